Source: an optimization exercise on an open RTL-to-GDS flow (aim: small area). Production flows keep margins and buffers that such runs may drop.
Where RTL was checked, it was by simulation tests only, not by an equivalence proof against the original.
The runs stand in the order in which they began. Some may have run side by side, so a run need not build on the results above it, and the first need not be the original design.
Some runs may be left out. An edit can pass the tests and still lose a function that they never use.
The RTL of runs 3 to 11 and 21 was laid out without a check of its function.
In runs 16 to 23 the design's own scripts or RTL, not TritonCTS, make the clock network.
No driver is modelled on the clock port, so clock power and skew are understated where the tree is cut down; a real chip needs a root buffer or a tree.
Power and IR drop assume default switching activity.

[flow/config.mk]
export PLATFORM = sky130hd
export DESIGN_NAME = top_parking_system_4slot
export DESIGN_NICKNAME = top_parking_system_4slot
export VERILOG_FILES = /design/flow/design.v
export SDC_FILE = /design/flow/constraint.sdc
export NUM_CORES = 4
export LEC_CHECK = 0
export CAP_MARGIN = 20
export CORE_MARGIN = 2
export CORE_UTILIZATION = 40
export PLACE_DENSITY = 0.6
export SLEW_MARGIN = 20
[flow/constraint.sdc]
create_clock -name core_clock -period 4.0 [get_ports {clk}]
set_input_delay 0.8000 -clock core_clock [delete_from_list [all_inputs] [get_ports {clk}]]
set_output_delay 0.8000 -clock core_clock [all_outputs]
set_load 0.01 [all_outputs]
[flow/design.v]
module fsm_parking(
input  wire       clk,
input  wire       rst,
input  wire       entry_pulse,
input  wire       exit_pulse_in,
input  wire       payment_received,     
input  wire       slot_available,
input  wire [3:0] occupancy,
output reg        alloc_req,
output reg        free_req,
output reg        entry_gate,
output reg        exit_gate,
output reg        full_led,
output reg        fee_ready          
);
localparam S_IDLE          = 3'd0;
localparam S_ALLOC         = 3'd1;
localparam S_GATEOPEN      = 3'd2;
localparam S_EXIT_REQUEST  = 3'd3;
localparam S_WAIT_PAYMENT  = 3'd4;
localparam S_EXITOPEN      = 3'd5;
reg [2:0] state, next;
always @(posedge clk or posedge rst)
    if (rst) state <= S_IDLE;
    else     state <= next;
always @(*) begin
    alloc_req=0; free_req=0; entry_gate=0; exit_gate=0;
    fee_ready=0;
    full_led = ~slot_available;
    next = state;
    case(state)
        S_IDLE:
            if(entry_pulse && slot_available)
                next = S_ALLOC;
            else if(exit_pulse_in && occupancy!=0)
                next = S_EXIT_REQUEST;
        S_ALLOC: begin
            alloc_req = 1;
            next = S_GATEOPEN;
        end
        S_GATEOPEN: begin
            entry_gate = 1;
            next = S_IDLE;
        end
        S_EXIT_REQUEST: begin
            fee_ready = 1;
            next = S_WAIT_PAYMENT;
        end
        S_WAIT_PAYMENT: begin
            fee_ready = 1;
            if(payment_received) begin
                free_req = 1;
                next = S_EXITOPEN;
            end
        end
        S_EXITOPEN: begin
            exit_gate = 1;
            next = S_IDLE;
        end
    endcase
end
endmodule
module slot_manager_4slot(
input  wire       clk,
input  wire       rst,
input  wire       alloc_req,
input  wire       free_req,
input  wire [1:0] exit_car_select,
output reg        slot_available,
output reg [1:0]  allocated_slot,
output reg [3:0]  occupancy,
output reg [2:0]  free_count,
output reg [1:0]  exit_slot
);
integer i;
reg found;
always @(posedge clk or posedge rst) begin
    if (rst) begin
        occupancy      <= 0;
        free_count     <= 4;
        slot_available <= 1;
        allocated_slot <= 0;
        exit_slot      <= 0;
    end else begin
        found = 0;
        if (free_req) begin
            if (occupancy[exit_car_select]) begin
                occupancy[exit_car_select] <= 0;
                exit_slot <= exit_car_select;
                free_count <= free_count + 1;
            end else begin
                for (i=0;i<4;i=i+1)
                    if (occupancy[i] && !found) begin
                        occupancy[i] <= 0;
                        exit_slot <= i;
                        free_count <= free_count + 1;
                        found = 1;
                    end
            end
        end
        found = 0;
        if (alloc_req && free_count > 0) begin
            for (i=0;i<4;i=i+1)
                if (!occupancy[i] && !found) begin
                    occupancy[i] <= 1;
                    allocated_slot <= i;
                    free_count <= free_count - 1;
                    found = 1;
                end
        end
        slot_available <= (free_count > 0);
    end
end
endmodule
module time_billing_4slot(
input  wire        clk,
input  wire        rst,
input  wire [3:0]  occupancy,
input  wire        exit_pulse,
input  wire [1:0]  exit_slot,
output reg [15:0]  elapsed0,
output reg [15:0]  elapsed1,
output reg [15:0]  elapsed2,
output reg [15:0]  elapsed3,
output reg [31:0]  fee
);
parameter RATE = 10;
reg run0, run1, run2, run3;
always @(posedge clk or posedge rst) begin
    if (rst) begin
        run0<=0; run1<=0; run2<=0; run3<=0;
        elapsed0<=0; elapsed1<=0; elapsed2<=0; elapsed3<=0;
        fee <= 0;
    end else begin
        if (exit_pulse) begin
            case(exit_slot)
                0: fee <= elapsed0 * RATE;
                1: fee <= elapsed1 * RATE;
                2: fee <= elapsed2 * RATE;
                3: fee <= elapsed3 * RATE;
            endcase
        end
        if (occupancy[0]) begin if(!run0) elapsed0<=0; run0<=1; end else run0<=0;
        if (occupancy[1]) begin if(!run1) elapsed1<=0; run1<=1; end else run1<=0;
        if (occupancy[2]) begin if(!run2) elapsed2<=0; run2<=1; end else run2<=0;
        if (occupancy[3]) begin if(!run3) elapsed3<=0; run3<=1; end else run3<=0;
        if (run0) elapsed0 <= elapsed0 + 1;
        if (run1) elapsed1 <= elapsed1 + 1;
        if (run2) elapsed2 <= elapsed2 + 1;
        if (run3) elapsed3 <= elapsed3 + 1;
    end
end
endmodule
module top_parking_system_4slot(
    input  wire        clk,
    input  wire        rst,
    input  wire        entry_pulse,
    input  wire        exit_pulse_for_system,
    input  wire        payment_received,     
    input  wire [1:0]  exit_car_select,
    output wire        entry_gate,
    output wire        exit_gate,
    output wire        full_led,
    output wire        fee_ready,            
    output wire [3:0]  occupancy,
    output wire [2:0]  free_count,
    output wire [15:0] e0,
    output wire [15:0] e1,
    output wire [15:0] e2,
    output wire [15:0] e3,
    output wire [31:0] fee
);
wire alloc_req, free_req;
wire slot_available;
wire [1:0] allocated_slot;
wire [1:0] exit_slot;
reg exit_event_for_billing;
always @(posedge clk or posedge rst) begin
    if (rst)
        exit_event_for_billing <= 0;
    else
        exit_event_for_billing <= payment_received; 
end
fsm_parking FSM(
    .clk(clk),
    .rst(rst),
    .entry_pulse(entry_pulse),
    .exit_pulse_in(exit_pulse_for_system),
    .payment_received(payment_received), 
    .slot_available(slot_available),
    .occupancy(occupancy),
    .alloc_req(alloc_req),
    .free_req(free_req),
    .entry_gate(entry_gate),
    .exit_gate(exit_gate),
    .full_led(full_led),
    .fee_ready(fee_ready)             
);
slot_manager_4slot SM(
    .clk(clk),
    .rst(rst),
    .alloc_req(alloc_req),
    .free_req(free_req),
    .slot_available(slot_available),
    .allocated_slot(allocated_slot),
    .occupancy(occupancy),
    .free_count(free_count),
    .exit_slot(exit_slot),
    .exit_car_select(exit_car_select)
);
time_billing_4slot TM(
    .clk(clk),
    .rst(rst),
    .occupancy(occupancy),
    .exit_pulse(exit_event_for_billing),
    .exit_slot(exit_slot),
    .elapsed0(e0),
    .elapsed1(e1),
    .elapsed2(e2),
    .elapsed3(e3),
    .fee(fee)
);
endmodule
[flow/run.sh]
#!/bin/bash
# synth_recipe.tcl (not shown) runs the flow's synth.tcl, then flattens the netlist and writes it again
# the make line also repeats each setting of config.mk as NAME=value (left out here)
make -C /OpenROAD-flow-scripts/flow DESIGN_CONFIG=/design/flow/config.mk WORK_HOME=/design/flow/orfs CLKGATE_MAP_FILE= SYNTH_SCRIPT=/design/flow/synth_recipe.tcl finish
==> results of run 1 <==
[flip-flops by register name, summed over array words and instances, names as in the netlist, 3 cells and up]
| register | cells |
|---|---|
| SM.free_count | 3 |
| TM.elapsed2 | 16 |
| TM.elapsed3 | 16 |
| TM.fee | 19 |
| TM.elapsed0 | 16 |
| FSM.state | 3 |
| SM.occupancy | 4 |
| TM.elapsed1 | 16 |
[worst max-delay path, stage by stage (launching register included)]
cell      delay (ps)
dfrtp_1          460
ha_1             370
ha_1             340
a211oi_2         200
nor2_1           100
o41a_1           340
o41a_1           370
xor2_1           150
mux4_2           460
mux2_2           270
[worst paths after layout]
check | from | to | slack (ps) | cells past startpoint
worst max-delay path | TM.elapsed0[2] | TM.fee[13] | 830 | 9
worst min-delay path | SM.free_count[2] | SM.free_count[2] | 510 | 1
worst max register to register | TM.elapsed0[2] | TM.fee[13] | 830 | 9
worst min register to register | SM.free_count[2] | SM.free_count[2] | 510 | 1
max in group asynchronous | rst | TM.elapsed1[15] | 2450 | 3
min in group asynchronous | rst | TM.elapsed1[2] | 840 | 2
[final cells by class]
type	instances	area [um^2]	share of cell area [%]
Sequential cell	101	2530	25.30
Clock buffer	9	225.2	2.252
Clock inverter	7	75.07	0.7507
Timing Repair Buffer	104	1044	10.43
Tap cell	275	344.1	3.441
Inverter	28	107.6	1.076
Multi-Input combinational cell	782	5675	56.75
[power breakdown]
part	switching (mW)	internal (mW)	total, mW
combinational	1.08	1.11	2.19
clock	0.474	0.447	0.920
sequential	0.470	1.26	1.73
total	2.03	2.82	4.84
[cell families (layout without fill, tap and decap cells)]
logic type,after synthesis,in the layout,synth area share (%)
simple gates,320,320,18.03
compound gates,242,242,18.79
fa+ha+maj,123,123,18.54
flops,101,101,29.89
buf+inv,68,148,3.592
xor+xnor,45,45,4.656
mux,39,39,6.460
other cells,1,13,0.04430
[cells in the final DEF, fill, tap and decap left out, drive strengths merged, types with 11 or more instances in the layout]
| cell type | count |
|---|---|
| o21ai | 72 |
| o21a | 15 |
| nand2b | 16 |
| nand3 | 59 |
| a21o | 13 |
| and3 | 11 |
| inv | 32 |
| mux2i | 13 |
| a211oi | 14 |
| a31oi | 13 |
| ha | 119 |
| a21oi | 39 |
| nor2b | 14 |
| nand2 | 85 |
| clkdlybuf4s50 | 100 |
| dfrtp | 99 |
| o211ai | 11 |
| o31ai | 13 |
| mux2 | 15 |
| xor2 | 17 |
| xnor2 | 28 |
| nor3 | 27 |
| conb | 13 |
| nand4 | 14 |
| nor2 | 69 |
| mux4 | 11 |
[routing by layer]
| layer | global-route usage [%] | wire length, um | up-vias |
|---|---|---|---|
| li1 | - | - | 3660 |
| met1 | 27.82 | 10480 | 3439 |
| met2 | 32.25 | 9792 | 118 |
| met3 | 3.323 | 730 | 18 |
| met4 | 5.238 | 323 | 0 |
| met5 | 0 | 0 | - |
[per-stage QoR]
step / hold slack (ps) / power (mW)
CTS: 508.6 / 4.904
floorplan: 485.3 / 3.015
global route: 533.2 / 5.231
detailed placement: 491.0 / 3.954
global placement: 486.5 / 3.944
finish: 508.4 / 4.844
==> results.json, run 1 <==
{
  "synth_top_cell_area_share_pct": 29.27,
  "placement.io_buffers": 100,
  "yosys_warnings": 4,
  "numClockSinks": 101,
  "cts.repair.resized": 0,
  "die_area_mm2": 0.02234,
  "vias": 7235,
  "synth-seq-cells": 101,
  "peakVddDrop_uv": 314.3,
  "cts_buffers": 9,
  "synthTopCellsByCount": "ha_1 (119), dfrtp_1 (99), nand2_1 (85), o21ai_0 (72), nor2_1 (69)",
  "setup_tns_ps": 0,
  "fin_skew_ps": 10.82,
  "worstPathMaxFanout": 8,
  "cellPowerDensity_mw_per_mm2": 484.3,
  "pre_cts_ws_ps": 852.6,
  "period_share_pct": 79.34,
  "cts_setup_buffers": 0,
  "overflow": 0,
  "grt_setup_unrepaired": "no",
  "worstSkewPairLatency_ps": 370,
  "setup_viol": 0,
  "p_leak_nw": 4.585,
  "hold_buffers": 0,
  "syn_to_final_growth_pct": 18.15,
  "ys_seq_area_share_pct": 29.89,
  "maxSlewViolCount": 0,
  "critical_path_class": "flip-flop to flip-flop",
  "drtIter0Drc": 300,
  "ioPinCount": 114,
  "syn_inst": 939,
  "placeableCoreArea_mm2": 0.02089,
  "finalWorstSetupSlack_ps": 826.2,
  "htree_levels": 3,
  "drc": 0,
  "start_kind": "flip-flop",
  "maxCapViolCount": 0,
  "status": "complete, no violations",
  "cts_tree": "built",
  "grt.total_usage_pct": 19.97,
  "dp_cells": 1290,
  "nets": 1156,
  "synth_top_flop_cell": "dfrtp_1",
  "viasPerCell": 5.540,
  "yosys.area.top_type": "dfrtp_1",
  "num_rows": 53,
  "detail_route.first_pass.iterations": 4,
  "fin_cells": 1306,
  "synth.most_common_cell": "ha_1",
  "start_util_pct": 40.52,
  "hp-class": "flip-flop to flip-flop",
  "tightestPinTransition_ps": 863.2,
  "place_congestion": 0.8887,
  "cts_root_buf": "clkbuf_16",
  "synth_area_leaders": "dfrtp_1 (29%), ha_1 (18%), o21ai_0 (4.3%), nand2_1 (3.8%), nand3_1 (3.5%)",
  "ys_types": 66,
  "routed_wl_mm": 21.33,
  "antenna_cells": 0,
  "grt_pass1_wl_mm": 35.67,
  "detail_route.wl_per_cell_um": 16.33,
  "cp.required_ps": 4250,
  "die_w_um": 149.5,
  "clk_pin_slew_worst_paths_ps": 80,
  "fill_cells": 2041,
  "grt_pass1_vias": 6985,
  "worstPathArrival_ps": 3420,
  "endpoint_kind": "flip-flop",
  "antenna_found_initial": 0,
  "hold_viol": 0,
  "drive_gt1_share_pct": 5.626,
  "ys_async_sr_fraction_pct": 100.0,
  "cts_buffer_depth": 2,
  "relSlewSlack_pct": 42.45,
  "placedInstanceArea_mm2": 0.009701,
  "syn_avg_cell_area_um2": 9.014,
  "fmax_mhz": 315.1,
  "min_period_ps": 3174,
  "die_h_um": 149.5,
  "ant_nets": 0,
  "dpl.hpwl_mm": 16.40,
  "final_util_pct": 47.88,
  "syn_area_mm2": 0.008464,
  "stdcell_area_mm2": 0.01000,
  "grt_max_degree": 45,
  "synth_edf_count": 0
}
==> run 2: changes to the inputs <==
==> flow/design.v (replaced) <==
module top_parking_system_4slot(
    input  wire        clk,
    input  wire        rst,
    input  wire        entry_pulse,
    input  wire        exit_pulse_for_system,
    input  wire        payment_received,
    input  wire [1:0]  exit_car_select,
    output wire        entry_gate,
    output wire        exit_gate,
    output wire        full_led,
    output wire        fee_ready,
    output wire [3:0]  occupancy,
    output wire [2:0]  free_count,
    output wire [15:0] e0,
    output wire [15:0] e1,
    output wire [15:0] e2,
    output wire [15:0] e3,
    output wire [31:0] fee
);
reg        st_f, st_x, st_y;
reg [3:0]  occ;
reg        slot_available;
reg [1:0]  exit_slot;
reg        bill;
reg [3:0]  run;
reg [15:0] t0, t1, t2, t3;
reg [15:0] fee_t;             
wire idle     = ~st_f & ~st_x & ~st_y;
wire alloc    = ~st_f & ~st_x &  st_y;
wire free     =  st_f & st_y & payment_received;
wire go_alloc = entry_pulse & slot_available;
wire go_exit  = ~go_alloc & exit_pulse_for_system & (|occ);
assign entry_gate = st_x & ~st_y;
assign exit_gate  = st_x &  st_y;
assign fee_ready  = st_f;
assign full_led   = ~slot_available;
assign occupancy  = occ;
assign free_count = 3'd4 - ({2'd0, occ[0]} + {2'd0, occ[1]} + {2'd0, occ[2]} + {2'd0, occ[3]});
wire [3:0] lo_empty = {occ[0] & occ[1] & occ[2] & ~occ[3],
                       occ[0] & occ[1] & ~occ[2],
                       occ[0] & ~occ[1],
                       ~occ[0]};
wire sel_occ = occ[exit_car_select];
wire [1:0] free_idx = sel_occ  ? exit_car_select :
                      occ[0]   ? 2'd0 :
                      occ[1]   ? 2'd1 :
                      occ[2]   ? 2'd2 : 2'd3;
wire [3:0] free_oh = 4'b0001 << free_idx;
always @(posedge clk or posedge rst) begin
    if (rst) begin
        st_f <= 1'b0; st_x <= 1'b0; st_y <= 1'b0;
        occ <= 4'b0;
        slot_available <= 1'b1;
        exit_slot <= 2'd0;
        bill <= 1'b0;
        run <= 4'b0;
    end else begin
        st_f <= (idle & go_exit) | (st_f & ~(st_y & payment_received));
        st_x <= alloc | free;
        st_y <= (idle & go_alloc) | st_f;
        occ <= (occ & ~(free ? free_oh : 4'b0)) | (alloc ? lo_empty : 4'b0);
        if (free) exit_slot <= free_idx;
        slot_available <= ~(&occ);
        bill <= payment_received;
        run <= occ;
    end
end
always @(posedge clk or posedge rst) begin
    if (rst) begin
        t0 <= 16'd0; t1 <= 16'd0; t2 <= 16'd0; t3 <= 16'd0;
    end else begin
        if (occ[0] & ~run[0]) t0 <= 16'd0; else if (run[0]) t0 <= t0 + 16'd1;
        if (occ[1] & ~run[1]) t1 <= 16'd0; else if (run[1]) t1 <= t1 + 16'd1;
        if (occ[2] & ~run[2]) t2 <= 16'd0; else if (run[2]) t2 <= t2 + 16'd1;
        if (occ[3] & ~run[3]) t3 <= 16'd0; else if (run[3]) t3 <= t3 + 16'd1;
    end
end
reg [15:0] t_sel;
always @(*) begin
    case (exit_slot)
        2'd0: t_sel = t0;
        2'd1: t_sel = t1;
        2'd2: t_sel = t2;
        default: t_sel = t3;
    endcase
end
always @(posedge clk or posedge rst) begin
    if (rst) fee_t <= 16'd0;
    else if (bill) fee_t <= t_sel;
end
assign e0 = t0;
assign e1 = t1;
assign e2 = t2;
assign e3 = t3;
assign fee = {12'd0, fee_t, 3'd0} + {14'd0, fee_t, 1'b0};
endmodule
==> run 2 against run 1 <==
  * Clock skew decreased by 1.1 ps
  * Largest power group is now sequential cells
  * Still clean on timing, DRC and antenna
  * Total power shrank 17%
  * Combinational power fell by 32%
==> results.json, run 2 <==
{
  "fin_cells": 825,
  "die_w_um": 122.6,
  "routed_wl_mm": 14.02,
  "setup_tns_ps": 0,
  "maxCapViolCount": 0,
  "drtIter0Drc": 219,
  "cp_slowest_cell": "clkdlybuf4s50_1",
  "whs_endpoint": "t2[15]",
  "relSlewSlack_pct": 36.91,
  "syn_area_mm2": 0.005622,
  "cts_setup_buffers": 0,
  "fmax_mhz": 269.6,
  "nets": 670,
  "syn_avg_cell_area_um2": 10.24,
  "yosys.area.top_type": "dfrtp_1",
  "cts_root_buf": "clkbuf_16",
  "peakVddDrop_uv": 332.4,
  "reg2reg_setup_slack_ps": 2000,
  "ys_types": 57,
  "p_total_mw": 4.028,
  "ioPinCount": 114,
  "hp-start": "t2[15]",
  "cts_buffers": 9,
  "period_share_pct": 92.73,
  "critical_path_class": "flip-flop to output pin",
  "synth-seq-cells": 95,
  "overflow": 0,
  "tightestPinTransition_ps": 946.4,
  "placement.io_buffers": 100,
  "maxSlewViolCount": 0,
  "grt_pass1_vias": 4461,
  "p_leak_nw": 2.917,
  "num_rows": 43,
  "placeableCoreArea_mm2": 0.01383,
  "stdcell_area_mm2": 0.007034,
  "r2r_cells": 2,
  "cp.required_ps": 3200,
  "viasPerCell": 5.565,
  "antenna_found_initial": 0,
  "ys_seq_area_share_pct": 42.31,
  "grt_pass1_wl_mm": 23.14,
  "synth_top_flop_cell": "dfrtp_1",
  "synth_top_cell_area_share_pct": 41.84,
  "syn_inst": 549,
  "grt.total_usage_pct": 19.59,
  "cts_buffer_depth": 2,
  "grt_max_degree": 50,
  "placedInstanceArea_mm2": 0.006715,
  "ant_nets": 0,
  "fin_skew_ps": 9.753,
  "setup_viol": 0,
  "grt_setup_unrepaired": "no",
  "dp_cells": 809,
  "numClockSinks": 95,
  "finalWorstSetupSlack_ps": 290.7,
  "final_util_pct": 50.87,
  "drive_gt1_share_pct": 11.16,
  "fill_cells": 1222,
  "dpl.hpwl_mm": 10.60,
  "ys_async_sr_fraction_pct": 100.0,
  "worstSkewPairLatency_ps": 340,
  "r2r_end": "fee_t[12]",
  "detail_route.wl_per_cell_um": 17.00,
  "vias": 4591,
  "path_cells": "ha_1, fa_1, a211oi_2, nor3_2, nor2_1, o31ai_2, xor2_1, clkdlybuf4s50_1",
  "final_cell_mix": "clkdlybuf4s50_1 (99), dfrtp_1 (94), nand2_1 (59)",
  "die_h_um": 122.6,
  "hold_buffers": 0,
  "worstPathMaxFanout": 3,
  "cts_tree": "built",
  "endpoint_kind": "output pin",
  "synth.most_common_cell": "dfrtp_1",
  "hold_viol": 0,
  "htree_levels": 3,
  "synth_area_leaders": "dfrtp_1 (42%), mux4_2 (6.4%), ha_1 (4.7%), nand2_1 (3.9%), nand3_1 (3.9%)",
  "syn_to_final_growth_pct": 25.13,
  "critPathTopFamily": "adder cells",
  "worstPathArrival_ps": 2910,
  "reg2reg_from": "exit_slot[1]",
  "slowest_delay_ps": 550,
  "die_area_mm2": 0.01502,
  "hold_depth": 1,
  "mostFrequentLayoutCell": "clkdlybuf4s50_1",
  "hold_slack_ps": 528.5,
  "start_util_pct": 40.66,
  "start_kind": "flip-flop",
  "min_period_ps": 3709,
  "synth_edf_count": 0,
  "cp_num_buf_inv": 1,
  "yosys_warnings": 1,
  "cellPowerDensity_mw_per_mm2": 572.7,
  "synthTopCellsByCount": "dfrtp_1 (94), nand2_1 (59), nand3_1 (44), o21ai_0 (31)",
  "pre_cts_ws_ps": 491.9,
  "detail_route.first_pass.iterations": 4,
  "drc": 0,
  "antenna_cells": 0,
  "hp-class": "flip-flop to flip-flop",
  "place_congestion": 0.8804,
  "status": "complete, no violations",
  "clk_pin_slew_worst_paths_ps": 60
}
[run 2: cell types whose count changed in the layout (fill, tap and decap cells not counted), moves of 12 or more]
cell / delta
ha_1: -98
nor2_1: -47
o21ai_0: -41
nand2_1: -26
a21oi_1: -24
nor3_1: -21
xnor2_1: -19
nand3_1: -15
o21a_1: -15
xor2_1: -14
a211oi_1: -12
[run 2: worst max-delay path by stage]
stage                  start  endpoint  slack, ps  depth (start not counted)
CTS                 fee_t[0]   fee[13]        120                          8
global placement    fee_t[0]   fee[13]        570                          8
global route        fee_t[0]   fee[15]        100                          8
detailed placement  fee_t[0]   fee[13]        490                          8
floorplan                rst      bill        720                          1
finish              fee_t[0]   fee[17]        290                          8
[run 2: cell families (layout without fill, tap and decap cells)]
group / count (synthesis) / after routing / share of synthesized area (%)
AND/OR/NAND/NOR: 188 / 188 / 17.18
AO/OA/AOI/OAI: 117 / 117 / 14.02
flip-flops: 95 / 95 / 42.31
buffers and inverters: 57 / 141 / 5.208
multiplexers: 56 / 56 / 13.96
adder cells (fa/ha/maj): 23 / 23 / 5.386
XOR/XNOR: 12 / 12 / 1.870
other: 1 / 13 / 0.06671
[run 2: power by group]
group          internal [mW]  total, mW  switching, mW
clock                  0.563      0.912          0.349
combinational          0.859       1.50          0.640
sequential              1.16       1.62          0.455
[run 2: timing repair]
item                                   in CTS  in global routing
endpoints found under the hold margin       0                  0
setup endpoints to repair                   0                  1
resized for setup                           0                  1
[run 2: cell type report]
cell class	count	area, um^2	share of cell area, %
Multi-Input combinational cell	409	2995	42.58
Sequential cell	95	2379	33.81
Timing Repair Buffer	102	1031	14.66
Inverter	23	87.58	1.245
Clock buffer	12	246.5	3.504
Clock inverter	4	70.07	0.9961
Tap cell	180	225.2	3.202
[run 2: metal layers]
metal | up-vias | GRT usage, % | share of wire, %
li1 | 2188 | - | -
met1 | 2254 | 26.75 | 45
met2 | 134 | 32.15 | 49
met3 | 15 | 2.835 | 4.7
met4 | 0 | 6.394 | 1.5
met5 | - | 0 | 0
==> run 3: changes to the inputs <==
--- a/flow/design.v
+++ b/flow/design.v
@@ -65,28 +65,35 @@
         run <= occ;
     end
 end
-always @(posedge clk or posedge rst) begin
-    if (rst) begin
-        t0 <= 16'd0; t1 <= 16'd0; t2 <= 16'd0; t3 <= 16'd0;
-    end else begin
-        if (occ[0] & ~run[0]) t0 <= 16'd0; else if (run[0]) t0 <= t0 + 16'd1;
-        if (occ[1] & ~run[1]) t1 <= 16'd0; else if (run[1]) t1 <= t1 + 16'd1;
-        if (occ[2] & ~run[2]) t2 <= 16'd0; else if (run[2]) t2 <= t2 + 16'd1;
-        if (occ[3] & ~run[3]) t3 <= 16'd0; else if (run[3]) t3 <= t3 + 16'd1;
+wire [3:0] clr = occ & ~run;
+wire [16:0] c0, c1, c2, c3;
+assign c0[0] = run[0];
+assign c1[0] = run[1];
+assign c2[0] = run[2];
+assign c3[0] = run[3];
+genvar k;
+generate for (k = 0; k < 16; k = k + 1) begin : tb
+    assign c0[k+1] = c0[k] & t0[k];
+    assign c1[k+1] = c1[k] & t1[k];
+    assign c2[k+1] = c2[k] & t2[k];
+    assign c3[k+1] = c3[k] & t3[k];
+    always @(posedge clk or posedge rst) begin
+        if (rst) begin
+            t0[k] <= 1'b0; t1[k] <= 1'b0; t2[k] <= 1'b0; t3[k] <= 1'b0;
+        end else begin
+            t0[k] <= ~clr[0] & (t0[k] ^ c0[k]);
+            t1[k] <= ~clr[1] & (t1[k] ^ c1[k]);
+            t2[k] <= ~clr[2] & (t2[k] ^ c2[k]);
+            t3[k] <= ~clr[3] & (t3[k] ^ c3[k]);
+        end
     end
-end
-reg [15:0] t_sel;
-always @(*) begin
-    case (exit_slot)
-        2'd0: t_sel = t0;
-        2'd1: t_sel = t1;
-        2'd2: t_sel = t2;
-        default: t_sel = t3;
-    endcase
-end
+end endgenerate
+wire [3:0] ld = {4{bill}} & (4'b0001 << exit_slot);
 always @(posedge clk or posedge rst) begin
     if (rst) fee_t <= 16'd0;
-    else if (bill) fee_t <= t_sel;
+    else fee_t <= ({16{ld[0]}} & t0) | ({16{ld[1]}} & t1) |
+                  ({16{ld[2]}} & t2) | ({16{ld[3]}} & t3) |
+                  ({16{~bill}} & fee_t);
 end
 assign e0 = t0;
 assign e1 = t1;
==> run 3 against run 2 <==
  * Synthesized cell count fell by 15%
  * Sequential power fell by 7%
  * Highest routed layer unchanged
  * Total power rose by 6.3%
  * Flip-flop and latch count did not move
  * Fmax fell by 1.1%
  * Clock power fell by 13%
  * Final cell count fell by 10%
  * Non-clock buffer count rose by 1
  * Clock skew fell by 3.4 ps
  * Critical path type unchanged
==> results.json, run 3 <==
{
  "status": "complete, no violations",
  "cts_tree": "built",
  "dp_cells": 726,
  "start_kind": "flip-flop",
  "fmax_mhz": 266.6,
  "routed_wl_mm": 11.43,
  "grt_pass1_vias": 3661,
  "regArea_mm2": 0.002379,
  "antenna_cells": 0,
  "synth_edf_count": 0,
  "yosys.area.top_type": "dfrtp_1",
  "pre_cts_ws_ps": 399.7,
  "cp_slowest_cell": "clkdlybuf4s50_1",
  "ys_async_sr_fraction_pct": 100.0,
  "ioPinCount": 114,
  "hold_buffers": 0,
  "cts_setup_buffers": 0,
  "period_share_pct": 93.79,
  "multi_input_area_mm2": 0.002766,
  "syn_to_final_growth_pct": 26.28,
  "drive_gt1_share_pct": 5.654,
  "placement.io_buffers": 100,
  "placeableCoreArea_mm2": 0.01314,
  "pwr-share-clk_pct": 18.5,
  "maxCapViolCount": 0,
  "detail_route.first_pass.iterations": 4,
  "synth_area_leaders": "dfrtp_1 (44%), ha_1 (18%), and2_1 (7.6%), mux2i_1 (2.4%), a221o_1 (2.3%)",
  "dpl.hpwl_mm": 8.672,
  "grt_max_degree": 60,
  "ant_nets": 0,
  "overflow": 0,
  "comb_power_share_pct": 46.4,
  "worstSkewPairLatency_ps": 340,
  "seqPwrFrac_pct": 35.1,
  "placedInstanceArea_mm2": 0.006455,
  "die_h_um": 119.4,
  "drtIter0Drc": 257,
  "min_period_ps": 3751,
  "num_rows": 42,
  "synth.most_common_cell": "dfrtp_1",
  "critPathTopFamily": "compound AO/OA/AOI/OAI gates",
  "mostFrequentLayoutCell": "clkdlybuf4s50_1",
  "finalWorstSetupSlack_ps": 248.6,
  "slowest_delay_ps": 600,
  "setup_tns_ps": 0,
  "cts.repair.resized": 0,
  "ys_types": 55,
  "critical_path_class": "flip-flop to output pin",
  "cts_buffers": 9,
  "synth_top_cell_area_share_pct": 44.15,
  "switching_share_pct": 36.10,
  "intPower_mw": 2.737,
  "worstPathArrival_ps": 2950,
  "grt.total_usage_pct": 17.04,
  "grt_setup_unrepaired": "no",
  "cellPowerDensity_mw_per_mm2": 636.7,
  "syn_inst": 465,
  "maxSlewViolCount": 0,
  "grt_pass1_wl_mm": 19.06,
  "cts_buffer_depth": 2,
  "synthTopCellsByCount": "dfrtp_1 (94), ha_1 (77), and2_1 (65), a21oi_1 (23), buf_4 (15)",
  "ys_seq_area_share_pct": 44.65,
  "nets": 647,
  "final_cell_mix": "clkdlybuf4s50_1 (100), dfrtp_1 (94), ha_1 (77)",
  "die_area_mm2": 0.01426,
  "peakVddDrop_uv": 334.7,
  "relSlewSlack_pct": 38.28,
  "start_util_pct": 40.55,
  "fin_skew_ps": 6.320,
  "drc": 0,
  "fin_cells": 742,
  "cp.required_ps": 3200,
  "p_leak_nw": 3.362,
  "vias": 3704,
  "syn_area_mm2": 0.005328,
  "fill_cells": 1211,
  "tightestPinTransition_ps": 925.8,
  "synth-seq-cells": 95,
  "cts_root_buf": "clkbuf_16",
  "die_w_um": 119.4,
  "htree_levels": 3,
  "viasPerCell": 4.992,
  "antenna_found_initial": 0,
  "hp-class": "flip-flop to flip-flop",
  "worstPathMaxFanout": 3,
  "syn_avg_cell_area_um2": 11.46,
  "numClockSinks": 95,
  "clk_pin_slew_worst_paths_ps": 60,
  "stdcell_area_mm2": 0.006728,
  "synth_top_flop_cell": "dfrtp_1",
  "cp_num_buf_inv": 2,
  "hold_viol": 0,
  "endpoint_kind": "output pin",
  "p_switching_mw": 1.546,
  "path_cells": "ha_1, inv_1, fa_1, nor2b_1, o31a_1, o21bai_1, nand2_2, a211o_1, o311ai_1, clkdlybuf4s50_1",
  "detail_route.wl_per_cell_um": 15.41,
  "yosys_warnings": 1,
  "place_congestion": 0.8150,
  "setup_viol": 0
}
[run 3: layout make-up]
class	instances	share of cell area [%]
tap	176	3.273
timing repair buffer	103	15.40
multi-input combinational	338	41.12
clock buffer	15	3.980
inverter	14	0.7997
sequential	95	35.35
clock inverter	1	0.07439
[run 3: power by group through the flow]
stage / Clock, mW / Combinational [mW] / Sequential [mW]
after global routing: 0.862 / 2.20 / 1.55
final: 0.792 / 1.99 / 1.50
after detailed placement: 0 / 2.00 / 1.52
after floorplan: 0 / 1.19 / 1.46
after CTS: 0.810 / 2.02 / 1.51
after global placement: 0 / 1.98 / 1.52
[run 3: path summary, 6_finish.rpt]
check	startpoint	end	slack, ps	cells past startpoint
min	t0[0]	fee_t[0]	540	1
max	fee_t[0]	fee[17]	250	10
min reg2reg	t0[0]	fee_t[0]	540	1
max reg2reg	t3[0]	t3[15]	400	17
min in group asynchronous	rst	fee_t[14]	850	2
max in group asynchronous	rst	t2[0]	2440	3
[run 3: per-layer routing]
metal / GRT usage, % / up-vias / part of all wire [%]
li1: - / 1843 / -
met1: 24.24 / 1764 / 49
met2: 24.89 / 85 / 43
met3: 4.885 / 12 / 5.7
met4: 5.882 / 0 / 1.6
met5: 0 / - / 0
[run 3: kinds of logic after synthesis]
group | count (synthesis) | share of synthesized area [%]
and+or+nand+nor | 124 | 13.34
AOI/OAI and AO/OA | 89 | 11.98
other | 1 | 0.07039
xor gates and xnor gates | 14 | 2.302
muxes | 19 | 4.556
DFF | 95 | 44.65
adders and majority gates | 79 | 18.84
buffers and inverters | 44 | 4.274
[run 3: per-stage QoR]
stage | utilization, % | power, mW | hold slack, ps
detailed placement | 49.13 | 3.525 | 529.7
floorplan | - | 2.646 | 452.4
CTS | 51.21 | 4.335 | 543.7
global placement | 49.13 | 3.502 | 525.8
finish | 51.21 | 4.283 | 541.5
global route | 51.21 | 4.616 | 577.0
==> run 4: changes to the inputs <==
--- a/flow/config.mk
+++ b/flow/config.mk
@@ -7,6 +7,7 @@
 export LEC_CHECK = 0
 export CAP_MARGIN = 20
 export CORE_MARGIN = 2
-export CORE_UTILIZATION = 40
-export PLACE_DENSITY = 0.6
+export CORE_UTILIZATION = 65
+export CTS_BUF_LIST = sky130_fd_sc_hd__clkbuf_8
+export PLACE_DENSITY = 0.75
 export SLEW_MARGIN = 20
==> run 4 against run 3 <==
  * Still clean on timing, DRC and antenna
  * Fmax decreased by 1.6%
  * Non-clock buffer count increased by 1
  * Sequential power about the same
  * Core utilization grew 30 points
  * Wire length fell by 4.8%
  * Register-to-register slack worse by 60 ps
  * Worst hold slack better by 3.5 ps
  * Critical path depth unchanged
  * Final cell count fell by 9.4%
  * Flip-flop and latch count unchanged
  * Die area decreased by 37%
  * Largest cell class unchanged
==> results.json, run 4 <==
{
  "grt_pass1_wl_mm": 17.87,
  "grt_setup_unrepaired": "no",
  "die_area_mm2": 0.008937,
  "yosys.area.top_type": "dfrtp_1",
  "peakVddDrop_uv": 442.8,
  "drive_gt1_share_pct": 6.526,
  "cts_setup_buffers": 0,
  "period_share_pct": 95.29,
  "worstSkewPairLatency_ps": 360,
  "grt.total_usage_pct": 25.83,
  "htree_levels": 3,
  "syn_to_final_growth_pct": 23.04,
  "setup_viol": 0,
  "worstPathMaxFanout": 3,
  "placement.io_buffers": 100,
  "endpoint_kind": "output pin",
  "ys_async_sr_fraction_pct": 100.0,
  "final_util_pct": 81.00,
  "antenna_cells": 0,
  "clk_pin_slew_worst_paths_ps": 100,
  "start_kind": "flip-flop",
  "setup_tns_ps": 0,
  "die_w_um": 94.54,
  "min_period_ps": 3812,
  "ant_nets": 0,
  "critPathTopFamily": "compound AO/OA/AOI/OAI gates",
  "cp_slowest_cell": "clkdlybuf4s50_1",
  "busiest_layer": "met2",
  "synth_edf_count": 0,
  "start_util_pct": 65.83,
  "detail_route.wl_per_cell_um": 16.20,
  "path_cells": "ha_1, inv_1, fa_1, nor2b_1, o31a_1, o21bai_1, nand2_2, a211o_1, o311ai_1, clkdlybuf4s50_1",
  "dpl.hpwl_mm": 8.383,
  "fin_skew_ps": 12.53,
  "num_rows": 33,
  "viasPerCell": 5.603,
  "die_h_um": 94.54,
  "synth_top_flop_cell": "dfrtp_1",
  "grt_pass1_vias": 3655,
  "tightestPinTransition_ps": 919.7,
  "cp_num_buf_inv": 2,
  "pre_cts_ws_ps": 399.7,
  "hold_viol": 0,
  "mostFrequentLayoutCell": "clkdlybuf4s50_1",
  "grt_max_degree": 37,
  "met3_usage_pct": 5.427,
  "ys_types": 55,
  "slowest_delay_ps": 580,
  "drc": 0,
  "fmax_mhz": 262.3,
  "maxSlewViolCount": 0,
  "hold_slack_ps": 545.1,
  "relSlewSlack_pct": 38.69,
  "worstPathArrival_ps": 3010,
  "syn_area_mm2": 0.005328,
  "status": "complete, no violations",
  "syn_inst": 465,
  "nets": 648,
  "finalWorstSetupSlack_ps": 188.2,
  "use_met2_pct": 41.90,
  "routed_wl_mm": 10.89,
  "antenna_found_initial": 0,
  "synthTopCellsByCount": "dfrtp_1 (94), ha_1 (77), and2_1 (65), a21oi_1 (23), buf_4 (15)",
  "dp_cells": 656,
  "cts_tree": "built",
  "vias": 3765,
  "use_met1_pct": 36.53,
  "synth.most_common_cell": "dfrtp_1",
  "cts_buffer_depth": 2,
  "hold_buffers": 0,
  "yosys_warnings": 1,
  "overflow": 0,
  "placeableCoreArea_mm2": 0.008093,
  "ys_seq_area_share_pct": 44.65,
  "place_congestion": 0.8161,
  "fin_cells": 672,
  "numClockSinks": 95,
  "syn_avg_cell_area_um2": 11.46,
  "drtIter0Drc": 220,
  "cellPowerDensity_mw_per_mm2": 629.8,
  "detail_route.first_pass.iterations": 4,
  "cts_root_buf": "clkbuf_8",
  "hp-class": "flip-flop to flip-flop",
  "final_cell_mix": "clkdlybuf4s50_1 (100), dfrtp_1 (94), ha_1 (77)",
  "synth-seq-cells": 95,
  "maxCapViolCount": 0,
  "synth_area_leaders": "dfrtp_1 (44%), ha_1 (18%), and2_1 (7.6%), mux2i_1 (2.4%), a221o_1 (2.3%)",
  "cts.repair.resized": 0,
  "ioPinCount": 114,
  "cts_buffers": 9,
  "critical_path_class": "flip-flop to output pin",
  "p_leak_nw": 3.328,
  "synth_top_cell_area_share_pct": 44.15,
  "cp.required_ps": 3200
}
-- run 4: final cells by class --
class                      count  area (um^2)
clock buffer                   9        123.9
clock inverter                 7        70.07
fill                         511         1538
inverter                      14        53.80
multi-input combinational    338         2766
sequential                    95         2379
tap                          105        131.4
timing repair buffer         104         1031
-- run 4: where the power goes --
| part | total [mW] | switching, mW | internal (mW) |
|---|---|---|---|
| combinational | 1.97 | 0.882 | 1.09 |
| sequential | 1.53 | 0.335 | 1.20 |
| clock | 0.624 | 0.334 | 0.290 |
| total | 4.13 | 1.55 | 2.58 |
-- run 4: final timing paths --
kind | start | end | slack, ps | cells past startpoint
max in group asynchronous | rst | slot_available | 2390 | 3
max | fee_t[0] | fee[17] | 190 | 10
min | t0[12] | fee_t[12] | 550 | 1
min reg2reg | t0[12] | fee_t[12] | 550 | 1
min in group asynchronous | rst | t0[15] | 780 | 2
max reg2reg | t3[0] | t3[15] | 340 | 17
-- run 4: logic make-up after synthesis --
kind of cell	share of synthesized area [%]
compound gates	11.98
buf+inv	4.274
simple gates	13.34
fa+ha+maj	18.84
flops	44.65
xor+xnor	2.302
other cells	0.07039
mux	4.556
-- run 4: layer usage --
layer,part of all wire (%),vias up
met4,0.62,0
met2,48,85
met3,5.0,8
li1,-,1845
met5,0,-
met1,46,1827
-- run 4: metrics by stage --
stage                     cell area (um^2)  power (mW)
after detailed placement              6361       3.530
after floorplan                       5373       2.646
after global routing                  6555       4.461
final                                 6555       4.128
after global placement                6361       3.444
after CTS                             6555       4.164
==> run 5: changes to the inputs <==
==> flow/flow/run.sh (new file) <==
#!/bin/bash
# Standard layout, with the port buffers made of the smallest buffer cell.
set -euo pipefail
export BUFFER_PORTS_ARGS="-buffer_cell sky130_fd_sc_hd__buf_1"
bash standard.sh > standard.log 2>&1
==> flow/standard.sh (new file) <==
#!/bin/bash
# synth_recipe.tcl (not shown) runs the flow's synth.tcl, then flattens the netlist and writes it again
# the make line also repeats each setting of config.mk as NAME=value (left out here)
make -C /OpenROAD-flow-scripts/flow DESIGN_CONFIG=/design/flow/config.mk WORK_HOME=/design/flow/orfs CLKGATE_MAP_FILE= SYNTH_SCRIPT=/design/flow/synth_recipe.tcl "${@:-finish}"
removed: flow/run.sh
==> run 5 against run 4 <==
  * Sequential share of layout area rose by 3.8 points
  * Setup slack better by 210 ps
  * Total power fell by 9.6%
  * Highest routed layer unchanged
  * Core utilization decreased by 7.7 points
  * Still clean
  * Non-clock buffer count did not move
  * Combinational power shrank about 20%
  * Fmax rose by 5.7%
==> results.json, run 5 <==
{
  "status": "complete, no violations",
  "mostFrequentLayoutCell": "buf_1",
  "synthTopCellsByCount": "dfrtp_1 (94), ha_1 (77), and2_1 (65), a21oi_1 (23), buf_4 (15)",
  "reg2reg_from": "t3[0]",
  "fmax_mhz": 277.3,
  "stdcell_area_mm2": 0.005936,
  "hp-class": "primary input to asynchronous set/reset pin",
  "critical_path_class": "flip-flop to flip-flop",
  "grt_max_degree": 47,
  "synth_edf_count": 0,
  "synth_simple_gate_area_share_pct": 13.34,
  "min_period_ps": 3607,
  "syn_avg_cell_area_um2": 11.46,
  "final_cell_mix": "buf_1 (100), dfrtp_1 (94), ha_1 (77)",
  "htree_levels": 3,
  "r2r_cells": 17,
  "synth_compound_area_share_pct": 11.98,
  "synthXorXnorAreaFrac_pct": 2.302,
  "overflow": 0,
  "endpoint_kind": "flip-flop",
  "grt.total_usage_pct": 25.19,
  "die_h_um": 94.54,
  "worstPathArrival_ps": 3880,
  "cts_setup_buffers": 0,
  "cp_slowest_cell": "dfrtp_1",
  "worstSkewPairLatency_ps": 370,
  "die_w_um": 94.54,
  "peakVddDrop_uv": 444.6,
  "path_cells": "ha_1, ha_1, ha_1, ha_1, ha_1, ha_1, ha_1, ha_1, ha_1, ha_1, ha_1, ha_1, ha_1, ha_1, ha_1, xor2_1, and2_1",
  "numClockSinks": 95,
  "syn_area_mm2": 0.005328,
  "maxCapViolCount": 0,
  "p_leak_nw": 3.085,
  "use_met1_pct": 34.79,
  "use_met2_pct": 39.40,
  "detail_route.first_pass.iterations": 4,
  "relSlewSlack_pct": 36.68,
  "grt_pass1_vias": 3557,
  "start_util_pct": 65.83,
  "r2r_end": "t3[15]",
  "detail_route.wl_per_cell_um": 16.09,
  "drc": 0,
  "period_share_pct": 90.17,
  "cts_tree": "built",
  "synth-seq-cells": 95,
  "synth_top_flop_cell": "dfrtp_1",
  "worstPathMaxFanout": 3,
  "yosys_warnings": 1,
  "ys_async_sr_fraction_pct": 100.0,
  "hold_slack_ps": 531.2,
  "drive_gt1_share_pct": 6.349,
  "placement.io_buffers": 100,
  "syn_to_final_growth_pct": 11.41,
  "grt_pass1_wl_mm": 17.17,
  "ys_types": 55,
  "reg2reg_setup_slack_ps": 390,
  "synth_top_family_by_area": "adder cells",
  "start_kind": "flip-flop",
  "place_congestion": 0.7955,
  "vias": 3787,
  "p_total_mw": 3.732,
  "setup_tns_ps": 0,
  "cts_root_buf": "clkbuf_8",
  "busiest_layer": "met2",
  "viasPerCell": 5.635,
  "fin_skew_ps": 17.53,
  "nets": 648,
  "setup_viol": 0,
  "drtIter0Drc": 171,
  "routed_wl_mm": 10.81,
  "final_util_pct": 73.35,
  "yosys.area.top_type": "dfrtp_1",
  "cp_num_buf_inv": 0,
  "cts.repair.resized": 0,
  "cp.required_ps": 4270,
  "cts_buffers": 9,
  "num_rows": 33,
  "hold_viol": 0,
  "tightestPinTransition_ps": 949.9,
  "grt_setup_unrepaired": "no",
  "placeableCoreArea_mm2": 0.008093,
  "ioPinCount": 114,
  "antenna_cells": 0,
  "maxSlewViolCount": 0,
  "cellPowerDensity_mw_per_mm2": 628.7,
  "die_area_mm2": 0.008937,
  "synth.most_common_cell": "dfrtp_1",
  "dpl.hpwl_mm": 8.324,
  "synth_mux_area_share_pct": 4.556,
  "post_synth_fa_ha_maj_area_fraction_pct": 18.84,
  "hold_buffers": 0,
  "syn_inst": 465,
  "antenna_found_initial": 0,
  "slowest_delay_ps": 410,
  "cp_common_cell": "ha_1",
  "met3_usage_pct": 4.469,
  "cts_buffer_depth": 2,
  "ant_nets": 0,
  "critPathTopFamily": "adder cells",
  "synth_area_leaders": "dfrtp_1 (44%), ha_1 (18%), and2_1 (7.6%), mux2i_1 (2.4%), a221o_1 (2.3%)",
  "placedInstanceArea_mm2": 0.005736,
  "clk_pin_slew_worst_paths_ps": 100,
  "synth_top_cell_area_share_pct": 44.15,
  "ys_seq_area_share_pct": 44.65
}
## run 5: how the worst max path moves through the flow
stage / startpoint / endpoint / depth (start not counted)
2_1_floorplan: t1[0] / t1[15] / 17
3_3_place_gp: t3[0] / t3[15] / 17
3_5_place_dp: t2[0] / t2[15] / 17
4_1_cts: t2[0] / t2[15] / 17
5_1_grt: t3[0] / t3[15] / 17
6_report: t3[0] / t3[15] / 17
## run 5: metal layers
layer / vias to the layer above / share of wire (%) / routed length [um]
li1: 1844 / - / -
met1: 1827 / 46 / 4964
met2: 96 / 47 / 5102
met3: 20 / 4.6 / 496
met4: 0 / 2.3 / 249
met5: - / 0 / 0
## run 5: area by class of cell
cell class | instances | area, um^2
Clock buffer | 10 | 137.6
Clock inverter | 6 | 62.56
Fill cell | 628 | 2157
Inverter | 14 | 53.80
Multi-Input combinational cell | 338 | 2766
Sequential cell | 95 | 2379
Tap cell | 105 | 131.4
Timing Repair Buffer | 104 | 405.4
## run 5: stage by stage
| stage | instances | setup slack, ps |
|---|---|---|
| CTS | 672 | 352.5 |
| detailed placement | 656 | 362.8 |
| floorplan | 477 | 569.8 |
| global placement | 656 | 451.2 |
| global route | 672 | 192.3 |
| finish | 672 | 393.2 |
## run 5: report_power, final
group          total (mW)  internal (mW)  switching, mW  leakage [nW]
combinational        1.57          0.693          0.876          1.76
sequential           1.53           1.20          0.333          1.23
clock               0.632          0.304          0.328        0.0997
total                3.73           2.19           1.54          3.08
## run 5: cell families (layout without fill, tap and decap cells)
family,count (synthesis),count (layout)
fa+ha+maj,79,79
compound gates,89,89
buf+inv,44,134
simple gates,124,124
xor+xnor,14,14
flops,95,95
other cells,1,13
mux,19,19
==> run 6: changes to the inputs <==
--- a/flow/design.v
+++ b/flow/design.v
@@ -24,7 +24,9 @@
 reg        bill;
 reg [3:0]  run;
 reg [15:0] t0, t1, t2, t3;
-reg [15:0] fee_t;             
+reg [9:0]  y_lo;
+reg        y_c10;
+reg [15:8] t_hi;
 wire idle     = ~st_f & ~st_x & ~st_y;
 wire alloc    = ~st_f & ~st_x &  st_y;
 wire free     =  st_f & st_y & payment_received;
@@ -89,15 +91,34 @@
     end
 end endgenerate
 wire [3:0] ld = {4{bill}} & (4'b0001 << exit_slot);
+wire [15:0] t_sel = ({16{ld[0]}} & t0) | ({16{ld[1]}} & t1) |
+                    ({16{ld[2]}} & t2) | ({16{ld[3]}} & t3);
+wire [10:2] cl;
+wire [9:2]  sl;
+assign cl[2] = 1'b0;
+generate for (k = 2; k < 10; k = k + 1) begin : lo_add
+    assign sl[k]   = t_sel[k] ^ t_sel[k-2] ^ cl[k];
+    assign cl[k+1] = (t_sel[k] & t_sel[k-2]) | (cl[k] & (t_sel[k] ^ t_sel[k-2]));
+end endgenerate
 always @(posedge clk or posedge rst) begin
-    if (rst) fee_t <= 16'd0;
-    else fee_t <= ({16{ld[0]}} & t0) | ({16{ld[1]}} & t1) |
-                  ({16{ld[2]}} & t2) | ({16{ld[3]}} & t3) |
-                  ({16{~bill}} & fee_t);
+    if (rst) begin
+        y_lo <= 10'd0; y_c10 <= 1'b0; t_hi <= 8'd0;
+    end else if (bill) begin
+        y_lo <= {sl, t_sel[1:0]}; y_c10 <= cl[10]; t_hi <= t_sel[15:8];
+    end
 end
+wire [17:10] ah = {2'b00, t_hi[15:10]};
+wire [17:10] bh = t_hi[15:8];
+wire [18:10] ch;
+wire [17:10] sh;
+assign ch[10] = y_c10;
+generate for (k = 10; k < 18; k = k + 1) begin : hi_add
+    assign sh[k]   = ah[k] ^ bh[k] ^ ch[k];
+    assign ch[k+1] = (ah[k] & bh[k]) | (ch[k] & (ah[k] ^ bh[k]));
+end endgenerate
 assign e0 = t0;
 assign e1 = t1;
 assign e2 = t2;
 assign e3 = t3;
-assign fee = {12'd0, fee_t, 3'd0} + {14'd0, fee_t, 1'b0};
+assign fee = {12'd0, ch[18], sh, y_lo, 1'b0};
 endmodule
==> run 6 against run 5 <==
  * Now fails the layout checks on setup timing
  * Final cell count decreased by 9.8%
  * First-iteration DRC count decreased by 29%
  * Sequential power decreased by 8%
  * Worst hold slack got worse by 16 ps
  * Combinational power decreased by 27%
==> results.json, run 6 <==
{
  "status": "finished with violations",
  "violatedChecks": "setup timing",
  "ys_async_sr_fraction_pct": 100.0,
  "cts_buffers": 9,
  "hold_depth": 1,
  "use_met2_pct": 40.46,
  "synth_top_flop_cell": "dfrtp_1",
  "die_w_um": 93.15,
  "min_period_ps": 4145,
  "grt.total_usage_pct": 26.14,
  "hold_buffers": 0,
  "setup_viol": 2,
  "synth-seq-cells": 98,
  "r2r_end": "y_lo[9]",
  "maxCapViolCount": 0,
  "die_area_mm2": 0.008677,
  "hold_viol": 0,
  "fmax_mhz": 241.3,
  "grt_pass1_vias": 3353,
  "intPower_mw": 2.016,
  "r2r_cells": 15,
  "cts_root_buf": "clkbuf_8",
  "worstSkewPairLatency_ps": 360,
  "syn_area_mm2": 0.005166,
  "drtIter0Drc": 121,
  "seqPwrFrac_pct": 44.7,
  "endpoint_kind": "output pin",
  "place_congestion": 0.8290,
  "worstPathMaxFanout": 2,
  "synth_area_leaders": "dfrtp_1 (47%), ha_1 (16%), and2_1 (8.4%), fa_1 (5.4%), mux2_2 (4.1%)",
  "syn_avg_cell_area_um2": 13.25,
  "yosys.area.top_type": "dfrtp_1",
  "synth.most_common_cell": "dfrtp_1",
  "p_total_mw": 3.150,
  "antenna_cells": 0,
  "overflow": 0,
  "peakVddDrop_uv": 394.1,
  "start_util_pct": 66.86,
  "drive_gt1_share_pct": 15.48,
  "fin_skew_ps": 7.592,
  "antenna_found_initial": 0,
  "cp.required_ps": 3200,
  "use_met1_pct": 37.63,
  "critical_path_class": "flip-flop to output pin",
  "synth_edf_count": 0,
  "synthTopCellsByCount": "dfrtp_1 (97), and2_1 (69), ha_1 (66), inv_1 (20), mux2_2 (19)",
  "comb_power_share_pct": 36.3,
  "cellPowerDensity_mw_per_mm2": 533.0,
  "clk_pin_slew_worst_paths_ps": 90,
  "syn_to_final_growth_pct": 14.39,
  "relSlewSlack_pct": 51.59,
  "viasPerCell": 5.432,
  "reg2reg_from": "exit_slot[0]",
  "fill_cells": 529,
  "cts_buffer_depth": 2,
  "ant_nets": 0,
  "ys_seq_area_share_pct": 47.49,
  "worstPathArrival_ps": 3340,
  "synth_top_cell_area_share_pct": 46.98,
  "num_rows": 32,
  "numClockSinks": 98,
  "period_share_pct": 103.6,
  "maxSlewViolCount": 0,
  "switching_share_pct": 35.99,
  "met3_usage_pct": 4.512,
  "placement.io_buffers": 100,
  "final_cell_mix": "dfrtp_1 (96), buf_1 (96), and2_1 (68)",
  "detail_route.first_pass.iterations": 4,
  "grt_pass1_wl_mm": 17.17,
  "fin_cells": 606,
  "nets": 586,
  "reg2reg_setup_slack_ps": 80,
  "tightestPinTransition_ps": 726.1,
  "dpl.hpwl_mm": 7.701,
  "drc": 0,
  "pwr-share-clk_pct": 19.1,
  "htree_levels": 3,
  "finalWorstSetupSlack_ps": -144.9,
  "ys_types": 37,
  "ioPinCount": 114,
  "hp-class": "flip-flop to flip-flop",
  "p_switching_mw": 1.133,
  "syn_inst": 390,
  "vias": 3292,
  "start_kind": "flip-flop",
  "routed_wl_mm": 10.24,
  "dp_cells": 587,
  "die_h_um": 93.15,
  "hp-start": "y_lo[2]",
  "detail_route.wl_per_cell_um": 16.90,
  "p_leak_nw": 3.123,
  "pre_cts_ws_ps": -110.0,
  "grt_setup_unrepaired": "yes",
  "whs_endpoint": "y_lo[2]",
  "busiest_layer": "met2",
  "cts_tree": "built",
  "yosys_warnings": 1,
  "placeableCoreArea_mm2": 0.007727,
  "grt_max_degree": 82
}
==> run 6: cell types whose count changed in the layout (fill, tap and decap cells not counted), sizes merged, moves of 12 or more <==
cell and change:
a221o -12, fa +12, a211oi -12, a21oi -22
inv +12, mux2 +17
==> run 6: cells by family (layout without fill, tap and decap cells) <==
logic type / count (synthesis) / after routing / share of synthesized area, %
buffers and inverters: 47 / 149 / 4.650
flip-flops: 98 / 98 / 47.49
AO/OA/AOI/OAI: 26 / 26 / 3.778
adder cells (fa/ha/maj): 80 / 80 / 21.41
other: 1 / 13 / 0.07259
XOR/XNOR: 4 / 4 / 0.6781
multiplexers: 38 / 38 / 10.95
AND/OR/NAND/NOR: 96 / 96 / 10.97
==> run 6: worst max-delay path by stage <==
stage,from,to,slack (ps),cells past startpoint
final,t_hi[10],fee[18],-140,11
after detailed placement,exit_slot[0],y_lo[9],-110,15
after global placement,exit_slot[0],y_lo[9],20,15
after floorplan,exit_slot[0],y_lo[9],3,16
after CTS,t_hi[10],fee[18],-120,11
after global routing,t_hi[10],fee[18],-250,11
==> run 6: repair_timing <==
item / in CTS / in global routing
gates cloned: 0 / 0
endpoints found under the setup margin: 5 / 5
resized for setup: 24 / 4
pin swaps: 1 / 1
buffers inserted: 2 / 1
==> run 6: cell type report <==
cell class              count  area [um^2]  area share [%]
clock inverters             7        56.30          0.9528
flip-flops and latches     98         2455           41.54
well taps                 102        127.6           2.160
clock buffers               9        123.9           2.096
multi-input cells         257         2566           43.43
inverters                  20        80.08           1.355
repair buffers            113        500.5           8.469
==> run 6: power by group through the flow <==
stage | Combinational, mW | Clock, mW | Sequential [mW]
5_1_grt | 1.30 | 0.652 | 1.44
2_1_floorplan | 0.728 | 0 | 1.44
4_1_cts | 1.16 | 0.612 | 1.41
6_report | 1.14 | 0.601 | 1.41
3_3_place_gp | 1.12 | 0 | 1.41
3_5_place_dp | 1.14 | 0 | 1.42
==> run 6: worst max-delay path, cell delays in order, from the launching register on <==
cell,delay (ps)
dfrtp_1,400
inv_2,70
fa_2,200
inv_2,40
fa_2,330
fa_2,360
fa_2,350
fa_2,350
fa_2,370
ha_4,170
ha_4,260
buf_6,90
==> run 6: routing by layer <==
layer | share of wire, % | up-vias
li1 | - | 1538
met5 | 0 | -
met3 | 5.2 | 18
met1 | 44 | 1630
met4 | 2.1 | 0
met2 | 49 | 106
==> run 6: per-stage QoR <==
step                      utilization, %  hold slack [ps]  instance area (um^2)  setup TNS, ps
after floorplan                        -            430.0                  5214              0
after global placement             72.85            488.6                  5629              0
after detailed placement           72.85            497.2                  5629         -155.6
after CTS                          76.21            517.5                  5889         -151.9
after global routing               76.47            529.9                  5909         -536.9
final                              76.47            515.1                  5909         -196.1
==> run 7: changes to the inputs <==
--- a/flow/design.v
+++ b/flow/design.v
@@ -20,13 +20,13 @@
 reg        st_f, st_x, st_y;
 reg [3:0]  occ;
 reg        slot_available;
-reg [1:0]  exit_slot;
+reg [3:0]  exit_oh;             
 reg        bill;
 reg [3:0]  run;
 reg [15:0] t0, t1, t2, t3;
-reg [9:0]  y_lo;
-reg        y_c10;
-reg [15:8] t_hi;
+reg [10:0] y_lo;
+reg        y_c11;
+reg [15:9] t_hi;
 wire idle     = ~st_f & ~st_x & ~st_y;
 wire alloc    = ~st_f & ~st_x &  st_y;
 wire free     =  st_f & st_y & payment_received;
@@ -53,7 +53,7 @@
         st_f <= 1'b0; st_x <= 1'b0; st_y <= 1'b0;
         occ <= 4'b0;
         slot_available <= 1'b1;
-        exit_slot <= 2'd0;
+        exit_oh <= 4'b0001;
         bill <= 1'b0;
         run <= 4'b0;
     end else begin
@@ -61,7 +61,7 @@
         st_x <= alloc | free;
         st_y <= (idle & go_alloc) | st_f;
         occ <= (occ & ~(free ? free_oh : 4'b0)) | (alloc ? lo_empty : 4'b0);
-        if (free) exit_slot <= free_idx;
+        if (free) exit_oh <= free_oh;
         slot_available <= ~(&occ);
         bill <= payment_received;
         run <= occ;
@@ -90,29 +90,29 @@
         end
     end
 end endgenerate
-wire [3:0] ld = {4{bill}} & (4'b0001 << exit_slot);
+wire [3:0] ld = {4{bill}} & exit_oh;
 wire [15:0] t_sel = ({16{ld[0]}} & t0) | ({16{ld[1]}} & t1) |
                     ({16{ld[2]}} & t2) | ({16{ld[3]}} & t3);
-wire [10:2] cl;
-wire [9:2]  sl;
+wire [11:2] cl;
+wire [10:2] sl;
 assign cl[2] = 1'b0;
-generate for (k = 2; k < 10; k = k + 1) begin : lo_add
+generate for (k = 2; k < 11; k = k + 1) begin : lo_add
     assign sl[k]   = t_sel[k] ^ t_sel[k-2] ^ cl[k];
     assign cl[k+1] = (t_sel[k] & t_sel[k-2]) | (cl[k] & (t_sel[k] ^ t_sel[k-2]));
 end endgenerate
 always @(posedge clk or posedge rst) begin
     if (rst) begin
-        y_lo <= 10'd0; y_c10 <= 1'b0; t_hi <= 8'd0;
+        y_lo <= 11'd0; y_c11 <= 1'b0; t_hi <= 7'd0;
     end else if (bill) begin
-        y_lo <= {sl, t_sel[1:0]}; y_c10 <= cl[10]; t_hi <= t_sel[15:8];
+        y_lo <= {sl, t_sel[1:0]}; y_c11 <= cl[11]; t_hi <= t_sel[15:9];
     end
 end
-wire [17:10] ah = {2'b00, t_hi[15:10]};
-wire [17:10] bh = t_hi[15:8];
-wire [18:10] ch;
-wire [17:10] sh;
-assign ch[10] = y_c10;
-generate for (k = 10; k < 18; k = k + 1) begin : hi_add
+wire [17:11] ah = {2'b00, t_hi[15:11]};
+wire [17:11] bh = t_hi[15:9];
+wire [18:11] ch;
+wire [17:11] sh;
+assign ch[11] = y_c11;
+generate for (k = 11; k < 18; k = k + 1) begin : hi_add
     assign sh[k]   = ah[k] ^ bh[k] ^ ch[k];
     assign ch[k+1] = (ah[k] & bh[k]) | (ch[k] & (ah[k] ^ bh[k]));
 end endgenerate
==> run 7 against run 6 <==
  * The layout still fails its checks (setup timing)
  * Core utilization about the same
  * Register-to-register slack worse by 160 ps
  * Die area fell by 0.62%
  * Final area decreased by 0.51%
  * Total power rose by 2.1%
  * Highest routed layer unchanged
==> results.json, run 7 <==
{
  "synth_top_cell_area_share_pct": 47.78,
  "fmax_mhz": 245.0,
  "slowest_delay_ps": 410,
  "drive_gt1_share_pct": 11.48,
  "hold_slack_ps": 448.3,
  "start_util_pct": 66.76,
  "tightestPinTransition_ps": 557.1,
  "reg2reg_setup_slack_ps": -80,
  "p_leak_nw": 3.034,
  "cts_root_buf": "clkbuf_8",
  "synth_area_leaders": "dfrtp_1 (48%), ha_1 (16%), and2_1 (8.4%), fa_1 (5.5%), a22oi_1 (4.1%)",
  "antenna_found_initial": 0,
  "placeableCoreArea_mm2": 0.007687,
  "cp_num_buf_inv": 4,
  "cellPowerDensity_mw_per_mm2": 546.7,
  "worstPathMaxFanout": 2,
  "cp_slowest_cell": "fa_2",
  "crit_path_start": "exit_oh[2]",
  "detail_route.wl_per_cell_um": 16.72,
  "worstPathArrival_ps": 4330,
  "grt_pass1_wl_mm": 17.25,
  "r2r_end": "y_lo[10]",
  "maxCapViolCount": 0,
  "cts_buffer_depth": 2,
  "clk_pin_slew_worst_paths_ps": 90,
  "dp_cells": 623,
  "setup_tns_ps": -82.27,
  "yosys.area.top_type": "dfrtp_1",
  "synthTopCellsByCount": "dfrtp_1 (98), and2_1 (69), ha_1 (66), a22oi_1 (28), nand2_1 (19)",
  "placedInstanceArea_mm2": 0.005633,
  "synth_edf_count": 0,
  "vias": 3513,
  "reg2reg_from": "exit_oh[2]",
  "viasPerCell": 5.472,
  "die_w_um": 92.86,
  "grt_setup_unrepaired": "yes",
  "min_period_ps": 4082,
  "num_rows": 32,
  "stdcell_area_mm2": 0.005879,
  "relSlewSlack_pct": 62.53,
  "syn_area_mm2": 0.005132,
  "status": "finished with violations",
  "placement.io_buffers": 100,
  "peakVddDrop_uv": 468.3,
  "syn_to_final_growth_pct": 14.55,
  "overflow": 0,
  "drtIter0Drc": 174,
  "final_cell_mix": "buf_1 (99), dfrtp_1 (98), and2_1 (69)",
  "start_kind": "flip-flop",
  "finalWorstSetupSlack_ps": -82.27,
  "critical_path_class": "flip-flop to flip-flop",
  "numClockSinks": 100,
  "htree_levels": 3,
  "cp_common_cell": "fa_2",
  "r2r_cells": 17,
  "place_congestion": 0.8759,
  "ioPinCount": 114,
  "grt_max_degree": 39,
  "fin_cells": 642,
  "critPathTopFamily": "adder cells",
  "worstSkewPairLatency_ps": 360,
  "ys_async_sr_fraction_pct": 100.0,
  "maxSlewViolCount": 0,
  "violatedChecks": "setup timing",
  "mostFrequentLayoutCell": "buf_1",
  "die_h_um": 92.86,
  "grt_pass1_vias": 3357,
  "hold_viol": 0,
  "path_cells": "a22o_1, a221oi_2, nor2b_1, ha_2, inv_1, fa_1, inv_1, fa_2, fa_2, fa_2, fa_2, inv_1, fa_2, fa_2, inv_1, fa_2, mux2_2",
  "synth.most_common_cell": "dfrtp_1",
  "grt.total_usage_pct": 26.25,
  "syn_inst": 425,
  "ant_nets": 0,
  "antenna_cells": 0,
  "final_util_pct": 76.48,
  "setup_viol": 1,
  "syn_avg_cell_area_um2": 12.08,
  "ys_seq_area_share_pct": 48.81,
  "dpl.hpwl_mm": 8.156,
  "fin_skew_ps": 12.52,
  "routed_wl_mm": 10.74,
  "period_share_pct": 102.1,
  "detail_route.first_pass.iterations": 4,
  "yosys_warnings": 1,
  "hp-class": "primary input to asynchronous set/reset pin",
  "drc": 0,
  "cp.required_ps": 4240,
  "ys_types": 41,
  "die_area_mm2": 0.008623,
  "synth_top_flop_cell": "dfrtp_1",
  "nets": 622,
  "cts_buffers": 9,
  "synth-seq-cells": 100,
  "cts_tree": "built",
  "endpoint_kind": "flip-flop"
}
==> run 7: final cells by class <==
cell class / count / area (um^2)
Tap cell: 102 / 127.6
Fill cell: 519 / 1808
Timing Repair Buffer: 118 / 511.7
Inverter: 18 / 70.07
Clock inverter: 6 / 57.56
Sequential cell: 100 / 2505
Clock buffer: 10 / 137.6
Multi-Input combinational cell: 288 / 2470
==> run 7: worst reg2reg max path: cells and delay by family, from the launching register on <==
family          cells  cell delay, ps
compound gates      2             470
buf+inv             4             250
flops               1             390
mux                 1             270
fa+ha+maj           9            2520
simple gates        1             100
==> run 7: per-layer routing <==
layer  wire (um)  vias to the layer above  global-route usage [%]
li1            -                     1660                       -
met1        5131                     1747                   39.96
met2        4874                       97                   38.95
met3         610                        9                   5.452
met4         120                        0                   6.618
met5           0                        -                       0
==> run 7: worst max-delay path by stage <==
stage                     to  cells past startpoint
floorplan           y_lo[10]                     18
global placement    y_lo[10]                     17
detailed placement  y_lo[10]                     17
CTS                 y_lo[10]                     17
global route        y_lo[10]                     17
finish              y_lo[10]                     17
==> run 7: cell families after synthesis <==
family	Yosys count	synth area share, %
flip-flops	100	48.81
multiplexers	10	2.218
AND/OR/NAND/NOR	115	12.48
other	1	0.07306
AO/OA/AOI/OAI	66	9.483
buffers and inverters	49	4.705
adder cells (fa/ha/maj)	80	21.55
XOR/XNOR	4	0.6825
==> run 7: repair_timing <==
action,in CTS,in global routing
setup endpoints to repair,2,4
gates cloned,0,0
hold buffers,0,0
pin swaps,0,1
gates resized for setup,3,9
setup buffers,2,1
==> run 7: stage by stage <==
step                setup WS [ps]  total power [mW]
floorplan                  -8.003             2.136
global placement           -5.728             2.510
detailed placement         -103.0             2.556
CTS                        -68.32             3.212
global route               -246.4             3.439
finish                     -82.27             3.214
==> run 7: power breakdown <==
part | total, mW | internal, mW | switching [mW]
registers | 1.45 | 1.23 | 0.222
logic | 1.13 | 0.490 | 0.638
clock network | 0.633 | 0.301 | 0.332
==> run 8: changes to the inputs <==
--- a/flow/design.v
+++ b/flow/design.v
@@ -24,9 +24,6 @@
 reg        bill;
 reg [3:0]  run;
 reg [15:0] t0, t1, t2, t3;
-reg [10:0] y_lo;
-reg        y_c11;
-reg [15:9] t_hi;
 wire idle     = ~st_f & ~st_x & ~st_y;
 wire alloc    = ~st_f & ~st_x &  st_y;
 wire free     =  st_f & st_y & payment_received;
@@ -90,6 +87,9 @@
         end
     end
 end endgenerate
+reg [10:0] y_lo;
+reg        y_cm;
+reg [15:9] t_hi;
 wire [3:0] ld = {4{bill}} & exit_oh;
 wire [15:0] t_sel = ({16{ld[0]}} & t0) | ({16{ld[1]}} & t1) |
                     ({16{ld[2]}} & t2) | ({16{ld[3]}} & t3);
@@ -102,23 +102,17 @@
 end endgenerate
 always @(posedge clk or posedge rst) begin
     if (rst) begin
-        y_lo <= 11'd0; y_c11 <= 1'b0; t_hi <= 7'd0;
-    end else if (bill) begin
-        y_lo <= {sl, t_sel[1:0]}; y_c11 <= cl[11]; t_hi <= t_sel[15:9];
+        y_lo <= 11'd0; y_cm <= 1'b0; t_hi <= 7'd0;
+    end else begin
+        y_lo <= {sl, t_sel[1:0]} | ({11{~bill}} & y_lo);
+        y_cm <= cl[11] | (~bill & y_cm);
+        t_hi <= t_sel[15:9] | ({7{~bill}} & t_hi);
     end
 end
-wire [17:11] ah = {2'b00, t_hi[15:11]};
-wire [17:11] bh = t_hi[15:9];
-wire [18:11] ch;
-wire [17:11] sh;
-assign ch[11] = y_c11;
-generate for (k = 11; k < 18; k = k + 1) begin : hi_add
-    assign sh[k]   = ah[k] ^ bh[k] ^ ch[k];
-    assign ch[k+1] = (ah[k] & bh[k]) | (ch[k] & (ah[k] ^ bh[k]));
-end endgenerate
+wire [18:11] y_hi = {3'b000, t_hi[15:11]} + {1'b0, t_hi[15:9]} + {7'd0, y_cm};
 assign e0 = t0;
 assign e1 = t1;
 assign e2 = t2;
 assign e3 = t3;
-assign fee = {12'd0, ch[18], sh, y_lo, 1'b0};
+assign fee = {12'd0, y_hi, y_lo, 1'b0};
 endmodule
==> run 8 against run 7 <==
  * Still fails the layout checks on setup timing
  * Global-route usage grew 2.4 points
  * Sequential share of layout area shrank 0.27 points
  * Total power grew 2.0%
  * Clock power grew 11%
  * Final cell count grew 1.4%
  * Setup slack gained 80 ps
  * Critical endpoint is now y_lo[10]
  * Largest power group unchanged
==> results.json, run 8 <==
{
  "synth.most_common_cell": "dfrtp_1",
  "path_cells": "a22oi_2, a21oi_2, ha_2, fa_2, fa_2, fa_2, fa_2, fa_2, inv_2, fa_2, inv_2, fa_2, fa_2, a21o_1",
  "synthTopCellsByCount": "dfrtp_1 (98), ha_1 (68), and2_1 (66), a22oi_1 (32)",
  "synth_top_cell_area_share_pct": 47.89,
  "htree_levels": 3,
  "status": "finished with violations",
  "critical_path_class": "flip-flop to flip-flop",
  "setup_tns_ps": -2.496,
  "tightestPinTransition_ps": 856.6,
  "cts_tree": "built",
  "mostFrequentLayoutCell": "buf_1",
  "fin_skew_ps": 13.15,
  "ys_async_sr_fraction_pct": 100.0,
  "yosys_warnings": 1,
  "viasPerCell": 5.605,
  "p_total_mw": 3.277,
  "placedInstanceArea_mm2": 0.005673,
  "cts_buffer_depth": 2,
  "p_leak_nw": 3.118,
  "yosys.area.top_type": "dfrtp_1",
  "synth_top_flop_cell": "dfrtp_1",
  "ioPinCount": 114,
  "peakVddDrop_uv": 493.3,
  "antenna_cells": 0,
  "num_rows": 32,
  "drtIter0Drc": 212,
  "period_share_pct": 100.1,
  "hold_buffers": 0,
  "vias": 3649,
  "maxCapViolCount": 0,
  "fin_cells": 651,
  "violatedChecks": "setup timing",
  "cts_buffers": 9,
  "fill_cells": 543,
  "die_h_um": 92.76,
  "maxSlewViolCount": 0,
  "relSlewSlack_pct": 42.89,
  "hold_viol": 0,
  "drive_gt1_share_pct": 11.11,
  "min_period_ps": 4002,
  "fmax_mhz": 249.8,
  "setup_viol": 1,
  "hp-class": "flip-flop to flip-flop",
  "cp_num_buf_inv": 2,
  "stdcell_area_mm2": 0.005923,
  "finalWorstSetupSlack_ps": -2.496,
  "placement.io_buffers": 100,
  "detail_route.wl_per_cell_um": 17.55,
  "place_congestion": 0.8728,
  "dpl.hpwl_mm": 8.419,
  "syn_to_final_growth_pct": 15.66,
  "syn_inst": 432,
  "placeableCoreArea_mm2": 0.007687,
  "start_util_pct": 66.62,
  "drc": 0,
  "detail_route.first_pass.iterations": 5,
  "synth_area_leaders": "dfrtp_1 (48%), ha_1 (17%), and2_1 (8.1%), a22oi_1 (4.7%), fa_1 (4.3%)",
  "ys_types": 42,
  "endpoint_kind": "flip-flop",
  "ant_nets": 0,
  "antenna_found_initial": 0,
  "cellPowerDensity_mw_per_mm2": 553.3,
  "syn_avg_cell_area_um2": 11.85,
  "routed_wl_mm": 11.43,
  "syn_area_mm2": 0.005121,
  "ys_seq_area_share_pct": 48.91,
  "grt_max_degree": 70,
  "grt_pass1_vias": 3721,
  "synth-seq-cells": 100,
  "cp_slowest_cell": "dfrtp_2",
  "worstPathMaxFanout": 6,
  "dp_cells": 634,
  "cp.required_ps": 4260,
  "grt_setup_unrepaired": "yes",
  "synth_edf_count": 0,
  "die_area_mm2": 0.008604,
  "slowest_delay_ps": 460,
  "grt_pass1_wl_mm": 18.95,
  "cp_common_cell": "fa_2",
  "nets": 630,
  "worstPathArrival_ps": 4260,
  "critPathTopFamily": "adder cells",
  "die_w_um": 92.76,
  "grt.total_usage_pct": 28.63,
  "final_cell_mix": "buf_1 (100), dfrtp_1 (96), and2_1 (66), ha_1 (66), a22oi_1 (28)",
  "start_kind": "flip-flop",
  "cts_root_buf": "clkbuf_8",
  "worstSkewPairLatency_ps": 360,
  "overflow": 0,
  "clk_pin_slew_worst_paths_ps": 100,
  "numClockSinks": 100
}
run 8: changes by cell type in the layout (fill, tap and decap cells not counted), sizes merged, moves of 3 or more:
cell / previous run / this run
a21boi: 3 / 0
a21o: 1 / 17
a21oi: 6 / 19
a22oi: 28 / 32
and2: 69 / 66
fa: 14 / 11
mux2: 8 / 1
nand2: 19 / 9
o21ai: 4 / 7
run 8: per-layer routing:
layer	GRT usage [%]	vias up	part of all wire (%)
li1	-	1709	-
met1	41.00	1802	45
met2	45.47	120	48
met3	3.580	18	5.4
met4	10.54	0	1.6
met5	0	-	0
run 8: repair_timing:
item	CTS	global route
endpoints found under the setup margin	2	3
gates resized for setup	3	8
buffers inserted	1	0
gates cloned	0	0
pin swaps	1	0
run 8: logic make-up (layout without fill, tap and decap cells):
family	after synthesis	in the layout	synth area share (%)
simple gates	102	102	11.63
flops	100	100	48.91
compound gates	91	91	12.14
fa+ha+maj	79	79	20.91
buf+inv	50	155	4.715
xor+xnor	7	7	1.197
mux	2	2	0.4153
other cells	1	13	0.07323
run 8: path summary, 6_finish.rpt:
kind                            slack [ps]  startpoint    endpoint  cells after the start
min in group asynchronous              600         rst        st_y                      2
worst min register to register         490     y_lo[3]     y_lo[3]                      1
worst min-delay path                   490     y_lo[3]     y_lo[3]                      1
worst max-delay path                    -2  exit_oh[2]    y_lo[10]                     14
max in group asynchronous             2580         rst  exit_oh[0]                      3
worst max register to register          -2  exit_oh[2]    y_lo[10]                     14
run 8: worst register-to-register path, stage by stage (launching register included):
cell and delay [ps]:
dfrtp_2 460, a22oi_2 200, a21oi_2 100, ha_2 200
fa_2 360, fa_2 350, fa_2 350, fa_2 360
fa_2 350, inv_2 60, fa_2 190, inv_2 40
fa_2 330, fa_2 400, a21o_1 160
run 8: report_power, final:
group          internal [mW]  switching [mW]
registers               1.24           0.231
logic                  0.481           0.630
clock network          0.350           0.350
run 8: per-stage QoR:
stage	hold slack, ps	util (%)	worst slack (ps)
floorplan	430.0	-	-62.59
global placement	461.0	73.80	20.13
detailed placement	471.5	73.80	-58.92
CTS	494.5	76.81	-55.48
global route	512.0	77.05	-83.19
finish	488.2	77.05	-2.496
run 8: area by class of cell:
type / count / area [um^2] / area share, %
sequential: 100 / 2507 / 42.33
multi-input combinational: 294 / 2472 / 41.74
timing repair buffer: 120 / 525.5 / 8.872
tap: 102 / 127.6 / 2.155
clock buffer: 9 / 123.9 / 2.091
clock inverter: 7 / 92.59 / 1.563
inverter: 19 / 73.82 / 1.246
==> run 9: changes to the inputs <==
--- a/flow/design.v
+++ b/flow/design.v
@@ -87,29 +87,38 @@
         end
     end
 end endgenerate
-reg [10:0] y_lo;
+reg [9:0] y_lo;
 reg        y_cm;
-reg [15:9] t_hi;
+reg [15:8] t_hi;
 wire [3:0] ld = {4{bill}} & exit_oh;
 wire [15:0] t_sel = ({16{ld[0]}} & t0) | ({16{ld[1]}} & t1) |
                     ({16{ld[2]}} & t2) | ({16{ld[3]}} & t3);
-wire [11:2] cl;
-wire [10:2] sl;
+wire [10:2] cl;
+wire [9:2] sl;
 assign cl[2] = 1'b0;
-generate for (k = 2; k < 11; k = k + 1) begin : lo_add
+generate for (k = 2; k < 10; k = k + 1) begin : lo_add
     assign sl[k]   = t_sel[k] ^ t_sel[k-2] ^ cl[k];
     assign cl[k+1] = (t_sel[k] & t_sel[k-2]) | (cl[k] & (t_sel[k] ^ t_sel[k-2]));
 end endgenerate
 always @(posedge clk or posedge rst) begin
     if (rst) begin
-        y_lo <= 11'd0; y_cm <= 1'b0; t_hi <= 7'd0;
+        y_lo <= 10'd0; y_cm <= 1'b0; t_hi <= 8'd0;
     end else begin
-        y_lo <= {sl, t_sel[1:0]} | ({11{~bill}} & y_lo);
-        y_cm <= cl[11] | (~bill & y_cm);
-        t_hi <= t_sel[15:9] | ({7{~bill}} & t_hi);
+        y_lo <= {sl, t_sel[1:0]} | ({10{~bill}} & y_lo);
+        y_cm <= cl[10] | (~bill & y_cm);
+        t_hi <= t_sel[15:8] | ({8{~bill}} & t_hi);
     end
 end
-wire [18:11] y_hi = {3'b000, t_hi[15:11]} + {1'b0, t_hi[15:9]} + {7'd0, y_cm};
+wire [17:10] ah = {2'b00, t_hi[15:10]};
+wire [17:10] bh = t_hi[15:8];
+wire [18:10] ch;
+wire [17:10] sh;
+assign ch[10] = y_cm;
+generate for (k = 10; k < 18; k = k + 1) begin : hi_add
+    assign sh[k]   = ah[k] ^ bh[k] ^ ch[k];
+    assign ch[k+1] = (ah[k] & bh[k]) | (ch[k] & (ah[k] ^ bh[k]));
+end endgenerate
+wire [18:10] y_hi = {ch[18], sh};
 assign e0 = t0;
 assign e1 = t1;
 assign e2 = t2;
==> flow/flow/run.sh (replaced) <==
#!/bin/bash
# Standard layout, with the port buffers made of the smallest buffer cell and
# a clock tree of few large leaf buffers without dummy loads.
set -euo pipefail
export BUFFER_PORTS_ARGS="-buffer_cell sky130_fd_sc_hd__buf_1"
export CTS_ARGS="-sink_clustering_enable -repair_clock_nets -dont_use_dummy_load -buf_list sky130_fd_sc_hd__clkbuf_16 -sink_clustering_size 30 -sink_clustering_max_diameter 200"
bash standard.sh > standard.log 2>&1
==> run 9 against run 8 <==
  * The layout still fails its checks (setup timing)
  * Flip-flop and latch count unchanged
  * Synthesized area down 1.8%
  * Register-to-register slack better by 90 ps
  * Critical path depth shrank 3
  * First-iteration DRC count is 27% lower
  * Die area down 1.7%
  * Global-route usage is 1.9 points lower
  * Total power up 2.0%
  * Sequential share of layout area up 0.32 points
  * Via count decreased by 6.6%
  * Core utilization increased by 0.15 points
  * Highest routed layer unchanged
==> results.json, run 9 <==
{
  "p_total_mw": 3.342,
  "syn_to_final_growth_pct": 16.82,
  "finalWorstSetupSlack_ps": -98.40,
  "min_period_ps": 4098,
  "detail_route.first_pass.iterations": 4,
  "drc": 0,
  "ys_seq_area_share_pct": 49.83,
  "yosys.area.top_type": "dfrtp_1",
  "synthTopCellsByCount": "dfrtp_1 (98), ha_1 (66), and2_1 (65), a22oi_1 (24)",
  "final_cell_mix": "dfrtp_1 (98), buf_1 (97), and2_1 (65)",
  "vias": 3407,
  "endpoint_kind": "output pin",
  "die_h_um": 91.95,
  "synth_compound_area_share_pct": 11.03,
  "syn_area_mm2": 0.005027,
  "drive_gt1_share_pct": 12.16,
  "status": "finished with violations",
  "hold_viol": 0,
  "seqPwrFrac_pct": 44.6,
  "fill_cells": 554,
  "comb_power_share_pct": 33.8,
  "slowest_delay_ps": 390,
  "worstPathMaxFanout": 2,
  "cp.required_ps": 3200,
  "fin_cells": 620,
  "period_share_pct": 102.5,
  "cp_slowest_cell": "dfrtp_1",
  "synth_top_cell_area_share_pct": 48.78,
  "reg2reg_setup_slack_ps": 90,
  "switching_share_pct": 36.02,
  "grt_pass1_wl_mm": 17.39,
  "worstSkewPairLatency_ps": 330,
  "worstPathArrival_ps": 3300,
  "relSlewSlack_pct": 41.32,
  "ant_nets": 0,
  "dpl.hpwl_mm": 7.998,
  "setup_viol": 2,
  "grt.total_usage_pct": 26.69,
  "p_leak_nw": 3.032,
  "synth.most_common_cell": "dfrtp_1",
  "synth_top_flop_cell": "dfrtp_1",
  "synth-seq-cells": 100,
  "synth_top_family_by_area": "adder cells",
  "synth_simple_gate_area_share_pct": 11.35,
  "antenna_cells": 0,
  "place_congestion": 0.9007,
  "cellPowerDensity_mw_per_mm2": 569.1,
  "nets": 607,
  "ys_types": 40,
  "numClockSinks": 100,
  "grt_max_degree": 75,
  "start_kind": "flip-flop",
  "cp_common_cell": "fa_2",
  "start_util_pct": 66.09,
  "placeableCoreArea_mm2": 0.007607,
  "post_synth_fa_ha_maj_area_fraction_pct": 22.00,
  "cts_buffers": 9,
  "syn_avg_cell_area_um2": 12.26,
  "synthXorXnorAreaFrac_pct": 0.6969,
  "p_switching_mw": 1.204,
  "ioPinCount": 114,
  "grt_setup_unrepaired": "yes",
  "critical_path_class": "flip-flop to output pin",
  "cts_root_buf": "clkbuf_16",
  "ys_async_sr_fraction_pct": 100.0,
  "drtIter0Drc": 154,
  "htree_levels": 3,
  "pwr-share-clk_pct": 21.6,
  "peakVddDrop_uv": 436.2,
  "placement.io_buffers": 100,
  "hp-class": "flip-flop to flip-flop",
  "die_w_um": 91.95,
  "viasPerCell": 5.495,
  "fin_skew_ps": 13.84,
  "mostFrequentLayoutCell": "dfrtp_1",
  "maxCapViolCount": 0,
  "intPower_mw": 2.139,
  "fmax_mhz": 244.0,
  "pre_cts_ws_ps": -61.08,
  "synth_edf_count": 0,
  "path_cells": "inv_2, fa_2, inv_2, fa_2, fa_2, fa_2, fa_2, fa_2, ha_4, ha_4, buf_6",
  "overflow": 0,
  "tightestPinTransition_ps": 880.2,
  "syn_inst": 410,
  "num_rows": 32,
  "detail_route.wl_per_cell_um": 17.04,
  "grt_pass1_vias": 3401,
  "violatedChecks": "setup timing",
  "maxSlewViolCount": 0,
  "antenna_found_initial": 0,
  "cts_tree": "built",
  "cts_buffer_depth": 2,
  "routed_wl_mm": 10.57,
  "die_area_mm2": 0.008454,
  "dp_cells": 608,
  "hold_buffers": 0,
  "clk_pin_slew_worst_paths_ps": 60,
  "synth_mux_area_share_pct": 0.5226,
  "synth_area_leaders": "dfrtp_1 (49%), ha_1 (16%), and2_1 (8.1%), fa_1 (5.6%), a22oi_1 (3.6%)",
  "yosys_warnings": 1
}
## run 9: cell type report
class | count | area, um^2 | area share, %
multi-input combinational | 275 | 2427 | 41.33
tap | 102 | 127.6 | 2.173
clock buffer | 9 | 225.2 | 3.835
timing repair buffer | 116 | 518.0 | 8.820
inverter | 18 | 70.07 | 1.193
sequential | 100 | 2505 | 42.65
## run 9: kinds of logic (layout without fill, tap and decap cells)
group,after synthesis,after routing
multiplexers,2,2
adder cells (fa/ha/maj),80,80
XOR/XNOR,4,4
AO/OA/AOI/OAI,76,76
AND/OR/NAND/NOR,100,100
flip-flops,100,100
buffers and inverters,47,143
other,1,13
## run 9: metal layers
metal	wire [um]	up-vias	share of wire [%]	GRT usage, %
met1	4926	1680	47	40.00
met2	4916	95	47	40.01
met3	600	12	5.7	5.670
li1	-	1620	-	-
met5	0	-	0	0
met4	122	0	1.2	7.338
## run 9: power groups by stage
stage	registers, mW	logic, mW	clock network, mW
floorplan	1.50	0.684	0
global placement	1.49	1.05	0
detailed placement	1.50	1.10	0
CTS	1.49	1.13	0.736
global route	1.52	1.28	0.774
finish	1.49	1.13	0.722
## run 9: final timing paths
path,startpoint,cells past startpoint,to
max reg2reg,exit_oh[1],14,y_lo[9]
max in group asynchronous,rst,3,t2[10]
min reg2reg,y_lo[8],1,y_lo[8]
min in group asynchronous,rst,2,t2[12]
min,y_lo[8],1,y_lo[8]
max,y_cm,11,fee[18]
## run 9: worst max-delay path: cells and delay by family (launching register included)
family                   cells  cell delay [ps]
buffers and inverters        3              200
adder cells (fa/ha/maj)      8             2380
flip-flops                   1              390
## run 9: repair_timing
action	4_1_cts	5_1_grt
setup buffers	1	2
hold endpoints to repair	0	0
pin swaps	10	6
setup endpoints to repair	6	5
gates resized for setup	23	5
## run 9: per-stage QoR
stage / hold slack, ps / TNS, ps / cell area (um^2) / utilization (%)
after detailed placement: 469.7 / -107.4 / 5547 / 72.91
after global routing: 501.3 / -312.1 / 5873 / 77.20
after floorplan: 449.7 / 0 / 5130 / -
after CTS: 482.6 / -137.7 / 5848 / 76.88
after global placement: 460.3 / 0 / 5547 / 72.91
final: 477.3 / -105.0 / 5873 / 77.20
==> run 10: changes to the inputs <==
--- a/flow/design.v
+++ b/flow/design.v
@@ -20,8 +20,8 @@
 reg        st_f, st_x, st_y;
 reg [3:0]  occ;
 reg        slot_available;
-reg [3:0]  exit_oh;             
-reg        bill;
+reg [1:0]  exit_slot;
+reg [3:0]  ld;                  
 reg [3:0]  run;
 reg [15:0] t0, t1, t2, t3;
 wire idle     = ~st_f & ~st_x & ~st_y;
@@ -45,22 +45,23 @@
                       occ[1]   ? 2'd1 :
                       occ[2]   ? 2'd2 : 2'd3;
 wire [3:0] free_oh = 4'b0001 << free_idx;
+wire [1:0] exit_next = free ? free_idx : exit_slot;
 always @(posedge clk or posedge rst) begin
     if (rst) begin
         st_f <= 1'b0; st_x <= 1'b0; st_y <= 1'b0;
         occ <= 4'b0;
         slot_available <= 1'b1;
-        exit_oh <= 4'b0001;
-        bill <= 1'b0;
+        exit_slot <= 2'd0;
+        ld <= 4'b0;
         run <= 4'b0;
     end else begin
         st_f <= (idle & go_exit) | (st_f & ~(st_y & payment_received));
         st_x <= alloc | free;
         st_y <= (idle & go_alloc) | st_f;
         occ <= (occ & ~(free ? free_oh : 4'b0)) | (alloc ? lo_empty : 4'b0);
-        if (free) exit_oh <= free_oh;
+        exit_slot <= exit_next;
         slot_available <= ~(&occ);
-        bill <= payment_received;
+        ld <= {4{payment_received}} & (4'b0001 << exit_next);
         run <= occ;
     end
 end
@@ -87,38 +88,38 @@
         end
     end
 end endgenerate
-reg [9:0] y_lo;
+reg [10:0] y_lo;
 reg        y_cm;
-reg [15:8] t_hi;
-wire [3:0] ld = {4{bill}} & exit_oh;
+reg [15:9] t_hi;
+wire bill = |ld;
 wire [15:0] t_sel = ({16{ld[0]}} & t0) | ({16{ld[1]}} & t1) |
                     ({16{ld[2]}} & t2) | ({16{ld[3]}} & t3);
-wire [10:2] cl;
-wire [9:2] sl;
+wire [11:2] cl;
+wire [10:2] sl;
 assign cl[2] = 1'b0;
-generate for (k = 2; k < 10; k = k + 1) begin : lo_add
+generate for (k = 2; k < 11; k = k + 1) begin : lo_add
     assign sl[k]   = t_sel[k] ^ t_sel[k-2] ^ cl[k];
     assign cl[k+1] = (t_sel[k] & t_sel[k-2]) | (cl[k] & (t_sel[k] ^ t_sel[k-2]));
 end endgenerate
 always @(posedge clk or posedge rst) begin
     if (rst) begin
-        y_lo <= 10'd0; y_cm <= 1'b0; t_hi <= 8'd0;
+        y_lo <= 11'd0; y_cm <= 1'b0; t_hi <= 7'd0;
     end else begin
-        y_lo <= {sl, t_sel[1:0]} | ({10{~bill}} & y_lo);
-        y_cm <= cl[10] | (~bill & y_cm);
-        t_hi <= t_sel[15:8] | ({8{~bill}} & t_hi);
+        y_lo <= {sl, t_sel[1:0]} | ({11{~bill}} & y_lo);
+        y_cm <= cl[11] | (~bill & y_cm);
+        t_hi <= t_sel[15:9] | ({7{~bill}} & t_hi);
     end
 end
-wire [17:10] ah = {2'b00, t_hi[15:10]};
-wire [17:10] bh = t_hi[15:8];
-wire [18:10] ch;
-wire [17:10] sh;
-assign ch[10] = y_cm;
-generate for (k = 10; k < 18; k = k + 1) begin : hi_add
+wire [17:11] ah = {2'b00, t_hi[15:11]};
+wire [17:11] bh = t_hi[15:9];
+wire [18:11] ch;
+wire [17:11] sh;
+assign ch[11] = y_cm;
+generate for (k = 11; k < 18; k = k + 1) begin : hi_add
     assign sh[k]   = ah[k] ^ bh[k] ^ ch[k];
     assign ch[k+1] = (ah[k] & bh[k]) | (ch[k] & (ah[k] ^ bh[k]));
 end endgenerate
-wire [18:10] y_hi = {ch[18], sh};
+wire [18:11] y_hi = {ch[18], sh};
 assign e0 = t0;
 assign e1 = t1;
 assign e2 = t2;
==> flow/flow/run.sh (replaced) <==
#!/bin/bash
# Standard layout, with the port buffers made of the smallest buffer cell and
# a clock tree of few large leaf buffers without dummy loads.
set -euo pipefail
export BUFFER_PORTS_ARGS="-buffer_cell sky130_fd_sc_hd__buf_1"
export CTS_ARGS="-sink_clustering_enable -repair_clock_nets -dont_use_dummy_load -buf_list sky130_fd_sc_hd__clkbuf_8"
bash standard.sh > standard.log 2>&1
==> run 10 against run 9 <==
  * Flip-flop and latch count is 1 higher
  * Worst hold slack gained 6.7 ps
  * Non-clock buffer count up 6
  * Clock skew grew 17 ps
  * Still fails the layout checks on setup timing
  * Clock-buffer cell count is the same
  * Synthesized cell count is 0.73% lower
  * Sequential power about the same
  * Sequential share of layout area up 0.90 points
  * Global-route usage shrank 0.91 points
  * Setup slack improved by 11 ps
==> results.json, run 10 <==
{
  "status": "finished with violations",
  "violatedChecks": "setup timing",
  "die_area_mm2": 0.008532,
  "fin_cells": 624,
  "dpl.hpwl_mm": 7.874,
  "htree_levels": 3,
  "vias": 3453,
  "relSlewSlack_pct": 57.94,
  "yosys_warnings": 1,
  "grt_pass1_vias": 3407,
  "antenna_cells": 0,
  "cts_tree": "built",
  "synth_top_cell_area_share_pct": 49.30,
  "cts_root_buf": "clkbuf_8",
  "placement.io_buffers": 100,
  "tightestPinTransition_ps": 630.9,
  "start_kind": "flip-flop",
  "finalWorstSetupSlack_ps": -87.28,
  "num_rows": 32,
  "synth-seq-cells": 101,
  "syn_to_final_growth_pct": 14.57,
  "ys_types": 42,
  "ys_async_sr_fraction_pct": 100.0,
  "hold_viol": 0,
  "yosys.area.top_type": "dfrtp_1",
  "critical_path_class": "flip-flop to flip-flop",
  "worstPathArrival_ps": 4330,
  "synth_top_flop_cell": "dfrtp_1",
  "grt_pass1_wl_mm": 17.01,
  "grt_max_degree": 53,
  "ys_seq_area_share_pct": 49.82,
  "cp_slowest_cell": "dfrtp_2",
  "worstPathMaxFanout": 5,
  "die_h_um": 92.37,
  "drive_gt1_share_pct": 13.60,
  "grt_setup_unrepaired": "yes",
  "fmax_mhz": 244.7,
  "place_congestion": 0.8384,
  "synth_area_leaders": "dfrtp_1 (49%), ha_1 (16%), and2_1 (8.0%), fa_1 (5.5%), a22oi_1 (4.7%)",
  "cts_buffers": 9,
  "cellPowerDensity_mw_per_mm2": 568.2,
  "endpoint_kind": "flip-flop",
  "hp-class": "flip-flop to flip-flop",
  "detail_route.wl_per_cell_um": 17.00,
  "fin_skew_ps": 30.68,
  "period_share_pct": 102.2,
  "drtIter0Drc": 196,
  "placedInstanceArea_mm2": 0.005612,
  "synth.most_common_cell": "dfrtp_1",
  "cts_buffer_depth": 2,
  "critPathTopFamily": "adder cells",
  "min_period_ps": 4087,
  "cp_common_cell": "fa_2",
  "cp.required_ps": 4240,
  "slowest_delay_ps": 450,
  "detail_route.first_pass.iterations": 4,
  "peakVddDrop_uv": 534.1,
  "synth_edf_count": 0,
  "syn_inst": 407,
  "start_util_pct": 66.38,
  "routed_wl_mm": 10.61,
  "synthTopCellsByCount": "dfrtp_1 (100), ha_1 (66), and2_1 (65), a22oi_1 (32), nand2_1 (23)",
  "ant_nets": 0,
  "stdcell_area_mm2": 0.005816,
  "die_w_um": 92.37,
  "setup_viol": 2,
  "drc": 0,
  "dp_cells": 610,
  "syn_area_mm2": 0.005076,
  "antenna_found_initial": 0,
  "final_cell_mix": "buf_1 (99), dfrtp_1 (97), and2_1 (65), ha_1 (65), a22oi_1 (27)",
  "mostFrequentLayoutCell": "buf_1",
  "p_leak_nw": 3.163,
  "syn_avg_cell_area_um2": 12.47,
  "nets": 611,
  "overflow": 0,
  "maxSlewViolCount": 0,
  "cp_num_buf_inv": 2,
  "worstSkewPairLatency_ps": 360,
  "p_total_mw": 3.304,
  "placeableCoreArea_mm2": 0.007647,
  "grt.total_usage_pct": 25.78,
  "path_cells": "a22oi_2, nand2_2, ha_4, fa_2, fa_2, fa_2, fa_2, fa_2, inv_2, fa_2, inv_2, fa_2, fa_2, a21o_1",
  "numClockSinks": 101,
  "viasPerCell": 5.534,
  "maxCapViolCount": 0,
  "fill_cells": 546,
  "clk_pin_slew_worst_paths_ps": 90,
  "ioPinCount": 114
}
[run 10: cell types whose count changed after synthesis, sizes merged, moves of 3 or more]
cell | previous run | this run
a221oi | 4 | 0
nand3 | 2 | 6
o21ai | 4 | 1
a21oi | 12 | 2
nor2 | 17 | 4
a31oi | 7 | 4
clkbuf | 15 | 9
nand2 | 6 | 23
a21o | 9 | 13
a22oi | 24 | 32
a22o | 4 | 0
buf | 14 | 19
o31ai | 3 | 0
[run 10: worst reg2reg max path, cell delays in order, from the launching register on]
cell     delay (ps)
dfrtp_2         450
a22oi_2         190
nand2_2         100
ha_4            170
fa_2            360
fa_2            390
fa_2            350
fa_2            370
fa_2            350
inv_2            80
fa_2            220
inv_2            40
fa_2            330
fa_2            410
a21o_1          160
[run 10: repair_timing]
action	CTS	global route
endpoints found under the setup margin	3	3
hold buffers	0	0
pin swaps	1	1
cloned	0	0
resized for setup	7	8
buffers inserted	2	2
[run 10: cell type report]
type,instances,area [um^2],area share [%]
Clock buffer,9,123.9,2.130
Inverter,18,70.07,1.205
Multi-Input combinational cell,272,2412,41.48
Sequential cell,101,2532,43.55
Tap cell,102,127.6,2.194
Timing Repair Buffer,122,549.3,9.445
[run 10: routing by layer]
metal | part of all wire, % | vias to the layer above | wire (um) | global-route usage [%]
met3 | 5.0 | 8 | 529 | 3.336
met5 | 0 | - | 0 | 0
li1 | - | 1604 | - | -
met4 | 1.1 | 0 | 118 | 8.582
met2 | 50 | 105 | 5318 | 42.58
met1 | 44 | 1736 | 4639 | 35.78
[run 10: through the flow]
stage	TNS [ps]	setup slack, ps	hold WS (ps)	utilization [%]
global route	-315.7	-198.9	502.3	76.05
global placement	0	9.643	458.8	73.38
CTS	-35.84	-35.84	485.5	75.47
detailed placement	-74.86	-74.86	464.3	73.38
floorplan	-67.17	-67.17	430.0	-
finish	-91.15	-87.28	484.0	76.05
[run 10: cells by family after synthesis]
family / after synthesis / synth area share, %
xor+xnor: 4 / 0.6901
fa+ha+maj: 80 / 21.79
other cells: 1 / 0.07388
flops: 101 / 49.82
buf+inv: 46 / 4.930
mux: 2 / 0.5175
simple gates: 112 / 12.77
compound gates: 61 / 9.416
[run 10: final timing paths]
path,start,to,slack (ps),cells after the start
hold / removal,y_lo[3],y_lo[3],480,1
setup / recovery,ld[2],y_lo[10],-90,14
hold reg to reg,y_lo[3],y_lo[3],480,1
setup reg to reg,ld[2],y_lo[10],-90,14
min in group asynchronous,rst,t2[8],530,2
max in group asynchronous,rst,ld[0],2620,3
[run 10: power breakdown]
part / leakage, nW / switching, mW / internal (mW)
clock: 0.0647 / 0.309 / 0.203
sequential: 1.31 / 0.233 / 1.26
combinational: 1.79 / 0.729 / 0.568
total: 3.16 / 1.27 / 2.03
==> run 11: changes to the inputs <==
--- a/flow/design.v
+++ b/flow/design.v
@@ -88,38 +88,48 @@
         end
     end
 end endgenerate
-reg [10:0] y_lo;
+reg [11:0] y_lo;
 reg        y_cm;
-reg [15:9] t_hi;
+reg [15:10] t_hi;
 wire bill = |ld;
 wire [15:0] t_sel = ({16{ld[0]}} & t0) | ({16{ld[1]}} & t1) |
                     ({16{ld[2]}} & t2) | ({16{ld[3]}} & t3);
-wire [11:2] cl;
-wire [10:2] sl;
+wire [12:2] cl;
+wire [11:2] sl;
 assign cl[2] = 1'b0;
-generate for (k = 2; k < 11; k = k + 1) begin : lo_add
+generate for (k = 2; k < 10; k = k + 1) begin : lo_add
     assign sl[k]   = t_sel[k] ^ t_sel[k-2] ^ cl[k];
     assign cl[k+1] = (t_sel[k] & t_sel[k-2]) | (cl[k] & (t_sel[k] ^ t_sel[k-2]));
 end endgenerate
+wire ca0 = t_sel[10] & t_sel[8];      
+wire ca1 = t_sel[10] | t_sel[8];      
+wire pb  = t_sel[11] ^ t_sel[9];
+wire sb0 = pb ^ ca0;
+wire sb1 = pb ^ ca1;
+wire cb0 = (t_sel[11] & t_sel[9]) | (ca0 & pb);
+wire cb1 = (t_sel[11] & t_sel[9]) | (ca1 & pb);
+assign sl[10] = t_sel[10] ^ t_sel[8] ^ cl[10];
+assign sl[11] = cl[10] ? sb1 : sb0;
+assign cl[12]   = cl[10] ? cb1 : cb0;
 always @(posedge clk or posedge rst) begin
     if (rst) begin
-        y_lo <= 11'd0; y_cm <= 1'b0; t_hi <= 7'd0;
+        y_lo <= 12'd0; y_cm <= 1'b0; t_hi <= 6'd0;
     end else begin
-        y_lo <= {sl, t_sel[1:0]} | ({11{~bill}} & y_lo);
-        y_cm <= cl[11] | (~bill & y_cm);
-        t_hi <= t_sel[15:9] | ({7{~bill}} & t_hi);
+        y_lo <= {sl, t_sel[1:0]} | ({12{~bill}} & y_lo);
+        y_cm <= cl[12] | (~bill & y_cm);
+        t_hi <= t_sel[15:10] | ({6{~bill}} & t_hi);
     end
 end
-wire [17:11] ah = {2'b00, t_hi[15:11]};
-wire [17:11] bh = t_hi[15:9];
-wire [18:11] ch;
-wire [17:11] sh;
-assign ch[11] = y_cm;
-generate for (k = 11; k < 18; k = k + 1) begin : hi_add
+wire [17:12] ah = {2'b00, t_hi[15:12]};
+wire [17:12] bh = t_hi[15:10];
+wire [18:12] ch;
+wire [17:12] sh;
+assign ch[12] = y_cm;
+generate for (k = 12; k < 18; k = k + 1) begin : hi_add
     assign sh[k]   = ah[k] ^ bh[k] ^ ch[k];
     assign ch[k+1] = (ah[k] & bh[k]) | (ch[k] & (ah[k] ^ bh[k]));
 end endgenerate
-wire [18:11] y_hi = {ch[18], sh};
+wire [18:12] y_hi = {ch[18], sh};
 assign e0 = t0;
 assign e1 = t1;
 assign e2 = t2;
==> run 11 against run 10 <==
  * Final cell count is 1.9% higher
  * Critical endpoint is now y_lo[11]
  * Critical path depth is 1 higher
  * Critical path type unchanged
  * Die area is 0.56% higher
  * The layout still fails its checks (setup timing)
==> results.json, run 11 <==
{
  "status": "finished with violations",
  "violatedChecks": "setup timing",
  "ioPinCount": 114,
  "synth_edf_count": 0,
  "p_total_mw": 3.399,
  "maxCapViolCount": 0,
  "min_period_ps": 4219,
  "worstPathMaxFanout": 4,
  "path_cells": "a22oi_2, nand2_2, ha_4, fa_2, fa_2, fa_2, fa_2, fa_2, inv_2, fa_1, inv_1, fa_2, a21oi_2, fa_1, a21o_1",
  "placedInstanceArea_mm2": 0.005699,
  "syn_area_mm2": 0.005106,
  "synth-seq-cells": 101,
  "grt_setup_unrepaired": "yes",
  "synth_top_cell_area_share_pct": 49.01,
  "viasPerCell": 5.436,
  "period_share_pct": 105.5,
  "nets": 624,
  "synthTopCellsByCount": "dfrtp_1 (100), ha_1 (68), and2_1 (65), a22oi_1 (32), nand2_1 (27)",
  "fill_cells": 551,
  "mostFrequentLayoutCell": "buf_1",
  "ys_async_sr_fraction_pct": 100.0,
  "grt.total_usage_pct": 26.84,
  "ant_nets": 0,
  "yosys.area.top_type": "dfrtp_1",
  "dp_cells": 624,
  "cts_tree": "built",
  "critical_path_class": "flip-flop to flip-flop",
  "numClockSinks": 101,
  "syn_to_final_growth_pct": 15.17,
  "clk_pin_slew_worst_paths_ps": 100,
  "place_congestion": 0.8500,
  "syn_avg_cell_area_um2": 12.33,
  "stdcell_area_mm2": 0.005881,
  "peakVddDrop_uv": 476.2,
  "p_leak_nw": 3.211,
  "placement.io_buffers": 100,
  "grt_pass1_wl_mm": 17.57,
  "multi_input_area_mm2": 0.002439,
  "cts_buffers": 9,
  "tightestPinTransition_ps": 968.9,
  "drc": 0,
  "dpl.hpwl_mm": 8.239,
  "maxSlewViolCount": 0,
  "fmax_mhz": 237.0,
  "ys_seq_area_share_pct": 49.52,
  "pre_cts_ws_ps": -261.2,
  "die_h_um": 92.63,
  "num_rows": 32,
  "regArea_mm2": 0.002531,
  "cp_slowest_cell": "dfrtp_2",
  "yosys_warnings": 1,
  "cp.required_ps": 4250,
  "overflow": 0,
  "hold_slack_ps": 456.2,
  "synth_area_leaders": "dfrtp_1 (49%), ha_1 (17%), and2_1 (8.0%), fa_1 (5.1%), a22oi_1 (4.7%)",
  "detail_route.wl_per_cell_um": 16.96,
  "hp-class": "primary input to asynchronous set/reset pin",
  "worstPathArrival_ps": 4470,
  "drtIter0Drc": 136,
  "slowest_delay_ps": 450,
  "hold_buffers": 0,
  "die_w_um": 92.63,
  "drive_gt1_share_pct": 13.48,
  "vias": 3457,
  "cellPowerDensity_mw_per_mm2": 578.0,
  "setup_tns_ps": -364.3,
  "grt_max_degree": 41,
  "ys_types": 44,
  "worstSkewPairLatency_ps": 360,
  "start_kind": "flip-flop",
  "finalWorstSetupSlack_ps": -218.8,
  "synth.most_common_cell": "dfrtp_1",
  "start_util_pct": 66.42,
  "antenna_found_initial": 0,
  "cts_root_buf": "clkbuf_8",
  "setup_viol": 2,
  "final_util_pct": 76.50,
  "placeableCoreArea_mm2": 0.007687,
  "final_cell_mix": "buf_1 (100), dfrtp_1 (98), ha_1 (67)",
  "fin_cells": 636,
  "die_area_mm2": 0.008580,
  "endpoint_kind": "flip-flop",
  "cts_buffer_depth": 2,
  "hold_viol": 0,
  "detail_route.first_pass.iterations": 4,
  "synth_top_flop_cell": "dfrtp_1",
  "syn_inst": 414,
  "relSlewSlack_pct": 34.92,
  "fin_skew_ps": 23.28,
  "cp_common_cell": "fa_2",
  "htree_levels": 3,
  "routed_wl_mm": 10.79,
  "grt_pass1_vias": 3503,
  "antenna_cells": 0
}
run 11: changes by cell type in the layout (fill, tap and decap cells not counted), moves of 2 or more:
cell | before | now
buf_4 | 20 | 25
fa_2 | 11 | 6
fa_1 | 3 | 7
nand2_1 | 21 | 24
ha_1 | 65 | 67
inv_1 | 14 | 16
run 11: layout make-up:
cell class | instances | area share, %
timing repair buffer | 127 | 9.957
inverter | 19 | 1.255
sequential | 101 | 43.04
clock buffer | 9 | 2.106
tap | 102 | 2.170
multi-input combinational | 278 | 41.47
run 11: power by group:
group          internal (mW)  leakage [nW]  switching, mW
Combinational          0.630          1.83          0.776
Clock                  0.203        0.0647          0.309
Sequential              1.26          1.31          0.219
Total                   2.09          3.21           1.30
run 11: worst max-delay path, delay by kind of cell (launching register included):
family                   cells  cell delay (ps)
AO/OA/AOI/OAI                3              540
flip-flops                   1              450
buffers and inverters        2              120
adder cells (fa/ha/maj)      9             2890
AND/OR/NAND/NOR              1              110
run 11: final timing paths:
check,from,end,slack (ps),cells past startpoint
max,ld[2],y_lo[11],-220,15
min,rst,t0[13],460,2
max reg2reg,ld[2],y_lo[11],-220,15
min reg2reg,y_lo[10],y_lo[10],480,2
max in group asynchronous,rst,ld[0],2700,3
min in group core_clock,y_lo[10],y_lo[10],480,2
run 11: what timing repair did:
action,CTS,global route
gates resized for setup,1,9
setup buffers,2,1
pin swaps,1,5
setup endpoints to repair,2,3
run 11: per-layer routing:
metal / part of all wire (%) / global-route usage [%]
met1: 45 / 37.31
met4: 0.94 / 7.598
met5: 0 / 0
met2: 49 / 44.28
met3: 5.1 / 4.475
run 11: kinds of logic (layout without fill, tap and decap cells):
| logic type | count (synthesis) | after routing | share of synthesized area, % |
|---|---|---|---|
| mux | 2 | 2 | 0.5145 |
| fa+ha+maj | 81 | 81 | 21.76 |
| simple gates | 116 | 116 | 12.96 |
| other cells | 1 | 13 | 0.07344 |
| buf+inv | 47 | 155 | 4.998 |
| compound gates | 61 | 61 | 9.312 |
| flops | 101 | 101 | 49.52 |
| xor+xnor | 5 | 5 | 0.8576 |
==> run 12: changes to the inputs <==
--- a/flow/design.v
+++ b/flow/design.v
@@ -88,48 +88,48 @@
         end
     end
 end endgenerate
-reg [11:0] y_lo;
+reg [10:0] y_lo;
 reg        y_cm;
-reg [15:10] t_hi;
+reg [15:9] t_hi;
 wire bill = |ld;
 wire [15:0] t_sel = ({16{ld[0]}} & t0) | ({16{ld[1]}} & t1) |
                     ({16{ld[2]}} & t2) | ({16{ld[3]}} & t3);
-wire [12:2] cl;
-wire [11:2] sl;
+wire [11:2] cl;
+wire [10:2] sl;
 assign cl[2] = 1'b0;
-generate for (k = 2; k < 10; k = k + 1) begin : lo_add
+generate for (k = 2; k < 9; k = k + 1) begin : lo_add
     assign sl[k]   = t_sel[k] ^ t_sel[k-2] ^ cl[k];
     assign cl[k+1] = (t_sel[k] & t_sel[k-2]) | (cl[k] & (t_sel[k] ^ t_sel[k-2]));
 end endgenerate
-wire ca0 = t_sel[10] & t_sel[8];      
-wire ca1 = t_sel[10] | t_sel[8];      
-wire pb  = t_sel[11] ^ t_sel[9];
+wire ca0 = t_sel[9] & t_sel[7];      
+wire ca1 = t_sel[9] | t_sel[7];      
+wire pb  = t_sel[10] ^ t_sel[8];
 wire sb0 = pb ^ ca0;
 wire sb1 = pb ^ ca1;
-wire cb0 = (t_sel[11] & t_sel[9]) | (ca0 & pb);
-wire cb1 = (t_sel[11] & t_sel[9]) | (ca1 & pb);
-assign sl[10] = t_sel[10] ^ t_sel[8] ^ cl[10];
-assign sl[11] = cl[10] ? sb1 : sb0;
-assign cl[12]   = cl[10] ? cb1 : cb0;
+wire cb0 = (t_sel[10] & t_sel[8]) | (ca0 & pb);
+wire cb1 = (t_sel[10] & t_sel[8]) | (ca1 & pb);
+assign sl[9] = t_sel[9] ^ t_sel[7] ^ cl[9];
+assign sl[10] = cl[9] ? sb1 : sb0;
+assign cl[11]   = cl[9] ? cb1 : cb0;
 always @(posedge clk or posedge rst) begin
     if (rst) begin
-        y_lo <= 12'd0; y_cm <= 1'b0; t_hi <= 6'd0;
+        y_lo <= 11'd0; y_cm <= 1'b0; t_hi <= 7'd0;
     end else begin
-        y_lo <= {sl, t_sel[1:0]} | ({12{~bill}} & y_lo);
-        y_cm <= cl[12] | (~bill & y_cm);
-        t_hi <= t_sel[15:10] | ({6{~bill}} & t_hi);
+        y_lo <= {sl, t_sel[1:0]} | ({11{~bill}} & y_lo);
+        y_cm <= cl[11] | (~bill & y_cm);
+        t_hi <= t_sel[15:9] | ({7{~bill}} & t_hi);
     end
 end
-wire [17:12] ah = {2'b00, t_hi[15:12]};
-wire [17:12] bh = t_hi[15:10];
-wire [18:12] ch;
-wire [17:12] sh;
-assign ch[12] = y_cm;
-generate for (k = 12; k < 18; k = k + 1) begin : hi_add
+wire [17:11] ah = {2'b00, t_hi[15:11]};
+wire [17:11] bh = t_hi[15:9];
+wire [18:11] ch;
+wire [17:11] sh;
+assign ch[11] = y_cm;
+generate for (k = 11; k < 18; k = k + 1) begin : hi_add
     assign sh[k]   = ah[k] ^ bh[k] ^ ch[k];
     assign ch[k+1] = (ah[k] & bh[k]) | (ch[k] & (ah[k] ^ bh[k]));
 end endgenerate
-wire [18:12] y_hi = {ch[18], sh};
+wire [18:11] y_hi = {ch[18], sh};
 assign e0 = t0;
 assign e1 = t1;
 assign e2 = t2;
==> run 12 against run 11 <==
  * Now clean on timing, DRC and antenna
  * Global-route usage decreased by 0.46 points
  * Clock skew about the same
  * Die area about the same
  * Final cell count decreased by 2.0%
  * Largest power group unchanged
  * Clock-buffer cell count unchanged
==> results.json, run 12 <==
{
  "status": "complete, no violations",
  "vias": 3415,
  "period_share_pct": 96.96,
  "cts_buffer_depth": 2,
  "cts_buffers": 9,
  "tightestPinTransition_ps": 1041,
  "ys_async_sr_fraction_pct": 100.0,
  "syn_to_final_growth_pct": 13.00,
  "crit_path_start": "ld[0]",
  "path_cells": "a22oi_2, nand2_2, ha_4, fa_2, fa_2, fa_2, fa_2, inv_2, fa_1, inv_1, fa_2, nor2_2, a21oi_2, fa_1, a21o_1",
  "drtIter0Drc": 132,
  "peakVddDrop_uv": 411.3,
  "antenna_found_initial": 0,
  "maxCapViolCount": 0,
  "worstPathArrival_ps": 4110,
  "syn_inst": 414,
  "yosys_warnings": 1,
  "critPathTopFamily": "adder cells",
  "synth_top_cell_area_share_pct": 49.04,
  "fin_skew_ps": 23.26,
  "yosys.area.top_type": "dfrtp_1",
  "synth_area_leaders": "dfrtp_1 (49%), ha_1 (17%), and2_1 (8.0%), fa_1 (5.1%), a22oi_1 (4.7%)",
  "dp_cells": 610,
  "synth_edf_count": 0,
  "cellPowerDensity_mw_per_mm2": 562.8,
  "placedInstanceArea_mm2": 0.005589,
  "fmax_mhz": 257.8,
  "endpoint_kind": "flip-flop",
  "grt_max_degree": 65,
  "placement.io_buffers": 100,
  "dpl.hpwl_mm": 8.143,
  "relSlewSlack_pct": 30.07,
  "hold_viol": 0,
  "grt_pass1_vias": 3434,
  "p_leak_nw": 3.134,
  "ant_nets": 0,
  "antenna_cells": 0,
  "hold_buffers": 0,
  "fin_cells": 623,
  "die_area_mm2": 0.008575,
  "synth-seq-cells": 101,
  "cp.required_ps": 4240,
  "syn_area_mm2": 0.005102,
  "hp-class": "flip-flop to flip-flop",
  "die_h_um": 92.60,
  "cp_slowest_cell": "fa_1",
  "ys_seq_area_share_pct": 49.56,
  "nets": 611,
  "ioPinCount": 114,
  "routed_wl_mm": 10.40,
  "synth.most_common_cell": "dfrtp_1",
  "ys_types": 43,
  "final_cell_mix": "dfrtp_1 (99), buf_1 (99), ha_1 (67)",
  "numClockSinks": 101,
  "num_rows": 32,
  "worstSkewPairLatency_ps": 360,
  "syn_avg_cell_area_um2": 12.32,
  "detail_route.wl_per_cell_um": 16.70,
  "cp_num_buf_inv": 2,
  "grt.total_usage_pct": 26.38,
  "synthTopCellsByCount": "dfrtp_1 (100), ha_1 (68), and2_1 (65), a22oi_1 (32), nand2_1 (27)",
  "start_util_pct": 66.72,
  "synth_top_flop_cell": "dfrtp_1",
  "slowest_delay_ps": 470,
  "place_congestion": 0.8699,
  "reg2reg_from": "ld[0]",
  "final_util_pct": 75.39,
  "grt_pass1_wl_mm": 17.28,
  "cp_common_cell": "fa_2",
  "drc": 0,
  "viasPerCell": 5.482,
  "detail_route.first_pass.iterations": 4,
  "min_period_ps": 3878,
  "cts_tree": "built",
  "hp-start": "y_lo[9]",
  "setup_viol": 0,
  "cts_root_buf": "clkbuf_8",
  "stdcell_area_mm2": 0.005766,
  "overflow": 0,
  "clk_pin_slew_worst_paths_ps": 90,
  "placeableCoreArea_mm2": 0.007647,
  "worstPathMaxFanout": 5,
  "critical_path_class": "flip-flop to flip-flop",
  "htree_levels": 3,
  "start_kind": "flip-flop",
  "die_w_um": 92.60,
  "maxSlewViolCount": 0,
  "drive_gt1_share_pct": 11.13
}
-- run 12: cell types whose count changed after synthesis, sizes merged --
| cell | change |
|---|---|
| a21o | -1 |
| nand3 | +1 |
| clkbuf | +3 |
| buf | -3 |
-- run 12: cell families after synthesis --
| kind of cell | share of synthesized area (%) |
|---|---|
| simple gates | 13.07 |
| flops | 49.56 |
| fa+ha+maj | 21.78 |
| compound gates | 9.171 |
| buf+inv | 4.978 |
| xor+xnor | 0.8582 |
| mux | 0.5149 |
| other cells | 0.07349 |
-- run 12: worst paths after layout --
check                                 to  slack [ps]  cells past startpoint
worst max-delay path            y_lo[10]         120                     15
min in group asynchronous         t3[13]         550                      2
max in group asynchronous          t1[9]        2580                      3
worst min register to register   y_lo[9]         470                      2
worst max register to register  y_lo[10]         120                     15
worst min-delay path             y_lo[9]         470                      2
-- run 12: through the flow --
stage	setup slack [ps]	total power, mW	hold slack [ps]	TNS [ps]
2_1_floorplan	41.31	2.348	430.0	0
3_5_place_dp	122.7	2.738	458.1	0
6_report	121.7	3.245	473.8	0
5_1_grt	-1.282	3.494	498.3	-1.282
4_1_cts	1.729	3.254	474.5	0
3_3_place_gp	179.5	2.684	450.6	0
-- run 12: layout make-up --
| class | instances | area, um^2 |
|---|---|---|
| clock buffers | 9 | 123.9 |
| repair buffers | 114 | 481.7 |
| fillers | 557 | 1882 |
| well taps | 102 | 127.6 |
| inverters | 19 | 73.82 |
| flip-flops and latches | 101 | 2530 |
| multi-input cells | 278 | 2429 |
-- run 12: routing by layer --
metal | track usage, % | up-vias | share of wire, %
met4 | 7.960 | 0 | 1.2
met5 | 0 | - | 0
met3 | 5.207 | 11 | 5.7
met2 | 40.75 | 110 | 47
li1 | - | 1611 | -
met1 | 38.29 | 1683 | 46
-- run 12: where the power goes --
group / internal (mW) / switching (mW)
sequential: 1.26 / 0.236
combinational: 0.529 / 0.713
clock: 0.203 / 0.303
-- run 12: tightest hold or removal path, stage by stage, from the launching register on --
cell,delay (ps)
dfrtp_1,340
nand2_1,50
nand2_1,50
-- run 12: timing repair --
item / CTS / global route
pin swaps: 0 / 2
setup endpoints to repair: 1 / 4
gates cloned: 0 / 0
gates resized for setup: 1 / 7
setup buffers: 1 / 3
==> run 13: changes to the inputs <==
==> flow/flow/run.sh (replaced) <==
#!/bin/bash
# Standard layout, with the port buffers made of the smallest buffer cell, a
# clock tree without dummy loads, and one tie cell for all constant outputs.
set -euo pipefail
export BUFFER_PORTS_ARGS="-buffer_cell sky130_fd_sc_hd__buf_1"
export CTS_ARGS="-sink_clustering_enable -repair_clock_nets -dont_use_dummy_load -buf_list sky130_fd_sc_hd__clkbuf_8"
export SKIP_REPAIR_TIE_FANOUT=1
bash standard.sh > standard.log 2>&1
--- a/flow/config.mk
+++ b/flow/config.mk
@@ -9,5 +9,6 @@
 export CORE_MARGIN = 2
 export CORE_UTILIZATION = 65
 export CTS_BUF_LIST = sky130_fd_sc_hd__clkbuf_8
+export GPL_TIMING_DRIVEN = 0
 export PLACE_DENSITY = 0.75
 export SLEW_MARGIN = 20
==> run 13 against run 12 <==
  * Now fails the layout checks on setup timing
  * Setup slack lost 150 ps
  * Worst hold slack got worse by 98 ps
  * Final area increased by 3.3%
  * Wire length rose by 1.3%
  * Die area stayed put
  * Clock-buffer cell count stayed put
  * Global-route usage fell by 0.35 points
  * Via count rose by 1.1%
  * Register-to-register slack lost 150 ps
  * Fmax fell by 3.6%
  * Sequential share of layout area decreased by 1.4 points
  * Clock power down 0.8%
==> results.json, run 13 <==
{
  "detail_route.first_pass.iterations": 4,
  "reg2reg_setup_slack_ps": -20,
  "placeableCoreArea_mm2": 0.007647,
  "stdcell_area_mm2": 0.005956,
  "relSlewSlack_pct": 59.31,
  "p_leak_nw": 3.220,
  "yosys.area.top_type": "dfrtp_1",
  "cp_common_cell": "fa_2",
  "overflow": 0,
  "grt_pass1_vias": 3387,
  "htree_levels": 3,
  "numClockSinks": 101,
  "critical_path_class": "flip-flop to flip-flop",
  "drc": 0,
  "min_period_ps": 4024,
  "antenna_cells": 0,
  "tightestPinTransition_ps": 605.9,
  "vias": 3454,
  "viasPerCell": 5.457,
  "fin_skew_ps": 21.49,
  "die_area_mm2": 0.008575,
  "hold_viol": 0,
  "syn_inst": 414,
  "antenna_found_initial": 0,
  "nets": 621,
  "grt_setup_unrepaired": "yes",
  "worstPathMaxFanout": 4,
  "synthTopCellsByCount": "dfrtp_1 (100), ha_1 (68), and2_1 (65), a22oi_1 (32), nand2_1 (27)",
  "cp_slowest_cell": "dfrtp_2",
  "start_kind": "flip-flop",
  "status": "finished with violations",
  "reg2reg_from": "ld[2]",
  "hp-class": "flip-flop to flip-flop",
  "final_cell_mix": "buf_1 (99), dfrtp_1 (98), ha_1 (67)",
  "start_util_pct": 66.72,
  "final_util_pct": 77.88,
  "worstSkewPairLatency_ps": 350,
  "placement.io_buffers": 100,
  "slowest_delay_ps": 450,
  "synth-seq-cells": 101,
  "period_share_pct": 100.6,
  "place_congestion": 0.8834,
  "yosys_warnings": 1,
  "path_cells": "clkbuf_16, a22oi_2, nand2_2, ha_4, fa_2, fa_2, fa_2, fa_2, inv_2, fa_1, inv_2, fa_2, nor2_2, a21oi_2, fa_2, a21o_1",
  "hold_slack_ps": 375.6,
  "ys_seq_area_share_pct": 49.56,
  "violatedChecks": "setup timing",
  "synth_area_leaders": "dfrtp_1 (49%), ha_1 (17%), and2_1 (8.0%), fa_1 (5.1%), a22oi_1 (4.7%)",
  "die_h_um": 92.60,
  "synth_top_flop_cell": "dfrtp_1",
  "syn_avg_cell_area_um2": 12.32,
  "maxSlewViolCount": 0,
  "worstPathArrival_ps": 4260,
  "grt_max_degree": 62,
  "r2r_cells": 16,
  "die_w_um": 92.60,
  "synth_top_cell_area_share_pct": 49.04,
  "cellPowerDensity_mw_per_mm2": 550.3,
  "mostFrequentLayoutCell": "buf_1",
  "ys_async_sr_fraction_pct": 100.0,
  "ys_types": 43,
  "setup_tns_ps": -24.20,
  "finalWorstSetupSlack_ps": -24.20,
  "synth.most_common_cell": "dfrtp_1",
  "hold_buffers": 0,
  "whs_endpoint": "run[0]",
  "endpoint_kind": "flip-flop",
  "num_rows": 32,
  "placedInstanceArea_mm2": 0.005733,
  "fmax_mhz": 248.5,
  "grt.total_usage_pct": 26.03,
  "peakVddDrop_uv": 394.0,
  "ioPinCount": 114,
  "ant_nets": 0,
  "maxCapViolCount": 0,
  "critPathTopFamily": "adder cells",
  "drive_gt1_share_pct": 14.31,
  "drtIter0Drc": 160,
  "cts_buffers": 9,
  "routed_wl_mm": 10.54,
  "syn_to_final_growth_pct": 16.72,
  "hold_depth": 0,
  "cp_num_buf_inv": 3,
  "cts_tree": "built",
  "dpl.hpwl_mm": 8.223,
  "cts_root_buf": "clkbuf_8",
  "setup_viol": 1,
  "synth_edf_count": 0,
  "cp.required_ps": 4240,
  "cts_buffer_depth": 2,
  "clk_pin_slew_worst_paths_ps": 90,
  "grt_pass1_wl_mm": 17.06,
  "r2r_end": "y_lo[10]",
  "detail_route.wl_per_cell_um": 16.65,
  "hp-start": "occ[0]",
  "syn_area_mm2": 0.005102
}
run 13: cell counts after synthesis:
No cell type changed its count.
run 13: worst max path at each step:
| stage | start | to | cells past startpoint |
|---|---|---|---|
| 2_1_floorplan | ld[0] | y_lo[10] | 17 |
| 3_3_place_gp | rst | y_lo[1] | 2 |
| 3_5_place_dp | ld[1] | y_lo[10] | 17 |
| 4_1_cts | ld[2] | y_lo[10] | 16 |
| 5_1_grt | ld[2] | y_lo[10] | 16 |
| 6_report | ld[2] | y_lo[10] | 16 |
run 13: final cells by class:
| cell class | count | area [um^2] |
|---|---|---|
| Buffer | 25 | 241.5 |
| Fill cell | 521 | 1692 |
| Timing Repair Buffer | 111 | 479.2 |
| Tap cell | 102 | 127.6 |
| Multi-Input combinational cell | 266 | 2376 |
| Sequential cell | 101 | 2531 |
| Clock buffer | 9 | 123.9 |
| Inverter | 19 | 76.32 |
run 13: timing repair:
action                                  CTS  global route
pin swaps                                 2             1
gates cloned                              0             0
buffers inserted                          7             3
gates resized for setup                   6             8
endpoints found under the setup margin    3             3
run 13: power breakdown:
group / internal [mW] / total [mW] / switching, mW
clock: 0.203 / 0.502 / 0.299
sequential: 1.26 / 1.48 / 0.217
combinational: 0.580 / 1.30 / 0.717
run 13: worst register-to-register path, delay by kind of cell, from the launching register on:
kind,cells,cell delay (ps)
adder cells (fa/ha/maj),8,2550
flip-flops,1,450
AO/OA/AOI/OAI,3,430
buffers and inverters,3,260
AND/OR/NAND/NOR,2,240
run 13: logic make-up (layout without fill, tap and decap cells):
group	after synthesis	in the layout	synth area share, %
muxes	2	2	0.5149
AOI/OAI and AO/OA	60	60	9.171
other	1	1	0.07349
and+or+nand+nor	117	117	13.07
adders and majority gates	81	81	21.78
xor gates and xnor gates	5	5	0.8582
buffers and inverters	47	164	4.978
DFF	101	101	49.56
run 13: per-stage QoR:
step	setup slack [ps]	power, mW	std cells
5_1_grt	-160.3	3.545	633
3_5_place_dp	-157.1	2.758	617
4_1_cts	-64.36	3.322	633
3_3_place_gp	-495.2	2.695	616
2_1_floorplan	41.31	2.348	414
6_report	-24.20	3.278	633
run 13: layer usage:
| metal | share of wire, % | GRT usage (%) | vias up |
|---|---|---|---|
| li1 | - | - | 1637 |
| met2 | 49 | 42.46 | 115 |
| met3 | 5.8 | 6.103 | 7 |
| met1 | 45 | 36.63 | 1695 |
| met4 | 0.65 | 4.353 | 0 |
| met5 | 0 | 0 | - |
==> run 14: changes to the inputs <==
==> flow/flow/run.sh (replaced) <==
#!/bin/bash
# Standard layout, with the port buffers made of the smallest buffer cell and
# a clock tree of few large leaf buffers without dummy loads.
set -euo pipefail
export BUFFER_PORTS_ARGS="-buffer_cell sky130_fd_sc_hd__buf_1"
export CTS_ARGS="-sink_clustering_enable -repair_clock_nets -dont_use_dummy_load -buf_list sky130_fd_sc_hd__clkbuf_8"
export SKIP_REPAIR_TIE_FANOUT=1
bash standard.sh > standard.log 2>&1
--- a/flow/config.mk
+++ b/flow/config.mk
@@ -9,6 +9,5 @@
 export CORE_MARGIN = 2
 export CORE_UTILIZATION = 65
 export CTS_BUF_LIST = sky130_fd_sc_hd__clkbuf_8
-export GPL_TIMING_DRIVEN = 0
 export PLACE_DENSITY = 0.75
 export SLEW_MARGIN = 20
==> run 14 against run 13 <==
  * Non-clock buffer count decreased by 23
  * Via count decreased by 4.9%
  * Sequential share of layout area increased by 1.8 points
  * Critical endpoint is now fee[18]
  * Clock power increased by 1%
  * Highest routed layer unchanged
  * Flip-flop and latch count unchanged
  * Clock-buffer cell count unchanged
  * Total power decreased by 1.1%
  * Now clean on timing, DRC and antenna
  * Synthesized area unchanged
  * Largest power group unchanged
  * Final cell count decreased by 3.6%
  * Critical path depth decreased by 6
  * Combinational power decreased by 5%
==> results.json, run 14 <==
{
  "yosys_warnings": 1,
  "pwr-share-clk_pct": 15.7,
  "stdcell_area_mm2": 0.005723,
  "synth_top_flop_cell": "dfrtp_1",
  "use_met1_pct": 39.58,
  "met3_usage_pct": 6.753,
  "mostFrequentLayoutCell": "buf_1",
  "maxSlewViolCount": 0,
  "cp_num_buf_inv": 3,
  "dpl.hpwl_mm": 8.033,
  "critPathTopFamily": "adder cells",
  "grt_setup_unrepaired": "yes",
  "hold_viol": 0,
  "synth_simple_gate_area_share_pct": 13.07,
  "antenna_found_initial": 0,
  "period_share_pct": 97.57,
  "syn_area_mm2": 0.005102,
  "placeableCoreArea_mm2": 0.007647,
  "detail_route.wl_per_cell_um": 17.14,
  "cellPowerDensity_mw_per_mm2": 566.6,
  "syn_to_final_growth_pct": 12.16,
  "p_switching_mw": 1.256,
  "r2r_end": "y_lo[10]",
  "synth_area_leaders": "dfrtp_1 (49%), ha_1 (17%), and2_1 (8.0%), fa_1 (5.1%), a22oi_1 (4.7%)",
  "clk_pin_slew_worst_paths_ps": 80,
  "drive_gt1_share_pct": 11.81,
  "place_congestion": 0.8865,
  "whs_endpoint": "y_lo[8]",
  "yosys.area.top_type": "dfrtp_1",
  "num_rows": 32,
  "slowest_delay_ps": 400,
  "placedInstanceArea_mm2": 0.005537,
  "critical_path_class": "flip-flop to output pin",
  "ioPinCount": 114,
  "synth-seq-cells": 101,
  "p_total_mw": 3.243,
  "relSlewSlack_pct": 26.43,
  "final_cell_mix": "buf_1 (99), dfrtp_1 (97), ha_1 (67)",
  "synth_compound_area_share_pct": 9.171,
  "p_leak_nw": 3.091,
  "min_period_ps": 3903,
  "syn_inst": 414,
  "intPower_mw": 1.987,
  "syn_avg_cell_area_um2": 12.32,
  "detail_route.first_pass.iterations": 5,
  "fill_cells": 560,
  "hp-start": "y_lo[8]",
  "worstSkewPairLatency_ps": 360,
  "synthTopCellsByCount": "dfrtp_1 (100), ha_1 (68), and2_1 (65), a22oi_1 (32), nand2_1 (27)",
  "fin_cells": 610,
  "synthXorXnorAreaFrac_pct": 0.8583,
  "reg2reg_setup_slack_ps": 120,
  "cts_buffer_depth": 2,
  "post_synth_fa_ha_maj_area_fraction_pct": 21.78,
  "maxCapViolCount": 0,
  "die_h_um": 92.60,
  "path_cells": "inv_1, fa_1, inv_1, fa_1, fa_2, fa_2, fa_1, ha_1, ha_1, buf_2",
  "use_met2_pct": 38.26,
  "comb_power_share_pct": 37.9,
  "seqPwrFrac_pct": 46.4,
  "start_util_pct": 66.72,
  "htree_levels": 3,
  "busiest_layer": "met1",
  "numClockSinks": 101,
  "ys_types": 43,
  "drc": 0,
  "cts_buffers": 9,
  "setup_viol": 0,
  "peakVddDrop_uv": 368.6,
  "viasPerCell": 5.387,
  "endpoint_kind": "output pin",
  "cts_root_buf": "clkbuf_8",
  "nets": 598,
  "drtIter0Drc": 166,
  "hp-class": "flip-flop to flip-flop",
  "grt_pass1_wl_mm": 17.22,
  "cp_common_cell": "fa_1",
  "crit_path_start": "y_cm",
  "cp_slowest_cell": "dfrtp_1",
  "worstPathMaxFanout": 2,
  "grt.total_usage_pct": 26.13,
  "routed_wl_mm": 10.45,
  "antenna_cells": 0,
  "synth_top_family_by_area": "adder cells",
  "reg2reg_from": "ld[0]",
  "fmax_mhz": 256.2,
  "status": "complete, no violations",
  "vias": 3286,
  "cts_tree": "built",
  "grt_pass1_vias": 3326,
  "synth_mux_area_share_pct": 0.5150,
  "die_area_mm2": 0.008575,
  "synth.most_common_cell": "dfrtp_1",
  "ys_async_sr_fraction_pct": 100.0,
  "cp.required_ps": 3200,
  "cp.depth": 10,
  "worstPathArrival_ps": 3100,
  "synth_edf_count": 0,
  "tightestPinTransition_ps": 1095,
  "start_kind": "flip-flop",
  "dp_cells": 597,
  "overflow": 0,
  "hold_depth": 1,
  "ys_seq_area_share_pct": 49.56,
  "r2r_cells": 15,
  "grt_max_degree": 56,
  "fin_skew_ps": 19.57,
  "synth_top_cell_area_share_pct": 49.04,
  "switching_share_pct": 38.73,
  "ant_nets": 0,
  "placement.io_buffers": 100,
  "die_w_um": 92.60
}
[run 14: power by group through the flow]
| stage | Clock, mW | Sequential [mW] | Combinational [mW] |
|---|---|---|---|
| floorplan | 0 | 1.52 | 0.828 |
| global placement | 0 | 1.50 | 1.18 |
| detailed placement | 0 | 1.51 | 1.22 |
| CTS | 0.518 | 1.49 | 1.22 |
| global route | 0.562 | 1.54 | 1.40 |
| finish | 0.508 | 1.51 | 1.23 |
[run 14: per-stage QoR]
stage          hold WS (ps)  util [%]  setup slack, ps  setup TNS, ps
2_1_floorplan         430.0         -            41.31              0
3_3_place_gp          460.1     72.40            184.7              0
3_5_place_dp          463.6     72.40            98.62              0
4_1_cts               480.9     74.17            34.56              0
5_1_grt               495.9     74.84           -26.76         -26.76
6_report              473.9     74.84            97.37              0
[run 14: final cells by class]
class | instances | area [um^2] | area share (%)
timing repair buffer | 113 | 474.2 | 8.286
sequential | 101 | 2532 | 44.25
clock buffer | 9 | 123.9 | 2.164
tap | 102 | 127.6 | 2.230
multi-input combinational | 266 | 2391 | 41.78
inverter | 19 | 73.82 | 1.290
[run 14: cell families after synthesis]
family | after synthesis
AND/OR/NAND/NOR | 117
flip-flops | 101
adder cells (fa/ha/maj) | 81
buffers and inverters | 47
multiplexers | 2
AO/OA/AOI/OAI | 60
other | 1
XOR/XNOR | 5
[run 14: metal layers]
layer,wire length [um],vias to the layer above
li1,-,1595
met3,696,8
met1,4931,1586
met4,92,0
met5,0,-
met2,4733,97
[run 14: how the worst max path moves through the flow]
| stage | end | slack [ps] |
|---|---|---|
| detailed placement | y_lo[10] | 100 |
| global route | y_lo[10] | -30 |
| finish | fee[18] | 100 |
| floorplan | y_lo[10] | 40 |
| global placement | y_lo[10] | 180 |
| CTS | y_lo[10] | 30 |
[run 14: what timing repair did]
action,4_1_cts,5_1_grt
cloned,0,0
setup buffers,1,3
setup endpoints to repair,1,3
pin swaps,0,2
hold buffers,0,0
resized for setup,2,9
==> run 15: changes to the inputs <==
--- a/flow/config.mk
+++ b/flow/config.mk
@@ -7,7 +7,7 @@
 export LEC_CHECK = 0
 export CAP_MARGIN = 20
 export CORE_MARGIN = 2
-export CORE_UTILIZATION = 65
+export CORE_UTILIZATION = 80
 export CTS_BUF_LIST = sky130_fd_sc_hd__clkbuf_8
-export PLACE_DENSITY = 0.75
+export PLACE_DENSITY = 0.88
 export SLEW_MARGIN = 20
==> run 15 against run 14 <==
  * The layout now fails its checks (setup timing)
  * Total power up 6.0%
  * Flip-flop and latch count unchanged
  * Via count up 18%
  * Final cell count down 2.5%
  * Combinational power up 14%
  * Clock-buffer cell count unchanged
  * Clock power up 3%
  * Synthesized cell count unchanged
  * Core utilization up 18 points
  * Die area down 18%
  * Final area up 1.1%
  * Register-to-register slack worse by 180 ps
  * Critical path type is now flip-flop to flip-flop
  * Highest routed layer unchanged
==> results.json, run 15 <==
{
  "status": "finished with violations",
  "violatedChecks": "setup timing",
  "met1_length_mm": 4.752,
  "cts_buffers": 9,
  "hold_depth": 1,
  "period_share_pct": 101.4,
  "critical_path_class": "flip-flop to flip-flop",
  "syn_inst": 414,
  "drc": 0,
  "p_leak_nw": 3.138,
  "grt_setup_unrepaired": "yes",
  "numClockSinks": 101,
  "ioPinCount": 114,
  "synth_simple_gate_area_share_pct": 13.07,
  "hold_viol": 0,
  "num_rows": 29,
  "reg2reg_setup_slack_ps": -60,
  "drtIter0Drc": 385,
  "synth_mux_area_share_pct": 0.5150,
  "hold_buffers": 0,
  "grt.total_usage_pct": 38.66,
  "start_util_pct": 81.76,
  "slowest_delay_ps": 460,
  "syn_avg_cell_area_um2": 12.32,
  "fmax_mhz": 246.6,
  "syn_to_final_growth_pct": 13.41,
  "clk_pin_slew_worst_paths_ps": 90,
  "ys_seq_area_share_pct": 49.56,
  "detail_route.first_pass.iterations": 5,
  "placedInstanceArea_mm2": 0.005505,
  "peakVddDrop_uv": 592.2,
  "path_cells": "buf_4, a22oi_2, nand2_1, fa_2, fa_2, fa_2, fa_2, inv_2, fa_2, inv_2, fa_2, nor2_4, a21oi_2, fa_2, a21o_1",
  "cts_buffer_depth": 2,
  "synth_area_leaders": "dfrtp_1 (49%), ha_1 (17%), and2_1 (8.0%), fa_1 (5.1%), a22oi_1 (4.7%)",
  "setup_tns_ps": -55.27,
  "routed_wl_mm": 13.21,
  "maxSlewViolCount": 0,
  "finalWorstSetupSlack_ps": -55.27,
  "place_congestion": 0.9312,
  "grt_max_degree": 62,
  "fin_skew_ps": 24.40,
  "grt_pass1_wl_mm": 20.22,
  "worstSkewPairLatency_ps": 380,
  "synth-seq-cells": 101,
  "syn_area_mm2": 0.005102,
  "synth.most_common_cell": "dfrtp_1",
  "synthXorXnorAreaFrac_pct": 0.8583,
  "post_synth_fa_ha_maj_area_fraction_pct": 21.78,
  "yosys.area.top_type": "dfrtp_1",
  "synth_compound_area_share_pct": 9.171,
  "die_h_um": 83.86,
  "die_w_um": 83.86,
  "drive_gt1_share_pct": 14.67,
  "hold_slack_ps": 477.2,
  "placement.io_buffers": 100,
  "worstPathArrival_ps": 4320,
  "start_kind": "flip-flop",
  "min_period_ps": 4055,
  "htree_levels": 3,
  "antenna_cells": 0,
  "cp.required_ps": 4270,
  "grt_pass1_vias": 3806,
  "cellPowerDensity_mw_per_mm2": 593.9,
  "cp_common_cell": "fa_2",
  "top_layer": "met4",
  "mostFrequentLayoutCell": "buf_1",
  "cp_slowest_cell": "dfrtp_2",
  "hp-class": "flip-flop to flip-flop",
  "stdcell_area_mm2": 0.005787,
  "synth_top_flop_cell": "dfrtp_1",
  "viasPerCell": 6.536,
  "dr_wl_met2_mm": 6.361,
  "tightestPinTransition_ps": 1021,
  "cts_root_buf": "clkbuf_8",
  "relSlewSlack_pct": 31.45,
  "worstPathMaxFanout": 6,
  "endpoint_kind": "flip-flop",
  "cts_tree": "built",
  "yosys_warnings": 1,
  "setup_viol": 1,
  "wl_met3_mm": 1.273,
  "fill_cells": 225,
  "synthTopCellsByCount": "dfrtp_1 (100), ha_1 (68), and2_1 (65), a22oi_1 (32), nand2_1 (27)",
  "synth_top_cell_area_share_pct": 49.04,
  "placeableCoreArea_mm2": 0.006241,
  "synth_edf_count": 0,
  "synth_top_family_by_area": "adder cells",
  "final_cell_mix": "buf_1 (99), dfrtp_1 (97), ha_1 (67)",
  "nets": 608,
  "die_area_mm2": 0.007033,
  "detail_route.wl_per_cell_um": 22.21,
  "ys_async_sr_fraction_pct": 100.0,
  "r2r_cells": 15,
  "vias": 3889,
  "maxCapViolCount": 0,
  "antenna_found_initial": 0,
  "dpl.hpwl_mm": 8.482,
  "ant_nets": 0,
  "ys_types": 43,
  "overflow": 0
}
-- run 15: stage by stage --
step	power (mW)	cells	utilization [%]	worst slack [ps]
floorplan	2.348	414	-	41.31
global placement	2.654	572	88.21	198.9
detailed placement	2.747	572	88.21	48.82
CTS	3.314	591	91.80	4.628
global route	3.613	595	92.72	-93.65
finish	3.437	595	92.72	-55.27
-- run 15: layout make-up --
type                       count  area (um^2)  share of cell area (%)
inverter                      19        73.82                   1.276
clock buffer                   9        123.9                   2.141
timing repair buffer         123        549.3                   9.492
tap                           77        96.34                   1.665
sequential                   101         2532                   43.76
multi-input combinational    266         2411                   41.66
-- run 15: cell families after synthesis --
kind of cell,Yosys count
other cells,1
xor+xnor,5
compound gates,60
simple gates,117
buf+inv,47
fa+ha+maj,81
mux,2
flops,101
-- run 15: what timing repair did --
| item | in CTS | in global routing |
|---|---|---|
| setup endpoints to repair | 3 | 3 |
| pin swaps | 3 | 2 |
| resized for setup | 8 | 10 |
| setup buffers | 10 | 4 |
-- run 15: power breakdown --
part	internal, mW	total, mW	switching [mW]
combinational	0.598	1.40	0.797
sequential	1.26	1.52	0.258
clock	0.203	0.522	0.319
-- run 15: path summary, 6_finish.rpt --
check / startpoint / end
min in group asynchronous: rst / t3[13]
max in group asynchronous: rst / slot_available
setup reg to reg: ld[3] / y_lo[10]
hold / removal: y_lo[6] / y_lo[6]
hold reg to reg: y_lo[6] / y_lo[6]
setup / recovery: ld[3] / y_lo[10]
-- run 15: critical path, delay by kind of cell, from the launching register on --
family	cells	cell delay, ps
simple gates	2	240
fa+ha+maj	7	2500
compound gates	3	410
flops	1	460
buf+inv	3	340
-- run 15: metal layers --
| metal | GRT usage [%] | vias up |
|---|---|---|
| met5 | 0 | - |
| met4 | 19.79 | 0 |
| met3 | 7.517 | 84 |
| met2 | 62.69 | 301 |
| met1 | 50.14 | 1891 |
| li1 | - | 1613 |
==> run 16: changes to the inputs <==
==> flow/flow/run.sh (replaced) <==
#!/bin/bash
# Standard layout, with: the port buffers made of the smallest buffer cell; one
# tie cell for all constant outputs; and a one-level clock tree (the clock port
# drives four clock buffers, each driving a cluster of flip-flops), built by
# flow/clock_tree.tcl in place of TritonCTS.
set -euo pipefail
export BUFFER_PORTS_ARGS="-buffer_cell sky130_fd_sc_hd__buf_1"
export SKIP_REPAIR_TIE_FANOUT=1
export PRE_CTS_TCL="$PWD/flow/clock_tree.tcl"
bash standard.sh > standard.log 2>&1
==> flow/flow/clock_tree.tcl (new file) <==
# Builds a one-level clock tree: the clock port drives NBUF clock buffers, each
# driving the clock pins of a cluster of nearby flip-flops (k-means on location).
proc manual_clock_tree { nbuf cell } {
  set block [ord::get_db_block]
  set db [ord::get_db]
  set master [$db findMaster $cell]
  set clknet [$block findNet clk]
  set sinks {}
  foreach it [$clknet getITerms] {
    lappend sinks $it
  }
  # k-means on sink locations
  set pts {}
  foreach it $sinks {
    set b [[$it getInst] getBBox]
    lappend pts [list [expr {([$b xMin] + [$b xMax]) / 2.0}] [expr {([$b yMin] + [$b yMax]) / 2.0}]]
  }
  set n [llength $pts]
  # initial centres: sinks sorted by x then spread
  set order [lsort -real -index 0 $pts]
  set cs {}
  for {set k 0} {$k < $nbuf} {incr k} {
    lappend cs [lindex $order [expr {int(($k + 0.5) * $n / $nbuf)}]]
  }
  for {set iter 0} {$iter < 50} {incr iter} {
    set asg {}
    foreach p $pts {
      set best 0; set bd 1e30
      for {set k 0} {$k < $nbuf} {incr k} {
        set c [lindex $cs $k]
        set d [expr {abs([lindex $p 0] - [lindex $c 0]) + abs([lindex $p 1] - [lindex $c 1])}]
        if {$d < $bd} { set bd $d; set best $k }
      }
      lappend asg $best
    }
    set ncs {}
    for {set k 0} {$k < $nbuf} {incr k} {
      set sx 0; set sy 0; set m 0
      foreach p $pts a $asg { if {$a == $k} { set sx [expr {$sx + [lindex $p 0]}]; set sy [expr {$sy + [lindex $p 1]}]; incr m } }
      if {$m > 0} { lappend ncs [list [expr {$sx / $m}] [expr {$sy / $m}]] } else { lappend ncs [lindex $cs $k] }
    }
    set cs $ncs
  }
  for {set k 0} {$k < $nbuf} {incr k} {
    set inst [odb::dbInst_create $block $master "clkbuf_leaf_$k"]
    set c [lindex $cs $k]
    $inst setLocation [expr {int([lindex $c 0])}] [expr {int([lindex $c 1])}]
    $inst setPlacementStatus PLACED
    set net [odb::dbNet_create $block "clknet_leaf_$k"]
    $net setSigType CLOCK
    [$inst findITerm A] connect $clknet
    [$inst findITerm X] connect $net
    set m 0
    foreach it $sinks a $asg {
      if {$a == $k} { $it disconnect; $it connect $net; incr m }
    }
    puts "clock buffer clkbuf_leaf_$k at $c drives $m sinks"
  }
}

# Run from ORFS's cts.tcl as its PRE_CTS_TCL hook: build the tree here and
# skip TritonCTS, whose H-tree would add a second level of buffers.
manual_clock_tree 4 sky130_fd_sc_hd__clkbuf_16
set_propagated_clock [all_clocks]
rename clock_tree_synthesis tritoncts_clock_tree_synthesis
proc clock_tree_synthesis { args } {
  puts "clock tree built by flow/clock_tree.tcl; clock_tree_synthesis $args skipped"
}
--- a/flow/config.mk
+++ b/flow/config.mk
@@ -7,7 +7,6 @@
 export LEC_CHECK = 0
 export CAP_MARGIN = 20
 export CORE_MARGIN = 2
-export CORE_UTILIZATION = 80
-export CTS_BUF_LIST = sky130_fd_sc_hd__clkbuf_8
-export PLACE_DENSITY = 0.88
+export CORE_UTILIZATION = 65
+export PLACE_DENSITY = 0.75
 export SLEW_MARGIN = 20
==> run 16 against run 15 <==
  * The run now finishes clean
  * Fmax grew 4.5%
  * First-iteration DRC count shrank 54%
  * Global-route usage shrank 14 points
  * Sequential share of layout area grew 0.68 points
  * Critical path type unchanged
  * Critical path depth is the same
  * Final cell count grew 1.8%
==> results.json, run 16 <==
{
  "status": "complete, no violations",
  "start_kind": "flip-flop",
  "path_cells": "a22oi_2, nand2_1, ha_4, fa_2, fa_2, fa_2, fa_2, inv_2, fa_1, inv_1, fa_2, nor2_2, a21oi_2, fa_1, a21o_1",
  "worstPathMaxFanout": 6,
  "dpl.hpwl_mm": 8.033,
  "critPathTopFamily": "adder cells",
  "maxSlewViolCount": 0,
  "synthTopCellsByCount": "dfrtp_1 (100), ha_1 (68), and2_1 (65), a22oi_1 (32), nand2_1 (27)",
  "vias": 3284,
  "detail_route.first_pass.iterations": 4,
  "synth_area_leaders": "dfrtp_1 (49%), ha_1 (17%), and2_1 (8.0%), fa_1 (5.1%), a22oi_1 (4.7%)",
  "syn_area_mm2": 0.005102,
  "setup_viol": 0,
  "tightestPinTransition_ps": 1050,
  "endpoint_kind": "flip-flop",
  "fmax_mhz": 257.8,
  "placeableCoreArea_mm2": 0.007647,
  "reg2reg_from": "ld[2]",
  "ys_types": 43,
  "detail_route.wl_per_cell_um": 17.24,
  "final_cell_mix": "buf_1 (100), dfrtp_1 (97), ha_1 (67)",
  "antenna_found_initial": 0,
  "overflow": 0,
  "fill_cells": 557,
  "drive_gt1_share_pct": 10.32,
  "die_area_mm2": 0.008575,
  "hold_buffers": 0,
  "placement.io_buffers": 100,
  "ys_async_sr_fraction_pct": 100.0,
  "yosys_warnings": 1,
  "num_rows": 32,
  "syn_to_final_growth_pct": 11.67,
  "grt_setup_unrepaired": "yes",
  "fin_skew_ps": 23.80,
  "syn_inst": 414,
  "clk_pin_slew_worst_paths_ps": 110,
  "critical_path_class": "flip-flop to flip-flop",
  "nets": 594,
  "hp-class": "flip-flop to flip-flop",
  "hold_slack_ps": 477.1,
  "grt_pass1_vias": 3301,
  "grt.total_usage_pct": 24.82,
  "period_share_pct": 96.99,
  "hold_viol": 0,
  "peakVddDrop_uv": 370.7,
  "maxCapViolCount": 0,
  "synth_top_cell_area_share_pct": 49.04,
  "relSlewSlack_pct": 29.46,
  "ys_seq_area_share_pct": 49.56,
  "cellPowerDensity_mw_per_mm2": 559.7,
  "grt_pass1_wl_mm": 17.06,
  "worstSkewPairLatency_ps": 170,
  "hp-start": "y_lo[4]",
  "p_leak_nw": 3.081,
  "die_w_um": 92.60,
  "die_h_um": 92.60,
  "ant_nets": 0,
  "worstPathArrival_ps": 3940,
  "viasPerCell": 5.419,
  "crit_path_start": "ld[2]",
  "drtIter0Drc": 177,
  "ioPinCount": 114,
  "place_congestion": 0.8865,
  "cp_common_cell": "fa_2",
  "cp_num_buf_inv": 2,
  "synth.most_common_cell": "dfrtp_1",
  "synth-seq-cells": 101,
  "start_util_pct": 66.72,
  "syn_avg_cell_area_um2": 12.32,
  "antenna_cells": 0,
  "slowest_delay_ps": 470,
  "min_period_ps": 3880,
  "synth_top_flop_cell": "dfrtp_1",
  "routed_wl_mm": 10.45,
  "cp.required_ps": 4060,
  "yosys.area.top_type": "dfrtp_1",
  "cp_slowest_cell": "dfrtp_2",
  "setup_tns_ps": 0,
  "grt_max_degree": 56,
  "synth_edf_count": 0,
  "drc": 0,
  "mostFrequentLayoutCell": "buf_1"
}
[run 16: cell count changes in the layout (fill, tap and decap cells not counted), sizes merged]
cell / before / now
buf: 123 / 114
clkbuf: 9 / 4
[run 16: layout make-up]
cell class | count | area (um^2) | share of cell area, %
flip-flops and latches | 101 | 2532 | 44.44
well taps | 102 | 127.6 | 2.240
plain buffers | 4 | 100.1 | 1.757
inverters | 19 | 73.82 | 1.296
repair buffers | 114 | 480.5 | 8.432
multi-input cells | 266 | 2384 | 41.83
[run 16: worst register-to-register path, stage by stage (launching register included)]
cell	delay, ps
dfrtp_2	470
a22oi_2	170
nand2_1	130
ha_4	190
fa_2	350
fa_2	350
fa_2	340
fa_2	340
inv_2	60
fa_1	160
inv_1	50
fa_2	370
nor2_2	120
a21oi_2	50
fa_1	460
a21o_1	160
[run 16: where the power goes]
part	switching (mW)	leakage [nW]	internal (mW)
clock network	0.262	0.0493	0.185
registers	0.244	1.31	1.26
logic	0.706	1.72	0.531
total	1.21	3.08	1.98
[run 16: path summary, 6_finish.rpt]
kind / cells past startpoint / to / slack [ps]
setup reg to reg: 15 / y_lo[10] / 120
setup / recovery: 15 / y_lo[10] / 120
hold / removal: 1 / y_lo[4] / 480
hold reg to reg: 1 / y_lo[4] / 480
min in group asynchronous: 2 / t3[14] / 720
max in group asynchronous: 3 / t1[6] / 2450
[run 16: timing repair]
item	CTS	global route
setup endpoints to repair	0	2
resized for setup	0	7
setup buffers	0	5
[run 16: per-stage QoR]
step	total power, mW	util, %	instances	worst slack, ps	area, um^2
2_1_floorplan	2.348	-	414	41.31	5197
3_3_place_gp	2.681	72.40	597	184.7	5537
3_5_place_dp	2.730	72.40	597	98.62	5537
4_1_cts	3.160	73.71	601	62.25	5637
5_1_grt	3.435	74.51	606	-38.33	5698
6_report	3.189	74.51	606	120.5	5698
[run 16: kinds of logic (layout without fill, tap and decap cells)]
family / after synthesis / in the layout / share of synthesized area (%)
adder cells (fa/ha/maj): 81 / 81 / 21.78
flip-flops: 101 / 101 / 49.56
AND/OR/NAND/NOR: 117 / 117 / 13.07
AO/OA/AOI/OAI: 60 / 60 / 9.171
multiplexers: 2 / 2 / 0.5149
buffers and inverters: 47 / 137 / 4.978
other: 1 / 1 / 0.07349
XOR/XNOR: 5 / 5 / 0.8582
[run 16: layer usage]
layer / GRT usage [%] / routed length, um
met1: 38.87 / 4990
met2: 38.26 / 4662
met3: 3.580 / 613
met4: 3.358 / 181
met5: 0 / 0
==> run 17: changes to the inputs <==
--- a/flow/config.mk
+++ b/flow/config.mk
@@ -5,8 +5,8 @@
 export SDC_FILE = /design/flow/constraint.sdc
 export NUM_CORES = 4
 export LEC_CHECK = 0
-export CAP_MARGIN = 20
+export CAP_MARGIN = 0
 export CORE_MARGIN = 2
 export CORE_UTILIZATION = 65
 export PLACE_DENSITY = 0.75
-export SLEW_MARGIN = 20
+export SLEW_MARGIN = 0
==> run 17 against run 16 <==
  * Still clean on timing, DRC and antenna
  * Global-route usage unchanged
  * Core utilization unchanged
  * Sequential power about the same
  * Wire length unchanged
  * First-iteration DRC count unchanged
  * Die area unchanged
  * Flip-flop and latch count unchanged
  * Critical path type unchanged
  * Largest power group unchanged
==> results.json, run 17 <==
{
  "detail_route.first_pass.iterations": 4,
  "grt.total_usage_pct": 24.82,
  "ys_async_sr_fraction_pct": 100.0,
  "drc": 0,
  "tightestPinTransition_ps": 1050,
  "p_total_mw": 3.189,
  "cp.required_ps": 4060,
  "nets": 594,
  "maxCapViolCount": 0,
  "syn_area_mm2": 0.005102,
  "ys_seq_area_share_pct": 49.56,
  "hold_depth": 1,
  "dpl.hpwl_mm": 8.033,
  "final_cell_mix": "buf_1 (100), dfrtp_1 (97), ha_1 (67)",
  "mostFrequentLayoutCell": "buf_1",
  "slowest_delay_ps": 470,
  "endpoint_kind": "flip-flop",
  "setup_viol": 0,
  "syn_avg_cell_area_um2": 12.32,
  "synth_edf_count": 0,
  "fin_cells": 606,
  "drtIter0Drc": 177,
  "path_cells": "a22oi_2, nand2_1, ha_4, fa_2, fa_2, fa_2, fa_2, inv_2, fa_1, inv_1, fa_2, nor2_2, a21oi_2, fa_1, a21o_1",
  "synth_top_cell_area_share_pct": 49.04,
  "start_util_pct": 66.72,
  "cellPowerDensity_mw_per_mm2": 559.7,
  "ioPinCount": 114,
  "overflow": 0,
  "synth_area_leaders": "dfrtp_1 (49%), ha_1 (17%), and2_1 (8.0%), fa_1 (5.1%), a22oi_1 (4.7%)",
  "finalWorstSetupSlack_ps": 120.5,
  "ant_nets": 0,
  "syn_to_final_growth_pct": 11.67,
  "met1_length_mm": 4.990,
  "critPathTopFamily": "adder cells",
  "fin_skew_ps": 23.80,
  "top_layer": "met4",
  "synthTopCellsByCount": "dfrtp_1 (100), ha_1 (68), and2_1 (65), a22oi_1 (32), nand2_1 (27)",
  "placedInstanceArea_mm2": 0.005537,
  "start_kind": "flip-flop",
  "syn_inst": 414,
  "num_rows": 32,
  "worstPathMaxFanout": 6,
  "min_period_ps": 3880,
  "grt_pass1_vias": 3301,
  "setup_tns_ps": 0,
  "yosys_warnings": 1,
  "synth_top_flop_cell": "dfrtp_1",
  "fmax_mhz": 257.8,
  "ys_types": 43,
  "dr_wl_met2_mm": 4.662,
  "place_congestion": 0.8865,
  "relSlewSlack_pct": 29.46,
  "viasPerCell": 5.419,
  "antenna_found_initial": 0,
  "yosys.area.top_type": "dfrtp_1",
  "placeableCoreArea_mm2": 0.007647,
  "synth.most_common_cell": "dfrtp_1",
  "vias": 3284,
  "pre_cts_ws_ps": 98.62,
  "die_w_um": 92.60,
  "period_share_pct": 96.99,
  "drive_gt1_share_pct": 10.32,
  "synth-seq-cells": 101,
  "hp-class": "flip-flop to flip-flop",
  "stdcell_area_mm2": 0.005698,
  "cp_slowest_cell": "dfrtp_2",
  "final_util_pct": 74.51,
  "routed_wl_mm": 10.45,
  "cp.depth": 15,
  "worstSkewPairLatency_ps": 170,
  "dp_cells": 597,
  "grt_pass1_wl_mm": 17.06,
  "clk_pin_slew_worst_paths_ps": 110,
  "worstPathArrival_ps": 3940,
  "cp_num_buf_inv": 2,
  "peakVddDrop_uv": 370.7,
  "die_h_um": 92.60,
  "wl_met3_um": 613,
  "antenna_cells": 0,
  "placement.io_buffers": 100,
  "cp_common_cell": "fa_2",
  "status": "complete, no violations",
  "hold_slack_ps": 477.1,
  "hold_viol": 0,
  "maxSlewViolCount": 0,
  "die_area_mm2": 0.008575,
  "p_leak_nw": 3.081,
  "critical_path_class": "flip-flop to flip-flop",
  "r2r_cells": 15,
  "detail_route.wl_per_cell_um": 17.24,
  "grt_max_degree": 56,
  "grt_setup_unrepaired": "yes",
  "hold_buffers": 0
}
## run 17: worst register-to-register path, stage by stage, from the launching register on
cell	delay (ps)
dfrtp_2	470
a22oi_2	170
nand2_1	130
ha_4	190
fa_2	350
fa_2	350
fa_2	340
fa_2	340
inv_2	60
fa_1	160
inv_1	50
fa_2	370
nor2_2	120
a21oi_2	50
fa_1	460
a21o_1	160
## run 17: logic make-up (layout without fill, tap and decap cells)
family	after synthesis	in the layout	share of synthesized area [%]
mux	2	2	0.5149
other cells	1	1	0.07349
fa+ha+maj	81	81	21.78
xor+xnor	5	5	0.8582
simple gates	117	117	13.07
compound gates	60	60	9.171
flops	101	101	49.56
buf+inv	47	137	4.978
## run 17: path summary, 6_finish.rpt
| path | start | to | slack, ps |
|---|---|---|---|
| setup reg to reg | ld[2] | y_lo[10] | 120 |
| hold reg to reg | y_lo[4] | y_lo[4] | 480 |
| max in group asynchronous | rst | t1[6] | 2450 |
| hold / removal | y_lo[4] | y_lo[4] | 480 |
| setup / recovery | ld[2] | y_lo[10] | 120 |
| min in group asynchronous | rst | t3[14] | 720 |
## run 17: layout make-up
type | instances | area [um^2]
sequential | 101 | 2532
multi-input combinational | 266 | 2384
fill | 557 | 1949
timing repair buffer | 114 | 480.5
tap | 102 | 127.6
buffer | 4 | 100.1
inverter | 19 | 73.82
## run 17: what timing repair did
action	in CTS	in global routing
endpoints found under the setup margin	0	2
gates resized for setup	0	7
setup buffers	0	5
## run 17: per-layer routing
metal | vias to the layer above | GRT usage, %
li1 | 1592 | -
met1 | 1594 | 38.87
met2 | 87 | 38.26
met3 | 11 | 3.580
met4 | 0 | 3.358
met5 | - | 0
## run 17: power by group
group | leakage, nW | total, mW | switching [mW] | internal [mW]
registers | 1.31 | 1.51 | 0.244 | 1.26
clock network | 0.0493 | 0.447 | 0.262 | 0.185
logic | 1.72 | 1.24 | 0.706 | 0.531
total | 3.08 | 3.19 | 1.21 | 1.98
==> run 18: changes to the inputs <==
==> flow/config.mk (replaced) <==
export PLATFORM = sky130hd
export DESIGN_NAME = top_parking_system_4slot
export DESIGN_NICKNAME = top_parking_system_4slot
export VERILOG_FILES = /design/flow/design.v
export SDC_FILE = /design/flow/constraint.sdc
export NUM_CORES = 4
export LEC_CHECK = 0
export CAP_MARGIN = 20
export CORE_MARGIN = 2
export CORE_UTILIZATION = 50
export PLACE_DENSITY = 0.8
export SLEW_MARGIN = 20
==> run 18 against run 17 <==
  * Final area barely moved
  * Synthesized cell count did not move
  * Core utilization fell by 16 points
  * Critical path depth did not move
  * Wire length rose by 4.1%
  * Critical path type unchanged
  * Sequential power barely moved
  * Sequential share of layout area barely moved
  * Total power fell by 0.74%
  * Clock power barely moved
  * Worst hold slack got worse by 0.57 ps
==> results.json, run 18 <==
{
  "status": "complete, no violations",
  "fmax_mhz": 255.9,
  "routed_wl_mm": 10.87,
  "die_h_um": 105.0,
  "grt_max_degree": 89,
  "syn_area_mm2": 0.005102,
  "num_rows": 36,
  "synthTopCellsByCount": "dfrtp_1 (100), ha_1 (68), and2_1 (65), a22oi_1 (32), nand2_1 (27)",
  "yosys.area.top_type": "dfrtp_1",
  "hp-class": "flip-flop to flip-flop",
  "period_share_pct": 97.70,
  "drtIter0Drc": 260,
  "use_met2_pct": 30.84,
  "critical_path_class": "flip-flop to flip-flop",
  "synth_top_flop_cell": "dfrtp_1",
  "p_total_mw": 3.166,
  "synth_area_leaders": "dfrtp_1 (49%), ha_1 (17%), and2_1 (8.0%), fa_1 (5.1%), a22oi_1 (4.7%)",
  "syn_inst": 414,
  "syn_avg_cell_area_um2": 12.32,
  "tightestPinTransition_ps": 996.8,
  "die_w_um": 105.0,
  "ys_seq_area_share_pct": 49.56,
  "clk_pin_slew_worst_paths_ps": 110,
  "synth_edf_count": 0,
  "ioPinCount": 114,
  "maxCapViolCount": 0,
  "grt_pass1_vias": 3334,
  "r2r_cells": 15,
  "die_area_mm2": 0.01103,
  "synth_top_cell_area_share_pct": 49.04,
  "vias": 3366,
  "setup_viol": 0,
  "drc": 0,
  "stdcell_area_mm2": 0.005699,
  "grt_pass1_wl_mm": 17.64,
  "final_util_pct": 58.04,
  "drive_gt1_share_pct": 9.419,
  "yosys_warnings": 1,
  "ant_nets": 0,
  "peakVddDrop_uv": 275.0,
  "antenna_found_initial": 0,
  "worstPathMaxFanout": 5,
  "dpl.hpwl_mm": 8.398,
  "use_met1_pct": 29.48,
  "endpoint_kind": "flip-flop",
  "ys_types": 43,
  "hold_slack_ps": 476.5,
  "start_util_pct": 51.96,
  "mostFrequentLayoutCell": "buf_1",
  "placedInstanceArea_mm2": 0.005553,
  "hold_depth": 2,
  "cellPowerDensity_mw_per_mm2": 555.5,
  "place_congestion": 0.8703,
  "detail_route.wl_per_cell_um": 17.20,
  "relSlewSlack_pct": 33.05,
  "syn_to_final_growth_pct": 11.70,
  "met3_usage_pct": 3.182,
  "worstPathArrival_ps": 3970,
  "antenna_cells": 0,
  "synth.most_common_cell": "dfrtp_1",
  "ys_async_sr_fraction_pct": 100.0,
  "min_period_ps": 3908,
  "p_leak_nw": 3.056,
  "hold_viol": 0,
  "nets": 589,
  "worstSkewPairLatency_ps": 170,
  "fin_skew_ps": 21.99,
  "synth-seq-cells": 101,
  "detail_route.first_pass.iterations": 4,
  "start_kind": "flip-flop",
  "grt_setup_unrepaired": "yes",
  "placement.io_buffers": 100,
  "cp.required_ps": 4060,
  "viasPerCell": 5.326,
  "pre_cts_ws_ps": 110.7,
  "finalWorstSetupSlack_ps": 92.12,
  "maxSlewViolCount": 0,
  "grt.total_usage_pct": 19.58,
  "overflow": 0,
  "busiest_layer": "met2",
  "placeableCoreArea_mm2": 0.009819,
  "final_cell_mix": "buf_1 (100), dfrtp_1 (97), ha_1 (67)"
}
run 18: cell counts after synthesis:
Identical to the previous run, type by type.
run 18: logic make-up (layout without fill, tap and decap cells):
kind of cell / count (synthesis) / after routing / synth area share [%]
AND/OR/NAND/NOR: 117 / 117 / 13.07
multiplexers: 2 / 2 / 0.5149
buffers and inverters: 47 / 132 / 4.978
AO/OA/AOI/OAI: 60 / 60 / 9.171
XOR/XNOR: 5 / 5 / 0.8582
flip-flops: 101 / 101 / 49.56
adder cells (fa/ha/maj): 81 / 81 / 21.78
other: 1 / 1 / 0.07349
run 18: routing by layer:
layer	routed length [um]	part of all wire (%)
met1	4944	45
met2	5025	46
met3	730	6.7
met4	172	1.6
met5	0	0
run 18: per-stage QoR:
step	instances	setup TNS, ps
2_1_floorplan	414	0
3_3_place_gp	625	0
3_5_place_dp	625	0
4_1_cts	629	0
5_1_grt	632	-45.85
6_report	632	0
run 18: timing repair:
item | in CTS | in global routing
hold buffers | 0 | 0
hold endpoints to repair | 0 | 0
setup endpoints to repair | 0 | 3
buffers inserted | 0 | 3
gates resized for setup | 0 | 7
run 18: power breakdown:
group	internal [mW]	switching [mW]	total [mW]
sequential	1.26	0.250	1.51
combinational	0.503	0.708	1.21
clock	0.184	0.259	0.444
run 18: worst paths after layout:
check	start	to	slack [ps]
max in group asynchronous	rst	t0[5]	2490
min	y_lo[9]	y_lo[9]	480
min reg2reg	y_lo[9]	y_lo[9]	480
max	ld[2]	y_lo[10]	90
max reg2reg	ld[2]	y_lo[10]	90
min in group asynchronous	rst	t2[13]	790
run 18: area by class of cell:
type,count,area (um^2)
flip-flops and latches,101,2532
repair buffers,109,442.9
fillers,860,4120
well taps,133,166.4
plain buffers,4,100.1
inverters,19,76.32
multi-input cells,266,2381
run 18: worst max-delay path, cell delays in order (launching register included):
cell and delay, ps:
dfrtp_2 460, a22oi_2 220, nand2_2 100, ha_4 160
fa_2 360, fa_2 350, fa_2 350, fa_2 350
inv_2 70, fa_1 160, inv_1 50, fa_2 370
nor2_2 110, a21oi_2 50, fa_1 470, a21o_1 160
==> run 19: changes to the inputs <==
--- a/flow/config.mk
+++ b/flow/config.mk
@@ -7,6 +7,6 @@
 export LEC_CHECK = 0
 export CAP_MARGIN = 20
 export CORE_MARGIN = 2
-export CORE_UTILIZATION = 50
-export PLACE_DENSITY = 0.8
+export CORE_UTILIZATION = 40
+export PLACE_DENSITY = 0.6
 export SLEW_MARGIN = 20
==> run 19 against run 18 <==
  * Synthesized cell count unchanged
  * Flip-flop and latch count unchanged
  * Setup slack improved by 4.8 ps
  * Worst hold slack got worse by 12 ps
  * Combinational power decreased by 5%
==> results.json, run 19 <==
{
  "period_share_pct": 97.58,
  "status": "complete, no violations",
  "synth_edf_count": 0,
  "syn_inst": 414,
  "syn_avg_cell_area_um2": 12.32,
  "crit_path_start": "ld[2]",
  "ant_nets": 0,
  "fin_cells": 667,
  "synthTopCellsByCount": "dfrtp_1 (100), ha_1 (68), and2_1 (65), a22oi_1 (32), nand2_1 (27)",
  "synth_area_leaders": "dfrtp_1 (49%), ha_1 (17%), and2_1 (8.0%), fa_1 (5.1%), a22oi_1 (4.7%)",
  "placeableCoreArea_mm2": 0.01252,
  "fin_skew_ps": 41.86,
  "mostFrequentLayoutCell": "buf_1",
  "die_h_um": 116.9,
  "grt_setup_unrepaired": "yes",
  "placement.io_buffers": 100,
  "nets": 585,
  "routed_wl_mm": 10.52,
  "relSlewSlack_pct": 35.47,
  "drc": 0,
  "ioPinCount": 114,
  "clk_pin_slew_worst_paths_ps": 120,
  "grt_pass1_wl_mm": 17.11,
  "syn_area_mm2": 0.005102,
  "start_kind": "flip-flop",
  "seqPwrFrac_pct": 48.6,
  "yosys_warnings": 1,
  "synth_top_flop_cell": "dfrtp_1",
  "setup_viol": 0,
  "maxSlewViolCount": 0,
  "cts.repair.resized": 0,
  "place_congestion": 0.7983,
  "endpoint_kind": "flip-flop",
  "hp-start": "y_lo[9]",
  "synth.most_common_cell": "dfrtp_1",
  "use_met2_pct": 23.74,
  "cts_setup_buffers": 0,
  "tightestPinTransition_ps": 960.7,
  "synth-seq-cells": 101,
  "met3_usage_pct": 2.214,
  "intPower_mw": 1.924,
  "final_cell_mix": "buf_1 (100), dfrtp_1 (99), ha_1 (67)",
  "drtIter0Drc": 120,
  "maxCapViolCount": 0,
  "detail_route.first_pass.iterations": 4,
  "min_period_ps": 3903,
  "busiest_layer": "met1",
  "p_switching_mw": 1.170,
  "grt.total_usage_pct": 15.73,
  "p_leak_nw": 3.034,
  "hold_buffers": 0,
  "worstPathArrival_ps": 3950,
  "die_area_mm2": 0.01368,
  "worstSkewPairLatency_ps": 180,
  "synth_top_cell_area_share_pct": 49.04,
  "grt_pass1_vias": 3204,
  "antenna_found_initial": 0,
  "worstPathMaxFanout": 5,
  "comb_power_share_pct": 37.3,
  "dpl.hpwl_mm": 8.258,
  "detail_route.wl_per_cell_um": 15.78,
  "grt_max_degree": 87,
  "start_util_pct": 40.76,
  "ys_types": 43,
  "peakVddDrop_uv": 269.5,
  "vias": 3177,
  "die_w_um": 116.9,
  "setup_tns_ps": 0,
  "ys_seq_area_share_pct": 49.56,
  "pwr-share-clk_pct": 14.1,
  "use_met1_pct": 25.03,
  "placedInstanceArea_mm2": 0.005594,
  "ys_async_sr_fraction_pct": 100.0,
  "hold_slack_ps": 464.1,
  "hp-class": "flip-flop to flip-flop",
  "cellPowerDensity_mw_per_mm2": 542.3,
  "dp_cells": 663,
  "critical_path_class": "flip-flop to flip-flop",
  "drive_gt1_share_pct": 7.879,
  "fmax_mhz": 256.2,
  "antenna_cells": 0,
  "overflow": 0,
  "switching_share_pct": 37.82,
  "viasPerCell": 4.763,
  "cp.required_ps": 4040,
  "syn_to_final_growth_pct": 11.82,
  "num_rows": 41,
  "stdcell_area_mm2": 0.005705,
  "reg2reg_from": "ld[2]",
  "hold_viol": 0,
  "yosys.area.top_type": "dfrtp_1"
}
[run 19: cell count changes in the layout (fill, tap and decap cells not counted)]
cell	change
dfrtp_1	+2
nand2_2	-1
dfrtp_2	-2
a22oi_1	+2
nand2_1	+1
fa_1	-1
fa_2	+1
buf_4	-4
a22oi_2	-2
[run 19: routing by layer]
metal / vias to the layer above / share of wire (%)
li1: 1563 / -
met2: 63 / 44
met1: 1544 / 50
met3: 7 / 4.7
met5: - / 0
met4: 0 / 1.1
[run 19: stage by stage]
| stage | worst slack (ps) | util, % | power [mW] |
|---|---|---|---|
| floorplan | 41.31 | - | 2.348 |
| global placement | 156.9 | 44.69 | 2.666 |
| detailed placement | 125.9 | 44.69 | 2.708 |
| CTS | 52.45 | 45.49 | 3.150 |
| global route | -55.56 | 45.58 | 3.383 |
| finish | 96.87 | 45.58 | 3.094 |
[run 19: final timing paths]
path                       endpoint  slack (ps)  cells past startpoint
setup / recovery           y_lo[10]         100                     14
hold reg to reg             y_lo[9]         460                      2
setup reg to reg           y_lo[10]         100                     14
min in group asynchronous    t3[14]         750                      2
hold / removal              y_lo[9]         460                      2
max in group asynchronous   y_lo[8]        2470                      3
[run 19: kinds of logic (layout without fill, tap and decap cells)]
kind of cell / after synthesis / in the layout / share of synthesized area, %
fa+ha+maj: 81 / 81 / 21.78
buf+inv: 47 / 128 / 4.978
mux: 2 / 2 / 0.5149
xor+xnor: 5 / 5 / 0.8582
simple gates: 117 / 117 / 13.07
flops: 101 / 101 / 49.56
compound gates: 60 / 60 / 9.171
other cells: 1 / 1 / 0.07349
[run 19: power groups by stage]
stage                     combinational [mW]  sequential (mW)  clock, mW
after floorplan                        0.828             1.52          0
after detailed placement                1.18             1.52          0
after CTS                               1.19             1.50      0.459
final                                   1.15             1.50      0.438
after global routing                    1.36             1.54      0.487
after global placement                  1.16             1.51          0
[run 19: worst max-delay path: stages (launching register included)]
cell	delay (ps)
dfrtp_2	460
a22oi_2	210
nand2_2	120
ha_4	180
fa_2	350
fa_2	350
fa_2	350
fa_2	340
inv_2	60
fa_1	160
inv_1	50
fa_2	370
a21oi_2	180
fa_2	430
a21o_1	160
[run 19: layout make-up]
type / count / area (um^2)
plain buffers: 4 / 100.1
fillers: 1206 / 6812
inverters: 19 / 76.32
multi-input cells: 266 / 2371
flip-flops and latches: 101 / 2530
well taps: 172 / 215.2
repair buffers: 105 / 412.9
==> run 20: changes to the inputs <==
--- a/flow/config.mk
+++ b/flow/config.mk
@@ -7,6 +7,6 @@
 export LEC_CHECK = 0
 export CAP_MARGIN = 20
 export CORE_MARGIN = 2
-export CORE_UTILIZATION = 40
-export PLACE_DENSITY = 0.6
+export CORE_UTILIZATION = 50
+export PLACE_DENSITY = 0.65
 export SLEW_MARGIN = 20
==> run 20 against run 19 <==
  * Still clean on timing, DRC and antenna
  * Sequential power about the same
  * Flip-flop and latch count stayed put
  * Combinational power rose by 4%
  * Wire length down 1.8%
  * Register-to-register slack barely moved
  * Critical path depth up 1
==> results.json, run 20 <==
{
  "status": "complete, no violations",
  "overflow": 0,
  "num_rows": 36,
  "fill_cells": 896,
  "start_kind": "flip-flop",
  "detail_route.first_pass.iterations": 4,
  "syn_avg_cell_area_um2": 12.32,
  "die_h_um": 105.0,
  "fin_skew_ps": 13.23,
  "dp_cells": 626,
  "cellPowerDensity_mw_per_mm2": 553.5,
  "detail_route.wl_per_cell_um": 16.35,
  "syn_to_final_growth_pct": 11.45,
  "fmax_mhz": 256.6,
  "hold_buffers": 0,
  "antenna_found_initial": 0,
  "ys_seq_area_share_pct": 49.56,
  "synth_area_leaders": "dfrtp_1 (49%), ha_1 (17%), and2_1 (8.0%), fa_1 (5.1%), a22oi_1 (4.7%)",
  "relSlewSlack_pct": 31.55,
  "reg2reg_setup_slack_ps": 100,
  "syn_inst": 414,
  "r2r_end": "y_lo[10]",
  "vias": 3220,
  "final_cell_mix": "buf_1 (100), dfrtp_1 (99), ha_1 (67)",
  "peakVddDrop_uv": 355.7,
  "grt_max_degree": 53,
  "antenna_cells": 0,
  "synth_simple_gate_area_share_pct": 13.07,
  "synth_top_family_by_area": "adder cells",
  "synth_mux_area_share_pct": 0.5150,
  "viasPerCell": 5.095,
  "r2r_cells": 15,
  "drc": 0,
  "synth.most_common_cell": "dfrtp_1",
  "tightestPinTransition_ps": 1019,
  "drive_gt1_share_pct": 8.617,
  "maxCapViolCount": 0,
  "worstPathMaxFanout": 5,
  "placement.io_buffers": 100,
  "start_util_pct": 51.96,
  "mostFrequentLayoutCell": "buf_1",
  "routed_wl_mm": 10.33,
  "ys_types": 43,
  "synthXorXnorAreaFrac_pct": 0.8583,
  "place_congestion": 0.7725,
  "hp-class": "flip-flop to flip-flop",
  "grt_setup_unrepaired": "yes",
  "placeableCoreArea_mm2": 0.009819,
  "synth_top_cell_area_share_pct": 49.04,
  "hold_viol": 0,
  "synth_top_flop_cell": "dfrtp_1",
  "synth-seq-cells": 101,
  "critical_path_class": "flip-flop to flip-flop",
  "reg2reg_from": "ld[0]",
  "min_period_ps": 3897,
  "grt_pass1_vias": 3128,
  "syn_area_mm2": 0.005102,
  "nets": 589,
  "synthTopCellsByCount": "dfrtp_1 (100), ha_1 (68), and2_1 (65), a22oi_1 (32), nand2_1 (27)",
  "ioPinCount": 114,
  "cp.required_ps": 4060,
  "period_share_pct": 97.41,
  "die_w_um": 105.0,
  "setup_viol": 0,
  "setup_tns_ps": 0,
  "post_synth_fa_ha_maj_area_fraction_pct": 21.78,
  "hp-start": "y_lo[9]",
  "grt.total_usage_pct": 18.75,
  "die_area_mm2": 0.01103,
  "finalWorstSetupSlack_ps": 103.4,
  "worstSkewPairLatency_ps": 160,
  "p_total_mw": 3.147,
  "yosys_warnings": 1,
  "grt_pass1_wl_mm": 16.88,
  "ys_async_sr_fraction_pct": 100.0,
  "drtIter0Drc": 146,
  "worstPathArrival_ps": 3950,
  "dpl.hpwl_mm": 8.110,
  "clk_pin_slew_worst_paths_ps": 100,
  "final_util_pct": 57.91,
  "hold_depth": 2,
  "fin_cells": 632,
  "synth_compound_area_share_pct": 9.171,
  "whs_endpoint": "y_lo[9]",
  "maxSlewViolCount": 0,
  "synth_edf_count": 0,
  "endpoint_kind": "flip-flop",
  "yosys.area.top_type": "dfrtp_1",
  "p_leak_nw": 3.057,
  "ant_nets": 0,
  "pre_cts_ws_ps": 116.5
}
-- run 20: changes by cell type in the layout (fill, tap and decap cells not counted) --
cell,delta
inv_6,-1
a22oi_1,-1
fa_2,-1
fa_1,+1
inv_4,+1
a22oi_2,+1
buf_4,+4
-- run 20: worst max path at each step --
stage | start | endpoint | slack [ps] | cells after the start
floorplan | ld[0] | y_lo[10] | 40 | 17
global placement | ld[0] | y_lo[10] | 180 | 15
detailed placement | ld[0] | y_lo[10] | 120 | 15
CTS | ld[0] | y_lo[10] | 90 | 15
global route | ld[0] | y_lo[10] | -30 | 15
finish | ld[0] | y_lo[10] | 100 | 15
-- run 20: stage by stage --
stage	hold slack [ps]	area (um^2)
global placement	450.3	5560
CTS	487.7	5660
finish	479.0	5687
floorplan	430.0	5197
detailed placement	465.5	5560
global route	510.5	5687
-- run 20: worst max-delay path: stages (launching register included) --
cell,delay (ps)
dfrtp_1,450
a22oi_1,200
nand2_1,140
ha_4,180
fa_2,350
fa_2,350
fa_2,340
fa_2,340
inv_2,60
fa_1,160
inv_1,50
fa_2,380
nor2_2,120
a21oi_2,50
fa_1,460
a21o_1,160
-- run 20: repair_timing --
item	4_1_cts	5_1_grt
setup buffers	0	2
gates resized for setup	0	3
endpoints found under the setup margin	0	2
-- run 20: power breakdown --
group | internal (mW) | switching (mW) | leakage (nW)
logic | 0.507 | 0.698 | 1.70
registers | 1.26 | 0.244 | 1.31
clock network | 0.184 | 0.255 | 0.0493
total | 1.95 | 1.20 | 3.06
-- run 20: layout make-up --
class                      instances  area (um^2)  area share [%]
multi-input combinational        266         2374           41.74
tap                              133        166.4           2.926
buffer                             4        100.1           1.760
timing repair buffer             109        442.9           7.789
sequential                       101         2530           44.49
inverter                          19        73.82           1.298
-- run 20: cell families after synthesis --
kind of cell | count (synthesis)
adders and majority gates | 81
muxes | 2
buffers and inverters | 47
AOI/OAI and AO/OA | 60
and+or+nand+nor | 117
DFF | 101
other | 1
xor gates and xnor gates | 5
-- run 20: routing by layer --
| metal | track usage (%) | up-vias | routed length [um] |
|---|---|---|---|
| met4 | 1.143 | 0 | 72 |
| met2 | 27.46 | 69 | 4494 |
| met1 | 30.62 | 1570 | 5187 |
| met5 | 0 | - | 0 |
| li1 | - | 1576 | - |
| met3 | 2.994 | 5 | 578 |
==> run 21: changes to the inputs <==
--- a/flow/design.v
+++ b/flow/design.v
@@ -99,7 +99,7 @@
 assign cl[2] = 1'b0;
 generate for (k = 2; k < 9; k = k + 1) begin : lo_add
     assign sl[k]   = t_sel[k] ^ t_sel[k-2] ^ cl[k];
-    assign cl[k+1] = (t_sel[k] & t_sel[k-2]) | (cl[k] & (t_sel[k] ^ t_sel[k-2]));
+    assign cl[k+1] = (t_sel[k] & t_sel[k-2]) | (t_sel[k] & cl[k]) | (t_sel[k-2] & cl[k]);
 end endgenerate
 wire ca0 = t_sel[9] & t_sel[7];      
 wire ca1 = t_sel[9] | t_sel[7];      
@@ -127,7 +127,7 @@
 assign ch[11] = y_cm;
 generate for (k = 11; k < 18; k = k + 1) begin : hi_add
     assign sh[k]   = ah[k] ^ bh[k] ^ ch[k];
-    assign ch[k+1] = (ah[k] & bh[k]) | (ch[k] & (ah[k] ^ bh[k]));
+    assign ch[k+1] = (ah[k] & bh[k]) | (ah[k] & ch[k]) | (bh[k] & ch[k]);
 end endgenerate
 wire [18:11] y_hi = {ch[18], sh};
 assign e0 = t0;
==> run 21 against run 20 <==
  * Global-route usage increased by 1.3 points
  * Synthesized area decreased by 0.44%
  * Fmax is 0.18% higher
  * Critical path depth down 2
  * Worst hold slack gained 7.7 ps
  * Combinational power increased by 3%
  * Final cell count up 0.47%
  * Clock skew rose by 18 ps
  * Die area shrank 0.43%
  * Wire length increased by 4.8%
  * Clock power about the same
  * Via count grew 3.5%
==> results.json, run 21 <==
{
  "hp-class": "flip-flop to flip-flop",
  "comb_power_share_pct": 38.9,
  "critical_path_class": "flip-flop to flip-flop",
  "grt_pass1_vias": 3389,
  "drc": 0,
  "worstPathMaxFanout": 14,
  "yosys_warnings": 1,
  "syn_area_mm2": 0.005080,
  "detail_route.first_pass.iterations": 4,
  "stdcell_area_mm2": 0.005697,
  "ant_nets": 0,
  "grt.total_usage_pct": 20.09,
  "viasPerCell": 5.250,
  "grt_setup_unrepaired": "yes",
  "die_h_um": 104.8,
  "maxCapViolCount": 0,
  "final_cell_mix": "buf_1 (99), dfrtp_1 (98), ha_1 (67)",
  "nets": 590,
  "clk_pin_slew_worst_paths_ps": 120,
  "synthTopCellsByCount": "dfrtp_1 (100), ha_1 (68), and2_1 (65), a22oi_1 (32), nand2_1 (24)",
  "synth_edf_count": 0,
  "relSlewSlack_pct": 49.51,
  "cp.required_ps": 4080,
  "pwr-share-clk_pct": 13.8,
  "routed_wl_mm": 10.83,
  "p_switching_mw": 1.211,
  "synth_area_leaders": "dfrtp_1 (49%), ha_1 (17%), and2_1 (8.0%), a22oi_1 (4.7%), fa_1 (4.3%)",
  "die_w_um": 104.8,
  "intPower_mw": 1.966,
  "ys_types": 43,
  "setup_viol": 0,
  "switching_share_pct": 38.12,
  "peakVddDrop_uv": 465.0,
  "status": "complete, no violations",
  "syn_to_final_growth_pct": 12.14,
  "period_share_pct": 97.24,
  "worstPathArrival_ps": 3970,
  "ys_async_sr_fraction_pct": 100.0,
  "p_total_mw": 3.177,
  "placedInstanceArea_mm2": 0.005534,
  "p_leak_nw": 3.076,
  "min_period_ps": 3890,
  "ys_seq_area_share_pct": 49.78,
  "vias": 3334,
  "maxSlewViolCount": 0,
  "mostFrequentLayoutCell": "buf_1",
  "drive_gt1_share_pct": 8.964,
  "cellPowerDensity_mw_per_mm2": 557.6,
  "yosys.area.top_type": "dfrtp_1",
  "worstSkewPairLatency_ps": 180,
  "antenna_cells": 0,
  "placement.io_buffers": 100,
  "fmax_mhz": 257.1,
  "endpoint_kind": "flip-flop",
  "antenna_found_initial": 0,
  "synth-seq-cells": 101,
  "placeableCoreArea_mm2": 0.009819,
  "synth.most_common_cell": "dfrtp_1",
  "tightestPinTransition_ps": 757.3,
  "die_area_mm2": 0.01098,
  "synth_top_flop_cell": "dfrtp_1",
  "overflow": 0,
  "hold_viol": 0,
  "start_kind": "flip-flop",
  "final_util_pct": 58.01,
  "grt_max_degree": 62,
  "syn_inst": 414,
  "syn_avg_cell_area_um2": 12.27,
  "fin_skew_ps": 31.45,
  "num_rows": 36,
  "drtIter0Drc": 139,
  "reg2reg_setup_slack_ps": 110,
  "dpl.hpwl_mm": 8.303,
  "seqPwrFrac_pct": 47.3,
  "start_util_pct": 51.73,
  "grt_pass1_wl_mm": 18.00,
  "detail_route.wl_per_cell_um": 17.05,
  "place_congestion": 0.7627,
  "fill_cells": 899,
  "ioPinCount": 114,
  "synth_top_cell_area_share_pct": 49.26,
  "hold_slack_ps": 486.7
}
==> run 21: cell count changes after synthesis, sizes merged, moves of 2 or more <==
cell,previous run,this run
a21oi,3,5
buf,19,21
clkbuf,9,7
fa,13,11
inv,19,17
maj3,0,2
mux2i,0,2
nand2,27,25
xnor2,1,3
==> run 21: critical path, cell delays in order, from the launching register on <==
cell and delay [ps]:
dfrtp_2 450, buf_6 170, a22oi_1 180, nand2_1 100, maj3_2 330, fa_2 390, maj3_2 320, fa_2 350
fa_2 350, fa_2 390, nor2_2 110, a21oi_2 50, fa_1 480, a21o_1 160
==> run 21: repair_timing <==
item / CTS / global route
hold buffers: 0 / 0
buffers inserted: 0 / 2
hold endpoints to repair: 0 / 0
setup endpoints to repair: 0 / 3
gates resized for setup: 0 / 11
==> run 21: layer usage <==
layer	track usage [%]	vias up	share of wire, %
li1	-	1584	-
met1	27.58	1654	44
met2	36.04	87	50
met3	2.059	9	5.2
met4	1.524	0	1.2
met5	0	-	0
==> run 21: area by class of cell <==
| class | instances | area [um^2] | share of cell area, % |
|---|---|---|---|
| Sequential cell | 101 | 2531 | 44.43 |
| Multi-Input combinational cell | 268 | 2351 | 41.27 |
| Timing Repair Buffer | 112 | 481.7 | 8.456 |
| Tap cell | 133 | 166.4 | 2.921 |
| Buffer | 4 | 100.1 | 1.757 |
| Inverter | 17 | 66.31 | 1.164 |
==> run 21: power by group through the flow <==
| stage | sequential [mW] | clock (mW) | combinational (mW) |
|---|---|---|---|
| after global routing | 1.54 | 0.488 | 1.41 |
| after CTS | 1.50 | 0.451 | 1.22 |
| after floorplan | 1.52 | 0 | 0.816 |
| after global placement | 1.51 | 0 | 1.19 |
| final | 1.50 | 0.440 | 1.24 |
| after detailed placement | 1.52 | 0 | 1.21 |
==> run 21: kinds of logic (layout without fill, tap and decap cells) <==
| kind of cell | after synthesis | after routing | share of synthesized area [%] |
|---|---|---|---|
| other cells | 1 | 1 | 0.07382 |
| fa+ha+maj | 81 | 81 | 21.48 |
| simple gates | 113 | 113 | 12.66 |
| buf+inv | 45 | 133 | 4.754 |
| flops | 101 | 101 | 49.78 |
| mux | 4 | 4 | 0.9112 |
| compound gates | 62 | 62 | 9.138 |
| xor+xnor | 7 | 7 | 1.207 |
==> run 21: worst paths after layout <==
kind                            cells after the start    start       end
worst max-delay path                               13    ld[0]  y_lo[10]
worst min-delay path                                2  y_lo[9]   y_lo[9]
worst max register to register                     13    ld[0]  y_lo[10]
worst min register to register                      2  y_lo[9]   y_lo[9]
max in group asynchronous                           3      rst     ld[0]
min in group asynchronous                           2      rst     t0[8]
==> run 21: through the flow <==
stage                     TNS (ps)  worst slack [ps]  cells
after global placement           0             128.6    628
after global routing        -22.79            -22.79    635
after detailed placement         0             76.90    628
after floorplan                  0            0.7772    414
after CTS                        0             87.50    632
final                            0             110.5    635
==> run 22: changes to the inputs <==
--- a/flow/design.v
+++ b/flow/design.v
@@ -99,7 +99,7 @@
 assign cl[2] = 1'b0;
 generate for (k = 2; k < 9; k = k + 1) begin : lo_add
     assign sl[k]   = t_sel[k] ^ t_sel[k-2] ^ cl[k];
-    assign cl[k+1] = (t_sel[k] & t_sel[k-2]) | (t_sel[k] & cl[k]) | (t_sel[k-2] & cl[k]);
+    assign cl[k+1] = (t_sel[k] & t_sel[k-2]) | (cl[k] & (t_sel[k] ^ t_sel[k-2]));
 end endgenerate
 wire ca0 = t_sel[9] & t_sel[7];      
 wire ca1 = t_sel[9] | t_sel[7];      
@@ -127,7 +127,7 @@
 assign ch[11] = y_cm;
 generate for (k = 11; k < 18; k = k + 1) begin : hi_add
     assign sh[k]   = ah[k] ^ bh[k] ^ ch[k];
-    assign ch[k+1] = (ah[k] & bh[k]) | (ah[k] & ch[k]) | (bh[k] & ch[k]);
+    assign ch[k+1] = (ah[k] & bh[k]) | (ch[k] & (ah[k] ^ bh[k]));
 end endgenerate
 wire [18:11] y_hi = {ch[18], sh};
 assign e0 = t0;
--- a/flow/config.mk
+++ b/flow/config.mk
@@ -8,5 +8,6 @@
 export CAP_MARGIN = 20
 export CORE_MARGIN = 2
 export CORE_UTILIZATION = 50
+export GPL_ROUTABILITY_DRIVEN = 0
 export PLACE_DENSITY = 0.65
 export SLEW_MARGIN = 20
==> run 22 against run 21 <==
  * Final cell count decreased by 0.47%
  * Still clean
  * Sequential power about the same
  * Largest cell class unchanged
  * Worst hold slack got worse by 7.7 ps
  * Flip-flop and latch count unchanged
  * Critical path depth increased by 2
  * Combinational power decreased by 3%
  * Synthesized cell count unchanged
  * Wire length decreased by 4.6%
  * Setup slack got worse by 7.1 ps
  * Via count decreased by 3.4%
  * Final area decreased by 0.18%
  * Global-route usage decreased by 1.3 points
==> results.json, run 22 <==
{
  "status": "complete, no violations",
  "start_kind": "flip-flop",
  "yosys.area.top_type": "dfrtp_1",
  "syn_area_mm2": 0.005102,
  "setup_tns_ps": 0,
  "die_area_mm2": 0.01103,
  "fmax_mhz": 256.6,
  "grt.total_usage_pct": 18.75,
  "clk_pin_slew_worst_paths_ps": 100,
  "endpoint_kind": "flip-flop",
  "pre_cts_ws_ps": 116.5,
  "drtIter0Drc": 146,
  "multi_input_area_mm2": 0.002374,
  "relSlewSlack_pct": 31.55,
  "ys_types": 43,
  "grt_pass1_wl_mm": 16.88,
  "hold_depth": 2,
  "p_leak_nw": 3.057,
  "cp.required_ps": 4060,
  "maxSlewViolCount": 0,
  "placement.io_buffers": 100,
  "overflow": 0,
  "synth.most_common_cell": "dfrtp_1",
  "min_period_ps": 3897,
  "dpl.hpwl_mm": 8.110,
  "peakVddDrop_uv": 355.7,
  "whs_endpoint": "y_lo[9]",
  "worstPathMaxFanout": 5,
  "synth_simple_gate_area_share_pct": 13.07,
  "placedInstanceArea_mm2": 0.005560,
  "p_total_mw": 3.147,
  "finalWorstSetupSlack_ps": 103.4,
  "fill_cells": 896,
  "grt_setup_unrepaired": "yes",
  "num_rows": 36,
  "synth-seq-cells": 101,
  "synth_top_family_by_area": "adder cells",
  "hold_slack_ps": 479.0,
  "syn_inst": 414,
  "synthXorXnorAreaFrac_pct": 0.8583,
  "hold_buffers": 0,
  "maxCapViolCount": 0,
  "worstPathArrival_ps": 3950,
  "r2r_cells": 15,
  "ant_nets": 0,
  "drive_gt1_share_pct": 8.617,
  "tightestPinTransition_ps": 1019,
  "viasPerCell": 5.095,
  "reg2reg_setup_slack_ps": 100,
  "syn_to_final_growth_pct": 11.45,
  "fin_skew_ps": 13.23,
  "detail_route.wl_per_cell_um": 16.35,
  "hp-start": "y_lo[9]",
  "die_h_um": 105.0,
  "grt_pass1_vias": 3128,
  "drc": 0,
  "regArea_mm2": 0.002530,
  "nets": 589,
  "synth_top_cell_area_share_pct": 49.04,
  "die_w_um": 105.0,
  "post_synth_fa_ha_maj_area_fraction_pct": 21.78,
  "synth_edf_count": 0,
  "setup_viol": 0,
  "hp-class": "flip-flop to flip-flop",
  "vias": 3220,
  "routed_wl_mm": 10.33,
  "hold_viol": 0,
  "detail_route.first_pass.iterations": 4,
  "placeableCoreArea_mm2": 0.009819,
  "start_util_pct": 51.96,
  "critical_path_class": "flip-flop to flip-flop",
  "r2r_end": "y_lo[10]",
  "synth_compound_area_share_pct": 9.171,
  "antenna_cells": 0,
  "synthTopCellsByCount": "dfrtp_1 (100), ha_1 (68), and2_1 (65), a22oi_1 (32), nand2_1 (27)",
  "ys_async_sr_fraction_pct": 100.0,
  "reg2reg_from": "ld[0]",
  "worstSkewPairLatency_ps": 160,
  "synth_mux_area_share_pct": 0.5150,
  "synth_top_flop_cell": "dfrtp_1",
  "grt_max_degree": 53,
  "ys_seq_area_share_pct": 49.56,
  "stdcell_area_mm2": 0.005687,
  "cellPowerDensity_mw_per_mm2": 553.5,
  "syn_avg_cell_area_um2": 12.32,
  "yosys_warnings": 1,
  "ioPinCount": 114,
  "period_share_pct": 97.41,
  "final_cell_mix": "buf_1 (100), dfrtp_1 (99), ha_1 (67)",
  "mostFrequentLayoutCell": "buf_1",
  "synth_area_leaders": "dfrtp_1 (49%), ha_1 (17%), and2_1 (8.0%), fa_1 (5.1%), a22oi_1 (4.7%)",
  "antenna_found_initial": 0
}
==> run 22: critical path, stage by stage (launching register included) <==
cell,delay (ps)
dfrtp_1,450
a22oi_1,200
nand2_1,140
ha_4,180
fa_2,350
fa_2,350
fa_2,340
fa_2,340
inv_2,60
fa_1,160
inv_1,50
fa_2,380
nor2_2,120
a21oi_2,50
fa_1,460
a21o_1,160
==> run 22: kinds of logic (layout without fill, tap and decap cells) <==
group,count (synthesis),count (layout)
fa+ha+maj,81,81
other cells,1,1
flops,101,101
mux,2,2
simple gates,117,117
compound gates,60,60
xor+xnor,5,5
buf+inv,47,132
==> run 22: report_power, final <==
group          switching [mW]  internal (mW)
logic                   0.698          0.507
clock network           0.255          0.184
registers               0.244           1.26
total                    1.20           1.95
==> run 22: through the flow <==
stage          utilization, %  std cells
2_1_floorplan               -        414
3_3_place_gp            56.63        626
3_5_place_dp            56.63        626
4_1_cts                 57.65        630
5_1_grt                 57.91        632
6_report                57.91        632
==> run 22: worst max path at each step <==
stage	start	end	slack, ps	cells after the start
final	ld[0]	y_lo[10]	100	15
after global routing	ld[0]	y_lo[10]	-30	15
after CTS	ld[0]	y_lo[10]	90	15
after detailed placement	ld[0]	y_lo[10]	120	15
after global placement	ld[0]	y_lo[10]	180	15
after floorplan	ld[0]	y_lo[10]	40	17
==> run 22: layout make-up <==
class | count | area share [%]
inverter | 19 | 1.298
buffer | 4 | 1.760
multi-input combinational | 266 | 41.74
sequential | 101 | 44.49
timing repair buffer | 109 | 7.789
tap | 133 | 2.926
==> run 22: layer usage <==
layer / routed length (um) / global-route usage (%) / part of all wire, % / up-vias
met5: 0 / 0 / 0 / -
met4: 72 / 1.143 / 0.70 / 0
met3: 578 / 2.994 / 5.6 / 5
met2: 4494 / 27.46 / 43 / 69
met1: 5187 / 30.62 / 50 / 1570
li1: - / - / - / 1576
==> run 22: timing repair <==
action / in CTS / in global routing
setup endpoints to repair: 0 / 2
resized for setup: 0 / 3
buffers inserted: 0 / 2
==> run 23: changes to the inputs <==
--- a/flow/flow/run.sh
+++ b/flow/flow/run.sh
@@ -7,4 +7,5 @@
 export BUFFER_PORTS_ARGS="-buffer_cell sky130_fd_sc_hd__buf_1"
 export SKIP_REPAIR_TIE_FANOUT=1
 export PRE_CTS_TCL="$PWD/flow/clock_tree.tcl"
+export SETUP_MOVE_SEQUENCE="unbuffer,sizeup,swap"
 bash standard.sh > standard.log 2>&1
--- a/flow/config.mk
+++ b/flow/config.mk
@@ -8,6 +8,5 @@
 export CAP_MARGIN = 20
 export CORE_MARGIN = 2
 export CORE_UTILIZATION = 50
-export GPL_ROUTABILITY_DRIVEN = 0
 export PLACE_DENSITY = 0.65
 export SLEW_MARGIN = 20
==> run 23 against run 22 <==
  * Clock power hardly changed
  * Total power is 0.17% lower
  * Highest routed layer unchanged
  * Core utilization hardly changed
  * Synthesized cell count stayed put
  * Fmax is 0.36% higher
  * First-iteration DRC count is 11% lower
  * Combinational power hardly changed
  * Critical endpoint unchanged
  * Largest cell class unchanged
  * Flip-flop and latch count stayed put
  * Final area hardly changed
  * Worst hold slack hardly changed
==> results.json, run 23 <==
{
  "hold_viol": 0,
  "fin_cells": 630,
  "antenna_found_initial": 0,
  "worstPathMaxFanout": 5,
  "routed_wl_mm": 10.36,
  "dp_cells": 626,
  "place_congestion": 0.7725,
  "critical_path_class": "flip-flop to flip-flop",
  "cp.required_ps": 4060,
  "tightestPinTransition_ps": 1004,
  "comb_power_share_pct": 38.0,
  "worstPathArrival_ps": 3940,
  "ys_async_sr_fraction_pct": 100.0,
  "dpl.hpwl_mm": 8.110,
  "cp_slowest_cell": "dfrtp_2",
  "peakVddDrop_uv": 354.3,
  "yosys.area.top_type": "dfrtp_1",
  "status": "complete, no violations",
  "cts_setup_buffers": 0,
  "num_rows": 36,
  "period_share_pct": 97.06,
  "cts.repair.resized": 0,
  "synth_area_leaders": "dfrtp_1 (49%), ha_1 (17%), and2_1 (8.0%), fa_1 (5.1%), a22oi_1 (4.7%)",
  "finalWorstSetupSlack_ps": 117.5,
  "grt_max_degree": 53,
  "syn_inst": 414,
  "antenna_cells": 0,
  "synth.most_common_cell": "dfrtp_1",
  "start_util_pct": 51.96,
  "detail_route.first_pass.iterations": 4,
  "hold_buffers": 0,
  "hp-class": "flip-flop to flip-flop",
  "ioPinCount": 114,
  "grt_pass1_wl_mm": 16.88,
  "path_cells": "a22oi_2, nand2_2, ha_4, fa_2, fa_2, fa_2, fa_2, inv_2, fa_1, inv_1, fa_2, nor2_2, a21oi_2, fa_1, a21o_1",
  "synth-seq-cells": 101,
  "switching_share_pct": 38.16,
  "p_switching_mw": 1.199,
  "ys_seq_area_share_pct": 49.56,
  "relSlewSlack_pct": 32.55,
  "syn_area_mm2": 0.005102,
  "drive_gt1_share_pct": 9.256,
  "hold_depth": 2,
  "die_w_um": 105.0,
  "yosys_warnings": 1,
  "die_h_um": 105.0,
  "viasPerCell": 5.105,
  "seqPwrFrac_pct": 48.0,
  "synth_top_flop_cell": "dfrtp_1",
  "ys_types": 43,
  "fill_cells": 892,
  "grt_setup_unrepaired": "yes",
  "final_cell_mix": "buf_1 (100), dfrtp_1 (96), ha_1 (67)",
  "hold_slack_ps": 479.2,
  "cellPowerDensity_mw_per_mm2": 552.9,
  "drtIter0Drc": 130,
  "grt_pass1_vias": 3128,
  "nets": 587,
  "pre_cts_ws_ps": 116.5,
  "syn_to_final_growth_pct": 11.38,
  "syn_avg_cell_area_um2": 12.32,
  "reg2reg_setup_slack_ps": 120,
  "pwr-share-clk_pct": 14.0,
  "cp_common_cell": "fa_2",
  "clk_pin_slew_worst_paths_ps": 110,
  "mostFrequentLayoutCell": "buf_1",
  "overflow": 0,
  "synth_top_cell_area_share_pct": 49.04,
  "detail_route.wl_per_cell_um": 16.44,
  "intPower_mw": 1.943,
  "ant_nets": 0,
  "final_util_pct": 57.87,
  "synthTopCellsByCount": "dfrtp_1 (100), ha_1 (68), and2_1 (65), a22oi_1 (32), nand2_1 (27)",
  "min_period_ps": 3882,
  "placeableCoreArea_mm2": 0.009819,
  "p_leak_nw": 3.043,
  "setup_viol": 0,
  "slowest_delay_ps": 460,
  "fin_skew_ps": 15.40,
  "vias": 3216,
  "worstSkewPairLatency_ps": 170,
  "maxSlewViolCount": 0,
  "maxCapViolCount": 0,
  "grt.total_usage_pct": 18.75,
  "endpoint_kind": "flip-flop",
  "start_kind": "flip-flop",
  "drc": 0,
  "placement.io_buffers": 100,
  "synth_edf_count": 0,
  "die_area_mm2": 0.01103,
  "fmax_mhz": 257.6,
  "r2r_cells": 15
}
-- run 23: cell counts after synthesis --
Identical to the previous run, type by type.
-- run 23: path summary, 6_finish.rpt --
kind	start	end
max reg2reg	ld[0]	y_lo[10]
min reg2reg	y_lo[9]	y_lo[9]
min in group asynchronous	rst	t3[14]
max	ld[0]	y_lo[10]
max in group asynchronous	rst	y_lo[9]
min	y_lo[9]	y_lo[9]
-- run 23: final cells by class --
type                    count  area (um^2)  share of cell area [%]
repair buffers            107        427.9                   7.530
plain buffers               4        100.1                   1.761
inverters                  19        73.82                   1.299
flip-flops and latches    101         2534                   44.58
well taps                 133        166.4                   2.928
multi-input cells         266         2381                   41.90
-- run 23: power by group through the flow --
stage,logic [mW],clock network (mW),registers (mW)
after CTS,1.21,0.448,1.50
after detailed placement,1.20,0,1.52
after floorplan,0.828,0,1.52
after global placement,1.18,0,1.50
after global routing,1.36,0.484,1.54
final,1.19,0.441,1.51
-- run 23: cell families after synthesis --
kind of cell	count (synthesis)	share of synthesized area (%)
compound gates	60	9.171
xor+xnor	5	0.8582
fa+ha+maj	81	21.78
buf+inv	47	4.978
flops	101	49.56
mux	2	0.5149
other cells	1	0.07349
simple gates	117	13.07
-- run 23: per-stage QoR --
step	power [mW]	area (um^2)	TNS (ps)
after CTS	3.154	5660	0
after floorplan	2.348	5197	0
after global placement	2.678	5560	0
after detailed placement	2.719	5560	0
after global routing	3.384	5683	-5.905
final	3.142	5683	0
-- run 23: metal layers --
layer,vias up,global-route usage [%],part of all wire (%)
li1,1580,-,-
met1,1567,30.62,50
met2,64,27.46,44
met3,5,2.994,5.5
met4,0,1.143,0.71
met5,-,0,0
-- run 23: critical path: cells and delay by family, from the launching register on --
family                     cells  cell delay [ps]
DFF                            1              460
and+or+nand+nor                2              230
AOI/OAI and AO/OA              3              420
buffers and inverters          2              110
adders and majority gates      8             2560

==> static timing again, ports no longer ideal <==
The flow's constraints put no driver on any port. The routed layouts listed below were extracted and timed again, unchanged, in two steps. Step 1 sets driving cells, clkbuf_16 on the clock port and buf_2 on the other inputs (assumed; they add their load-dependent delay and slew). Step 2 adds t to the input delays and takes it off the output delays; t is the mean of the earliest and latest rising clock arrival at the registers after step 1. Input paths then give back, and output paths get back, about the clock's delay inside the block. a / b / c = ideal ports / drivers / drivers and shift; a / b = the first two.
| run | shift t [ns] | setup WS [ns] | hold WS [ns] |
|---|---|---|---|
| run 1 | 0.410 | 0.826 / 0.826 / 0.826 | 0.508 / 0.508 / 0.508 |
| run 2 | 0.375 | 0.291 / 0.253 / 0.628 | 0.529 / 0.529 / 0.529 |
| run 3 | 0.380 | 0.249 / 0.205 / 0.401 | 0.542 / 0.542 / 0.542 |
| run 4 | 0.380 | 0.188 / 0.157 / 0.342 | 0.545 / 0.545 / 0.545 |
| run 5 | 0.391 | 0.393 / 0.393 / 0.393 | 0.531 / 0.520 / 0.552 |
| run 6 | 0.390 | -0.145 / -0.179 / 0.084 | 0.515 / 0.515 / 0.515 |
| run 7 | 0.381 | -0.082 / -0.082 / -0.082 | 0.448 / 0.441 / 0.514 |
| run 8 | 0.389 | -0.002 / -0.002 / -0.002 | 0.488 / 0.488 / 0.488 |
| run 9 | 0.367 | -0.098 / -0.138 / 0.087 | 0.477 / 0.477 / 0.477 |
| run 10 | 0.382 | -0.087 / -0.087 / -0.087 | 0.484 / 0.484 / 0.484 |
| run 11 | 0.383 | -0.219 / -0.219 / -0.219 | 0.456 / 0.446 / 0.478 |
| run 12 | 0.383 | 0.122 / 0.122 / 0.122 | 0.474 / 0.474 / 0.474 |
| run 13 | 0.370 | -0.024 / -0.024 / -0.024 | 0.376 / 0.376 / 0.376 |
| run 14 | 0.378 | 0.097 / 0.068 / 0.119 | 0.474 / 0.474 / 0.474 |
| run 15 | 0.396 | -0.055 / -0.055 / -0.055 | 0.477 / 0.477 / 0.477 |
| run 16 | 0.239 | 0.120 / 0.071 / 0.120 | 0.477 / 0.477 / 0.477 |
| run 17 | 0.239 | 0.120 / 0.071 / 0.120 | 0.477 / 0.477 / 0.477 |
| run 18 | 0.249 | 0.092 / 0.092 / 0.092 | 0.477 / 0.477 / 0.477 |
| run 19 | 0.242 | 0.097 / 0.097 / 0.097 | 0.464 / 0.464 / 0.464 |
| run 20 | 0.243 | 0.103 / 0.103 / 0.103 | 0.479 / 0.479 / 0.479 |
| run 21 | 0.239 | 0.110 / 0.078 / 0.110 | 0.487 / 0.487 / 0.487 |
| run 22 | 0.243 | 0.103 / 0.103 / 0.103 | 0.479 / 0.479 / 0.479 |
| run 23 | 0.244 | 0.118 / 0.113 / 0.117 | 0.479 / 0.479 / 0.479 |
The setup slack of run 23, which loses most, moves by -0.005 ns with the drivers and by -0.001 ns with both steps.
